Context: an optimization exercise on an open-source flow, tuned for small area. The choices shown serve that exercise and are no tape-out recipe.
RTL that was checked went through simulation tests only; none was proved equivalent to the original.
The runs stand in the order in which they began. Some may have run side by side, so a run need not build on the results above it, and the first need not be the original design.
The series may have gaps, and a smaller design here may also do less where the tests do not look.
The RTL of runs 18 to 20 was laid out without a check of its function.
In runs 11 to 13 and 15 to 22 the design's own scripts or RTL, not TritonCTS, make the clock network.
The clock input has no modelled driver; a real chip could not lean on it and would need a root buffer or a full tree.
Power figures rest on the tool's default switching activity, not on a simulated workload.

**config.mk**
```make
export PLATFORM = sky130hd
export DESIGN_NAME = fmeter
export DESIGN_NICKNAME = fmeter
export VERILOG_FILES = /design/flow/design.v
export SDC_FILE = /design/flow/constraint.sdc
export NUM_CORES = 4
export LEC_CHECK = 0
export CAP_MARGIN = 20
export CORE_MARGIN = 2
export CORE_UTILIZATION = 40
export SLEW_MARGIN = 20
```
**constraint.sdc**
```tcl
create_clock -name core_clock -period 10.0 [get_ports {CLK100MHz}]
set_input_delay 2.0000 -clock core_clock [delete_from_list [all_inputs] [get_ports {CLK100MHz}]]
set_output_delay 2.0000 -clock core_clock [all_outputs]
set_load 0.01 [all_outputs]
```
**design.v**
```verilog
`timescale 1ns / 1ps
module fmeter(
	CLK100MHz,
	RST,
	FREQIN,
	TXD,
	LED1,
	LED2
);
input	CLK100MHz;
input	RST;
input   FREQIN;
output  TXD;
output	LED1;
output	LED2;
reg [1:0]	r_fin;
reg		r_LED1;
reg		r_txd;
reg	[11:0]	presc_uart;
reg	[27:0]	prescaler;
reg	[3:0]	frequency [0:7];
reg 	[100:0] bitresult;
parameter	PRESCR = 999999;	 
parameter 	BAUDRATE = 1735;  
assign LED1 = r_LED1;
assign LED2 = r_txd;
assign TXD = r_txd;
always @ (posedge CLK100MHz) begin
	if (RST) begin
		prescaler <= 0;
		presc_uart <= 0;
		bitresult <= {101{1'b1}};
		r_txd <= 1;
		r_LED1 <= 0;
		r_fin <= 0;
		frequency[0] <= 0;
		frequency[1] <= 0;
		frequency[2] <= 0;
		frequency[3] <= 0;
		frequency[4] <= 0;
		frequency[5] <= 0;
		frequency[6] <= 0;
		frequency[7] <= 0;
	end else begin
	if (presc_uart == BAUDRATE) begin
		presc_uart <= 0;
		r_txd <= bitresult[0];
		bitresult <= bitresult >> 1;
		bitresult[100] <= 1;
		end else presc_uart <= presc_uart + 1;
		r_fin <= r_fin >> 1;
		r_fin[1] <= FREQIN;
		if (r_fin == 2'b10) begin
		frequency[0] <= frequency[0] + 1;
		if (frequency[0] == 9) begin
			frequency[0] <= 0;
			frequency[1] <= frequency[1] + 1;
			if (frequency[1] == 9) begin
				frequency[1] <= 0;
				frequency[2] <= frequency[2] + 1;
				if (frequency[2] == 9) begin
					frequency[2] <= 0;
					frequency[3] <= frequency[3] + 1;
					if (frequency[3] == 9) begin
						frequency[3] <= 0;
						frequency[4] <= frequency[4] + 1;
						if (frequency[4] == 9) begin
							frequency[4] <= 0;
							frequency[5] <= frequency[5] + 1;
							if (frequency[5] == 9) begin
								frequency[5] <= 0;
								frequency[6] <= frequency[6] + 1;
								if (frequency[6] == 9) begin
								frequency[6] <= 0;
								frequency[7] <= frequency[7] + 1;
								end
							end
						end
					end
				end
			end
		end
	end
	if (prescaler == PRESCR) begin
		prescaler <= 0;
		bitresult[0] <= 0;
		bitresult[4:1] <= frequency[7];
		bitresult[8:5] <= 3;
		bitresult[10] <= 0;
		bitresult[14:11] <= frequency[6];
		bitresult[18:15] <= 3;
		bitresult[20] <= 0;
		bitresult[24:21] <= frequency[5];
		bitresult[28:25] <= 3;
		bitresult[30] <= 0;
		bitresult[34:31] <= frequency[4];
		bitresult[38:35] <= 3;
		bitresult[40] <= 0;
		bitresult[44:41] <= frequency[3];
		bitresult[48:45] <= 3;
		bitresult[50] <= 0;
		bitresult[54:51] <= frequency[2];
		bitresult[58:55] <= 3;
		bitresult[60] <= 0;
		bitresult[64:61] <= frequency[1];
		bitresult[68:65] <= 3;
		bitresult[70] <= 0;
		bitresult[74:71] <= frequency[0];
		bitresult[78:75] <= 3;
		bitresult[80] <= 0;
		bitresult[84:81] <= 4'b1101;
		bitresult[88:85] <= 0;
		bitresult[90] <= 0;
		bitresult[94:91] <= 4'b1010;
		bitresult[98:95] <= 0;
		frequency[0] <= (r_fin == 2'b10) ? 4'd1 : 4'd0;
		frequency[1] <= 0;
		frequency[2] <= 0;
		frequency[3] <= 0;
		frequency[4] <= 0;
		frequency[5] <= 0;
		frequency[6] <= 0;
		frequency[7] <= 0;
		r_LED1 <= !r_LED1;
	end else prescaler <= prescaler + 1;
	end
end
endmodule
```
**run.sh**
```bash
#!/bin/bash
# synth_recipe.tcl (not shown) runs the flow's synth.tcl, then flattens the netlist and writes it again
# the make line also repeats each setting of config.mk as NAME=value (left out here)
make -C /OpenROAD-flow-scripts/flow DESIGN_CONFIG=/design/flow/config.mk WORK_HOME=/design/flow/orfs CLKGATE_MAP_FILE= SYNTH_SCRIPT=/design/flow/synth_recipe.tcl finish
```
==> impl_metrics.toml, run 1 <==
[floorplanning]
die_y_um = 141
die_x_um = 141
initial_core_util_pct = 40.5
rows = 50
design.die.area_um2 = 19900
core_area_um2 = 18600
ios = 6

[timing]
fmax_mhz = 284
fin_skew_ns = 0.0107
final.period_utilization_pct = 35.2
finalSetupTns_ns = 0
period_needed_ns = 3.52
worst_slew_pin_slew_ns = 0.839
whs_ns = 0.451
rsz0062_at_grt = "no"
slew_headroom_pct = 44.0
slew_violations = 0
finalSetupViolCount = 0
finalHoldViolations = 0
worst_slack_ns = 6.48

[synth]
yosys.area.top_type = "dfxtp_1"
ys_seq_elements = 175
syn-cell-area_um2 = 7530
synth_edf_count = 0
syn_avg_cell_area_um2 = 8.65
ys_seq_area_share_pct = 46.6
synthCells = 870
synthFlopType = "dfxtp_1"
synth-async-reset-ratio_pct = 0
ys_top_cells_by_area = "dfxtp_1, nand2_1, mux2i_1"
syn_nets = 878
synth.distinct_cells = 48
ys_warn_count = 2
synth_top_area_share_pct = 46.6

[power]
power.leakage_nw = 3.14
p_per_area_nw_per_um2 = 170
power_mw = 1.41
ir_drop_uv = 114

[final_layout]
fin_nets = 845
mostFrequentLayoutCell = "dfxtp_1"
syn_to_final_growth_pct = 9.79
fin_area_um2 = 8260
antenna_cells = 0
final_cell_mix = "dfxtp_1, nand2_1, nor2_1"
drive_gt1_share_pct = 6.00

[clock_network]
ctsResizeCount = 0
path_clk_slew_ns = 0.07
h-tree-depth = 4
holdBufCountCts = 0
numCtsBuffers = 17
insertion_delay_ns = 0.42
clockBufferDepth = 2
cts_sinks = 175
clock-root-buffer = "clkbuf_16"
cts_tree = "yes"
post_cts_buffers = 0

[status]
status = "complete, no violations"

[global_route]
grt_max_degree = 91
grt_pass1_vias = 5539
grt_antenna_before_repair = 0
grtUsageTotal_pct = 15.7
grt.overflow.total = 0
grt_pass1_wl_um = 26100

[setup_path]
crit_buf_inv = 3
crit_path_start_kind = "input port"
slowest_delay_ns = 0.73
cp.arrival_ns = 3.79
path_cells = "buf_2, buf_4, o21ba_2, buf_4, a32oi_1"
crit_family = "compound AO/OA/AOI/OAI gates"
crit_required_ns = 10.27
cp_max_fo = 90
path_class = "input port to flop"
cpMaxStageDelayCell = "o21ba_2"
cpMostUsedCell = "buf_4"
end_kind = "flop"

[route]
detail-route-antenna-nets = 0
post_drt_wl_per_cell_um = 13.7
routed_wl_um = 14900
drtIter0Drc = 399
vias = 5820
route.detailed.drc = 0
via_per_inst = 5.37
drt_pass1_iterations = 4

[placed_design]
globalplace.congestion = 0.747
place_area_um2 = 7660
dp_slack_ns = 6.03
dp_hpwl_um = 8620
port_buffers = 5

[hold_path]
hold_path_class = "flop to flop"

[flow_run]
max_cap_violations = 0
[logic make-up after synthesis]
family	after synthesis	share of synthesized area [%]
simple gates	392	26.1
flops	175	46.6
compound gates	157	14.1
buf+inv	78	4.47
mux	37	4.92
xor+xnor	26	3.03
fa+ha+maj	5	0.831
[Yosys cell counts, types with 13 or more instances]
cell / instances
a21oi_1: 36
a32oi_1: 32
buf_2: 20
clkbuf_1: 41
dfxtp_1: 175
inv_1: 13
mux2i_1: 37
nand2_1: 149
nand3_1: 38
nand3b_1: 17
nand4_1: 16
nor2_1: 74
o21ai_0: 27
o21bai_1: 37
or3_1: 20
or4_1: 19
xnor2_1: 18
[sequential cells by signal, summed over array words and instances (netlist names)]
signal	flops
r_fin	2
frequency	32
r_txd	1
presc_uart	12
prescaler	28
r_LED1	1
bitresult	99
[worst paths after layout]
path | from | end | slack [ns] | cells after the start
worst min-delay path | presc_uart[0] | presc_uart[0] | 0.45 | 1
worst max-delay path | RST | bitresult[13] | 6.48 | 5
worst min register to register | presc_uart[0] | presc_uart[0] | 0.45 | 1
worst max register to register | prescaler[0] | bitresult[86] | 7.31 | 6
[metrics by stage]
step / std cells / utilization (%)
final: 1084 / 44.5
after global routing: 1084 / 44.5
after CTS: 1084 / 44.5
after detailed placement: 1052 / 41.2
after global placement: 1052 / 41.2
after floorplan: 870 / -
[power by group]
part	internal [mW]	switching [mW]	total (mW)
sequential	0.700	0.00355	0.703
clock	0.399	0.278	0.677
combinational	0.00991	0.0181	0.0280
total	1.11	0.299	1.41
[layer usage]
| metal | global-route usage [%] | routed length (um) |
|---|---|---|
| met1 | 21.6 | 7630 |
| met2 | 24.8 | 6640 |
| met3 | 3.60 | 480 |
| met4 | 4.58 | 120 |
| met5 | 0 | 0 |
[worst reg2reg max path, cell delays in order, from the launching register on]
cell and delay (ns):
dfxtp_1 0.42, ha_1 0.34, nand2_1 0.11, or4_1 0.72
nor2_4 0.14, buf_4 0.63, o21bai_1 0.19
[layout make-up]
cell class                 instances  area, um^2
multi-input combinational        617        3710
clock inverter                    14         165
tap                              234         293
sequential                       175        3500
fill                            1818       10300
inverter                          13        48.8
clock buffer                      18         439
timing repair buffer              13         105
==> inputs of run 2 (changes only) <==
==> design.v (replaced) <==
`timescale 1ns / 1ps
module fmeter(
	CLK100MHz,
	RST,
	FREQIN,
	TXD,
	LED1,
	LED2
);
input	CLK100MHz;
input	RST;
input	FREQIN;
output	TXD;
output	LED1;
output	LED2;
reg		r_LED1;
reg		r_txd;
assign LED1 = r_LED1;
assign LED2 = r_txd;
assign TXD = r_txd;
reg	[10:0]	u;
wire		tick = ((u & 11'b11111110101) == 11'b11110000001);
wire		uclr = RST | tick;
always @(posedge CLK100MHz) begin
	u[10:1] <= ~({10{uclr}} | u[9:0]);
	u[0] <= ~uclr & (u[1] ^ u[10]);
end
reg	[19:0]	g;
wire		gate = ((g & 20'b11111111110111111111) == 20'b10000010110010100110);
wire		gclr = RST | gate;
always @(posedge CLK100MHz) begin
	g[19:1] <= ~({19{gclr}} | g[18:0]);
	g[0] <= ~gclr & (g[16] ^ g[19]);
end
reg	[1:0]	r_fin;
wire		edg = r_fin[1] & ~r_fin[0];
always @(posedge CLK100MHz) begin
	r_fin <= RST ? 2'b00 : {FREQIN, r_fin[1]};
end
reg	[3:0]	d0, d1, d2, d3, d4;
reg	[2:0]	d5;
function [3:0] bcd_inc;
	input [3:0] q;
	input c;
	begin
		bcd_inc[0] = q[0] ^ c;
		bcd_inc[1] = q[1] ^ (c & q[0] & ~q[3]);
		bcd_inc[2] = q[2] ^ (c & q[0] & q[1]);
		bcd_inc[3] = q[3] ^ (c & q[0] & (q[3] | (q[1] & q[2])));
	end
endfunction
wire	c1 = edg & d0[0] & d0[3];
wire	c2 = c1 & d1[0] & d1[3];
wire	c3 = c2 & d2[0] & d2[3];
wire	c4 = c3 & d3[0] & d3[3];
wire	c5 = c4 & d4[0] & d4[3];
wire	cclr = RST | gate;
always @(posedge CLK100MHz) begin
	d0 <= RST ? 4'd0 : bcd_inc(gate ? 4'd0 : d0, edg);
	d1 <= cclr ? 4'd0 : bcd_inc(d1, c1);
	d2 <= cclr ? 4'd0 : bcd_inc(d2, c2);
	d3 <= cclr ? 4'd0 : bcd_inc(d3, c3);
	d4 <= cclr ? 4'd0 : bcd_inc(d4, c4);
	d5 <= cclr ? 3'd0 : (d5 + {2'b00, c5});
end
reg	[6:0]	pos;
reg	[22:0]	sr;		 
reg		bitv;
reg		isdat;
always @(*) begin
	isdat = 1'b0;
	bitv = 1'b1;
	if (pos <= 7'd99) begin
		case (pos % 10)
		0: bitv = 1'b0;
		9: bitv = 1'b1;
		default: begin
			if (pos < 7'd80) begin
				if (pos % 10 >= 5) bitv = (pos % 10 <= 6);
				else if (pos < 7'd20 || pos == 7'd24) bitv = 1'b0;
				else begin
					isdat = 1'b1;
					bitv = sr[0];
				end
			end else if (pos < 7'd90)
				bitv = 8'h0D >> (pos % 10 - 1);
			else
				bitv = 8'h0A >> (pos % 10 - 1);
		end
		endcase
	end
end
always @(posedge CLK100MHz) begin
	if (RST) begin
		pos <= 7'd127;
		r_txd <= 1'b1;
		r_LED1 <= 1'b0;
	end else begin
		if (tick) begin
			r_txd <= bitv;
			if (pos == 7'd99)
				pos <= 7'd127;
			else if (pos != 7'd127)
				pos <= pos + 7'd1;
		end
		if (gate) begin
			pos <= 7'd0;
			r_LED1 <= ~r_LED1;
		end
	end
	if (gate)
		sr <= {d0, d1, d2, d3, d4, d5};
	else if (tick & isdat)
		sr <= {sr[22], sr[22:1]};
end
endmodule
==> run 2 against run 1 <==
  * Critical path type is now flop to flop
  * Worst setup slack worse by 1.3 ns
  * Sequential share of layout area increased by 1.4 points
  * First-iteration DRC count down 69%
  * Final cell count down 48%
  * Combinational power down about 50%
  * Largest power group unchanged
  * Global-route usage down 1.9 points
  * Routed wire length down 49%
  * Count of clock-buffer cells in the layout shrank 8
==> impl_metrics.toml, run 2 <==
[clock_network]
insertion_delay_ns = 0.35
h-tree-depth = 3
ctsResizeCount = 0
holdBufCountCts = 0
numCtsBuffers = 9
post_cts_buffers = 0
cts_sinks = 88
clockBufferDepth = 2
path_clk_slew_ns = 0.09
cts_tree = "yes"
clock-root-buffer = "clkbuf_8"

[synth]
syn_avg_cell_area_um2 = 9.96
syn-cell-area_um2 = 4210
syn_nets = 440
synth.distinct_cells = 67
synth_most_common_cell = "dfxtp_1"
ys_top_cells_by_area = "dfxtp_1, edfxtp_1, mux2_2"
synth-async-reset-ratio_pct = 0
yosys.area.top_type = "dfxtp_1"
synth_common_cells = "dfxtp_1, nor2_1, mux2_2, edfxtp_1, nand2_1"
synth_edf_count = 23
ys_seq_area_share_pct = 47.3
synthFlopType = "dfxtp_1"
synth_top_area_share_pct = 30.9
ys_seq_elements = 88
ys_warn_count = 1
synthCells = 423

[timing]
finalSetupViolCount = 0
fmax_mhz = 207
final.period_utilization_pct = 48.4
worst_slew_pin_slew_ns = 0.739
finalSetupTns_ns = 0
finalHoldViolations = 0
period_needed_ns = 4.84
slew_headroom_pct = 50.3
fin_skew_ns = 0.0141
slew_violations = 0
rsz0062_at_grt = "no"

[setup_path]
crit_path_start_kind = "flop"
end_kind = "flop"
slowest_delay_ns = 0.68
reg2reg_slack_ns = 5.16
path_class = "flop to flop"
crit_required_ns = 9.98
cpMaxStageDelayCell = "dfxtp_1"
cp_num_cells = 16
crit_family = "simple AND/OR/NAND/NOR gates"
startpoint = "pos[4]"
cp.arrival_ns = 4.82
worst_r2r_path_depth = 16
cp_max_fo = 22
path_cells = "nor2_1, inv_1, ha_1, nand2b_1, maj3_1, a31oi_1, or3b_1, nand4_2, a31oi_1, or2_2, ha_1, inv_1, nand2_1, mux2i_1, nand4_1, o21bai_4"
crit_buf_inv = 2
reg2reg_from = "pos[4]"

[power]
switching_share_pct = 22.8
pwr-share-comb_pct = 2.3
pwr-share-clk_pct = 36.8
seqPwrFrac_pct = 60.9
p_int_mw = 0.480
ir_drop_uv = 120
power.switching_mw = 0.141
power.leakage_nw = 1.69
power_mw = 0.622
p_per_area_nw_per_um2 = 137

[global_route]
grt-busiest-layer = "met2"
grt_pass1_vias = 2779
grt_max_degree = 34
grt_util_met1_pct = 17.8
grtUsageTotal_pct = 13.8
grt_antenna_before_repair = 0
grtUsageMet2_pct = 23.1
met3_usage_pct = 1.64
grt_pass1_wl_um = 12700
grt.overflow.total = 0

[floorplanning]
die_y_um = 107
design.die.area_um2 = 11400
rows = 37
core_area_um2 = 10300
ios = 6
initial_core_util_pct = 41.0
die_x_um = 107

[route]
routed_wl_um = 7530
vias = 2921
drtIter0Drc = 125
detail-route-antenna-nets = 0
drt_pass1_iterations = 4
route.detailed.drc = 0
post_drt_wl_per_cell_um = 13.5
via_per_inst = 5.23

[placed_design]
place_area_um2 = 4350
dp_hpwl_um = 5140
port_buffers = 5
globalplace.congestion = 0.835

[hold_path]
hold_path_class = "flop to flop"
worstHoldPathCells = 1
worstHoldStart = "g[9]"

[final_layout]
fillers = 1005
fin_nets = 435
fin_area_um2 = 4540
syn_to_final_growth_pct = 7.84
top_register = "sr"
reg_top3 = "sr (23), g (20), u (11)"
largest_reg_flops = 23
final_cell_mix = "dfxtp_1, nor2_1, mux2_2"
drive_gt1_share_pct = 15.6
antenna_cells = 0
mostFrequentLayoutCell = "dfxtp_1"

[status]
status = "complete, no violations"

[flow_run]
max_cap_violations = 0
## run 2: cell families (layout without fill, tap and decap cells)
logic type | count (synthesis) | after routing | synth area share (%)
flops | 88 | 88 | 47.3
simple gates | 178 | 178 | 22.4
xor+xnor | 18 | 18 | 3.92
compound gates | 64 | 64 | 11.2
buf+inv | 31 | 31 | 3.18
fa+ha+maj | 15 | 15 | 4.39
mux | 29 | 29 | 7.69
## run 2: final timing paths
check / end
worst min register to register: g[10]
worst min-delay path: g[10]
worst max register to register: sr[11]
worst max-delay path: sr[11]
## run 2: metal layers
metal  share of wire, %  vias up
met4                2.0        0
met3                2.6       12
met5                  0        -
met2                 47       41
met1                 48     1378
li1                   -     1490
## run 2: layout make-up
type / instances / area, um^2 / area share (%)
multi-input combinational: 304 / 2100 / 46.3
sequential: 88 / 1990 / 43.8
tap: 136 / 170 / 3.74
clock buffer: 10 / 138 / 3.03
timing repair buffer: 6 / 57.6 / 1.27
clock inverter: 6 / 48.8 / 1.07
inverter: 9 / 33.8 / 0.743
## run 2: per-stage QoR
step | setup WS [ns] | hold WS (ns) | std cells | util (%)
2_1_floorplan | 5.18 | 0.368 | 423 | -
3_3_place_gp | 5.11 | 0.376 | 543 | 42.3
3_5_place_dp | 4.94 | 0.381 | 543 | 42.3
4_1_cts | 4.90 | 0.395 | 559 | 44.1
5_1_grt | 4.77 | 0.401 | 559 | 44.2
6_report | 5.16 | 0.392 | 559 | 44.2
## run 2: power by group through the flow
| stage | Clock, mW | Sequential [mW] | Combinational, mW |
|---|---|---|---|
| after CTS | 0.236 | 0.379 | 0.0147 |
| after detailed placement | 0 | 0.387 | 0.0146 |
| after global routing | 0.252 | 0.380 | 0.0164 |
| after global placement | 0 | 0.387 | 0.0141 |
| final | 0.229 | 0.379 | 0.0141 |
| after floorplan | 0 | 0.385 | 0.0113 |
==> inputs of run 3 (changes only) <==
--- a/design.v
+++ b/design.v
@@ -65,28 +65,34 @@
 end
-reg	[6:0]	pos;
-reg	[22:0]	sr;		 
+reg	[3:0]	bc;
+reg	[3:0]	cc;
+reg	[3:0]	s0, s1, s2, s3, s4;	 
+reg	[2:0]	s5;			 
+wire		idle = cc[3] & ~cc[2];
+reg	[3:0]	dsel;
+always @(*) begin
+	case (cc[2:0])
+	3'd0: dsel = {1'b0, s5};
+	3'd1: dsel = s4;
+	3'd2: dsel = s3;
+	3'd3: dsel = s2;
+	3'd4: dsel = s1;
+	3'd5: dsel = s0;
+	3'd6: dsel = 4'hD;
+	default: dsel = 4'hA;
+	endcase
+end
 reg		bitv;
-reg		isdat;
 always @(*) begin
-	isdat = 1'b0;
-	bitv = 1'b1;
-	if (pos <= 7'd99) begin
-		case (pos % 10)
-		0: bitv = 1'b0;
-		9: bitv = 1'b1;
-		default: begin
-			if (pos < 7'd80) begin
-				if (pos % 10 >= 5) bitv = (pos % 10 <= 6);
-				else if (pos < 7'd20 || pos == 7'd24) bitv = 1'b0;
-				else begin
-					isdat = 1'b1;
-					bitv = sr[0];
-				end
-			end else if (pos < 7'd90)
-				bitv = 8'h0D >> (pos % 10 - 1);
-			else
-				bitv = 8'h0A >> (pos % 10 - 1);
-		end
-		endcase
-	end
+	if (idle)
+		bitv = 1'b1;
+	else if (bc == 4'd3)
+		bitv = 1'b0;
+	else if (bc == 4'd12)
+		bitv = 1'b1;
+	else if (bc[3:2] == 2'b01)
+		bitv = ~cc[3] & dsel[bc[1:0]];
+	else if (bc[3:1] == 3'b100)
+		bitv = ~(~cc[3] & cc[2] & cc[1]);
+	else
+		bitv = 1'b0;
 end
@@ -94,3 +100,3 @@
 	if (RST) begin
-		pos <= 7'd127;
+		cc <= 4'd8;
 		r_txd <= 1'b1;
@@ -100,9 +106,13 @@
 			r_txd <= bitv;
-			if (pos == 7'd99)
-				pos <= 7'd127;
-			else if (pos != 7'd127)
-				pos <= pos + 7'd1;
+			if (!idle) begin
+				if (bc == 4'd12) begin
+					bc <= 4'd3;
+					cc <= cc + 4'd1;
+				end else
+					bc <= bc + 4'd1;
+			end
 		end
 		if (gate) begin
-			pos <= 7'd0;
+			bc <= 4'd3;
+			cc <= 4'd14;
 			r_LED1 <= ~r_LED1;
@@ -110,6 +120,10 @@
 	end
-	if (gate)
-		sr <= {d0, d1, d2, d3, d4, d5};
-	else if (tick & isdat)
-		sr <= {sr[22], sr[22:1]};
+	if (gate) begin
+		s0 <= d0;
+		s1 <= d1;
+		s2 <= d2;
+		s3 <= d3;
+		s4 <= d4;
+		s5 <= d5;
+	end
 end
==> run 3 against run 2 <==
  * Fmax up 40%
  * Synthesized cell count down 29%
  * Routed wire length down 27%
  * Largest power group unchanged
  * Die area down 19%
  * Combinational power about the same
  * Flip-flop and latch count up 1
  * Still clean
  * Non-clock buffer count up 1
  * Highest routed layer unchanged
  * Global-route usage down 0.73 points
  * Critical path depth down 12
==> impl_metrics.toml, run 3 <==
[status]
status = "complete, no violations"

[synth]
yosys.area.top_type = "dfxtp_1"
syn-cell-area_um2 = 3380
synth.distinct_cells = 49
synthCells = 300
ys_seq_elements = 89
syn_avg_cell_area_um2 = 11.3
ys_warn_count = 1
synthFlopType = "dfxtp_1"
syn_nets = 317
synth_edf_count = 27
synth_common_cells = "dfxtp_1, nor2_1, edfxtp_1, nand2_1, ha_1"
ys_seq_area_share_pct = 60.8
synth_top_area_share_pct = 36.8
synth-async-reset-ratio_pct = 0
ys_top_cells_by_area = "dfxtp_1, edfxtp_1, nor2_1"
synth_most_common_cell = "dfxtp_1"

[clock_network]
numCtsBuffers = 9
cts_sinks = 89
clockBufferDepth = 2
clock-root-buffer = "clkbuf_8"
post_cts_buffers = 0
insertion_delay_ns = 0.34
cts_tree = "yes"
h-tree-depth = 3
holdBufCountCts = 0
ctsResizeCount = 0
path_clk_slew_ns = 0.08

[timing]
worst_slew_pin_slew_ns = 0.995
slew_headroom_pct = 33.7
fmax_mhz = 290
slew_violations = 0
fin_skew_ns = 0.0125
rsz0062_at_grt = "no"
finalHoldViolations = 0
finalSetupTns_ns = 0
period_needed_ns = 3.44
whs_ns = 0.384
final.period_utilization_pct = 34.4
finalSetupViolCount = 0
worst_slack_ns = 6.56

[placed_design]
dp_hpwl_um = 3730
place_area_um2 = 3520
globalplace.congestion = 0.735
place_inst = 402
dp_slack_ns = 6.19
port_buffers = 5

[hold_path]
worstHoldEndpoint = "g[10]"
worstHoldStart = "g[9]"
worstHoldPathCells = 1
hold_path_class = "flop to flop"

[power]
p_int_mw = 0.548
p_per_area_nw_per_um2 = 181
power.leakage_nw = 1.42
ir_drop_uv = 63.5
switching_share_pct = 19.4
power.switching_mw = 0.132
seqPwrFrac_pct = 56.6
pwr-share-clk_pct = 41.3
power_mw = 0.680
pwr-share-comb_pct = 2.0

[floorplanning]
core_area_um2 = 8220
die_x_um = 95.9
ios = 6
design.die.area_um2 = 9190
die_y_um = 95.9
rows = 33
initial_core_util_pct = 41.1

[final_layout]
reg_top3 = "g (20), u (11)"
antenna_cells = 0
syn_to_final_growth_pct = 11.4
final_util_pct = 45.8
mostFrequentLayoutCell = "dfxtp_1"
fin_nets = 325
largest_reg_flops = 20
fin_cells = 418
fin_area_um2 = 3760
top_register = "g"
final_cell_mix = "dfxtp_1, nor2_1, edfxtp_1"
drive_gt1_share_pct = 9.90

[setup_path]
reg2reg_from = "r_fin[1]"
reg2reg_slack_ns = 6.95
worst_r2r_path_depth = 14
path_class = "input port to flop"
end_kind = "flop"
cp.arrival_ns = 3.63
reg2reg_to = "d5[2]"
crit_required_ns = 10.19
crit_path_start_kind = "input port"
cp_max_fo = 29

[global_route]
grtUsageTotal_pct = 13.1
grt_max_degree = 34
grt_pass1_vias = 1911
grt_antenna_before_repair = 0
grt.overflow.total = 0
grt_pass1_wl_um = 9080

[route]
vias = 1990
drtIter0Drc = 41
detail-route-antenna-nets = 0
via_per_inst = 4.76
drt_pass1_iterations = 6
routed_wl_um = 5470
route.detailed.drc = 0
post_drt_wl_per_cell_um = 13.1

[flow_run]
max_cap_violations = 0
==> run 3: kinds of logic after synthesis <==
logic type	share of synthesized area [%]
mux	2.63
fa+ha+maj	5.19
xor+xnor	3.89
buf+inv	2.63
compound gates	6.37
flops	60.8
simple gates	18.5
==> run 3: per-layer routing <==
layer	GRT usage (%)	routed length (um)	vias to the layer above
met3	4.07	192	5
met2	20.5	2510	19
met4	5.00	56	0
met1	16.9	2720	923
met5	0	0	-
li1	-	-	1043
==> run 3: critical path, stage by stage <==
cell and delay [ns]:
clkdlybuf4s50_1 0.46, buf_4 0.24, or2_1 0.80, nor2_1 0.12
==> run 3: power groups by stage <==
stage | clock network (mW) | registers [mW] | logic, mW
after floorplan | 0 | 0.392 | 0.0111
after global placement | 0 | 0.393 | 0.0138
after detailed placement | 0 | 0.393 | 0.0140
after CTS | 0.290 | 0.385 | 0.0141
after global routing | 0.303 | 0.386 | 0.0157
final | 0.281 | 0.385 | 0.0138
==> run 3: area by class of cell <==
type	instances	area, um^2
tap	105	131
fill	746	4460
clock buffer	14	206
inverter	7	26.3
multi-input combinational	194	1240
clock inverter	2	38.8
sequential	89	2050
timing repair buffer	7	65.1
==> run 3: how the worst max path moves through the flow <==
stage | startpoint | to | slack (ns)
2_1_floorplan | RST | bc[0] | 7.21
3_3_place_gp | RST | d5[2] | 6.21
3_5_place_dp | RST | d3[2] | 6.19
4_1_cts | RST | d3[2] | 6.55
5_1_grt | RST | d4[2] | 6.42
6_report | RST | d3[2] | 6.56
==> inputs of run 4 (changes only) <==
--- a/design.v
+++ b/design.v
@@ -40,2 +40,3 @@
 reg	[3:0]	d0, d1, d2, d3, d4;
+wire		d5clr;
 reg	[2:0]	d5;
@@ -63,20 +64,28 @@
 	d4 <= cclr ? 4'd0 : bcd_inc(d4, c4);
-	d5 <= cclr ? 3'd0 : (d5 + {2'b00, c5});
+	d5 <= (RST | d5clr) ? 3'd0 : (d5 + {2'b00, c5});
 end
-reg	[3:0]	bc;
+reg	[4:0]	jb;
 reg	[3:0]	cc;
 reg	[3:0]	s0, s1, s2, s3, s4;	 
-reg	[2:0]	s5;			 
 wire		idle = cc[3] & ~cc[2];
-reg	[3:0]	dsel;
+wire		stopb = jb[4] & ~jb[3];
+assign		d5clr = tick & stopb & (cc == 4'd0);
+function dbit;
+	input [3:0] d;
+	input [2:0] t;
+	begin
+		dbit = t[2] ? d[3] : t[1] ? d[2] : t[0] ? d[1] : d[0];
+	end
+endfunction
+reg		dv;
 always @(*) begin
 	case (cc[2:0])
-	3'd0: dsel = {1'b0, s5};
-	3'd1: dsel = s4;
-	3'd2: dsel = s3;
-	3'd3: dsel = s2;
-	3'd4: dsel = s1;
-	3'd5: dsel = s0;
-	3'd6: dsel = 4'hD;
-	default: dsel = 4'hA;
+	3'd0: dv = dbit({1'b0, d5}, jb[3:1]);
+	3'd1: dv = dbit(s4, jb[3:1]);
+	3'd2: dv = dbit(s3, jb[3:1]);
+	3'd3: dv = dbit(s2, jb[3:1]);
+	3'd4: dv = dbit(s1, jb[3:1]);
+	3'd5: dv = dbit(s0, jb[3:1]);
+	3'd6: dv = dbit(4'hD, jb[3:1]);
+	default: dv = dbit(4'hA, jb[3:1]);
 	endcase
@@ -87,12 +96,8 @@
 		bitv = 1'b1;
-	else if (bc == 4'd3)
-		bitv = 1'b0;
-	else if (bc == 4'd12)
-		bitv = 1'b1;
-	else if (bc[3:2] == 2'b01)
-		bitv = ~cc[3] & dsel[bc[1:0]];
-	else if (bc[3:1] == 3'b100)
-		bitv = ~(~cc[3] & cc[2] & cc[1]);
+	else if (~jb[4])
+		bitv = jb[0] & ~cc[3] & dv;		 
+	else if (jb[1])
+		bitv = ~(~cc[3] & cc[2] & cc[1]);	 
 	else
-		bitv = 1'b0;
+		bitv = ~jb[3];				 
 end
@@ -106,12 +111,6 @@
 			r_txd <= bitv;
-			if (!idle) begin
-				if (bc == 4'd12) begin
-					bc <= 4'd3;
-					cc <= cc + 4'd1;
-				end else
-					bc <= bc + 4'd1;
-			end
+			if (stopb & ~idle)
+				cc <= cc + 4'd1;
 		end
 		if (gate) begin
-			bc <= 4'd3;
 			cc <= 4'd14;
@@ -120,2 +119,6 @@
 	end
+	if (gate)
+		jb <= 5'd0;
+	else if (tick)
+		jb <= {jb[3:0], ~jb[4]};
 	if (gate) begin
@@ -126,3 +129,2 @@
 		s4 <= d4;
-		s5 <= d5;
 	end
--- a/config.mk
+++ b/config.mk
@@ -9,3 +9,5 @@
 export CORE_MARGIN = 2
-export CORE_UTILIZATION = 40
+export CORE_UTILIZATION = 85
+export CTS_BUF_LIST = sky130_fd_sc_hd__clkbuf_8
+export PLACE_DENSITY = 0.9
 export SLEW_MARGIN = 20
==> run 4 against run 3 <==
  * Critical path type unchanged
  * Fmax fell by 8.0%
  * Still clean on timing, DRC and antenna
  * Highest routed layer unchanged
  * Sequential power fell by 2%
  * Global-route usage rose by 28 points
  * Clock power fell by 15%
  * Register-to-register slack got worse by 0.12 ns
==> impl_metrics.toml, run 4 <==
[status]
status = "complete, no violations"

[synth]
syn_nets = 308
ys_seq_elements = 87
yosys.area.top_type = "dfxtp_1"
synthFlopType = "dfxtp_1"
synth_most_common_cell = "dfxtp_1"
synth_common_cells = "dfxtp_1, nor2_1, edfxtp_1, ha_1"
synthCells = 293
synth-async-reset-ratio_pct = 0
synth_edf_count = 20
syn_avg_cell_area_um2 = 11.2
ys_top_cells_by_area = "dfxtp_1, edfxtp_1, nor2_1"
syn-cell-area_um2 = 3280
synth_top_area_share_pct = 40.9
synth.distinct_cells = 49
ys_warn_count = 1
ys_seq_area_share_pct = 59.1

[clock_network]
clock-root-buffer = "clkbuf_8"
cts_sinks = 87
cts_tree = "yes"
numCtsBuffers = 9
clockBufferDepth = 2
post_cts_buffers = 0
path_clk_slew_ns = 0.09
h-tree-depth = 3
holdBufCountCts = 0
ctsResizeCount = 0
insertion_delay_ns = 0.36

[timing]
fin_skew_ns = 0.0139
period_needed_ns = 3.75
finalSetupViolCount = 0
whs_ns = 0.406
worst_slack_ns = 6.25
fmax_mhz = 267
finalHoldViolations = 0
slew_violations = 0
rsz0062_at_grt = "no"
worst_slew_pin_slew_ns = 0.768
finalSetupTns_ns = 0
final.period_utilization_pct = 37.5
slew_headroom_pct = 48.4

[floorplanning]
design.die.area_um2 = 4380
rows = 22
die_y_um = 66.2
die_x_um = 66.2
initial_core_util_pct = 89.0
ios = 6
core_area_um2 = 3690

[setup_path]
crit_required_ns = 10.25
reg2reg_to = "d5[2]"
crit_path_start_kind = "input port"
cp.arrival_ns = 3.99
path_class = "input port to flop"
crit_family = "buffers and inverters"
reg2reg_slack_ns = 6.83
cpMaxStageDelayCell = "clkdlybuf4s50_1"
reg2reg_from = "r_fin[1]"
path_cells = "clkdlybuf4s50_1, or2_0, buf_4, nor2_1"
worst_r2r_path_depth = 14
cp_max_fo = 22
slowest_delay_ns = 0.97
crit_buf_inv = 2
end_kind = "flop"

[placed_design]
dp_slack_ns = 5.94
port_buffers = 5
globalplace.congestion = 0.982
place_area_um2 = 3360
dp_hpwl_um = 4290

[flow_run]
max_cap_violations = 0

[power]
pwr-share-comb_pct = 2.6
power_mw = 0.631
pwr-share-clk_pct = 37.9
seqPwrFrac_pct = 59.5
power.switching_mw = 0.143
p_per_area_nw_per_um2 = 178
power.leakage_nw = 1.34
ir_drop_uv = 198
p_int_mw = 0.489
switching_share_pct = 22.6

[global_route]
grt_max_degree = 33
grtUsageTotal_pct = 40.6
grt_pass1_wl_um = 12500
grt_pass1_vias = 2409
grt_antenna_before_repair = 0
grt.overflow.total = 0

[route]
drtIter0Drc = 357
drt_pass1_iterations = 7
vias = 2365
detail-route-antenna-nets = 0
routed_wl_um = 8010
post_drt_wl_per_cell_um = 22.8
via_per_inst = 6.72
route.detailed.drc = 0

[final_layout]
reg_top3 = "g (20), u (11), jb (5)"
final_cell_mix = "dfxtp_1, nor2_1, edfxtp_1"
syn_to_final_growth_pct = 8.00
largest_reg_flops = 20
antenna_cells = 0
fin_area_um2 = 3550
drive_gt1_share_pct = 9.21
top_register = "g"
mostFrequentLayoutCell = "dfxtp_1"
fin_nets = 314
fillers = 82

[hold_path]
worstHoldStart = "g[9]"
worstHoldEndpoint = "g[10]"
hold_path_class = "flop to flop"
worstHoldPathCells = 1
run 4: logic make-up (layout without fill, tap and decap cells):
logic type / Yosys count / after routing / share of synthesized area [%]
buf+inv: 18 / 29 / 2.48
fa+ha+maj: 12 / 12 / 4.57
flops: 87 / 87 / 59.1
simple gates: 120 / 120 / 19.2
mux: 17 / 17 / 5.53
xor+xnor: 15 / 15 / 4.00
compound gates: 24 / 24 / 5.03
run 4: worst register-to-register path: stages, from the launching register on:
cell,delay [ns]
dfxtp_1,0.31
nor2b_1,0.14
and3_1,0.21
ha_1,0.25
and2_1,0.18
ha_1,0.23
and2_1,0.20
ha_1,0.24
and2_1,0.16
ha_1,0.25
and2_1,0.21
ha_1,0.19
ha_1,0.19
xor2_1,0.16
and2_1,0.16
run 4: worst max path at each step:
stage	start	to	cells after the start
floorplan	RST	d3[1]	5
global placement	RST	d0[3]	4
detailed placement	RST	d1[1]	4
CTS	RST	d1[3]	4
global route	RST	d1[3]	4
finish	RST	d1[3]	4
run 4: final cells by class:
type / count / area, um^2 / share of cell area [%]
multi-input combinational: 188 / 1270 / 35.8
clock buffer: 9 / 124 / 3.49
inverter: 6 / 22.5 / 0.635
sequential: 87 / 1940 / 54.8
timing repair buffer: 7 / 65.1 / 1.83
tap: 48 / 60.1 / 1.69
clock inverter: 7 / 63.8 / 1.80
run 4: power by group through the flow:
stage | Sequential (mW) | Combinational (mW) | Clock [mW]
floorplan | 0.380 | 0.0115 | 0
global placement | 0.382 | 0.0135 | 0
detailed placement | 0.383 | 0.0150 | 0
CTS | 0.376 | 0.0161 | 0.237
global route | 0.377 | 0.0175 | 0.251
finish | 0.376 | 0.0162 | 0.239
run 4: per-layer routing:
layer	share of wire, %	track usage, %	wire, um
met1	38	47.0	3040
met2	49	67.9	3930
met3	8.3	10.2	663
met4	4.7	23.7	376
met5	0	0	0
run 4: through the flow:
stage	util, %	std cells
global placement	91.0	336
global route	96.1	352
CTS	96.1	352
floorplan	-	293
detailed placement	91.0	336
finish	96.1	352
==> inputs of run 5 (changes only) <==
--- a/config.mk
+++ b/config.mk
@@ -11,2 +11,4 @@
 export CTS_BUF_LIST = sky130_fd_sc_hd__clkbuf_8
+export CTS_CLUSTER_DIAMETER = 60
+export CTS_CLUSTER_SIZE = 20
 export PLACE_DENSITY = 0.9
==> run 5 against run 4 <==
  * Still clean
  * Largest power group unchanged
  * Routed wire length is the same
  * Global-route usage is the same
  * First-iteration DRC count is the same
  * Clock power is essentially flat
  * Total power is the same
  * Critical path type unchanged
==> impl_metrics.toml, run 5 <==
[final_layout]
final_cell_mix = "dfxtp_1, nor2_1, edfxtp_1"
largest_reg_flops = 20
syn_to_final_growth_pct = 8.00
reg_top3 = "g (20), u (11), jb (5)"
antenna_cells = 0
mostFrequentLayoutCell = "dfxtp_1"
fin_cells = 352
drive_gt1_share_pct = 9.21
fin_area_um2 = 3550
final_util_pct = 96.1
fin_nets = 314
top_register = "g"

[synth]
syn_avg_cell_area_um2 = 11.2
ys_seq_area_share_pct = 59.1
syn_nets = 308
synth_top_area_share_pct = 40.9
synth_common_cells = "dfxtp_1, nor2_1, edfxtp_1, ha_1"
synth_most_common_cell = "dfxtp_1"
synthFlopType = "dfxtp_1"
ys_seq_elements = 87
syn-cell-area_um2 = 3280
synth.distinct_cells = 49
synthCells = 293
ys_top_cells_by_area = "dfxtp_1, edfxtp_1, nor2_1"
synth_edf_count = 20
synth-async-reset-ratio_pct = 0
ys_warn_count = 1
yosys.area.top_type = "dfxtp_1"

[placed_design]
globalplace.congestion = 0.982
place_area_um2 = 3360
dp_slack_ns = 5.94
port_buffers = 5
dp_hpwl_um = 4290
place_inst = 336

[timing]
finalSetupTns_ns = 0
fmax_mhz = 267
whs_ns = 0.406
slew_violations = 0
final.period_utilization_pct = 37.5
slew_headroom_pct = 48.4
finalHoldViolations = 0
rsz0062_at_grt = "no"
worst_slew_pin_slew_ns = 0.768
fin_skew_ns = 0.0139
period_needed_ns = 3.75
finalSetupViolCount = 0
worst_slack_ns = 6.25

[setup_path]
worst_r2r_path_depth = 14
cp_num_cells = 4
path_class = "input port to flop"
path_cells = "clkdlybuf4s50_1, or2_0, buf_4, nor2_1"
crit_path_start_kind = "input port"
crit_buf_inv = 2
slowest_delay_ns = 0.97
cp.arrival_ns = 3.99
crit_required_ns = 10.25
cp_max_fo = 22
end_kind = "flop"
crit_family = "buffers and inverters"
reg2reg_slack_ns = 6.83
cpMaxStageDelayCell = "clkdlybuf4s50_1"

[clock_network]
cts_sinks = 87
h-tree-depth = 3
clockBufferDepth = 2
path_clk_slew_ns = 0.09
ctsResizeCount = 0
cts_tree = "yes"
numCtsBuffers = 9
insertion_delay_ns = 0.36
holdBufCountCts = 0
clock-root-buffer = "clkbuf_8"
post_cts_buffers = 0

[global_route]
grt_pass1_vias = 2409
met3_usage_pct = 10.2
grt_pass1_wl_um = 12500
grt_max_degree = 33
grt_util_met1_pct = 47.0
grt_antenna_before_repair = 0
grtUsageTotal_pct = 40.6
grt.overflow.total = 0
grtUsageMet2_pct = 67.9
grt-busiest-layer = "met2"

[power]
pwr-share-clk_pct = 37.9
seqPwrFrac_pct = 59.5
power_mw = 0.631
power.switching_mw = 0.143
ir_drop_uv = 198
power.leakage_nw = 1.34
switching_share_pct = 22.6
p_int_mw = 0.489
p_per_area_nw_per_um2 = 178
pwr-share-comb_pct = 2.6

[route]
route.detailed.drc = 0
via_per_inst = 6.72
drt_pass1_iterations = 7
drtIter0Drc = 357
vias = 2365
routed_wl_um = 8010
post_drt_wl_per_cell_um = 22.8
detail-route-antenna-nets = 0

[flow_run]
max_cap_violations = 0

[floorplanning]
ios = 6
design.die.area_um2 = 4380
rows = 22
initial_core_util_pct = 89.0
die_x_um = 66.2
die_y_um = 66.2
core_area_um2 = 3690

[hold_path]
worstHoldPathCells = 1
hold_path_class = "flop to flop"

[status]
status = "complete, no violations"
[run 5: power groups by stage]
stage                     logic (mW)  clock network (mW)  registers (mW)
after floorplan               0.0115                   0           0.380
after detailed placement      0.0150                   0           0.383
after global routing          0.0175               0.251           0.377
final                         0.0162               0.239           0.376
after CTS                     0.0161               0.237           0.376
after global placement        0.0135                   0           0.382
[run 5: per-layer routing]
metal  wire (um)  vias to the layer above  part of all wire [%]
met5           0                        -                     0
met3         663                       49                   8.3
met4         376                        0                   4.7
li1            -                     1013                     -
met1        3040                     1127                    38
met2        3930                      176                    49
[run 5: final cells by class]
class | instances | area (um^2)
Clock buffer | 9 | 124
Timing Repair Buffer | 7 | 65.1
Tap cell | 48 | 60.1
Clock inverter | 7 | 63.8
Sequential cell | 87 | 1940
Multi-Input combinational cell | 188 | 1270
Inverter | 6 | 22.5
Fill cell | 82 | 143
[run 5: final timing paths]
kind | startpoint | to
hold reg to reg | g[9] | g[10]
hold / removal | g[9] | g[10]
setup reg to reg | r_fin[1] | d5[2]
setup / recovery | RST | d1[3]
[run 5: cell families after synthesis]
group	count (synthesis)	share of synthesized area (%)
buffers and inverters	18	2.48
xor gates and xnor gates	15	4.00
AOI/OAI and AO/OA	24	5.03
DFF	87	59.1
adders and majority gates	12	4.57
and+or+nand+nor	120	19.2
muxes	17	5.53
==> inputs of run 6 (changes only) <==
--- a/config.mk
+++ b/config.mk
@@ -10,5 +10,5 @@
 export CORE_UTILIZATION = 85
-export CTS_BUF_LIST = sky130_fd_sc_hd__clkbuf_8
-export CTS_CLUSTER_DIAMETER = 60
-export CTS_CLUSTER_SIZE = 20
+export CTS_BUF_LIST = sky130_fd_sc_hd__clkbuf_16
+export CTS_CLUSTER_DIAMETER = 100
+export CTS_CLUSTER_SIZE = 30
 export PLACE_DENSITY = 0.9
==> run 6 against run 5 <==
  * The run now fails in clock tree synthesis
  * Synthesized cell count did not move
  * Area after synthesis unchanged
==> impl_metrics.toml, run 6 <==
[status]
status = "did not finish"
lastStage = "clock tree synthesis"
stop_error = "[ERROR DPL-0033] detailed placement checks failed during check placement."

[synth]
synth-async-reset-ratio_pct = 0
ys_seq_elements = 87
synth.distinct_cells = 49
syn_nets = 308
ys_top_cells_by_area = "dfxtp_1, edfxtp_1, nor2_1"
synthCells = 293
syn-cell-area_um2 = 3280
synth_common_cells = "dfxtp_1, nor2_1, edfxtp_1, ha_1"
synth_top_area_share_pct = 40.9
syn_avg_cell_area_um2 = 11.2
yosys.area.top_type = "dfxtp_1"
ys_seq_area_share_pct = 59.1
synth_most_common_cell = "dfxtp_1"
synthFlopType = "dfxtp_1"
ys_warn_count = 1
synth_edf_count = 20

[floorplanning]
ios = 6
die_y_um = 66.2
die_x_um = 66.2
initial_core_util_pct = 89.0
rows = 22

[clock_network]
h-tree-depth = 3
ctsResizeCount = 0
numCtsBuffers = 9
holdBufCountCts = 0
clock-root-buffer = "clkbuf_16"
cts_sinks = 87
post_cts_buffers = 0
clockBufferDepth = 2

[placed_design]
place_inst = 336
place_area_um2 = 3360
dp_hpwl_um = 4290
port_buffers = 5
dp_slack_ns = 5.94
globalplace.congestion = 0.982
[run 6: worst max path at each step]
stage | startpoint | to | slack [ns] | cells after the start
floorplan | RST | d3[1] | 7.16 | 5
detailed placement | RST | d1[1] | 5.94 | 4
global placement | RST | d0[3] | 6.05 | 4
[run 6: power groups by stage]
stage,clock network (mW),registers [mW],logic [mW]
2_1_floorplan,0,0.380,0.0115
3_3_place_gp,0,0.382,0.0135
3_5_place_dp,0,0.383,0.0150
[run 6: cells by family after synthesis]
kind of cell               share of synthesized area [%]
and+or+nand+nor                                     19.2
DFF                                                 59.1
AOI/OAI and AO/OA                                   5.03
buffers and inverters                               2.48
muxes                                               5.53
xor gates and xnor gates                            4.00
adders and majority gates                           4.57
==> inputs of run 7 (changes only) <==
--- a/config.mk
+++ b/config.mk
@@ -9,3 +9,3 @@
 export CORE_MARGIN = 2
-export CORE_UTILIZATION = 85
+export CORE_UTILIZATION = 75
 export CTS_BUF_LIST = sky130_fd_sc_hd__clkbuf_16
@@ -13,3 +13,3 @@
 export CTS_CLUSTER_SIZE = 30
-export PLACE_DENSITY = 0.9
+export PLACE_DENSITY = 0.85
 export SLEW_MARGIN = 20
==> run 7 against run 6 <==
  * The run now finishes clean
  * Area after synthesis did not move
  * Synthesized cell count stayed put
==> impl_metrics.toml, run 7 <==
[clock_network]
cts_tree = "yes"
cts_sinks = 87
ctsResizeCount = 0
holdBufCountCts = 0
clockBufferDepth = 2
post_cts_buffers = 0
clock-root-buffer = "clkbuf_16"
numCtsBuffers = 9
path_clk_slew_ns = 0.06
h-tree-depth = 3
insertion_delay_ns = 0.33

[route]
post_drt_wl_per_cell_um = 17.0
drtIter0Drc = 236
via_per_inst = 5.91
vias = 2103
drt_pass1_iterations = 4
detail-route-antenna-nets = 0
routed_wl_um = 6060
route.detailed.drc = 0

[setup_path]
cp.arrival_ns = 3.74
slowest_delay_ns = 0.97
cpMaxStageDelayCell = "clkdlybuf4s50_1"
reg2reg_slack_ns = 6.92
endpoint = "d0[3]"
cp_max_fo = 27
crit_buf_inv = 2
crit_required_ns = 10.21
path_cells = "clkdlybuf4s50_1, or2_0, buf_4, nor2_1"
startpoint = "RST"
crit_family = "buffers and inverters"
end_kind = "flop"
crit_path_start_kind = "input port"
path_class = "input port to flop"
reg2reg_to = "d5[2]"
reg2reg_from = "r_fin[1]"
worst_r2r_path_depth = 14
cp_num_cells = 4

[global_route]
grt.overflow.total = 0
grt_pass1_vias = 2044
grt_pass1_wl_um = 10000
grtUsageTotal_pct = 27.5
grt_antenna_before_repair = 0
grt_max_degree = 28

[final_layout]
fin_cells = 356
antenna_cells = 0
largest_reg_flops = 20
drive_gt1_share_pct = 9.21
reg_top3 = "g (20), u (11), jb (5)"
syn_to_final_growth_pct = 11.1
mostFrequentLayoutCell = "dfxtp_1"
fillers = 227
final_cell_mix = "dfxtp_1, nor2_1, edfxtp_1"
fin_nets = 314
top_register = "g"

[floorplanning]
rows = 24
initial_core_util_pct = 76.5
core_area_um2 = 4290
die_y_um = 70.2
design.die.area_um2 = 4920
die_x_um = 70.2
ios = 6

[synth]
syn_avg_cell_area_um2 = 11.2
synth_edf_count = 20
synth-async-reset-ratio_pct = 0
ys_seq_elements = 87
ys_warn_count = 1
synth_common_cells = "dfxtp_1, nor2_1, edfxtp_1, ha_1"
synthCells = 293
synth_most_common_cell = "dfxtp_1"
syn_nets = 308
syn-cell-area_um2 = 3280
synthFlopType = "dfxtp_1"
ys_seq_area_share_pct = 59.1
synth_top_area_share_pct = 40.9
yosys.area.top_type = "dfxtp_1"
ys_top_cells_by_area = "dfxtp_1, edfxtp_1, nor2_1"
synth.distinct_cells = 49

[timing]
fin_skew_ns = 0.00712
fmax_mhz = 283
finalSetupTns_ns = 0
final.period_utilization_pct = 35.4
slew_violations = 0
slew_headroom_pct = 48.8
worst_slack_ns = 6.46
rsz0062_at_grt = "no"
worst_slew_pin_slew_ns = 0.766
period_needed_ns = 3.54
finalHoldViolations = 0
finalSetupViolCount = 0

[power]
ir_drop_uv = 140
power.leakage_nw = 1.38
power_mw = 0.699
p_per_area_nw_per_um2 = 192

[placed_design]
globalplace.congestion = 0.855
dp_slack_ns = 6.16
port_buffers = 5
dp_hpwl_um = 3760
place_inst = 340

[hold_path]
hold_path_class = "flop to flop"

[status]
status = "complete, no violations"

[flow_run]
max_cap_violations = 0
==> run 7: cell counts after synthesis <==
No cell type changed its count.
==> run 7: worst min path at each step <==
stage,from,end,slack [ns],depth (start not counted)
after floorplan,g[9],g[10],0.37,1
after global placement,g[9],g[10],0.37,1
after detailed placement,u[3],u[4],0.39,1
after CTS,u[3],u[4],0.40,1
after global routing,u[3],u[4],0.40,1
final,u[3],u[4],0.39,1
==> run 7: area by class of cell <==
type,instances,area [um^2],area share [%]
tap,52,65.1,1.78
multi-input combinational,188,1270,34.8
inverter,6,22.5,0.618
sequential,87,1940,53.3
clock buffer,10,250,6.86
clock inverter,6,32.5,0.892
timing repair buffer,7,65.1,1.78
==> run 7: through the flow <==
stage,utilization [%],instance area [um^2],hold slack [ns]
6_report,84.9,3650,0.390
4_1_cts,84.9,3650,0.399
3_3_place_gp,78.3,3360,0.372
3_5_place_dp,78.3,3360,0.390
2_1_floorplan,-,3280,0.368
5_1_grt,84.9,3650,0.400
==> run 7: report_power, final <==
group / switching [mW] / internal (mW)
Clock: 0.128 / 0.181
Sequential: 0.00662 / 0.369
Combinational: 0.00816 / 0.00670
Total: 0.143 / 0.556
==> run 7: kinds of logic after synthesis <==
group,count (synthesis),share of synthesized area (%)
fa+ha+maj,12,4.57
xor+xnor,15,4.00
mux,17,5.53
buf+inv,18,2.48
simple gates,120,19.2
compound gates,24,5.03
flops,87,59.1
==> run 7: layer usage <==
| metal | part of all wire (%) | routed length, um | global-route usage, % |
|---|---|---|---|
| met1 | 43 | 2600 | 34.7 |
| met2 | 51 | 3070 | 45.2 |
| met3 | 4.8 | 290 | 7.79 |
| met4 | 1.7 | 101 | 10.7 |
| met5 | 0 | 0 | 0 |
==> inputs of run 8 (changes only) <==
==> flow/run.sh (new file) <==
#!/bin/bash
# Standard layout, with clock tree synthesis told not to add dummy loads.
set -euo pipefail
export CTS_ARGS="-sink_clustering_enable -repair_clock_nets -dont_use_dummy_load -buf_list sky130_fd_sc_hd__clkbuf_8 -sink_clustering_size 30 -sink_clustering_max_diameter 80"
bash standard.sh finish > standard_flow.log 2>&1
==> standard.sh (new file) <==
#!/bin/bash
# synth_recipe.tcl (not shown) runs the flow's synth.tcl, then flattens the netlist and writes it again
# the make line also repeats each setting of config.mk as NAME=value (left out here)
make -C /OpenROAD-flow-scripts/flow DESIGN_CONFIG=/design/flow/config.mk WORK_HOME=/design/flow/orfs CLKGATE_MAP_FILE= SYNTH_SCRIPT=/design/flow/synth_recipe.tcl "${@:-finish}"
--- a/config.mk
+++ b/config.mk
@@ -9,7 +9,5 @@
 export CORE_MARGIN = 2
-export CORE_UTILIZATION = 75
-export CTS_BUF_LIST = sky130_fd_sc_hd__clkbuf_16
-export CTS_CLUSTER_DIAMETER = 100
-export CTS_CLUSTER_SIZE = 30
-export PLACE_DENSITY = 0.85
+export CORE_UTILIZATION = 85
+export CTS_BUF_LIST = sky130_fd_sc_hd__clkbuf_8
+export PLACE_DENSITY = 0.9
 export SLEW_MARGIN = 20
removed: run.sh
==> run 8 against run 7 <==
  * Sequential share of layout area up 2.5 points
  * Worst setup slack got worse by 0.32 ns
  * Area after synthesis stayed put
  * Worst hold slack gained 0.012 ns
  * Highest routed layer unchanged
  * Utilization up 9.5 points
  * Final cell count down 3.1%
  * Fmax shrank 8.3%
  * Non-clock buffer count unchanged
  * Critical path depth unchanged
  * Largest power group unchanged
  * Combinational power rose by 5%
  * Cell area down 4.5%
==> impl_metrics.toml, run 8 <==
[status]
status = "complete, no violations"

[route]
via_per_inst = 6.67
vias = 2301
drtIter0Drc = 312
detail-route-antenna-nets = 0
routed_wl_um = 7480
route.detailed.drc = 0
post_drt_wl_per_cell_um = 21.7
drt_pass1_iterations = 5

[power]
seqPwrFrac_pct = 64.8
ir_drop_uv = 170
p_int_mw = 0.456
power_mw = 0.580
pwr-share-comb_pct = 2.7
switching_share_pct = 21.4
p_per_area_nw_per_um2 = 166
power.switching_mw = 0.124
pwr-share-clk_pct = 32.5
power.leakage_nw = 1.30

[final_layout]
largest_reg_flops = 20
fin_nets = 314
fin_area_um2 = 3480
fillers = 110
mostFrequentLayoutCell = "dfxtp_1"
fin_cells = 345
final_util_pct = 94.4
final_cell_mix = "dfxtp_1, nor2_1, edfxtp_1"
drive_gt1_share_pct = 7.74
reg_top3 = "g (20), u (11), jb (5)"
syn_to_final_growth_pct = 6.06
top_register = "g"
antenna_cells = 0

[floorplanning]
rows = 22
die_y_um = 66.2
core_area_um2 = 3690
design.die.area_um2 = 4380
die_x_um = 66.2
ios = 6
initial_core_util_pct = 89.0

[timing]
finalHoldViolations = 0
slew_violations = 0
fmax_mhz = 259
finalSetupViolCount = 0
period_needed_ns = 3.86
rsz0062_at_grt = "no"
worst_slew_pin_slew_ns = 0.794
fin_skew_ns = 0.0254
final.period_utilization_pct = 38.6
whs_ns = 0.402
slew_headroom_pct = 46.9
worst_slack_ns = 6.14
finalSetupTns_ns = 0

[synth]
syn_avg_cell_area_um2 = 11.2
syn-cell-area_um2 = 3280
yosys.area.top_type = "dfxtp_1"
syn_nets = 308
ys_seq_area_share_pct = 59.1
ys_warn_count = 1
synthFlopType = "dfxtp_1"
synth-async-reset-ratio_pct = 0
synth_edf_count = 20
ys_seq_elements = 87
synthCells = 293
synth.distinct_cells = 49
ys_top_cells_by_area = "dfxtp_1, edfxtp_1, nor2_1"
synth_most_common_cell = "dfxtp_1"
synth_common_cells = "dfxtp_1, nor2_1, edfxtp_1, ha_1"
synth_top_area_share_pct = 40.9

[global_route]
grt_max_degree = 33
grt_pass1_vias = 2321
grt.overflow.total = 0
grtUsageTotal_pct = 38.5
grt_antenna_before_repair = 0
grt_pass1_wl_um = 11900

[placed_design]
dp_slack_ns = 5.94
place_area_um2 = 3360
dp_hpwl_um = 4290
place_inst = 336
globalplace.congestion = 0.982
port_buffers = 5

[clock_network]
cts_tree = "yes"
numCtsBuffers = 9
ctsResizeCount = 0
post_cts_buffers = 0
holdBufCountCts = 0
cts_sinks = 87
path_clk_slew_ns = 0.08
insertion_delay_ns = 0.36
clock-root-buffer = "clkbuf_8"
clockBufferDepth = 2
h-tree-depth = 3

[setup_path]
end_kind = "flop"
path_class = "input port to flop"
cp.arrival_ns = 4.09
startpoint = "RST"
crit_required_ns = 10.23
reg2reg_from = "r_fin[1]"
cp_max_fo = 22
crit_path_start_kind = "input port"

[flow_run]
max_cap_violations = 0

[hold_path]
worstHoldStart = "g[9]"
hold_path_class = "flop to flop"
-- run 8: logic make-up (layout without fill, tap and decap cells) --
group | after synthesis | in the layout | share of synthesized area (%)
XOR/XNOR | 15 | 15 | 4.00
buffers and inverters | 18 | 22 | 2.48
adder cells (fa/ha/maj) | 12 | 12 | 4.57
multiplexers | 17 | 17 | 5.53
AND/OR/NAND/NOR | 120 | 120 | 19.2
AO/OA/AOI/OAI | 24 | 24 | 5.03
flip-flops | 87 | 87 | 59.1
-- run 8: power by group through the flow --
stage,registers [mW],clock network (mW),logic [mW]
2_1_floorplan,0.380,0,0.0115
3_3_place_gp,0.382,0,0.0135
3_5_place_dp,0.383,0,0.0150
4_1_cts,0.376,0.186,0.0155
5_1_grt,0.377,0.200,0.0169
6_report,0.376,0.188,0.0157
-- run 8: worst paths after layout --
kind	endpoint	slack, ns	depth (start not counted)
worst max-delay path	d0[3]	6.14	4
worst min-delay path	g[10]	0.40	1
worst max register to register	d5[2]	6.79	14
worst min register to register	g[10]	0.40	1
-- run 8: layout make-up --
type	instances	area, um^2	share of cell area [%]
sequential	87	1940	55.8
tap	48	60.1	1.72
multi-input combinational	188	1270	36.4
inverter	6	22.5	0.647
clock buffer	9	124	3.56
timing repair buffer	7	65.1	1.87
-- run 8: per-layer routing --
metal	up-vias	GRT usage, %	wire, um
met5	-	0	0
met4	0	20.9	346
met3	37	9.88	564
met2	136	63.9	3670
met1	1120	45.8	2900
li1	1008	-	-
-- run 8: worst max-delay path, stage by stage --
cell and delay [ns]:
clkdlybuf4s50_1 0.99, or2_0 0.62, buf_4 0.37, nor2_1 0.10
==> inputs of run 9 (changes only) <==
==> flow/run.sh (replaced) <==
#!/bin/bash
# Standard layout, with clock tree synthesis told not to add dummy loads.
set -euo pipefail
export CTS_ARGS="-sink_clustering_enable -repair_clock_nets -dont_use_dummy_load -buf_list sky130_fd_sc_hd__clkbuf_8"
bash standard.sh finish > standard_flow.log 2>&1
==> run 9 against run 8 <==
  * Non-clock buffer count unchanged
  * Largest cell class unchanged
  * Still clean
  * Die area unchanged
  * Fmax unchanged
  * Flip-flop and latch count unchanged
  * Clock skew unchanged
==> impl_metrics.toml, run 9 <==
[route]
vias = 2301
drtIter0Drc = 312
detail-route-antenna-nets = 0
via_per_inst = 6.67
route.detailed.drc = 0
post_drt_wl_per_cell_um = 21.7
drt_pass1_iterations = 5
routed_wl_um = 7480

[synth]
synth_common_cells = "dfxtp_1, nor2_1, edfxtp_1, ha_1"
ys_seq_elements = 87
ys_warn_count = 1
syn_avg_cell_area_um2 = 11.2
synth.distinct_cells = 49
synth_top_area_share_pct = 40.9
syn_nets = 308
yosys.area.top_type = "dfxtp_1"
ys_top_cells_by_area = "dfxtp_1, edfxtp_1, nor2_1"
synthCells = 293
syn-cell-area_um2 = 3280
synth_edf_count = 20
synth-async-reset-ratio_pct = 0
synth_most_common_cell = "dfxtp_1"
ys_seq_area_share_pct = 59.1
synthFlopType = "dfxtp_1"

[setup_path]
end_kind = "flop"
cp.arrival_ns = 4.09
crit_required_ns = 10.23
crit_path_start_kind = "input port"
path_class = "input port to flop"
cp_max_fo = 22

[timing]
slew_headroom_pct = 46.9
finalHoldViolations = 0
slew_violations = 0
finalSetupTns_ns = 0
period_needed_ns = 3.86
fmax_mhz = 259
final.period_utilization_pct = 38.6
worst_slew_pin_slew_ns = 0.794
rsz0062_at_grt = "no"
finalSetupViolCount = 0
worst_slack_ns = 6.14
whs_ns = 0.402
fin_skew_ns = 0.0254

[power]
seqPwrFrac_pct = 64.8
p_per_area_nw_per_um2 = 166
power.leakage_nw = 1.30
power_mw = 0.580
pwr-share-clk_pct = 32.5
p_int_mw = 0.456
switching_share_pct = 21.4
power.switching_mw = 0.124
ir_drop_uv = 170
pwr-share-comb_pct = 2.7

[global_route]
grtUsageTotal_pct = 38.5
grt.overflow.total = 0
grt_pass1_wl_um = 11900
grt_antenna_before_repair = 0
grt_max_degree = 33
grt_pass1_vias = 2321

[clock_network]
cts_sinks = 87
clock-root-buffer = "clkbuf_8"
h-tree-depth = 3
numCtsBuffers = 9
insertion_delay_ns = 0.36
clockBufferDepth = 2
ctsResizeCount = 0
holdBufCountCts = 0
path_clk_slew_ns = 0.08
cts_tree = "yes"
post_cts_buffers = 0

[placed_design]
place_area_um2 = 3360
dp_slack_ns = 5.94
place_inst = 336
dp_hpwl_um = 4290
port_buffers = 5
globalplace.congestion = 0.982

[flow_run]
max_cap_violations = 0

[floorplanning]
ios = 6
rows = 22
die_y_um = 66.2
initial_core_util_pct = 89.0
design.die.area_um2 = 4380
core_area_um2 = 3690
die_x_um = 66.2

[final_layout]
drive_gt1_share_pct = 7.74
fin_area_um2 = 3480
mostFrequentLayoutCell = "dfxtp_1"
final_util_pct = 94.4
antenna_cells = 0
seq_area_um2 = 1940
final_cell_mix = "dfxtp_1, nor2_1, edfxtp_1"
multi_input_area_um2 = 1270
fillers = 110
reg_top3 = "g (20), u (11), jb (5)"
fin_cells = 345
largest_reg_flops = 20
syn_to_final_growth_pct = 6.06
top_register = "g"
fin_nets = 314

[status]
status = "complete, no violations"

[hold_path]
hold_path_class = "flop to flop"
## run 9: cell type report
class,count,share of cell area (%)
Sequential cell,87,55.8
Multi-Input combinational cell,188,36.4
Clock buffer,9,3.56
Timing Repair Buffer,7,1.87
Tap cell,48,1.72
Inverter,6,0.647
## run 9: worst max-delay path: stages
cell and delay (ns):
clkdlybuf4s50_1 0.99, or2_0 0.62, buf_4 0.37, nor2_1 0.10
## run 9: kinds of logic after synthesis
family,synth area share (%)
compound gates,5.03
xor+xnor,4.00
fa+ha+maj,4.57
buf+inv,2.48
flops,59.1
mux,5.53
simple gates,19.2
## run 9: path summary, 6_finish.rpt
| path | start | end | slack, ns | cells past startpoint |
|---|---|---|---|---|
| max | RST | d0[3] | 6.14 | 4 |
| min | g[9] | g[10] | 0.40 | 1 |
| min reg2reg | g[9] | g[10] | 0.40 | 1 |
| max reg2reg | r_fin[1] | d5[2] | 6.79 | 14 |
## run 9: layer usage
metal  routed length, um  global-route usage [%]  up-vias  share of wire (%)
met4                 346                    20.9        0                4.6
met5                   0                       0        -                  0
met2                3670                    63.9      136                 49
met1                2900                    45.8     1120                 39
li1                    -                       -     1008                  -
met3                 564                    9.88       37                7.5
## run 9: power by group through the flow
stage	clock, mW	combinational, mW	sequential [mW]
6_report	0.188	0.0157	0.376
5_1_grt	0.200	0.0169	0.377
4_1_cts	0.186	0.0155	0.376
3_5_place_dp	0	0.0150	0.383
3_3_place_gp	0	0.0135	0.382
2_1_floorplan	0	0.0115	0.380
==> inputs of run 10 (changes only) <==
--- a/design.v
+++ b/design.v
@@ -52,3 +52,3 @@
 endfunction
-wire	c1 = edg & d0[0] & d0[3];
+wire	c1 = edg & ~gate & d0[0] & d0[3];	 
 wire	c2 = c1 & d1[0] & d1[3];
@@ -66,3 +66,3 @@
 end
-reg	[4:0]	jb;
+reg	[3:0]	bc;
 reg	[3:0]	cc;
@@ -70,22 +70,15 @@
 wire		idle = cc[3] & ~cc[2];
-wire		stopb = jb[4] & ~jb[3];
+wire		stopb = bc[3] & bc[2];
 assign		d5clr = tick & stopb & (cc == 4'd0);
-function dbit;
-	input [3:0] d;
-	input [2:0] t;
-	begin
-		dbit = t[2] ? d[3] : t[1] ? d[2] : t[0] ? d[1] : d[0];
-	end
-endfunction
-reg		dv;
+reg	[3:0]	dsel;
 always @(*) begin
 	case (cc[2:0])
-	3'd0: dv = dbit({1'b0, d5}, jb[3:1]);
-	3'd1: dv = dbit(s4, jb[3:1]);
-	3'd2: dv = dbit(s3, jb[3:1]);
-	3'd3: dv = dbit(s2, jb[3:1]);
-	3'd4: dv = dbit(s1, jb[3:1]);
-	3'd5: dv = dbit(s0, jb[3:1]);
-	3'd6: dv = dbit(4'hD, jb[3:1]);
-	default: dv = dbit(4'hA, jb[3:1]);
+	3'd0: dsel = {1'b0, d5};
+	3'd1: dsel = s4;
+	3'd2: dsel = s3;
+	3'd3: dsel = s2;
+	3'd4: dsel = s1;
+	3'd5: dsel = s0;
+	3'd6: dsel = 4'hD;
+	default: dsel = 4'hA;
 	endcase
@@ -96,8 +89,8 @@
 		bitv = 1'b1;
-	else if (~jb[4])
-		bitv = jb[0] & ~cc[3] & dv;		 
-	else if (jb[1])
-		bitv = ~(~cc[3] & cc[2] & cc[1]);	 
+	else if (bc[3:2] == 2'b01)
+		bitv = ~cc[3] & dsel[bc[1:0]];		 
+	else if (bc[3:2] == 2'b10)
+		bitv = ~bc[1] & ~(~cc[3] & cc[2] & cc[1]);	 
 	else
-		bitv = ~jb[3];				 
+		bitv = bc[3];				 
 end
@@ -120,5 +113,5 @@
 	if (gate)
-		jb <= 5'd0;
+		bc <= 4'd3;
 	else if (tick)
-		jb <= {jb[3:0], ~jb[4]};
+		bc <= stopb ? 4'd3 : bc + 4'd1;
 	if (gate) begin
==> run 10 against run 9 <==
  * Sequential share of layout area increased by 0.97 points
  * Register-to-register slack got worse by 1.1 ns
  * Largest power group unchanged
  * Clock skew is 0.0067 ns lower
  * Area after synthesis is 2.3% lower
  * Worst hold slack lost 0.012 ns
  * Non-clock buffer count decreased by 2
  * Flip-flop and latch count is 1 lower
  * Cell area shrank 2.7%
  * Global-route usage is 2.2 points lower
  * Final cell count grew 0.87%
  * Fmax fell by 9.7%
==> impl_metrics.toml, run 10 <==
[floorplanning]
core_area_um2 = 3630
rows = 22
initial_core_util_pct = 88.3
design.die.area_um2 = 4280
ios = 6
die_x_um = 65.4
die_y_um = 65.4

[route]
via_per_inst = 6.60
post_drt_wl_per_cell_um = 20.2
vias = 2297
route.detailed.drc = 0
detail-route-antenna-nets = 0
drtIter0Drc = 269
routed_wl_um = 7040
drt_pass1_iterations = 5

[power]
pwr-share-comb_pct = 3.4
p_int_mw = 0.453
power_mw = 0.575
ir_drop_uv = 146
seqPwrFrac_pct = 64.7
switching_share_pct = 21.2
power.leakage_nw = 1.36
power.switching_mw = 0.122
pwr-share-clk_pct = 32.0
p_per_area_nw_per_um2 = 170

[timing]
finalSetupViolCount = 0
fmax_mhz = 234
whs_ns = 0.390
final.period_utilization_pct = 42.7
slew_headroom_pct = 26.0
rsz0062_at_grt = "no"
finalSetupTns_ns = 0
slew_violations = 0
fin_skew_ns = 0.0186
worst_slew_pin_slew_ns = 1.11
period_needed_ns = 4.27
finalHoldViolations = 0

[synth]
ys_top_cells_by_area = "dfxtp_1, edfxtp_1, nor2_1"
synthAdderAreaFrac_pct = 5.07
synth_top_family_by_area = "simple AND/OR/NAND/NOR gates"
synthFlopType = "dfxtp_1"
synthCells = 297
synth_edf_count = 20
synth-async-reset-ratio_pct = 0
syn-cell-area_um2 = 3210
synth_most_common_cell = "dfxtp_1"
synth_compound_area_share_pct = 7.84
syn_nets = 313
yosys.area.top_type = "dfxtp_1"
ys_seq_elements = 86
synth_top_area_share_pct = 41.2
synthXorXnorAreaFrac_pct = 4.37
synth_common_cells = "dfxtp_1, nor2_1, edfxtp_1, nand2_1, ha_1"
ys_warn_count = 1
synth.distinct_cells = 46
yosys.area_share.simple_pct = 18.4
muxShareOfSynthArea_pct = 1.68
syn_avg_cell_area_um2 = 10.8
ys_seq_area_share_pct = 59.9

[final_layout]
reg_top3 = "g (20), u (11)"
syn_to_final_growth_pct = 5.58
antenna_cells = 0
drive_gt1_share_pct = 4.67
largest_reg_flops = 20
fillers = 110
seq_area_um2 = 1920
final_cell_mix = "dfxtp_1, nor2_1, edfxtp_1"
fin_nets = 318
multi_input_area_um2 = 1200
mostFrequentLayoutCell = "dfxtp_1"
top_register = "g"

[hold_path]
hold_path_class = "flop to flop"
worstHoldPathCells = 1

[clock_network]
post_cts_buffers = 0
clock-root-buffer = "clkbuf_8"
holdBufCountCts = 0
cts_sinks = 86
cts_tree = "yes"
clockBufferDepth = 2
ctsResizeCount = 0
insertion_delay_ns = 0.35
path_clk_slew_ns = 0.07
h-tree-depth = 3
numCtsBuffers = 9

[setup_path]
path_class = "flop to flop"
end_kind = "flop"
worst_r2r_path_depth = 17
cp_max_fo = 7
crit_path_start_kind = "flop"
crit_required_ns = 10.24
cp.arrival_ns = 4.51
reg2reg_slack_ns = 5.73

[global_route]
grt_antenna_before_repair = 0
grtUsageTotal_pct = 36.4
grt_pass1_wl_um = 11100
grt_pass1_vias = 2224
grt_max_degree = 31
grt.overflow.total = 0

[flow_run]
max_cap_violations = 0

[status]
status = "complete, no violations"

[placed_design]
globalplace.congestion = 0.829
dp_hpwl_um = 4010
port_buffers = 5
run 10: changes by cell type after synthesis, moves of 3 or more:
cell	previous run	this run
a211oi_1	1	4
a21oi_1	5	9
a22o_1	0	3
a22oi_1	0	3
buf_2	5	2
inv_1	6	9
mux2i_1	11	2
nand2_1	7	14
nand2b_1	6	3
nand3_1	8	4
nand4_1	2	5
nor3_1	0	4
o21ai_0	2	9
run 10: area by class of cell:
cell class	count	share of cell area, %
clock buffer	9	3.66
inverter	9	0.997
multi-input combinational	191	35.4
sequential	86	56.7
tap	48	1.77
timing repair buffer	5	1.48
run 10: power groups by stage:
stage          logic, mW  clock network (mW)  registers, mW
3_3_place_gp      0.0164                   0          0.378
6_report          0.0193               0.184          0.372
3_5_place_dp      0.0179                   0          0.379
4_1_cts           0.0192               0.183          0.371
5_1_grt           0.0209               0.195          0.372
2_1_floorplan     0.0140                   0          0.377
run 10: critical path: stages (launching register included):
cell      delay [ns]
dfxtp_1         0.35
nor4bb_1        0.44
nand4_1         0.15
nor2_1          0.50
nor2b_1         0.18
and3_1          0.24
ha_1            0.24
and2_1          0.16
ha_1            0.23
and2_1          0.18
ha_1            0.23
and2_1          0.18
ha_1            0.23
and2_1          0.19
ha_1            0.18
ha_1            0.19
xor2_1          0.15
and2_1          0.15
run 10: final timing paths:
path | from | endpoint
setup / recovery | g[5] | d5[2]
hold / removal | g[9] | g[10]
setup reg to reg | g[5] | d5[2]
hold reg to reg | g[9] | g[10]
run 10: cell families (layout without fill, tap and decap cells):
logic type,after synthesis,in the layout
and+or+nand+nor,120,120
DFF,86,86
AOI/OAI and AO/OA,37,37
buffers and inverters,20,23
xor gates and xnor gates,16,16
adders and majority gates,13,13
muxes,5,5
run 10: per-layer routing:
metal / track usage (%) / vias up / share of wire (%)
li1: - / 1021 / -
met4: 17.4 / 0 / 4.1
met5: 0 / - / 0
met2: 59.4 / 150 / 48
met1: 45.7 / 1093 / 40
met3: 8.73 / 33 / 8.1
run 10: metrics by stage:
step	area, um^2	utilization [%]	std cells	setup slack [ns]
CTS	3390	93.2	348	5.77
global route	3390	93.2	348	5.52
detailed placement	3260	89.8	339	5.85
global placement	3260	89.8	339	5.97
floorplan	3210	-	297	6.50
finish	3390	93.2	348	5.73
==> inputs of run 11 (changes only) <==
==> flow/run.sh (replaced) <==
#!/bin/bash
# Standard layout, except that after clock tree synthesis the tree is replaced
# (flow/mytree.tcl, run as ORFS's POST_CTS_TCL hook) by three clock buffers fed
# from the clock port, each driving a cluster of nearby flip-flops.
set -euo pipefail
export CTS_ARGS="-sink_clustering_enable -repair_clock_nets -dont_use_dummy_load -buf_list sky130_fd_sc_hd__clkbuf_8"
export POST_CTS_TCL="$PWD/flow/mytree.tcl"
export MYTREE_NLEAF=3
export MYTREE_BUF=sky130_fd_sc_hd__clkbuf_16
bash standard.sh finish > standard_flow.log 2>&1
==> flow/mytree.tcl (new file) <==
# Replace the clock tree CTS built with a flat one: NLEAF clock buffers, each
# driving a cluster of nearby flip-flops, all fed straight from the clock port.
set nleaf [expr {[info exists ::env(MYTREE_NLEAF)] ? $::env(MYTREE_NLEAF) : 4}]
set bufm [expr {[info exists ::env(MYTREE_BUF)] ? $::env(MYTREE_BUF) : "sky130_fd_sc_hd__clkbuf_8"}]
set block [ord::get_db_block]
set db [ord::get_db]
set port_net [$block findNet CLK100MHz]
# collect register clock pins by walking through buffers CTS inserted
set sinks {}
set cts_insts {}
set todo [list $port_net]
while {[llength $todo]} {
  set net [lindex $todo 0]; set todo [lrange $todo 1 end]
  foreach it [$net getITerms] {
    set inst [$it getInst]
    set mname [[$inst getMaster] getName]
    if {[$it isOutputSignal]} { continue }
    if {[string match "*clkbuf*" $mname] || [string match "*clkinv*" $mname]} {
      lappend cts_insts $inst
      set onet [[$inst findITerm X] getNet]
      if {$onet ne "NULL"} { lappend todo $onet }
    } else {
      lappend sinks $it
    }
  }
}
puts "MYTREE sinks [llength $sinks] removing [llength $cts_insts] buffers"
# disconnect and delete CTS buffers and their nets
foreach inst $cts_insts {
  set onet [[$inst findITerm X] getNet]
  foreach it [$inst getITerms] { if {[$it getNet] ne "NULL"} { $it disconnect } }
  odb::dbInst_destroy $inst
  if {$onet ne "NULL" && $onet ne $port_net} {
    foreach it [$onet getITerms] { $it disconnect }
    odb::dbNet_destroy $onet
  }
}
# k-means on sink locations
set pts {}
foreach it $sinks { set b [[$it getInst] getBBox]; lappend pts [list [expr {([$b xMin]+[$b xMax])/2.0}] [expr {([$b yMin]+[$b yMax])/2.0}]] }
set n [llength $pts]
set sorted [lsort -real -index 0 $pts]
set cents {}
for {set k 0} {$k < $nleaf} {incr k} { lappend cents [lindex $sorted [expr {int(($k+0.5)*$n/$nleaf)}]] }
set cap [expr {int(ceil(double($n)/$nleaf))}]
for {set iter 0} {$iter < 30} {incr iter} {
  # balanced assignment: greedy by distance with capacity
  set pairs {}
  for {set i 0} {$i < $n} {incr i} { for {set k 0} {$k < $nleaf} {incr k} {
    set p [lindex $pts $i]; set c [lindex $cents $k]
    lappend pairs [list [expr {abs([lindex $p 0]-[lindex $c 0])+abs([lindex $p 1]-[lindex $c 1])}] $i $k] } }
  set pairs [lsort -real -index 0 $pairs]
  set asg [lrepeat $n -1]; set cnt [lrepeat $nleaf 0]
  foreach pr $pairs { lassign $pr d i k
    if {[lindex $asg $i] >= 0 || [lindex $cnt $k] >= $cap} continue
    lset asg $i $k; lset cnt $k [expr {[lindex $cnt $k]+1}] }
  set newc {}
  for {set k 0} {$k < $nleaf} {incr k} { set sx 0; set sy 0; set m 0
    for {set i 0} {$i < $n} {incr i} { if {[lindex $asg $i]==$k} { set p [lindex $pts $i]; set sx [expr {$sx+[lindex $p 0]}]; set sy [expr {$sy+[lindex $p 1]}]; incr m } }
    lappend newc [list [expr {$sx/$m}] [expr {$sy/$m}]] }
  set cents $newc
}
set master [$db findMaster $bufm]
for {set k 0} {$k < $nleaf} {incr k} {
  set inst [odb::dbInst_create $block $master "clkleaf_$k"]
  set net [odb::dbNet_create $block "clknet_leaf_$k"]
  $net setSigType CLOCK
  [$inst findITerm A] connect $port_net
  [$inst findITerm X] connect $net
  foreach vdd {VPWR VPB} { catch {[$inst findITerm $vdd] connect [$block findNet VDD]} }
  foreach vss {VGND VNB} { catch {[$inst findITerm $vss] connect [$block findNet VSS]} }
  set c [lindex $cents $k]
  $inst setLocation [expr {int([lindex $c 0])}] [expr {int([lindex $c 1])}]
  $inst setPlacementStatus PLACED
}
for {set i 0} {$i < $n} {incr i} {
  set it [lindex $sinks $i]; set k [lindex $asg $i]
  $it disconnect
  $it connect [$block findNet "clknet_leaf_$k"]
}
puts "MYTREE built $nleaf x $bufm, cluster sizes $cnt"
detailed_placement
check_placement -verbose
==> run 11 against run 10 <==
  * Global-route usage decreased by 1.6 points
  * Sequential power about the same
  * Clock power decreased by 27%
  * Worst setup slack got worse by 0.058 ns
  * First-iteration DRC count decreased by 5.6%
  * Flip-flop and latch count unchanged
  * Area after synthesis unchanged
  * Via count decreased by 1.9%
  * Critical path depth unchanged
  * Critical endpoint unchanged
  * Largest cell class unchanged
==> impl_metrics.toml, run 11 <==
[status]
status = "complete, no violations"

[route]
detail-route-antenna-nets = 0
via_per_inst = 6.59
routed_wl_um = 6970
post_drt_wl_per_cell_um = 20.4
route.detailed.drc = 0
vias = 2253
drt_pass1_iterations = 7
drtIter0Drc = 254

[timing]
final.period_utilization_pct = 43.3
fmax_mhz = 231
worst_slew_pin_slew_ns = 1.10
rsz0062_at_grt = "no"
finalHoldViolations = 0
worst_slack_ns = 5.67
period_needed_ns = 4.33
finalSetupViolCount = 0
finalSetupTns_ns = 0
slew_headroom_pct = 26.7
slew_violations = 0
fin_skew_ns = 0.00700

[setup_path]
reg2reg_to = "d5[2]"
endpoint = "d5[2]"
reg2reg_from = "g[5]"
startpoint = "g[5]"
worst_r2r_path_depth = 17
cp.arrival_ns = 4.40
cp_max_fo = 7
crit_path_start_kind = "flop"
path_class = "flop to flop"
end_kind = "flop"
reg2reg_slack_ns = 5.67
crit_required_ns = 10.07

[synth]
ys_top_cells_by_area = "dfxtp_1, edfxtp_1, nor2_1"
synth_edf_count = 20
synth_common_cells = "dfxtp_1, nor2_1, edfxtp_1, nand2_1, ha_1"
synth-async-reset-ratio_pct = 0
yosys.area.top_type = "dfxtp_1"
syn-cell-area_um2 = 3210
synth_top_area_share_pct = 41.2
syn_avg_cell_area_um2 = 10.8
synth.distinct_cells = 46
ys_warn_count = 1
ys_seq_area_share_pct = 59.9
synthCells = 297
synthFlopType = "dfxtp_1"
synth_most_common_cell = "dfxtp_1"
ys_seq_elements = 86
syn_nets = 313

[placed_design]
port_buffers = 5
globalplace.congestion = 0.829
dp_hpwl_um = 4010
place_area_um2 = 3260
dp_slack_ns = 5.85

[final_layout]
fillers = 121
multi_input_area_um2 = 1200
largest_reg_flops = 20
top_register = "g"
drive_gt1_share_pct = 2.72
final_cell_mix = "dfxtp_1, nor2_1, edfxtp_1"
fin_area_um2 = 3340
antenna_cells = 0
seq_area_um2 = 1920
syn_to_final_growth_pct = 4.06
fin_nets = 312
reg_top3 = "g (20), u (11)"
mostFrequentLayoutCell = "dfxtp_1"

[global_route]
grt_antenna_before_repair = 0
grt.overflow.total = 0
grtUsageTotal_pct = 34.8
grt_max_degree = 31
grt_pass1_wl_um = 11000
grt_pass1_vias = 2197

[power]
power.leakage_nw = 1.33
pwr-share-clk_pct = 25.6
power.switching_mw = 0.0984
p_int_mw = 0.428
pwr-share-comb_pct = 3.7
seqPwrFrac_pct = 70.7
ir_drop_uv = 155
p_per_area_nw_per_um2 = 158
switching_share_pct = 18.7

[floorplanning]
initial_core_util_pct = 88.3
design.die.area_um2 = 4280
rows = 22
ios = 6
die_y_um = 65.4
die_x_um = 65.4
core_area_um2 = 3630

[flow_run]
max_cap_violations = 0

[clock_network]
path_clk_slew_ns = 0.10
insertion_delay_ns = 0.16
cts_sinks = 86

[hold_path]
hold_path_class = "flop to flop"
-- run 11: cells by family (layout without fill, tap and decap cells) --
group,count (synthesis),after routing,synth area share [%]
buffers and inverters,20,17,2.77
AND/OR/NAND/NOR,120,120,18.4
multiplexers,5,5,1.68
AO/OA/AOI/OAI,37,37,7.84
XOR/XNOR,16,16,4.37
flip-flops,86,86,59.9
adder cells (fa/ha/maj),13,13,5.07
-- run 11: final cells by class --
| cell class | instances | share of cell area, % |
|---|---|---|
| flip-flops and latches | 86 | 57.6 |
| well taps | 48 | 1.80 |
| plain buffers | 3 | 2.25 |
| multi-input cells | 191 | 35.9 |
| inverters | 9 | 1.01 |
| repair buffers | 5 | 1.50 |
-- run 11: worst min path at each step --
stage | start | end | slack [ns] | cells past startpoint
floorplan | g[9] | g[10] | 0.37 | 1
global placement | g[9] | g[10] | 0.37 | 1
detailed placement | g[9] | g[10] | 0.38 | 1
global route | g[9] | g[10] | 0.41 | 1
finish | g[9] | g[10] | 0.39 | 1
-- run 11: routing by layer --
metal | global-route usage, % | routed length, um | vias up
li1 | - | - | 1007
met1 | 43.9 | 2810 | 1075
met2 | 57.0 | 3320 | 135
met3 | 8.22 | 513 | 36
met4 | 16.1 | 329 | 0
met5 | 0 | 0 | -
-- run 11: stage by stage --
step	power, mW	utilization (%)	hold slack, ns	std cells
after global placement	0.394	89.8	0.374	339
after global routing	0.539	91.9	0.410	342
after detailed placement	0.397	89.8	0.380	339
after floorplan	0.391	-	0.368	297
final	0.526	91.9	0.391	342
-- run 11: power by group through the flow --
stage          Sequential [mW]  Clock [mW]  Combinational (mW)
3_3_place_gp             0.378           0              0.0164
6_report                 0.372       0.135              0.0196
5_1_grt                  0.373       0.145              0.0210
2_1_floorplan            0.377           0              0.0140
3_5_place_dp             0.379           0              0.0179
-- run 11: critical path: stages, from the launching register on --
cell	delay, ns
dfxtp_1	0.35
nor4bb_1	0.47
nand4_1	0.17
nor2_1	0.55
nor2b_1	0.18
and3_1	0.23
ha_1	0.23
and2_1	0.16
ha_1	0.22
and2_1	0.18
ha_1	0.23
and2_1	0.18
ha_1	0.23
and2_1	0.19
ha_1	0.18
ha_1	0.19
xor2_1	0.15
and2_1	0.15
==> inputs of run 12 (changes only) <==
--- a/flow/run.sh
+++ b/flow/run.sh
@@ -9,2 +9,3 @@
 export MYTREE_BUF=sky130_fd_sc_hd__clkbuf_16
+export BUFFER_PORTS_ARGS="-buffer_cell sky130_fd_sc_hd__buf_1"
 bash standard.sh finish > standard_flow.log 2>&1
==> run 12 against run 11 <==
  * Cell area fell by 0.86%
  * Final cell count did not move
  * Routed wire length fell by 2.0%
  * Register-to-register slack got worse by 0.32 ns
  * Largest power group unchanged
==> impl_metrics.toml, run 12 <==
[setup_path]
crit_required_ns = 10.07
cp_max_fo = 7
path_class = "flop to flop"
cp.arrival_ns = 4.73
reg2reg_from = "g[13]"
startpoint = "g[13]"
end_kind = "flop"
crit_path_start_kind = "flop"

[global_route]
grt_pass1_vias = 2072
grt.overflow.total = 0
grt_antenna_before_repair = 2
grt_max_degree = 31
grtUsageTotal_pct = 34.1
grt_pass1_wl_um = 10700

[final_layout]
largest_reg_flops = 20
antenna_cells = 0
fin_nets = 312
seq_area_um2 = 1920
fillers = 141
drive_gt1_share_pct = 3.06
top_register = "g"
final_cell_mix = "dfxtp_1, nor2_1, edfxtp_1"
multi_input_area_um2 = 1200
syn_to_final_growth_pct = 3.16
reg_top3 = "g (20), u (11)"
mostFrequentLayoutCell = "dfxtp_1"

[synth]
synthAdderAreaFrac_pct = 5.07
ys_seq_elements = 86
synth_top_family_by_area = "simple AND/OR/NAND/NOR gates"
yosys.area_share.simple_pct = 18.4
synth_common_cells = "dfxtp_1, nor2_1, edfxtp_1, nand2_1, ha_1"
synthXorXnorAreaFrac_pct = 4.37
synth_edf_count = 20
synth.distinct_cells = 46
synthCells = 297
syn_avg_cell_area_um2 = 10.8
ys_top_cells_by_area = "dfxtp_1, edfxtp_1, nor2_1"
synth_compound_area_share_pct = 7.84
syn-cell-area_um2 = 3210
synth-async-reset-ratio_pct = 0
synth_most_common_cell = "dfxtp_1"
syn_nets = 313
muxShareOfSynthArea_pct = 1.68
synth_top_area_share_pct = 41.2
yosys.area.top_type = "dfxtp_1"
synthFlopType = "dfxtp_1"
ys_warn_count = 1
ys_seq_area_share_pct = 59.9

[placed_design]
globalplace.congestion = 0.896
dp_hpwl_um = 4470
dp_slack_ns = 5.92
port_buffers = 5

[hold_path]
hold_path_class = "flop to flop"
worstHoldStart = "g[2]"

[timing]
rsz0062_at_grt = "no"
fin_skew_ns = 0.00880
worst_slew_pin_slew_ns = 0.831
fmax_mhz = 215
final.period_utilization_pct = 46.5
finalSetupViolCount = 0
slew_violations = 0
whs_ns = 0.410
finalHoldViolations = 0
worst_slack_ns = 5.35
period_needed_ns = 4.65
slew_headroom_pct = 44.6
finalSetupTns_ns = 0

[power]
power.leakage_nw = 1.31
p_per_area_nw_per_um2 = 160
ir_drop_uv = 163

[floorplanning]
core_area_um2 = 3630
design.die.area_um2 = 4280
rows = 22
die_x_um = 65.4
initial_core_util_pct = 88.3
die_y_um = 65.4
ios = 6

[clock_network]
insertion_delay_ns = 0.16
path_clk_slew_ns = 0.10
cts_sinks = 86

[route]
detail-route-antenna-nets = 0
via_per_inst = 6.37
drtIter0Drc = 353
vias = 2180
route.detailed.drc = 0
post_drt_wl_per_cell_um = 20.0
drt_pass1_iterations = 5
routed_wl_um = 6830

[status]
status = "complete, no violations"

[flow_run]
max_cap_violations = 0
[run 12: cell types whose count changed in the layout (fill, tap and decap cells not counted)]
cell / change
nand2b_2: +1
nand2b_1: -1
clkdlybuf4s50_1: -5
buf_1: +5
[run 12: path summary, 6_finish.rpt]
| check | end | slack [ns] | cells past startpoint |
|---|---|---|---|
| max | d5[2] | 5.35 | 17 |
| min | g[3] | 0.41 | 1 |
| max reg2reg | d5[2] | 5.35 | 17 |
| min reg2reg | g[3] | 0.41 | 1 |
[run 12: kinds of logic after synthesis]
group                      count (synthesis)
buffers and inverters                     20
DFF                                       86
adders and majority gates                 13
muxes                                      5
AOI/OAI and AO/OA                         37
and+or+nand+nor                          120
xor gates and xnor gates                  16
[run 12: layout make-up]
type / count / share of cell area [%]
Buffer: 3 / 2.27
Inverter: 9 / 1.02
Multi-Input combinational cell: 191 / 36.3
Sequential cell: 86 / 58.1
Tap cell: 48 / 1.81
Timing Repair Buffer: 5 / 0.567
[run 12: worst max-delay path, cell delays in order (launching register included)]
cell	delay [ns]
dfxtp_1	0.46
nor4bb_1	0.67
nand4_1	0.16
nor2_1	0.48
nor2b_1	0.18
and3_1	0.25
ha_1	0.23
and2_1	0.16
ha_1	0.24
and2_1	0.19
ha_1	0.24
and2_1	0.18
ha_1	0.24
and2_1	0.19
ha_1	0.18
ha_1	0.19
xor2_1	0.16
and2_1	0.16
[run 12: where the power goes]
group          internal, mW  total (mW)  switching [mW]
registers             0.365       0.373         0.00862
logic               0.00729      0.0192          0.0119
clock network        0.0555       0.137          0.0819
[run 12: through the flow]
| stage | cells | cell area (um^2) | util, % | total power, mW |
|---|---|---|---|---|
| 3_3_place_gp | 339 | 3230 | 88.9 | 0.394 |
| 3_5_place_dp | 339 | 3230 | 88.9 | 0.397 |
| 2_1_floorplan | 297 | 3210 | - | 0.391 |
| 6_report | 342 | 3310 | 91.1 | 0.530 |
| 5_1_grt | 342 | 3310 | 91.1 | 0.545 |
[run 12: metal layers]
metal | global-route usage (%) | wire [um] | vias to the layer above
met3 | 8.56 | 635 | 29
met2 | 56.9 | 3240 | 112
met4 | 10.9 | 233 | 4
met1 | 44.1 | 2700 | 1027
met5 | 0 | 24 | -
li1 | - | - | 1008
==> inputs of run 13 (changes only) <==
==> design.v (replaced) <==
`timescale 1ns / 1ps
module fmeter(
	CLK100MHz,
	RST,
	FREQIN,
	TXD,
	LED1,
	LED2
);
input	CLK100MHz;
input	RST;
input	FREQIN;
output	TXD;
output	LED1;
output	LED2;
reg		r_LED1;
reg		r_txd;
assign LED1 = r_LED1;
assign LED2 = r_txd;
assign TXD = r_txd;
function [4:0] bcd_add;
	input [3:0] h;
	input [1:0] a;
	reg t0, t1, t2, t3, k0, k1, k2, ge;
	begin
		t0 = h[0] ^ a[0];
		k0 = h[0] & a[0];
		t1 = h[1] ^ a[1] ^ k0;
		k1 = (h[1] & a[1]) | (h[1] & k0) | (a[1] & k0);
		t2 = h[2] ^ k1;
		k2 = h[2] & k1;
		t3 = h[3] ^ k2;
		ge = t3 & (t2 | t1);
		bcd_add = {ge, t3 & ~ge, t2 & ~ge, ge ? t2 : t1, t0};
	end
endfunction
function [2:0] ph_next;
	input [2:0] p;
	begin
		ph_next[0] = (~p[0] & ~p[2]);
		ph_next[1] = (~p[0] & p[1]) | (p[0] & ~p[1]);
		ph_next[2] = (p[0] & p[1]);
	end
endfunction
function [2:0] d5_inc;
	input [2:0] d;
	begin
		d5_inc[0] = (~d[0]);
		d5_inc[1] = (~d[0] & d[1]) | (d[0] & ~d[1]);
		d5_inc[2] = (d[2]) | (d[0] & d[1]);
	end
endfunction
function [3:0] bc_next;
	input [3:0] b;
	begin
		bc_next[0] = (~b[0]);
		bc_next[1] = (b[0] & ~b[1]) | (~b[0] & b[1]) | (b[2] & b[3]);
		bc_next[2] = (~b[0] & ~b[3]) | (b[0] & b[1] & ~b[2]) | (~b[1] & ~b[3]);
		bc_next[3] = (~b[2] & b[3]) | (b[0] & b[1] & b[2]);
	end
endfunction
function [3:0] cc_next;
	input [3:0] c;
	begin
		cc_next[0] = (~c[0]);
		cc_next[1] = (c[0] & c[1]) | (~c[0] & ~c[1]);
		cc_next[2] = (c[1] & c[2]) | (c[0] & c[2]) | (~c[0] & ~c[1] & ~c[2]);
		cc_next[3] = (c[3]) | (~c[0] & ~c[1] & ~c[2]);
	end
endfunction
reg	[10:0]	u;
wire		tick = ((u & 11'b11111110101) == 11'b11110000001);
wire		uclr = RST | tick;
always @(posedge CLK100MHz) begin
	u[10:1] <= ~({10{uclr}} | u[9:0]);
	u[0] <= ~uclr & (u[1] ^ u[10]);
end
reg	[19:0]	g;
wire		gate = ((g & 20'b11111111110111111111) == 20'b10000010110010100110);
wire		gclr = RST | gate;
always @(posedge CLK100MHz) begin
	g[19:1] <= ~({19{gclr}} | g[18:0]);
	g[0] <= ~gclr & (g[16] ^ g[19]);
end
reg	[1:0]	r_fin;
wire		edg = r_fin[1] & ~r_fin[0];
always @(posedge CLK100MHz) begin
	r_fin <= RST ? 2'b00 : {FREQIN, r_fin[1]};
end
reg	[2:0]	ph;
reg	[3:0]	q0, q1, q2, q3, q4;	 
reg	[3:0]	s0, s1, s2, s3, s4;	 
reg	[1:0]	pe;			 
reg		cy;			 
reg		fl;			 
reg		sg;			 
reg	[2:0]	d5;			 
wire		d5clr;
wire		ph0 = (ph == 3'd0);
wire	[3:0]	head = (fl & ~sg) ? 4'd0 : q0;
wire	[1:0]	pe_e = {pe[1] | (pe[0] & edg), pe[0] ^ edg};
wire	[1:0]	addend = ph0 ? (gate ? pe : pe_e) : {1'b0, cy};
wire	[4:0]	csum = bcd_add(head, addend);
wire		cout = csum[4];
wire	[3:0]	sum = csum[3:0];
always @(posedge CLK100MHz) begin
	q0 <= q1;
	q1 <= q2;
	q2 <= q3;
	q3 <= q4;
	q4 <= (gate | (fl & ~ph0)) ? 4'd0 : sum;
	s0 <= s1;
	s1 <= s2;
	s2 <= s3;
	s3 <= s4;
	s4 <= (gate | (sg & ~ph0)) ? sum : s0;
	if (RST) begin
		ph <= 3'd1;
		pe <= 2'd0;
		cy <= 1'b0;
		fl <= 1'b1;
		sg <= 1'b0;
		d5 <= 3'd0;
	end else begin
		ph <= ph_next(ph);
		pe <= ph0 ? {1'b0, edg & gate} : pe_e;
		cy <= cout;
		if (gate) begin
			fl <= 1'b1;
			sg <= 1'b1;
		end else if (ph0) begin
			fl <= 1'b0;
			sg <= 1'b0;
		end
		if (d5clr)
			d5 <= 3'd0;
		else if ((ph == 3'd4) & cout)
			d5 <= d5_inc(d5);
	end
end
reg	[3:0]	bc;
reg	[3:0]	cc;
reg		nb;		 
wire		idle = cc[3] & ~cc[1];
wire		stopb = bc[3] & bc[2];
assign		d5clr = tick & stopb & (cc == 4'd5);
always @(posedge CLK100MHz)
	if (cc[2:0] == ph)
		nb <= s0[bc[1:0]];
reg		dv;
always @(*) begin
	case (cc)
	4'd0, 4'd1, 4'd2, 4'd3, 4'd4: dv = nb;
	4'd5: dv = ~bc[1] | ~bc[0] ? d5[bc[1:0]] : 1'b0;
	4'd15: dv = 4'hD >> bc[1:0];
	4'd14: dv = 4'hA >> bc[1:0];
	default: dv = 1'b0;
	endcase
end
reg		bitv;
always @(*) begin
	if (idle)
		bitv = 1'b1;
	else if (bc[3:2] == 2'b01)
		bitv = dv;				 
	else if (bc[3:2] == 2'b10)
		bitv = ~bc[1] & ~cc[3];			 
	else
		bitv = bc[3];				 
end
always @(posedge CLK100MHz) begin
	if (RST) begin
		cc <= 4'd13;
		r_txd <= 1'b1;
		r_LED1 <= 1'b0;
	end else begin
		if (tick) begin
			r_txd <= bitv;
			if (stopb & ~idle)
				cc <= cc_next(cc);
		end
		if (gate) begin
			cc <= 4'd7;
			r_LED1 <= ~r_LED1;
		end
	end
	if (gate)
		bc <= 4'd3;
	else if (tick)
		bc <= bc_next(bc);
end
endmodule
==> run 13 against run 12 <==
  * Still clean
  * Sequential share of layout area increased by 0.77 points
  * Clock skew about the same
  * First-iteration DRC count decreased by 35%
  * Flip-flop and latch count increased by 9
  * Fmax increased by 25%
  * Synthesized cell count decreased by 5.7%
  * Critical path type unchanged
  * Highest routed layer is now met4
==> impl_metrics.toml, run 13 <==
[floorplanning]
rows = 22
die_y_um = 64.7
ios = 6
initial_core_util_pct = 87.0
core_area_um2 = 3610
die_x_um = 64.7
design.die.area_um2 = 4190

[route]
drt_pass1_iterations = 4
vias = 2017
routed_wl_um = 6480
route.detailed.drc = 0
post_drt_wl_per_cell_um = 19.9
detail-route-antenna-nets = 0
drtIter0Drc = 230
via_per_inst = 6.19

[timing]
worst_slew_pin_slew_ns = 0.578
period_needed_ns = 3.74
fmax_mhz = 268
slew_headroom_pct = 61.5
finalSetupTns_ns = 0
fin_skew_ns = 0.00854
whs_ns = 0.339
final.period_utilization_pct = 37.4
finalSetupViolCount = 0
slew_violations = 0
finalHoldViolations = 0
rsz0062_at_grt = "no"

[setup_path]
cp_max_fo = 9
crit_required_ns = 10.08
slowest_delay_ns = 0.41
reg2reg_from = "g[13]"
cpMaxStageDelayCell = "or3_1"
startpoint = "g[13]"
end_kind = "flop"
crit_family = "simple AND/OR/NAND/NOR gates"
cp.arrival_ns = 3.81
crit_path_start_kind = "flop"
crit_buf_inv = 0
path_class = "flop to flop"
path_cells = "nor4bb_1, and4b_1, nand4_4, mux2_4, mux2_2, ha_1, fa_1, ha_1, or3_1, a211oi_2, mux2i_1, nor2_1"
cpMostUsedCell = "ha_1"

[synth]
synth-async-reset-ratio_pct = 0
ys_top_cells_by_area = "dfxtp_1, nor2_1, ha_1"
ys_seq_elements = 95
synthCells = 280
yosys.area.top_type = "dfxtp_1"
synth_common_cells = "dfxtp_1, nor2_1, ha_1, inv_1, nand2_1"
ys_seq_area_share_pct = 61.0
synth_top_area_share_pct = 60.0
synth_most_common_cell = "dfxtp_1"
syn_avg_cell_area_um2 = 11.2
ys_warn_count = 1
synth_edf_count = 1
syn_nets = 296
synthFlopType = "dfxtp_1"
synth.distinct_cells = 51
syn-cell-area_um2 = 3140

[power]
pwr-share-comb_pct = 4.7
ir_drop_uv = 170
p_int_mw = 0.462
power.switching_mw = 0.118
power_mw = 0.579
power.leakage_nw = 1.39
pwr-share-clk_pct = 25.6
p_per_area_nw_per_um2 = 178
seqPwrFrac_pct = 69.8
switching_share_pct = 20.3

[final_layout]
mostFrequentLayoutCell = "dfxtp_1"
largest_reg_flops = 20
reg_top3 = "g (20), u (11)"
final_cell_mix = "dfxtp_1, nor2_1, ha_1"
antenna_cells = 0
fin_area_um2 = 3250
fin_nets = 296
syn_to_final_growth_pct = 3.63
fillers = 125
drive_gt1_share_pct = 7.91
final_util_pct = 90.1
top_register = "g"

[flow_run]
max_cap_violations = 0

[status]
status = "complete, no violations"

[clock_network]
path_clk_slew_ns = 0.11
cts_sinks = 95
insertion_delay_ns = 0.17

[global_route]
grt_pass1_vias = 2062
grt.overflow.total = 0
grt_max_degree = 33
grt_pass1_wl_um = 10500
grt_antenna_before_repair = 0
grtUsageTotal_pct = 33.8

[placed_design]
place_area_um2 = 3170
globalplace.congestion = 0.841
port_buffers = 5
dp_hpwl_um = 4070

[hold_path]
worstHoldStart = "q2[2]"
hold_path_class = "flop to flop"
[run 13: logic make-up (layout without fill, tap and decap cells)]
logic type,after synthesis,in the layout,synth area share [%]
xor+xnor,9,9,2.51
compound gates,28,28,5.95
buf+inv,23,21,3.07
simple gates,101,101,17.8
mux,11,11,4.23
fa+ha+maj,13,13,5.43
flops,95,95,61.0
[run 13: metrics by stage]
step	instances	setup slack, ns
3_3_place_gp	323	6.60
6_report	326	6.26
5_1_grt	326	6.10
2_1_floorplan	280	6.72
3_5_place_dp	323	6.34
[run 13: final timing paths]
check / endpoint / slack [ns] / cells after the start
worst min-delay path: q1[2] / 0.34 / 0
worst max register to register: d5[1] / 6.26 / 12
worst min register to register: q1[2] / 0.34 / 0
worst max-delay path: d5[1] / 6.26 / 12
[run 13: worst register-to-register path, cell delays in order, from the launching register on]
cell and delay (ns):
dfxtp_1 0.35, nor4bb_1 0.25, and4b_1 0.32, nand4_4 0.19, mux2_4 0.37, mux2_2 0.28
ha_1 0.21, fa_1 0.38, ha_1 0.21, or3_1 0.41, a211oi_2 0.39, mux2i_1 0.23
nor2_1 0.07
[run 13: cell type report]
cell class	instances	area, um^2	area share [%]
Buffer	3	75.1	2.31
Inverter	11	41.3	1.27
Multi-Input combinational cell	162	1130	34.7
Sequential cell	95	1910	58.8
Timing Repair Buffer	7	33.8	1.04
Tap cell	48	60.1	1.85
[run 13: routing by layer]
layer,up-vias,share of wire [%],GRT usage (%)
li1,929,-,-
met2,77,51,60.3
met5,-,0,0
met3,30,4.7,5.38
met4,0,4.1,14.4
met1,981,40,40.3
[run 13: power by group through the flow]
stage / sequential (mW) / clock [mW] / combinational [mW]
6_report: 0.404 / 0.148 / 0.0270
3_5_place_dp: 0.412 / 0 / 0.0254
3_3_place_gp: 0.411 / 0 / 0.0231
5_1_grt: 0.406 / 0.159 / 0.0295
2_1_floorplan: 0.409 / 0 / 0.0203
==> inputs of run 14 (changes only) <==
--- a/config.mk
+++ b/config.mk
@@ -7,7 +7,7 @@
 export LEC_CHECK = 0
-export CAP_MARGIN = 20
+export CAP_MARGIN = 0
 export CORE_MARGIN = 2
-export CORE_UTILIZATION = 85
+export CORE_UTILIZATION = 90
 export CTS_BUF_LIST = sky130_fd_sc_hd__clkbuf_8
-export PLACE_DENSITY = 0.9
-export SLEW_MARGIN = 20
+export PLACE_DENSITY = 0.95
+export SLEW_MARGIN = 0
==> run 14 against run 13 <==
  * The run now fails in global placement without I/O
  * Area after synthesis did not move
  * Synthesized cell count did not move
==> impl_metrics.toml, run 14 <==
[synth]
muxShareOfSynthArea_pct = 4.23
synth.distinct_cells = 51
synth-async-reset-ratio_pct = 0
synthFlopType = "dfxtp_1"
ys_top_cells_by_area = "dfxtp_1, nor2_1, ha_1"
synth_top_area_share_pct = 60.0
synth_edf_count = 1
ys_seq_elements = 95
synth_common_cells = "dfxtp_1, nor2_1, ha_1, inv_1, nand2_1"
synthXorXnorAreaFrac_pct = 2.51
synth_most_common_cell = "dfxtp_1"
synth_top_family_by_area = "simple AND/OR/NAND/NOR gates"
yosys.area_share.simple_pct = 17.8
synthAdderAreaFrac_pct = 5.43
synth_compound_area_share_pct = 5.95
syn-cell-area_um2 = 3140
ys_seq_area_share_pct = 61.0
synthCells = 280
syn_nets = 296
ys_warn_count = 1
syn_avg_cell_area_um2 = 11.2
yosys.area.top_type = "dfxtp_1"

[status]
stop_error = "[ERROR GPL-0301] Utilization 100.537 % exceeds 100%."
lastStage = "global placement without I/O"
status = "did not finish"

[floorplanning]
rows = 21
die_y_um = 63.0
die_x_um = 63.0
initial_core_util_pct = 94.0
## run 14: cell counts after synthesis
Identical to the previous run, type by type.
## run 14: logic make-up after synthesis
family                   count (synthesis)
XOR/XNOR                                 9
adder cells (fa/ha/maj)                 13
multiplexers                            11
AO/OA/AOI/OAI                           28
buffers and inverters                   23
AND/OR/NAND/NOR                        101
flip-flops                              95
==> inputs of run 15 (changes only) <==
--- a/config.mk
+++ b/config.mk
@@ -9,5 +9,5 @@
 export CORE_MARGIN = 2
-export CORE_UTILIZATION = 90
+export CORE_UTILIZATION = 85
 export CTS_BUF_LIST = sky130_fd_sc_hd__clkbuf_8
-export PLACE_DENSITY = 0.95
+export PLACE_DENSITY = 0.9
 export SLEW_MARGIN = 0
==> run 15 against run 14 <==
  * Now clean on timing, DRC and antenna
  * Area after synthesis unchanged
  * Synthesized cell count unchanged
==> impl_metrics.toml, run 15 <==
[global_route]
grt_pass1_wl_um = 10500
grtUsageTotal_pct = 33.8
grt_pass1_vias = 2062
grt.overflow.total = 0
grt_max_degree = 33
grt_antenna_before_repair = 0

[hold_path]
hold_path_class = "flop to flop"
worstHoldPathCells = 0

[setup_path]
cp_max_fo = 9
cpMostUsedCell = "ha_1"
crit_path_start_kind = "flop"
path_cells = "nor4bb_1, and4b_1, nand4_4, mux2_4, mux2_2, ha_1, fa_1, ha_1, or3_1, a211oi_2, mux2i_1, nor2_1"
end_kind = "flop"
crit_family = "simple AND/OR/NAND/NOR gates"
cpMaxStageDelayCell = "or3_1"
path_class = "flop to flop"
reg2reg_slack_ns = 6.26
slowest_delay_ns = 0.41
crit_required_ns = 10.08
cp_num_cells = 12
cp.arrival_ns = 3.81
worst_r2r_path_depth = 12
crit_buf_inv = 0

[timing]
slew_violations = 0
worst_slew_pin_slew_ns = 0.578
finalSetupViolCount = 0
fin_skew_ns = 0.00854
slew_headroom_pct = 61.5
rsz0062_at_grt = "no"
period_needed_ns = 3.74
fmax_mhz = 268
finalHoldViolations = 0
final.period_utilization_pct = 37.4
finalSetupTns_ns = 0
whs_ns = 0.339

[route]
drtIter0Drc = 230
route.detailed.drc = 0
detail-route-antenna-nets = 0
vias = 2017
via_per_inst = 6.19
drt_pass1_iterations = 4
post_drt_wl_per_cell_um = 19.9
routed_wl_um = 6480

[synth]
syn_avg_cell_area_um2 = 11.2
synth_edf_count = 1
synthFlopType = "dfxtp_1"
ys_warn_count = 1
synth_most_common_cell = "dfxtp_1"
ys_seq_area_share_pct = 61.0
synth_common_cells = "dfxtp_1, nor2_1, ha_1, inv_1, nand2_1"
syn_nets = 296
synth_top_area_share_pct = 60.0
yosys.area.top_type = "dfxtp_1"
synth-async-reset-ratio_pct = 0
syn-cell-area_um2 = 3140
synth.distinct_cells = 51
ys_top_cells_by_area = "dfxtp_1, nor2_1, ha_1"
synthCells = 280
ys_seq_elements = 95

[final_layout]
mostFrequentLayoutCell = "dfxtp_1"
antenna_cells = 0
syn_to_final_growth_pct = 3.63
largest_reg_flops = 20
fin_nets = 296
drive_gt1_share_pct = 7.91
top_register = "g"
final_util_pct = 90.1
fillers = 125
reg_top3 = "g (20), u (11)"
final_cell_mix = "dfxtp_1, nor2_1, ha_1"

[floorplanning]
design.die.area_um2 = 4190
initial_core_util_pct = 87.0
ios = 6
die_y_um = 64.7
rows = 22
core_area_um2 = 3610
die_x_um = 64.7

[placed_design]
dp_hpwl_um = 4070
globalplace.congestion = 0.841
port_buffers = 5

[clock_network]
cts_sinks = 95
insertion_delay_ns = 0.17
path_clk_slew_ns = 0.11

[power]
p_per_area_nw_per_um2 = 178
ir_drop_uv = 170
power.leakage_nw = 1.39
power_mw = 0.579

[flow_run]
max_cap_violations = 0

[status]
status = "complete, no violations"
-- run 15: worst register-to-register path: stages (launching register included) --
cell	delay [ns]
dfxtp_1	0.35
nor4bb_1	0.25
and4b_1	0.32
nand4_4	0.19
mux2_4	0.37
mux2_2	0.28
ha_1	0.21
fa_1	0.38
ha_1	0.21
or3_1	0.41
a211oi_2	0.39
mux2i_1	0.23
nor2_1	0.07
-- run 15: logic make-up (layout without fill, tap and decap cells) --
logic type / count (synthesis) / in the layout / synth area share (%)
xor+xnor: 9 / 9 / 2.51
compound gates: 28 / 28 / 5.95
mux: 11 / 11 / 4.23
simple gates: 101 / 101 / 17.8
fa+ha+maj: 13 / 13 / 5.43
flops: 95 / 95 / 61.0
buf+inv: 23 / 21 / 3.07
-- run 15: final timing paths --
path,from,end
min reg2reg,q2[2],q1[2]
max,g[13],d5[1]
min,q2[2],q1[2]
max reg2reg,g[13],d5[1]
-- run 15: layout make-up --
class | instances | area, um^2 | area share (%)
Multi-Input combinational cell | 162 | 1130 | 34.7
Tap cell | 48 | 60.1 | 1.85
Buffer | 3 | 75.1 | 2.31
Sequential cell | 95 | 1910 | 58.8
Timing Repair Buffer | 7 | 33.8 | 1.04
Inverter | 11 | 41.3 | 1.27
-- run 15: through the flow --
step / worst slack, ns / cells / area, um^2
final: 6.26 / 326 / 3250
after global routing: 6.10 / 326 / 3250
after detailed placement: 6.34 / 323 / 3170
after global placement: 6.60 / 323 / 3170
after floorplan: 6.72 / 280 / 3140
-- run 15: power by group --
group          switching [mW]  internal (mW)
Clock                  0.0923         0.0560
Sequential             0.0104          0.394
Combinational          0.0152         0.0118
Total                   0.118          0.462
-- run 15: metal layers --
metal	wire [um]	GRT usage, %	vias to the layer above	part of all wire [%]
li1	-	-	929	-
met1	2590	40.3	981	40
met2	3320	60.3	77	51
met3	305	5.38	30	4.7
met4	264	14.4	0	4.1
met5	0	0	-	0
==> inputs of run 16 (changes only) <==
--- a/config.mk
+++ b/config.mk
@@ -7,3 +7,3 @@
 export LEC_CHECK = 0
-export CAP_MARGIN = 0
+export CAP_MARGIN = 20
 export CORE_MARGIN = 2
@@ -11,3 +11,4 @@
 export CTS_BUF_LIST = sky130_fd_sc_hd__clkbuf_8
+export GPL_TIMING_DRIVEN = 0
 export PLACE_DENSITY = 0.9
-export SLEW_MARGIN = 0
+export SLEW_MARGIN = 20
==> run 16 against run 15 <==
  * Still clean
  * Largest cell class unchanged
  * Routed wire length increased by 13%
  * Critical path depth did not move
  * Largest power group unchanged
  * Sequential power is essentially flat
  * Sequential share of layout area down 0.72 points
  * Cell area is 1.2% higher
  * Clock power is essentially flat
  * Fmax decreased by 7.1%
  * Worst setup slack worse by 0.28 ns
  * Utilization grew 1.1 points
==> impl_metrics.toml, run 16 <==
[status]
status = "complete, no violations"

[timing]
finalHoldViolations = 0
worst_slew_pin_slew_ns = 0.597
period_needed_ns = 4.02
slew_violations = 0
fmax_mhz = 249
rsz0062_at_grt = "no"
fin_skew_ns = 0.0139
slew_headroom_pct = 60.2
whs_ns = 0.333
finalSetupTns_ns = 0
final.period_utilization_pct = 40.2
finalSetupViolCount = 0

[synth]
syn_nets = 296
ys_seq_area_share_pct = 61.0
ys_warn_count = 1
synth_top_area_share_pct = 60.0
synth.distinct_cells = 51
ys_seq_elements = 95
yosys.area.top_type = "dfxtp_1"
synth-async-reset-ratio_pct = 0
synthFlopType = "dfxtp_1"
ys_top_cells_by_area = "dfxtp_1, nor2_1, ha_1"
synth_edf_count = 1
syn_avg_cell_area_um2 = 11.2
synth_common_cells = "dfxtp_1, nor2_1, ha_1, inv_1, nand2_1"
syn-cell-area_um2 = 3140
synthCells = 280
synth_most_common_cell = "dfxtp_1"

[setup_path]
cp.arrival_ns = 4.05
crit_required_ns = 10.03
cp_max_fo = 9
reg2reg_to = "s4[1]"
crit_path_start_kind = "flop"
reg2reg_from = "g[13]"
path_cells = "nor4bb_1, and4b_1, nand4_4, mux2_4, mux2_2, ha_1, fa_1, ha_1, or3_1, and2_1, mux2i_1, mux2i_1"
end_kind = "flop"
slowest_delay_ns = 0.41
cpMaxStageDelayCell = "or3_1"
worst_r2r_path_depth = 12
path_class = "flop to flop"
reg2reg_slack_ns = 5.98

[route]
drtIter0Drc = 246
via_per_inst = 6.35
drt_pass1_iterations = 5
route.detailed.drc = 0
post_drt_wl_per_cell_um = 21.9
vias = 2133
routed_wl_um = 7340
detail-route-antenna-nets = 0

[power]
power.leakage_nw = 1.41
ir_drop_uv = 186
power.switching_mw = 0.120
pwr-share-clk_pct = 25.2
pwr-share-comb_pct = 5.2
p_per_area_nw_per_um2 = 177
p_int_mw = 0.462
seqPwrFrac_pct = 69.6
switching_share_pct = 20.6

[placed_design]
port_buffers = 5
place_inst = 333
dp_hpwl_um = 4580
globalplace.congestion = 0.780

[final_layout]
multi_input_area_um2 = 1130
final_cell_mix = "dfxtp_1, nor2_1, ha_1"
final_util_pct = 91.2
seq_area_um2 = 1910
syn_to_final_growth_pct = 4.91
top_register = "g"
mostFrequentLayoutCell = "dfxtp_1"
largest_reg_flops = 20
reg_top3 = "g (20), u (11)"
antenna_cells = 0
fin_cells = 336
fin_nets = 306
drive_gt1_share_pct = 8.33
fillers = 119

[clock_network]
path_clk_slew_ns = 0.12
insertion_delay_ns = 0.17
cts_sinks = 95

[global_route]
grt_max_degree = 33
grt_pass1_wl_um = 11600
grt_antenna_before_repair = 0
grt_pass1_vias = 2215
grtUsageTotal_pct = 37.8
grt.overflow.total = 0

[hold_path]
hold_path_class = "flop to flop"
worstHoldEndpoint = "q3[0]"
worstHoldPathCells = 0
worstHoldStart = "q4[0]"

[floorplanning]
die_x_um = 64.7
initial_core_util_pct = 87.0
ios = 6
core_area_um2 = 3610
design.die.area_um2 = 4190
die_y_um = 64.7
rows = 22

[flow_run]
max_cap_violations = 0
run 16: cell counts after synthesis:
Identical to the previous run, type by type.
run 16: kinds of logic (layout without fill, tap and decap cells):
kind of cell | count (synthesis) | in the layout | share of synthesized area (%)
flip-flops | 95 | 95 | 61.0
multiplexers | 11 | 11 | 4.23
XOR/XNOR | 9 | 9 | 2.51
AO/OA/AOI/OAI | 28 | 28 | 5.95
adder cells (fa/ha/maj) | 13 | 13 | 5.43
buffers and inverters | 23 | 31 | 3.07
AND/OR/NAND/NOR | 101 | 101 | 17.8
run 16: worst max-delay path, delay by kind of cell (launching register included):
kind	cells	cell delay (ns)
DFF	1	0.35
muxes	4	1.09
adders and majority gates	3	0.83
and+or+nand+nor	5	1.60
run 16: how the worst max path moves through the flow:
stage | start | to | slack [ns] | depth (start not counted)
detailed placement | g[13] | d5[1] | 6.31 | 12
global placement | g[13] | d5[1] | 6.48 | 12
global route | g[13] | s4[1] | 5.88 | 12
floorplan | g[13] | d5[1] | 6.72 | 12
finish | g[13] | s4[1] | 5.98 | 12
run 16: power by group through the flow:
stage / registers [mW] / clock network, mW / logic (mW)
floorplan: 0.409 / 0 / 0.0203
global placement: 0.410 / 0 / 0.0241
detailed placement: 0.412 / 0 / 0.0275
global route: 0.406 / 0.157 / 0.0325
finish: 0.405 / 0.146 / 0.0303
run 16: cell type report:
class                   instances  share of cell area, %
plain buffers                  15                   3.96
inverters                      11                   1.26
multi-input cells             162                   34.3
flip-flops and latches         95                   58.1
well taps                      48                   1.83
repair buffers                  5                  0.571
run 16: per-layer routing:
layer | vias up | global-route usage, % | part of all wire, %
met2 | 130 | 68.6 | 51
met3 | 44 | 5.90 | 5.3
met1 | 1008 | 43.7 | 38
met4 | 0 | 17.0 | 5.5
met5 | - | 0 | 0
li1 | 951 | - | -
run 16: through the flow:
step / total power [mW] / area, um^2 / setup WS (ns)
floorplan: 0.429 / 3140 / 6.72
finish: 0.582 / 3290 / 5.98
global placement: 0.434 / 3210 / 6.48
detailed placement: 0.439 / 3210 / 6.31
global route: 0.595 / 3290 / 5.88
==> inputs of run 17 (changes only) <==
--- a/design.v
+++ b/design.v
@@ -44,28 +44,2 @@
 endfunction
-function [2:0] d5_inc;
-	input [2:0] d;
-	begin
-		d5_inc[0] = (~d[0]);
-		d5_inc[1] = (~d[0] & d[1]) | (d[0] & ~d[1]);
-		d5_inc[2] = (d[2]) | (d[0] & d[1]);
-	end
-endfunction
-function [3:0] bc_next;
-	input [3:0] b;
-	begin
-		bc_next[0] = (~b[0]);
-		bc_next[1] = (b[0] & ~b[1]) | (~b[0] & b[1]) | (b[2] & b[3]);
-		bc_next[2] = (~b[0] & ~b[3]) | (b[0] & b[1] & ~b[2]) | (~b[1] & ~b[3]);
-		bc_next[3] = (~b[2] & b[3]) | (b[0] & b[1] & b[2]);
-	end
-endfunction
-function [3:0] cc_next;
-	input [3:0] c;
-	begin
-		cc_next[0] = (~c[0]);
-		cc_next[1] = (c[0] & c[1]) | (~c[0] & ~c[1]);
-		cc_next[2] = (c[1] & c[2]) | (c[0] & c[2]) | (~c[0] & ~c[1] & ~c[2]);
-		cc_next[3] = (c[3]) | (~c[0] & ~c[1] & ~c[2]);
-	end
-endfunction
 reg	[10:0]	u;
@@ -87,3 +61,4 @@
 always @(posedge CLK100MHz) begin
-	r_fin <= RST ? 2'b00 : {FREQIN, r_fin[1]};
+	r_fin[1] <= ~RST & FREQIN;
+	r_fin[0] <= r_fin[1];
 end
@@ -105,2 +80,4 @@
 wire	[3:0]	sum = csum[3:0];
+wire		d5inc = ph[2] & cout;
+wire		d5z = RST | d5clr;
 always @(posedge CLK100MHz) begin
@@ -116,2 +93,3 @@
 	s4 <= (gate | (sg & ~ph0)) ? sum : s0;
+	cy <= cout;
 	if (RST) begin
@@ -119,6 +97,4 @@
 		pe <= 2'd0;
-		cy <= 1'b0;
 		fl <= 1'b1;
 		sg <= 1'b0;
-		d5 <= 3'd0;
 	end else begin
@@ -126,3 +102,2 @@
 		pe <= ph0 ? {1'b0, edg & gate} : pe_e;
-		cy <= cout;
 		if (gate) begin
@@ -134,7 +109,6 @@
 		end
-		if (d5clr)
-			d5 <= 3'd0;
-		else if ((ph == 3'd4) & cout)
-			d5 <= d5_inc(d5);
 	end
+	d5[0] <= ~d5z & (d5[0] ^ d5inc);
+	d5[1] <= ~d5z & (d5[1] ^ (d5inc & d5[0]));
+	d5[2] <= ~d5z & (d5[2] | (d5inc & d5[0] & d5[1]));
 end
@@ -149,26 +123,28 @@
 		nb <= s0[bc[1:0]];
-reg		dv;
-always @(*) begin
-	case (cc)
-	4'd0, 4'd1, 4'd2, 4'd3, 4'd4: dv = nb;
-	4'd5: dv = ~bc[1] | ~bc[0] ? d5[bc[1:0]] : 1'b0;
-	4'd15: dv = 4'hD >> bc[1:0];
-	4'd14: dv = 4'hA >> bc[1:0];
-	default: dv = 1'b0;
-	endcase
-end
-reg		bitv;
-always @(*) begin
-	if (idle)
-		bitv = 1'b1;
-	else if (bc[3:2] == 2'b01)
-		bitv = dv;				 
-	else if (bc[3:2] == 2'b10)
-		bitv = ~bc[1] & ~cc[3];			 
-	else
-		bitv = bc[3];				 
-end
+wire		j0 = bc[0];
+wire		j1 = bc[1];
+wire		d5b = j1 ? (~j0 & d5[2]) : (j0 ? d5[1] : d5[0]);	 
+wire		crlf = cc[0] ? (j1 | ~j0) : j0;		 
+wire		ringc = ~cc[2] | ~(cc[1] | cc[0]);	 
+wire		dv = cc[3] ? crlf : ringc ? nb : (~cc[1] & cc[0] & d5b);
+wire		dataw = ~bc[3] & bc[2];			 
+wire		fixb = bc[3] & (bc[2] | (~bc[1] & ~cc[3]));
+wire		bitv = idle | (dataw ? dv : fixb);
+wire		adv = tick & stopb & ~idle;
+wire		ct1 = adv & ~cc[0];
+wire		ct2 = ct1 & ~cc[1];
+wire		ct3 = ct2 & ~cc[2];
+wire		bt1 = tick & (bc[0] | stopb);
+wire		bt2 = tick & ((bc[0] & bc[1]) | stopb);
+wire		bt3 = tick & ((bc[0] & bc[1] & bc[2]) | stopb);
 always @(posedge CLK100MHz) begin
+	cc[0] <= gclr | (cc[0] ^ adv);
+	cc[1] <= ~RST & (gate | (cc[1] ^ ct1));
+	cc[2] <= gclr | (cc[2] ^ ct2);
+	cc[3] <= RST | (~gate & (cc[3] ^ ct3));
+	bc[0] <= gate | (bc[0] ^ tick);
+	bc[1] <= gate | (bc[1] ^ bt1);
+	bc[2] <= ~gate & (bc[2] ^ bt2);
+	bc[3] <= ~gate & (bc[3] ^ bt3);
 	if (RST) begin
-		cc <= 4'd13;
 		r_txd <= 1'b1;
@@ -176,16 +152,7 @@
 	end else begin
-		if (tick) begin
+		if (tick)
 			r_txd <= bitv;
-			if (stopb & ~idle)
-				cc <= cc_next(cc);
-		end
-		if (gate) begin
-			cc <= 4'd7;
+		if (gate)
 			r_LED1 <= ~r_LED1;
-		end
 	end
-	if (gate)
-		bc <= 4'd3;
-	else if (tick)
-		bc <= bc_next(bc);
 end
--- a/config.mk
+++ b/config.mk
@@ -11,3 +11,2 @@
 export CTS_BUF_LIST = sky130_fd_sc_hd__clkbuf_8
-export GPL_TIMING_DRIVEN = 0
 export PLACE_DENSITY = 0.9
==> run 17 against run 16 <==
  * Flip-flop and latch count is the same
  * Utilization grew 1.4 points
  * Routed wire length grew 10%
==> impl_metrics.toml, run 17 <==
[status]
status = "complete, no violations"

[clock_network]
cts_sinks = 95
path_clk_slew_ns = 0.12
insertion_delay_ns = 0.17

[final_layout]
syn_to_final_growth_pct = 4.00
mostFrequentLayoutCell = "dfxtp_1"
largest_reg_flops = 20
fillers = 103
final_cell_mix = "dfxtp_1, nor2_1, nand2_1"
top_register = "g"
drive_gt1_share_pct = 6.08
fin_nets = 279
antenna_cells = 0
fin_area_um2 = 3090
reg_top3 = "g (20), u (11)"

[route]
drt_pass1_iterations = 6
vias = 2071
detail-route-antenna-nets = 0
post_drt_wl_per_cell_um = 26.2
drtIter0Drc = 264
routed_wl_um = 8090
via_per_inst = 6.70
route.detailed.drc = 0

[setup_path]
path_cells = "nand4b_1, nor2_1, nand4_2, nand3_1, o211ai_1, ha_1, fa_1, ha_1, xor2_1, nor2_1, and2_1, ha_1, ha_1, and2_1"
crit_required_ns = 10.08
end_kind = "flop"
cp_max_fo = 19
path_class = "flop to flop"
cpMaxStageDelayCell = "nand4_2"
cpMostUsedCell = "ha_1"
cp.arrival_ns = 3.92
crit_path_start_kind = "flop"
slowest_delay_ns = 0.47

[synth]
ys_seq_area_share_pct = 64.3
synth_edf_count = 1
syn-cell-area_um2 = 2970
synth.distinct_cells = 42
synthCells = 263
ys_seq_elements = 95
synth_most_common_cell = "dfxtp_1"
synth-async-reset-ratio_pct = 0
yosys.area.top_type = "dfxtp_1"
synth_common_cells = "dfxtp_1, nor2_1, nand2_1, ha_1"
ys_top_cells_by_area = "dfxtp_1, nor2_1, ha_1"
synthFlopType = "dfxtp_1"
syn_nets = 277
ys_warn_count = 1
synth_top_area_share_pct = 63.3
syn_avg_cell_area_um2 = 11.3

[placed_design]
dp_hpwl_um = 4210
port_buffers = 5
globalplace.congestion = 0.909
place_area_um2 = 3020

[floorplanning]
die_x_um = 63.1
core_area_um2 = 3340
rows = 21
ios = 6
die_y_um = 63.1
design.die.area_um2 = 3990
initial_core_util_pct = 89.1

[timing]
slew_violations = 0
finalHoldViolations = 0
period_needed_ns = 3.84
fmax_mhz = 260
final.period_utilization_pct = 38.4
rsz0062_at_grt = "no"
worst_slew_pin_slew_ns = 0.604
slew_headroom_pct = 59.4
finalSetupTns_ns = 0
finalSetupViolCount = 0
fin_skew_ns = 0.0123

[global_route]
grt_pass1_wl_um = 12300
grt_max_degree = 33
grtUsageTotal_pct = 43.1
grt.overflow.total = 0
grt_pass1_vias = 2153
grt_antenna_before_repair = 0

[hold_path]
hold_path_class = "flop to flop"

[flow_run]
max_cap_violations = 0

[power]
p_per_area_nw_per_um2 = 187
ir_drop_uv = 194
power.leakage_nw = 1.34
==> run 17: cell type report <==
class | count | area [um^2] | share of cell area (%)
timing repair buffer | 6 | 26.3 | 0.850
buffer | 3 | 75.1 | 2.43
multi-input combinational | 152 | 995 | 32.2
tap | 46 | 57.6 | 1.86
sequential | 95 | 1910 | 61.8
inverter | 7 | 26.3 | 0.850
==> run 17: kinds of logic after synthesis <==
logic type	after synthesis	share of synthesized area, %
mux	7	2.95
fa+ha+maj	11	4.88
buf+inv	16	2.23
compound gates	20	4.12
xor+xnor	10	2.95
flops	95	64.3
simple gates	104	18.6
==> run 17: final timing paths <==
kind,endpoint,slack (ns),depth (start not counted),from
max reg2reg,d5[1],6.16,14,g[19]
min reg2reg,q0[0],0.34,0,q1[0]
max,d5[1],6.16,14,g[19]
min,q0[0],0.34,0,q1[0]
==> run 17: where the power goes <==
part | switching, mW | internal (mW) | total [mW] | leakage [nW]
logic | 0.0167 | 0.00988 | 0.0266 | 0.520
clock network | 0.0908 | 0.0559 | 0.147 | 0.0370
registers | 0.0122 | 0.393 | 0.405 | 0.780
==> run 17: stage by stage <==
stage | setup WS [ns] | util, % | std cells | hold WS [ns] | power [mW]
after global routing | 6.01 | 92.7 | 309 | 0.341 | 0.587
after global placement | 6.73 | 90.4 | 306 | 0.310 | 0.430
after detailed placement | 6.47 | 90.4 | 306 | 0.312 | 0.434
after floorplan | 7.00 | - | 263 | 0.310 | 0.425
final | 6.16 | 92.7 | 309 | 0.340 | 0.578
==> run 17: per-layer routing <==
metal | global-route usage (%) | up-vias | part of all wire, %
met5 | 0 | - | 0
met4 | 31.1 | 0 | 8.6
met3 | 11.1 | 68 | 8.2
met2 | 71.0 | 174 | 48
met1 | 48.5 | 967 | 36
li1 | - | 862 | -
==> run 17: worst max-delay path: cells and delay by family, from the launching register on <==
| family | cells | cell delay, ns |
|---|---|---|
| DFF | 1 | 0.40 |
| AOI/OAI and AO/OA | 1 | 0.14 |
| adders and majority gates | 5 | 1.29 |
| and+or+nand+nor | 7 | 1.55 |
| xor gates and xnor gates | 1 | 0.35 |
==> inputs of run 18 (changes only) <==
--- a/design.v
+++ b/design.v
@@ -74,9 +74,8 @@
 wire		ph0 = (ph == 3'd0);
-wire	[3:0]	head = (fl & ~sg) ? 4'd0 : q0;
 wire	[1:0]	pe_e = {pe[1] | (pe[0] & edg), pe[0] ^ edg};
 wire	[1:0]	addend = ph0 ? (gate ? pe : pe_e) : {1'b0, cy};
-wire	[4:0]	csum = bcd_add(head, addend);
+wire	[4:0]	csum = bcd_add(q0, addend);
 wire		cout = csum[4];
 wire	[3:0]	sum = csum[3:0];
-wire		d5inc = ph[2] & cout;
+wire		d5inc = ph[2] & cout & (sg | ~fl);
 wire		d5z = RST | d5clr;
@@ -87,3 +86,3 @@
 	q3 <= q4;
-	q4 <= (gate | (fl & ~ph0)) ? 4'd0 : sum;
+	q4 <= (RST | gate | (fl & ~ph0)) ? 4'd0 : sum;
 	s0 <= s1;
--- a/flow/run.sh
+++ b/flow/run.sh
@@ -3,3 +3,4 @@
 # (flow/mytree.tcl, run as ORFS's POST_CTS_TCL hook) by three clock buffers fed
-# from the clock port, each driving a cluster of nearby flip-flops.
+# from the clock port, each driving a cluster of nearby flip-flops; the hook
+# then sizes down cells that have timing slack to spare.
 set -euo pipefail
--- a/flow/mytree.tcl
+++ b/flow/mytree.tcl
@@ -83 +83,7 @@
 check_placement -verbose
+
+# Size down cells off the critical paths (the design has several ns of slack).
+estimate_parasitics -placement
+repair_timing -recover_power 100
+detailed_placement
+check_placement -verbose
==> run 18 against run 17 <==
  * Worst setup slack worse by 0.47 ns
  * Register-to-register slack improved by 0.16 ns
  * Highest routed layer unchanged
  * Clock skew down 0.0041 ns
==> impl_metrics.toml, run 18 <==
[power]
ir_drop_uv = 174
power.switching_mw = 0.117
power.leakage_nw = 1.26
p_int_mw = 0.460
seqPwrFrac_pct = 69.8
p_per_area_nw_per_um2 = 184
pwr-share-comb_pct = 5.1
switching_share_pct = 20.3
pwr-share-clk_pct = 25.1

[placed_design]
dp_hpwl_um = 4370
globalplace.congestion = 0.790
port_buffers = 5
place_area_um2 = 3070
dp_slack_ns = 6.54

[timing]
finalHoldViolations = 0
worst_slack_ns = 5.69
fin_skew_ns = 0.00822
final.period_utilization_pct = 43.1
whs_ns = 0.338
fmax_mhz = 232
period_needed_ns = 4.31
finalSetupTns_ns = 0
worst_slew_pin_slew_ns = 1.09
slew_violations = 0
rsz0062_at_grt = "no"
finalSetupViolCount = 0
slew_headroom_pct = 27.3

[synth]
synth_most_common_cell = "dfxtp_1"
ys_warn_count = 1
yosys.area.top_type = "dfxtp_1"
ys_seq_elements = 95
synth_top_area_share_pct = 61.9
synth_common_cells = "dfxtp_1, nor2_1, ha_1, inv_1, clkbuf_1"
synth_edf_count = 1
syn-cell-area_um2 = 3040
synth.distinct_cells = 47
ys_top_cells_by_area = "dfxtp_1, nor2_1, ha_1"
synth-async-reset-ratio_pct = 0
syn_nets = 282
synthFlopType = "dfxtp_1"
ys_seq_area_share_pct = 62.9
synthCells = 268
syn_avg_cell_area_um2 = 11.3

[clock_network]
path_clk_slew_ns = 0.11
cts_sinks = 95
insertion_delay_ns = 0.17

[final_layout]
drive_gt1_share_pct = 5.64
fin_area_um2 = 3130
mostFrequentLayoutCell = "dfxtp_1"
reg_top3 = "g (20), u (11)"
final_cell_mix = "dfxtp_1, nor2_1, ha_1"
antenna_cells = 0
fillers = 110
syn_to_final_growth_pct = 2.92
largest_reg_flops = 20
final_util_pct = 92.3
fin_nets = 282
top_register = "g"

[setup_path]
path_class = "input port to flop"
reg2reg_slack_ns = 6.32
cp.arrival_ns = 4.33
cp_max_fo = 22
crit_required_ns = 10.02
crit_path_start_kind = "input port"
end_kind = "flop"

[global_route]
grt_antenna_before_repair = 0
grt.overflow.total = 0
grtUsageTotal_pct = 37.6
grt_pass1_wl_um = 11200
grt_pass1_vias = 2096
grt_max_degree = 33

[floorplanning]
design.die.area_um2 = 4070
initial_core_util_pct = 89.7
die_x_um = 63.8
rows = 21
ios = 6
die_y_um = 63.8
core_area_um2 = 3390

[flow_run]
max_cap_violations = 0

[route]
detail-route-antenna-nets = 0
route.detailed.drc = 0
routed_wl_um = 7180
drtIter0Drc = 266
via_per_inst = 6.66
vias = 2079
drt_pass1_iterations = 5
post_drt_wl_per_cell_um = 23.0

[status]
status = "complete, no violations"

[hold_path]
hold_path_class = "flop to flop"
==> run 18: kinds of logic (layout without fill, tap and decap cells) <==
family,count (synthesis),count (layout),share of synthesized area [%]
XOR/XNOR,9,9,2.59
multiplexers,9,9,3.62
AO/OA/AOI/OAI,27,27,5.68
flip-flops,95,95,62.9
AND/OR/NAND/NOR,96,96,17.4
buffers and inverters,21,19,3.05
adder cells (fa/ha/maj),11,11,4.77
==> run 18: path summary, 6_finish.rpt <==
path	start	endpoint	cells after the start
min	s4[0]	s3[0]	0
min reg2reg	s4[0]	s3[0]	0
max reg2reg	g[2]	d5[1]	13
max	RST	q4[3]	6
==> run 18: worst max-delay path, cell delays in order <==
cell      delay (ns)
buf_1           0.07
clkbuf_1        0.80
inv_1           0.34
o21ai_0         0.25
clkbuf_1        0.69
nor3b_1         0.17
==> run 18: power groups by stage <==
stage / sequential (mW) / clock (mW) / combinational (mW)
after floorplan: 0.407 / 0 / 0.0210
final: 0.403 / 0.145 / 0.0294
after detailed placement: 0.411 / 0 / 0.0268
after global placement: 0.409 / 0 / 0.0243
after global routing: 0.404 / 0.155 / 0.0309
==> run 18: area by class of cell <==
type	instances	area, um^2	area share, %
buffer	3	75.1	2.40
inverter	9	33.8	1.08
multi-input combinational	152	1020	32.7
sequential	95	1910	61.1
tap	46	57.6	1.84
timing repair buffer	7	26.3	0.840
==> run 18: stage by stage <==
step / std cells / total power, mW
3_5_place_dp: 309 / 0.437
5_1_grt: 312 / 0.590
2_1_floorplan: 268 / 0.428
3_3_place_gp: 309 / 0.434
6_report: 312 / 0.577
==> run 18: metal layers <==
layer	global-route usage [%]	routed length, um
met1	43.3	2620
met2	66.3	3610
met3	7.04	484
met4	19.3	466
met5	0	0
==> inputs of run 19 (changes only) <==
--- a/design.v
+++ b/design.v
@@ -118,3 +118,3 @@
 wire		stopb = bc[3] & bc[2];
-assign		d5clr = tick & stopb & (cc == 4'd5);
+assign		d5clr = ~cc[3] & ~cc[2];
 always @(posedge CLK100MHz)
==> run 19 against run 18 <==
  * Largest cell class unchanged
  * Still clean on timing, DRC and antenna
  * Highest routed layer unchanged
  * Critical endpoint is now g[14]
  * Total power grew 0.14%
  * Critical path depth shrank 1
  * First-iteration DRC count decreased by 14%
  * Largest power group unchanged
  * Worst setup slack improved by 0.53 ns
  * Register-to-register slack got worse by 0.06 ns
  * Critical path type unchanged
==> impl_metrics.toml, run 19 <==
[floorplanning]
initial_core_util_pct = 89.1
ios = 6
rows = 21
core_area_um2 = 3340
die_y_um = 63.2
design.die.area_um2 = 3990
die_x_um = 63.2

[timing]
slew_violations = 0
whs_ns = 0.333
finalSetupViolCount = 0
final.period_utilization_pct = 37.8
fin_skew_ns = 0.00745
finalSetupTns_ns = 0
slew_headroom_pct = 30.9
finalHoldViolations = 0
worst_slew_pin_slew_ns = 1.04
rsz0062_at_grt = "no"
fmax_mhz = 265
period_needed_ns = 3.78

[final_layout]
final_cell_mix = "dfxtp_1, nor2_1, inv_1, ha_1"
antenna_cells = 0
largest_reg_flops = 20
fin_nets = 281
reg_top3 = "g (20), u (11)"
drive_gt1_share_pct = 4.91
syn_to_final_growth_pct = 3.91
fin_area_um2 = 3090
top_register = "g"
mostFrequentLayoutCell = "dfxtp_1"
fillers = 108
final_util_pct = 92.6

[setup_path]
cpMaxStageDelayCell = "clkbuf_1"
cp_max_fo = 21
crit_required_ns = 10.01
crit_family = "buffers and inverters"
path_class = "input port to flop"
crit_path_start_kind = "input port"
end_kind = "flop"
crit_buf_inv = 3
cp.arrival_ns = 3.79
slowest_delay_ns = 0.77
path_cells = "buf_1, clkbuf_1, inv_1, o21ai_2, nor2_1"

[synth]
synth_edf_count = 1
synth_top_area_share_pct = 63.3
ys_top_cells_by_area = "dfxtp_1, nor2_1, ha_1"
syn_avg_cell_area_um2 = 11.2
yosys.area.top_type = "dfxtp_1"
synth_common_cells = "dfxtp_1, nor2_1, ha_1, inv_1, o21ai_0"
syn_nets = 279
synth.distinct_cells = 41
syn-cell-area_um2 = 2970
ys_warn_count = 1
synthFlopType = "dfxtp_1"
ys_seq_elements = 95
ys_seq_area_share_pct = 64.3
synthCells = 265
synth-async-reset-ratio_pct = 0
synth_most_common_cell = "dfxtp_1"

[power]
power_mw = 0.578
power.leakage_nw = 1.23
ir_drop_uv = 132
p_per_area_nw_per_um2 = 187

[hold_path]
hold_path_class = "flop to flop"

[placed_design]
globalplace.congestion = 0.760
dp_hpwl_um = 4520
place_area_um2 = 3020
port_buffers = 5

[clock_network]
path_clk_slew_ns = 0.11
insertion_delay_ns = 0.17
cts_sinks = 95

[flow_run]
max_cap_violations = 0

[global_route]
grtUsageTotal_pct = 40.0
grt_antenna_before_repair = 0
grt.overflow.total = 0
grt_pass1_vias = 2184
grt_pass1_wl_um = 11600
grt_max_degree = 33

[route]
drtIter0Drc = 230
drt_pass1_iterations = 5
route.detailed.drc = 0
via_per_inst = 6.74
detail-route-antenna-nets = 0
post_drt_wl_per_cell_um = 24.0
routed_wl_um = 7480
vias = 2096

[status]
status = "complete, no violations"
run 19: cell families (layout without fill, tap and decap cells):
family | count (synthesis) | after routing | synth area share [%]
adder cells (fa/ha/maj) | 11 | 11 | 4.88
multiplexers | 7 | 7 | 2.99
XOR/XNOR | 9 | 9 | 2.65
buffers and inverters | 19 | 19 | 2.52
AND/OR/NAND/NOR | 97 | 97 | 17.3
AO/OA/AOI/OAI | 27 | 27 | 5.34
flip-flops | 95 | 95 | 64.3
run 19: worst register-to-register path, stage by stage (launching register included):
cell,delay [ns]
dfxtp_1,0.38
nor4b_1,0.41
nand4_1,0.28
nor2_1,0.32
o21ai_0,0.25
fa_1,0.49
ha_1,0.22
xnor2_1,0.33
nor2_1,0.13
and3_1,0.19
ha_1,0.19
ha_1,0.31
and2_0,0.15
run 19: area by class of cell:
cell class | count | area [um^2] | share of cell area (%)
well taps | 46 | 57.6 | 1.86
inverters | 10 | 37.5 | 1.21
repair buffers | 6 | 22.5 | 0.729
plain buffers | 3 | 75.1 | 2.43
flip-flops and latches | 95 | 1910 | 61.9
multi-input cells | 151 | 986 | 31.9
run 19: final timing paths:
path	start	endpoint	slack (ns)	cells after the start
worst max-delay path	RST	g[14]	6.22	5
worst min-delay path	q4[1]	q3[1]	0.33	0
worst max register to register	g[16]	d5[1]	6.26	12
worst min register to register	q4[1]	q3[1]	0.33	0
run 19: report_power, final:
part	switching, mW	leakage (nW)	internal [mW]
sequential	0.0122	0.779	0.393
combinational	0.0166	0.416	0.0104
clock	0.0903	0.0370	0.0559
total	0.119	1.23	0.459
run 19: metal layers:
layer  track usage, %  wire, um  share of wire, %  vias to the layer above
met5                0         0                 0                        -
met2             69.5      3750                50                      155
li1                 -         -                 -                      894
met1             45.4      2690                36                      997
met3             6.61       533               7.1                       50
met4             25.6       497               6.6                        0
run 19: metrics by stage:
stage          setup WS, ns  cells
5_1_grt                6.05    311
6_report               6.22    311
3_3_place_gp           6.55    308
2_1_floorplan          7.09    265
3_5_place_dp           6.43    308
==> inputs of run 20 (changes only) <==
--- a/design.v
+++ b/design.v
@@ -86,3 +86,3 @@
 	q3 <= q4;
-	q4 <= (RST | gate | (fl & ~ph0)) ? 4'd0 : sum;
+	q4 <= (RST | gate | fl) ? 4'd0 : sum;
 	s0 <= s1;
@@ -91,3 +91,3 @@
 	s3 <= s4;
-	s4 <= (gate | (sg & ~ph0)) ? sum : s0;
+	s4 <= (gate | sg) ? sum : s0;
 	cy <= cout;
@@ -104,3 +104,3 @@
 			sg <= 1'b1;
-		end else if (ph0) begin
+		end else if (ph[2]) begin	 
 			fl <= 1'b0;
==> run 20 against run 19 <==
  * Still clean
  * Die area is 0.35% lower
  * Utilization is 0.19 points lower
  * Clock power hardly changed
  * Sequential share of layout area up 0.13 points
  * Highest routed layer unchanged
==> impl_metrics.toml, run 20 <==
[floorplanning]
core_area_um2 = 3340
initial_core_util_pct = 88.8
ios = 6
die_x_um = 63.0
design.die.area_um2 = 3970
die_y_um = 63.0
rows = 21

[placed_design]
globalplace.congestion = 0.847
place_inst = 306
port_buffers = 5
dp_hpwl_um = 3890
dp_slack_ns = 6.46
place_area_um2 = 3020

[synth]
ys_seq_elements = 95
ys_warn_count = 1
synth.distinct_cells = 46
yosys.area.top_type = "dfxtp_1"
syn_avg_cell_area_um2 = 11.4
synth_edf_count = 1
synth_most_common_cell = "dfxtp_1"
ys_top_cells_by_area = "dfxtp_1, nor2_1, ha_1"
syn-cell-area_um2 = 2960
syn_nets = 274
ys_seq_area_share_pct = 64.5
synth-async-reset-ratio_pct = 0
synth_top_area_share_pct = 63.5
synth_common_cells = "dfxtp_1, nor2_1, inv_1, ha_1, a21oi_1"
synthCells = 260
synthFlopType = "dfxtp_1"

[global_route]
grt_pass1_wl_um = 11700
grt_antenna_before_repair = 0
grt.overflow.total = 0
grtUsageTotal_pct = 40.9
grt_pass1_vias = 2122
grt_max_degree = 33

[power]
pwr-share-clk_pct = 25.1
p_per_area_nw_per_um2 = 185
power.leakage_nw = 1.23
p_int_mw = 0.457
power.switching_mw = 0.115
switching_share_pct = 20.1
seqPwrFrac_pct = 70.5
pwr-share-comb_pct = 4.5
ir_drop_uv = 244

[timing]
slew_headroom_pct = 23.5
worst_slack_ns = 5.59
fin_skew_ns = 0.00813
slew_violations = 0
finalSetupViolCount = 0
finalHoldViolations = 0
period_needed_ns = 4.41
whs_ns = 0.335
finalSetupTns_ns = 0
fmax_mhz = 227
final.period_utilization_pct = 44.1
rsz0062_at_grt = "no"
worst_slew_pin_slew_ns = 1.15

[final_layout]
fin_area_um2 = 3080
largest_reg_flops = 20
mostFrequentLayoutCell = "dfxtp_1"
syn_to_final_growth_pct = 4.10
fillers = 102
fin_nets = 279
reg_top3 = "g (20), u (11)"
drive_gt1_share_pct = 3.80
final_cell_mix = "dfxtp_1, nor2_1, inv_1"
antenna_cells = 0
fin_cells = 309
top_register = "g"

[route]
drtIter0Drc = 359
detail-route-antenna-nets = 0
routed_wl_um = 7550
post_drt_wl_per_cell_um = 24.4
route.detailed.drc = 0
vias = 2101
via_per_inst = 6.80
drt_pass1_iterations = 6

[flow_run]
max_cap_violations = 0

[hold_path]
hold_path_class = "flop to flop"

[setup_path]
crit_required_ns = 10.01
path_class = "input port to flop"
end_kind = "flop"
crit_path_start_kind = "input port"
cp.arrival_ns = 4.42
cp_max_fo = 22

[clock_network]
path_clk_slew_ns = 0.11
insertion_delay_ns = 0.17
cts_sinks = 95

[status]
status = "complete, no violations"
run 20: cell count changes after synthesis, sizes merged, moves of 2 or more:
cell,delta
a21boi,+2
a21o,+2
clkbuf,-2
nand2,-2
nor4b,-2
o21ai,-4
or2,-2
or3,-2
run 20: routing by layer:
metal	global-route usage (%)	wire (um)
met3	7.75	564
met5	0	0
met2	71.7	3850
met4	26.4	525
met1	45.0	2610
run 20: kinds of logic (layout without fill, tap and decap cells):
kind of cell / count (synthesis) / count (layout) / share of synthesized area (%)
fa+ha+maj: 11 / 11 / 4.90
buf+inv: 18 / 21 / 2.41
xor+xnor: 9 / 9 / 2.66
mux: 7 / 7 / 3.00
simple gates: 89 / 89 / 15.6
compound gates: 31 / 31 / 6.88
flops: 95 / 95 / 64.5
run 20: worst paths after layout:
path	endpoint	from	slack, ns	depth (start not counted)
max	g[1]	RST	5.59	6
min	s1[2]	s2[2]	0.33	0
max reg2reg	d5[1]	g[19]	5.91	12
min reg2reg	s1[2]	s2[2]	0.33	0
run 20: critical path: stages:
cell and delay [ns]:
buf_1 0.07, clkbuf_1 0.84, inv_1 0.36, o21ai_0 0.24, clkbuf_1 0.72, nor2_1 0.17
run 20: final cells by class:
cell class | count | area (um^2) | share of cell area (%)
flip-flops and latches | 95 | 1910 | 62.0
multi-input cells | 147 | 972 | 31.5
plain buffers | 3 | 75.1 | 2.43
well taps | 46 | 57.6 | 1.87
inverters | 11 | 41.3 | 1.34
repair buffers | 7 | 26.3 | 0.852
run 20: stage by stage:
step                utilization (%)  power [mW]
global route                   92.4       0.583
floorplan                         -       0.423
finish                         92.4       0.571
global placement               90.6       0.429
detailed placement             90.6       0.432
run 20: power by group through the flow:
stage          Combinational, mW  Sequential, mW  Clock, mW
6_report                  0.0256           0.403      0.143
5_1_grt                   0.0272           0.404      0.152
3_5_place_dp              0.0229           0.409          0
3_3_place_gp              0.0206           0.408          0
2_1_floorplan             0.0172           0.406          0
==> inputs of run 21 (changes only) <==
--- a/design.v
+++ b/design.v
@@ -74,8 +74,9 @@
 wire		ph0 = (ph == 3'd0);
+wire	[3:0]	head = (fl & ~sg) ? 4'd0 : q0;
 wire	[1:0]	pe_e = {pe[1] | (pe[0] & edg), pe[0] ^ edg};
 wire	[1:0]	addend = ph0 ? (gate ? pe : pe_e) : {1'b0, cy};
-wire	[4:0]	csum = bcd_add(q0, addend);
+wire	[4:0]	csum = bcd_add(head, addend);
 wire		cout = csum[4];
 wire	[3:0]	sum = csum[3:0];
-wire		d5inc = ph[2] & cout & (sg | ~fl);
+wire		d5inc = ph[2] & cout;
 wire		d5z = RST | d5clr;
@@ -86,3 +87,3 @@
 	q3 <= q4;
-	q4 <= (RST | gate | fl) ? 4'd0 : sum;
+	q4 <= (gate | (fl & ~ph0)) ? 4'd0 : sum;
 	s0 <= s1;
@@ -91,3 +92,3 @@
 	s3 <= s4;
-	s4 <= (gate | sg) ? sum : s0;
+	s4 <= (gate | (sg & ~ph0)) ? sum : s0;
 	cy <= cout;
@@ -104,3 +105,3 @@
 			sg <= 1'b1;
-		end else if (ph[2]) begin	 
+		end else if (ph0) begin
 			fl <= 1'b0;
@@ -118,3 +119,3 @@
 wire		stopb = bc[3] & bc[2];
-assign		d5clr = ~cc[3] & ~cc[2];
+assign		d5clr = tick & stopb & (cc == 4'd5);
 always @(posedge CLK100MHz)
==> run 21 against run 20 <==
  * Still clean
  * Worst setup slack improved by 0.085 ns
  * Combinational power rose by 2%
  * Worst hold slack barely moved
  * Via count fell by 1.9%
  * Utilization fell by 0.37 points
  * Routed wire length rose by 7.0%
  * Total power rose by 1.1%
==> impl_metrics.toml, run 21 <==
[synth]
synth_edf_count = 1
synthFlopType = "dfxtp_1"
syn_nets = 277
syn_avg_cell_area_um2 = 11.3
syn-cell-area_um2 = 2970
ys_top_cells_by_area = "dfxtp_1, nor2_1, ha_1"
ys_warn_count = 1
synthCells = 263
yosys.area.top_type = "dfxtp_1"
synth_top_area_share_pct = 63.3
synth.distinct_cells = 42
synth-async-reset-ratio_pct = 0
synth_common_cells = "dfxtp_1, nor2_1, nand2_1, ha_1"
synth_most_common_cell = "dfxtp_1"
ys_seq_elements = 95
ys_seq_area_share_pct = 64.3

[floorplanning]
core_area_um2 = 3340
die_x_um = 63.1
initial_core_util_pct = 89.1
rows = 21
die_y_um = 63.1
ios = 6
design.die.area_um2 = 3990

[final_layout]
reg_top3 = "g (20), u (11)"
fin_nets = 280
final_cell_mix = "dfxtp_1, nor2_1, nand2_1"
antenna_cells = 0
drive_gt1_share_pct = 4.17
mostFrequentLayoutCell = "dfxtp_1"
largest_reg_flops = 20
syn_to_final_growth_pct = 3.33
top_register = "g"

[hold_path]
hold_path_class = "flop to flop"
worstHoldStart = "s2[2]"
worstHoldPathCells = 0
worstHoldEndpoint = "s1[2]"

[timing]
worst_slack_ns = 5.68
final.period_utilization_pct = 43.2
slew_violations = 0
rsz0062_at_grt = "no"
finalSetupViolCount = 0
fmax_mhz = 231
whs_ns = 0.335
worst_slew_pin_slew_ns = 1.11
period_needed_ns = 4.32
fin_skew_ns = 0.0121
slew_headroom_pct = 26.3
finalSetupTns_ns = 0
finalHoldViolations = 0

[route]
routed_wl_um = 8070
post_drt_wl_per_cell_um = 26.0
drtIter0Drc = 262
drt_pass1_iterations = 6
vias = 2061
via_per_inst = 6.65
detail-route-antenna-nets = 0
route.detailed.drc = 0

[power]
p_int_mw = 0.458
switching_share_pct = 20.6
power.leakage_nw = 1.32
ir_drop_uv = 194
seqPwrFrac_pct = 70.1
power.switching_mw = 0.119
pwr-share-comb_pct = 4.5
pwr-share-clk_pct = 25.4
p_per_area_nw_per_um2 = 188

[global_route]
grtUsageTotal_pct = 43.1
grt.overflow.total = 0
grt_antenna_before_repair = 0
grt_max_degree = 33
grt_pass1_vias = 2126
grt_pass1_wl_um = 12400

[placed_design]
dp_slack_ns = 6.47
globalplace.congestion = 0.909
dp_hpwl_um = 4210
port_buffers = 5

[setup_path]
reg2reg_from = "g[0]"
crit_required_ns = 10.07
worst_r2r_path_depth = 13
end_kind = "flop"
crit_path_start_kind = "flop"
cp_max_fo = 19
path_class = "flop to flop"
path_cells = "nor4b_1, nand4_1, nand3_1, o211ai_1, ha_1, fa_1, ha_1, xor2_1, nor2_1, and2_0, ha_1, ha_1, and2_0"
cp.arrival_ns = 4.39
slowest_delay_ns = 0.80
reg2reg_slack_ns = 5.68
reg2reg_to = "d5[1]"
cpMostUsedCell = "ha_1"
cpMaxStageDelayCell = "nand4_1"

[clock_network]
insertion_delay_ns = 0.17
path_clk_slew_ns = 0.11
cts_sinks = 95

[status]
status = "complete, no violations"

[flow_run]
max_cap_violations = 0
run 21: layout make-up:
type | count | area (um^2)
multi-input combinational | 152 | 973
sequential | 95 | 1910
timing repair buffer | 7 | 27.5
fill | 111 | 265
buffer | 3 | 75.1
inverter | 7 | 26.3
tap | 46 | 57.6
run 21: worst max path at each step:
| stage | startpoint | to | slack (ns) | depth (start not counted) |
|---|---|---|---|---|
| floorplan | g[15] | d5[1] | 7.00 | 13 |
| detailed placement | g[6] | d5[1] | 6.47 | 14 |
| global route | g[0] | d5[1] | 5.58 | 13 |
| finish | g[0] | d5[1] | 5.68 | 13 |
| global placement | g[0] | d5[1] | 6.73 | 13 |
run 21: cells by family after synthesis:
kind of cell | Yosys count | share of synthesized area, %
and+or+nand+nor | 104 | 18.6
muxes | 7 | 2.95
DFF | 95 | 64.3
AOI/OAI and AO/OA | 20 | 4.12
adders and majority gates | 11 | 4.88
buffers and inverters | 16 | 2.23
xor gates and xnor gates | 10 | 2.95
run 21: power groups by stage:
| stage | logic, mW | clock network (mW) | registers, mW |
|---|---|---|---|
| final | 0.0261 | 0.147 | 0.405 |
| after global routing | 0.0272 | 0.154 | 0.405 |
| after detailed placement | 0.0230 | 0 | 0.411 |
| after global placement | 0.0205 | 0 | 0.409 |
| after floorplan | 0.0177 | 0 | 0.407 |
run 21: critical path: cells and delay by family (launching register included):
| kind | cells | cell delay, ns |
|---|---|---|
| compound gates | 1 | 0.16 |
| xor+xnor | 1 | 0.35 |
| fa+ha+maj | 5 | 1.34 |
| flops | 1 | 0.35 |
| simple gates | 6 | 2.01 |
run 21: metrics by stage:
| stage | std cells | util [%] | area [um^2] | total power [mW] |
|---|---|---|---|---|
| after floorplan | 263 | - | 2970 | 0.425 |
| after global placement | 306 | 90.4 | 3020 | 0.430 |
| after detailed placement | 306 | 90.4 | 3020 | 0.434 |
| after global routing | 310 | 92.1 | 3070 | 0.586 |
| final | 310 | 92.1 | 3070 | 0.578 |
run 21: layer usage:
metal	wire [um]	up-vias	part of all wire, %	GRT usage, %
li1	-	863	-	-
met1	2860	965	35	49.5
met2	3860	167	48	71.1
met3	672	66	8.3	9.11
met4	676	0	8.4	31.4
met5	0	-	0	0
==> inputs of run 22 (changes only) <==
--- a/design.v
+++ b/design.v
@@ -70,13 +70,13 @@
 reg		fl;			 
-reg		sg;			 
 reg	[2:0]	d5;			 
+reg	[3:0]	cc;			 
+wire		idle = cc[3] & ~cc[1];
 wire		d5clr;
 wire		ph0 = (ph == 3'd0);
-wire	[3:0]	head = (fl & ~sg) ? 4'd0 : q0;
 wire	[1:0]	pe_e = {pe[1] | (pe[0] & edg), pe[0] ^ edg};
 wire	[1:0]	addend = ph0 ? (gate ? pe : pe_e) : {1'b0, cy};
-wire	[4:0]	csum = bcd_add(head, addend);
+wire	[4:0]	csum = bcd_add(q0, addend);
 wire		cout = csum[4];
 wire	[3:0]	sum = csum[3:0];
-wire		d5inc = ph[2] & cout;
+wire		d5inc = ph[2] & cout & ~(fl & idle);
 wire		d5z = RST | d5clr;
@@ -87,3 +87,3 @@
 	q3 <= q4;
-	q4 <= (gate | (fl & ~ph0)) ? 4'd0 : sum;
+	q4 <= (RST | gate | fl) ? 4'd0 : sum;
 	s0 <= s1;
@@ -92,3 +92,3 @@
 	s3 <= s4;
-	s4 <= (gate | (sg & ~ph0)) ? sum : s0;
+	s4 <= (gate | (fl & ~idle)) ? sum : s0;
 	cy <= cout;
@@ -98,3 +98,2 @@
 		fl <= 1'b1;
-		sg <= 1'b0;
 	end else begin
@@ -102,9 +101,6 @@
 		pe <= ph0 ? {1'b0, edg & gate} : pe_e;
-		if (gate) begin
+		if (gate)
 			fl <= 1'b1;
-			sg <= 1'b1;
-		end else if (ph0) begin
+		else if (ph[2])		 
 			fl <= 1'b0;
-			sg <= 1'b0;
-		end
 	end
@@ -115,7 +111,5 @@
 reg	[3:0]	bc;
-reg	[3:0]	cc;
 reg		nb;		 
-wire		idle = cc[3] & ~cc[1];
 wire		stopb = bc[3] & bc[2];
-assign		d5clr = tick & stopb & (cc == 4'd5);
+assign		d5clr = ~cc[3] & ~cc[2];
 always @(posedge CLK100MHz)
==> run 22 against run 21 <==
  * Area after synthesis is 1.1% lower
  * Combinational power is 4% higher
  * Worst setup slack better by 0.089 ns
  * Highest routed layer unchanged
  * Critical endpoint unchanged
  * Global-route usage is 2.6 points higher
  * Die area is 1.0% lower
  * Utilization is 0.30 points lower
  * Clock power hardly changed
  * Clock skew is 0.00066 ns higher
  * Via count is 5.7% higher
  * Critical path depth is 1 lower
  * Largest cell class unchanged
  * Synthesized cell count is 0.38% lower
  * Worst hold slack better by 0.0020 ns
==> impl_metrics.toml, run 22 <==
[timing]
period_needed_ns = 4.23
finalHoldViolations = 0
slew_headroom_pct = 24.9
slew_violations = 0
fin_skew_ns = 0.0128
finalSetupTns_ns = 0
rsz0062_at_grt = "no"
finalSetupViolCount = 0
fmax_mhz = 236
whs_ns = 0.337
final.period_utilization_pct = 42.3
worst_slew_pin_slew_ns = 1.13

[setup_path]
cpMaxStageDelayCell = "nor4b_1"
crit_path_start_kind = "flop"
cpMostUsedCell = "ha_1"
crit_required_ns = 10.07
path_cells = "nor4b_1, nand4b_1, nor2_1, o21ai_0, fa_1, ha_1, xnor2_1, nor2_1, and3_1, ha_1, ha_1, and2_0"
slowest_delay_ns = 0.64
path_class = "flop to flop"
end_kind = "flop"
reg2reg_slack_ns = 5.77
crit_buf_inv = 0
cp.arrival_ns = 4.30
crit_family = "simple AND/OR/NAND/NOR gates"
cp_max_fo = 4

[power]
power.leakage_nw = 1.25
ir_drop_uv = 205
p_per_area_nw_per_um2 = 187

[synth]
synth_compound_area_share_pct = 5.32
synth_most_common_cell = "dfxtp_1"
syn_nets = 276
synthCells = 262
synth-async-reset-ratio_pct = 0
ys_top_cells_by_area = "dfxtp_1, nor2_1, ha_1"
ys_seq_area_share_pct = 64.3
yosys.area.top_type = "dfxtp_1"
muxShareOfSynthArea_pct = 3.36
synth_edf_count = 1
syn-cell-area_um2 = 2940
yosys.area_share.simple_pct = 16.8
ys_warn_count = 1
synthAdderAreaFrac_pct = 4.93
ys_seq_elements = 94
synth_top_area_share_pct = 63.3
synth_top_family_by_area = "simple AND/OR/NAND/NOR gates"
synth.distinct_cells = 44
syn_avg_cell_area_um2 = 11.2
synthFlopType = "dfxtp_1"
synthXorXnorAreaFrac_pct = 2.68
synth_common_cells = "dfxtp_1, nor2_1, inv_1, ha_1, nand2_1"

[final_layout]
antenna_cells = 0
largest_reg_flops = 20
top_register = "g"
reg_top3 = "g (20), u (11)"
syn_to_final_growth_pct = 4.08
fin_nets = 279
mostFrequentLayoutCell = "dfxtp_1"
final_cell_mix = "dfxtp_1, nor2_1, inv_1"
drive_gt1_share_pct = 4.94
fillers = 109

[status]
status = "complete, no violations"

[global_route]
grt_pass1_wl_um = 13000
grt_max_degree = 33
grt_pass1_vias = 2287
grt.overflow.total = 0
grt_antenna_before_repair = 0
grtUsageTotal_pct = 45.7

[route]
detail-route-antenna-nets = 0
via_per_inst = 7.05
vias = 2179
drt_pass1_iterations = 5
drtIter0Drc = 249
post_drt_wl_per_cell_um = 27.1
routed_wl_um = 8380
route.detailed.drc = 0

[placed_design]
port_buffers = 5
dp_hpwl_um = 4590
globalplace.congestion = 0.821

[floorplanning]
core_area_um2 = 3340
rows = 21
die_y_um = 62.8
ios = 6
design.die.area_um2 = 3950
initial_core_util_pct = 88.2
die_x_um = 62.8

[hold_path]
hold_path_class = "flop to flop"

[clock_network]
cts_sinks = 94
insertion_delay_ns = 0.17
path_clk_slew_ns = 0.11

[flow_run]
max_cap_violations = 0
[run 22: cell count changes after synthesis, sizes merged, moves of 3 or more]
| cell | delta |
|---|---|
| nor3b | +3 |
| nand2 | -6 |
| or3 | +4 |
| nand2b | -4 |
| nor4bb | +3 |
| xor2 | -3 |
| and2 | -5 |
| inv | +4 |
[run 22: cell type report]
class                           instances  area, um^2  share of cell area [%]
Buffer                                  3        75.1                    2.45
Inverter                               11        41.3                    1.35
Multi-Input combinational cell        149         973                    31.8
Sequential cell                        94        1890                    61.8
Tap cell                               46        57.6                    1.88
Timing Repair Buffer                    6        22.5                   0.736
[run 22: per-stage QoR]
stage | cell area, um^2 | cells | utilization (%) | setup WS [ns] | total power, mW
2_1_floorplan | 2940 | 262 | - | 7.05 | 0.419
3_3_place_gp | 2990 | 306 | 89.6 | 6.85 | 0.425
3_5_place_dp | 2990 | 306 | 89.6 | 6.51 | 0.429
5_1_grt | 3060 | 309 | 91.8 | 5.83 | 0.583
6_report | 3060 | 309 | 91.8 | 5.77 | 0.572
[run 22: path summary, 6_finish.rpt]
kind | startpoint | endpoint | depth (start not counted)
setup / recovery | g[15] | d5[1] | 12
hold / removal | q2[2] | q1[2] | 0
setup reg to reg | g[15] | d5[1] | 12
hold reg to reg | q2[2] | q1[2] | 0
[run 22: worst reg2reg max path, stage by stage (launching register included)]
cell and delay, ns:
dfxtp_1 0.35, nor4b_1 0.64, nand4b_1 0.37, nor2_1 0.40
o21ai_0 0.26, fa_1 0.49, ha_1 0.21, xnor2_1 0.45
nor2_1 0.12, and3_1 0.22, ha_1 0.19, ha_1 0.28
and2_0 0.15
[run 22: where the power goes]
part           internal, mW  total (mW)  switching, mW
clock                0.0558       0.145         0.0890
combinational       0.00997      0.0272         0.0172
sequential            0.388       0.400         0.0127
total                 0.453       0.572          0.119
[run 22: metal layers]
layer  up-vias  part of all wire, %  routed length (um)  track usage [%]
li1        877                    -                   -                -
met1      1005                   34                2810             48.8
met5         -                    0                   0                0
met2       223                   50                4150             78.4
met3        74                  8.3                 697             10.8
met4         0                  8.5                 716             33.9
[run 22: kinds of logic after synthesis]
group | count (synthesis)
mux | 8
simple gates | 96
fa+ha+maj | 11
xor+xnor | 9
flops | 94
buf+inv | 19
compound gates | 25
==> inputs of run 23 (changes only) <==
==> run.sh (new file) <==
#!/bin/bash
# synth_recipe.tcl (not shown) runs the flow's synth.tcl, then flattens the netlist and writes it again
# the make line also repeats each setting of config.mk as NAME=value (left out here)
make -C /OpenROAD-flow-scripts/flow DESIGN_CONFIG=/design/flow/config.mk WORK_HOME=/design/flow/orfs CLKGATE_MAP_FILE= SYNTH_SCRIPT=/design/flow/synth_recipe.tcl finish
removed: flow/run.sh
removed: flow/mytree.tcl
removed: standard.sh
==> run 23 against run 22 <==
  * Total power rose by 14%
  * Worst setup slack improved by 0.11 ns
  * Flip-flop and latch count did not move
  * Via count rose by 2.2%
  * Combinational power fell by 3%
  * First-iteration DRC count rose by 32%
  * Worst hold slack got worse by 0.0049 ns
==> impl_metrics.toml, run 23 <==
[power]
power.leakage_nw = 1.32
ir_drop_uv = 168
p_per_area_nw_per_um2 = 205

[clock_network]
h-tree-depth = 3
holdBufCountCts = 0
clockBufferDepth = 2
ctsResizeCount = 0
clock-root-buffer = "clkbuf_8"
numCtsBuffers = 9
path_clk_slew_ns = 0.09
cts_tree = "yes"
cts_sinks = 94
insertion_delay_ns = 0.36
post_cts_buffers = 0

[timing]
slew_violations = 0
period_needed_ns = 4.12
worst_slack_ns = 5.88
finalSetupTns_ns = 0
finalSetupViolCount = 0
slew_headroom_pct = 40.7
final.period_utilization_pct = 41.2
fin_skew_ns = 0.0140
rsz0062_at_grt = "no"
finalHoldViolations = 0
worst_slew_pin_slew_ns = 0.887
fmax_mhz = 243

[global_route]
grtUsageTotal_pct = 46.6
grt_antenna_before_repair = 0
grt_pass1_wl_um = 12900
grt.overflow.total = 0
grt_max_degree = 23
grt_pass1_vias = 2260

[synth]
ys_seq_area_share_pct = 64.3
synth_edf_count = 1
ys_seq_elements = 94
synth_common_cells = "dfxtp_1, nor2_1, inv_1, ha_1, nand2_1"
synth_top_area_share_pct = 63.3
ys_warn_count = 1
ys_top_cells_by_area = "dfxtp_1, nor2_1, ha_1"
synthFlopType = "dfxtp_1"
yosys.area.top_type = "dfxtp_1"
syn-cell-area_um2 = 2940
syn_avg_cell_area_um2 = 11.2
synth-async-reset-ratio_pct = 0
synth.distinct_cells = 44
synth_most_common_cell = "dfxtp_1"
synthCells = 262
syn_nets = 276

[placed_design]
globalplace.congestion = 0.802
dp_hpwl_um = 4440
dp_slack_ns = 5.99
port_buffers = 5

[floorplanning]
die_y_um = 62.8
core_area_um2 = 3340
rows = 21
ios = 6
die_x_um = 62.8
design.die.area_um2 = 3950
initial_core_util_pct = 88.2

[final_layout]
drive_gt1_share_pct = 9.09
final_cell_mix = "dfxtp_1, nor2_1, inv_1"
mostFrequentLayoutCell = "dfxtp_1"
antenna_cells = 0
reg_top3 = "g (20), u (11)"
fin_nets = 284
top_register = "g"
largest_reg_flops = 20
syn_to_final_growth_pct = 8.46

[setup_path]
end_kind = "flop"
cp.arrival_ns = 4.38
crit_path_start_kind = "flop"
cpMostUsedCell = "ha_1"
cpMaxStageDelayCell = "nor4bb_1"
path_class = "flop to flop"
path_cells = "nor4bb_1, nand3_1, o21ai_0, a31oi_1, ha_1, fa_1, ha_1, xnor2_1, nor2_1, and3_1, ha_1, ha_1, and2_1"
crit_required_ns = 10.25
cp_max_fo = 5
slowest_delay_ns = 0.51

[hold_path]
hold_path_class = "flop to flop"

[status]
status = "complete, no violations"

[route]
drt_pass1_iterations = 5
vias = 2226
drtIter0Drc = 329
via_per_inst = 6.93
post_drt_wl_per_cell_um = 25.7
route.detailed.drc = 0
routed_wl_um = 8240
detail-route-antenna-nets = 0

[flow_run]
max_cap_violations = 0
==> run 23: changes by cell type in the layout (fill, tap and decap cells not counted), sizes merged <==
| cell | before | now |
|---|---|---|
| clkbuf | 4 | 10 |
| buf | 5 | 0 |
| clkdlybuf4s50 | 0 | 5 |
| clkinv | 0 | 3 |
| inv | 11 | 14 |
==> run 23: cell families (layout without fill, tap and decap cells) <==
| kind of cell | count (synthesis) | count (layout) | share of synthesized area [%] |
|---|---|---|---|
| simple gates | 96 | 96 | 16.8 |
| flops | 94 | 94 | 64.3 |
| compound gates | 25 | 25 | 5.32 |
| buf+inv | 19 | 32 | 2.59 |
| fa+ha+maj | 11 | 11 | 4.93 |
| xor+xnor | 9 | 9 | 2.68 |
| mux | 8 | 8 | 3.36 |
==> run 23: worst paths after layout <==
kind	from	to	slack, ns	depth (start not counted)
setup / recovery	g[16]	d5[1]	5.88	13
hold / removal	s2[2]	s1[2]	0.33	0
setup reg to reg	g[16]	d5[1]	5.88	13
hold reg to reg	s2[2]	s1[2]	0.33	0
==> run 23: cell type report <==
class / instances / area [um^2]
Multi-Input combinational cell: 149 / 973
Sequential cell: 94 / 1890
Timing Repair Buffer: 5 / 50.0
Clock inverter: 6 / 38.8
Inverter: 11 / 41.3
Fill cell: 69 / 146
Clock buffer: 10 / 138
Tap cell: 46 / 57.6
==> run 23: per-layer routing <==
metal | share of wire, % | GRT usage (%)
met5 | 0 | 0
met4 | 9.4 | 39.4
met3 | 9.2 | 15.9
met2 | 47 | 76.1
met1 | 34 | 48.0
==> run 23: through the flow <==
| step | cells | power (mW) | utilization [%] | hold WS (ns) | area (um^2) |
|---|---|---|---|---|---|
| final | 321 | 0.654 | 95.6 | 0.332 | 3190 |
| after global routing | 321 | 0.666 | 95.6 | 0.336 | 3190 |
| after CTS | 321 | 0.648 | 95.6 | 0.331 | 3190 |
| after detailed placement | 305 | 0.429 | 90.3 | 0.313 | 3010 |
| after global placement | 305 | 0.425 | 90.3 | 0.310 | 3010 |
| after floorplan | 262 | 0.419 | - | 0.310 | 2940 |
==> run 23: report_power, final <==
group	total [mW]	internal [mW]	switching, mW
Combinational	0.0264	0.0102	0.0163
Sequential	0.400	0.387	0.0123
Clock	0.228	0.0969	0.131
==> run 23: worst max-delay path, delay by kind of cell (launching register included) <==
kind	cells	cell delay, ns
AOI/OAI and AO/OA	2	0.53
xor gates and xnor gates	1	0.41
adders and majority gates	5	1.34
DFF	1	0.37
and+or+nand+nor	5	1.37

==> separate check: timing with driven ports <==
In the flow no input, the clock included, has a driving cell. The finished layouts below were timed again as built, in two steps. Step 1, drivers: a clkbuf_16 drives CLK100MHz and a buf_2 each remaining input, both assumed. Step 2 moves the port delays by t, midway between the first and last clock arrival at a register: inputs arrive t later, outputs are due t later. That takes back most of the time a late clock gives input paths. Slacks: ideal ports / drivers / drivers and shift; pairs: ideal ports / drivers.
run	t, ns	slack for setup (ns)	latest minus earliest clock arrival (ns)	worst register clock-pin slew, ns
run 1	0.459	6.485 / 6.509 / 6.050	0.011 / 0.010	0.07 / 0.07
run 2	0.375	5.164 / 5.164 / 5.164	0.014 / 0.014	0.09 / 0.09
run 3	0.367	6.555 / 6.559 / 6.192	0.013 / 0.013	0.09 / 0.09
run 4	0.386	6.255 / 6.259 / 5.873	0.014 / 0.015	0.09 / 0.09
run 5	0.386	6.255 / 6.259 / 5.873	0.014 / 0.015	0.09 / 0.09
run 7	0.360	6.465 / 6.474 / 6.114	0.008 / 0.007	0.06 / 0.06
run 8	0.371	6.143 / 6.146 / 5.775	0.026 / 0.026	0.09 / 0.09
run 9	0.371	6.143 / 6.146 / 5.775	0.026 / 0.026	0.09 / 0.09
run 10	0.369	5.727 / 5.727 / 5.727	0.019 / 0.019	0.08 / 0.08
run 11	0.215	5.669 / 5.669 / 5.669	0.007 / 0.007	0.10 / 0.10
run 12	0.217	5.346 / 5.346 / 5.346	0.009 / 0.008	0.10 / 0.10
run 13	0.225	6.265 / 6.265 / 6.265	0.009 / 0.008	0.11 / 0.11
run 15	0.225	6.265 / 6.265 / 6.265	0.009 / 0.008	0.11 / 0.11
run 16	0.226	5.980 / 5.980 / 5.980	0.014 / 0.015	0.12 / 0.12
run 17	0.227	6.160 / 6.160 / 6.160	0.014 / 0.014	0.12 / 0.12
run 18	0.224	5.692 / 5.726 / 5.502	0.008 / 0.008	0.11 / 0.11
run 19	0.229	6.219 / 6.243 / 6.014	0.008 / 0.008	0.11 / 0.11
run 20	0.222	5.592 / 5.627 / 5.406	0.009 / 0.009	0.11 / 0.11
run 21	0.225	5.677 / 5.677 / 5.677	0.013 / 0.013	0.12 / 0.12
run 22	0.227	5.767 / 5.766 / 5.766	0.013 / 0.013	0.11 / 0.11
run 23	0.388	5.878 / 5.878 / 5.847	0.014 / 0.015	0.09 / 0.09
After both steps every run listed still meets setup and hold. The setup slack of run 1, which loses most, moves by +0.024 ns with the drivers and by -0.435 ns with both steps.
